Background: an optimization exercise with open tools, aiming at small area. Do not read the settings as production practice.
At most, simulation tests tie the RTL to the original design; equivalence was not proved.
Order is by start time. A run may have started before the one above it ended, and the first run may already hold edits.
The series may have gaps, and a smaller design here may also do less where the tests do not look.
The RTL of run 1 was laid out without a check of its function.
Power is estimated from default activity; no workload was simulated.

===== flow/run.sh =====
#!/bin/bash
# synth_recipe.tcl (not shown) runs the flow's synth.tcl, then flattens the netlist and writes it again
# the make line also repeats each setting of config.mk as NAME=value (left out here)
make -C /OpenROAD-flow-scripts/flow DESIGN_CONFIG=/design/flow/config.mk WORK_HOME=/design/flow/orfs CLKGATE_MAP_FILE= SYNTH_SCRIPT=/design/flow/synth_recipe.tcl finish

===== flow/config.mk =====
export PLATFORM = sky130hd
export DESIGN_NAME = top1
export DESIGN_NICKNAME = top1
export VERILOG_FILES = /design/flow/design.v
export SDC_FILE = /design/flow/constraint.sdc
export NUM_CORES = 8
export LEC_CHECK = 0
export CAP_MARGIN = 20
export CORE_MARGIN = 2
export CORE_UTILIZATION = 40
export SLEW_MARGIN = 20

===== flow/constraint.sdc =====
create_clock -name core_clock -period 20.0 [get_ports {CLOCK_50}]
set_input_delay 4.0000 -clock core_clock [delete_from_list [all_inputs] [get_ports {CLOCK_50}]]
set_output_delay 4.0000 -clock core_clock [all_outputs]
set_load 0.01 [all_outputs]

===== flow/design.v =====
module LFSR #(parameter NUM_BITS = 10) (
	input i_Clk,
	input i_Rst_n,   
	input i_Enable,  
	output [NUM_BITS-1:0] o_LFSR_Data
);
	reg [NUM_BITS:1] r_LFSR;
	reg              r_XNOR;
	always @(posedge i_Clk) begin
		if (!i_Rst_n) begin
			r_LFSR <= 0;
		end else if (i_Enable == 1'b1) begin
			r_LFSR <= {r_LFSR[NUM_BITS-1:1], r_XNOR};
		end
	end
	always @(*) begin
		r_XNOR = r_LFSR[10] ^~ r_LFSR[7];
    end
	assign o_LFSR_Data = r_LFSR[NUM_BITS:1];
endmodule
module bin2bcd
 #( parameter                W = 10)   
  ( input      [W-1      :0] bin   ,   
    output reg [W+(W-4)/3:0] bcd   );  
  integer i,j;
  always @(bin) begin
    for(i = 0; i <= W+(W-4)/3; i = i+1) bcd[i] = 0;      
    bcd[W-1:0] = bin;                                    
    for(i = 0; i <= W-4; i = i+1)                        
      for(j = 0; j <= i/3; j = j+1)                      
        if (bcd[W-i+4*j -: 4] > 4)                       
          bcd[W-i+4*j -: 4] = bcd[W-i+4*j -: 4] + 4'd3;  
  end
endmodule
module cb7s (
    input [3:0] numero,         
    output reg [6:0] segmentos  
);
always @ (numero) begin
    case(numero)
        4'b0000: segmentos = ~7'b0111111;  
        4'b0001: segmentos = ~7'b0000110;  
        4'b0010: segmentos = ~7'b1011011;  
        4'b0011: segmentos = ~7'b1001111;  
        4'b0100: segmentos = ~7'b1100110;  
        4'b0101: segmentos = ~7'b1101101;  
        4'b0110: segmentos = ~7'b1111101;  
        4'b0111: segmentos = ~7'b0000111;  
        4'b1000: segmentos = ~7'b1111111;  
        4'b1001: segmentos = ~7'b1101111;  
        default: segmentos = ~7'b0000000;  
    endcase
end
endmodule
module switches(
	input clk,        
	input rst_n,      
	input vga_sobe,   
	input [9:0] SW,
	output reg abertura,
	output reg bandeira,
	output reset,
	output debug
);
	assign reset = SW[9];
	assign debug = SW[8];
	reg anterior_0;
	always @(posedge clk) begin
		if (!rst_n) begin
			anterior_0 <= 0;
			abertura <= 0;
		end else if (vga_sobe) begin
			if (reset) begin
				anterior_0 <= SW[0];
				abertura <= 0;
			end else begin
				if (SW[0] != anterior_0) begin
					abertura <= 1;
				end else begin
					abertura <= 0;
				end
				anterior_0 <= SW[0];
			end
		end
	end
	reg anterior_1;
	always @(posedge clk) begin
		if (!rst_n) begin
			anterior_1 <= 0;
			bandeira <= 0;
		end else if (vga_sobe) begin
			if (reset) begin
				anterior_1 <= SW[1];
				bandeira <= 0;
			end else begin
				if (SW[1] != anterior_1) begin
					bandeira <= 1;
				end else begin
					bandeira <= 0;
				end
				anterior_1 <= SW[1];
			end
		end
	end
endmodule
module botoes(
	input [3:0] key,  
	input clk_50,     
	input rst_n,      
	output reg N,
	output reg S,
	output reg L,
	output reg O
);
    localparam [40:0] REPETE = 5000/4;
    reg [40:0] contador0;
    reg [40:0] contador1;
    reg [40:0] contador2;
    reg [40:0] contador3;
    wire [40:0] prox0 = contador0 + 1;
    wire [40:0] prox1 = contador1 + 1;
    wire [40:0] prox2 = contador2 + 1;
    wire [40:0] prox3 = contador3 + 1;
    always @(posedge clk_50) begin
        if (!rst_n) begin
            contador0 <= 0;
            contador1 <= 0;
            contador2 <= 0;
            contador3 <= 0;
            N <= 0;
            S <= 0;
            L <= 0;
            O <= 0;
        end else begin
            if (!key[3]) begin
                if (prox0 >= REPETE) begin
                    contador0 <= 0;
                    N <= 1;
                end else begin
                    contador0 <= prox0;
                    N <= 0;
                end
            end else begin
                N <= 0;
            end
            if (!key[2]) begin
                if (prox1 >= REPETE) begin
                    contador1 <= 0;
                    S <= 1;
                end else begin
                    contador1 <= prox1;
                    S <= 0;
                end
            end else begin
                S <= 0;
            end
            if (!key[0]) begin
                if (prox2 >= REPETE) begin
                    contador2 <= 0;
                    L <= 1;
                end else begin
                    contador2 <= prox2;
                    L <= 0;
                end
            end else begin
                L <= 0;
            end
            if (!key[1]) begin
                if (prox3 >= REPETE) begin
                    contador3 <= 0;
                    O <= 1;
                end else begin
                    contador3 <= prox3;
                    O <= 0;
                end
            end else begin
                O <= 0;
            end
        end
    end
endmodule
module movimentacao(
	input reset,
	input rst_n,      
	input clk_50,
	input N,
	input S,
	input L, 
	input O,
	input [7:0] largura,
	input [7:0] altura,
	output reg [9:0] x_jogador,
	output reg [9:0] y_jogador
);
	always @(posedge clk_50) begin
		if (!rst_n || reset) begin
			x_jogador <= 0;
			y_jogador <= 0;
		end else begin
			case ({N, S, L, O})
				4'b1000: begin
					if (y_jogador != 0) begin
						y_jogador <= y_jogador - 1;
					end else begin
						y_jogador <= altura - 1;
					end
				end
				4'b0100: begin
					if (y_jogador < altura - 1) begin
						y_jogador <= y_jogador + 1;
					end else begin
						y_jogador <= 0;
					end
				end
				4'b0010: begin
					if (x_jogador < largura - 1) begin
						x_jogador <= x_jogador + 1;
					end else begin
						x_jogador <= 0;
					end
				end
				4'b0001: begin
					if (x_jogador != 0) begin
						x_jogador <= x_jogador - 1;
					end else begin
						x_jogador <= largura - 1;
					end
				end
			endcase
		end
	end
endmodule
module temporizador(
	input clk_50,
	input rst_n,      
	input reset,
	input stop,
	output [6:0] s0, 
	output [6:0] s1,
	output [6:0] s2
);
	localparam [26:0] SEGUNDO = 5000;
	reg [9:0] t_seg;
	reg [26:0] cont;
	wire [26:0] prox = cont + 1;
	always @(posedge clk_50) begin
		if (!rst_n || reset) begin
			cont <= 0;
			t_seg <= 0;
		end else if (!stop && t_seg < 1000) begin
			if (prox >= SEGUNDO) begin
				cont <= 0;
				t_seg <= t_seg + 1;
			end else begin
				cont <= prox;
			end
		end
	end
	wire [12:0] bcd;
	bin2bcd b2bcd(
		.bin(t_seg),
		.bcd(bcd)
	);
	cb7s dig0(
		.numero(bcd[3:0]),
		.segmentos(s0)
	);
	cb7s dig1(
		.numero(bcd[7:4]),
		.segmentos(s1)
	);
	cb7s dig2(
		.numero(bcd[11:8]),
		.segmentos(s2)
	);
endmodule
module vga(
	input reset,
	input rst_n,		 
	input clk_50,		 
	output reg VGA_CLK,  
	output reg VGA_HS,
	output reg VGA_VS,
	output VGA_BLANK_N,
	output VGA_SYNC_N,
	output [9:0] vga_x,  
	output [9:0] vga_y,  
	output wire ativo,
	output vga_sobe,     
	output vga_desce     
);
	assign vga_x = contador_h - 144;
	assign vga_y = contador_v - 35;
	reg [9:0] contador_h;
	reg [9:0] contador_v;
	wire [9:0] prox_h = contador_h + 1;
	wire [9:0] prox_v = contador_v + 1;
	assign VGA_BLANK_N = 1;
	assign VGA_SYNC_N = 0;
	assign ativo = (contador_h >= 144 && contador_h < 784) && (contador_v >= 35 && contador_v < 515);
	assign vga_sobe = !VGA_CLK && !reset;
	assign vga_desce = VGA_CLK;
	always @(posedge clk_50) begin
		if (!rst_n || reset) begin
			VGA_CLK <= 0;
		end
		else begin
			VGA_CLK <= ~VGA_CLK;  
		end
	end
	always @(posedge clk_50) begin
		if (!rst_n) begin
			contador_h <= 0;
			contador_v <= 0;
		end else if (vga_sobe) begin
			if (prox_h >= 800) begin
				contador_h <= 0;
				if (prox_v >= 525) begin
					contador_v <= 0;
				end else begin
					contador_v <= prox_v;
				end
			end else begin
				contador_h <= prox_h;
			end
		end
	end
	always @(posedge clk_50) begin
		if (!rst_n) begin
			VGA_HS <= 0;
			VGA_VS <= 0;
		end else if (vga_sobe) begin
			VGA_HS <= (contador_h < 96) ? 0 : 1;
			VGA_VS <= (contador_v < 2) ? 0 : 1;
		end
	end
endmodule
module tela(
	input reset,
	input rst_n,      
	input clk,        
	input vga_sobe,   
	input vga_desce,  
	input [9:0] vga_x,
	input [9:0] vga_y,
	input [9:0] selecao_x,
	input [9:0] selecao_y,
	input [5:0] info_selec,
	input vga_ativo,
	input [7:0] altura,
	input [7:0] largura,
	output reg [8:0] linha,
	output reg [8:0] coluna,
	output reg [7:0] R,
	output reg [7:0] G,
	output reg [7:0] B,
	input debug_minas,
	input explodiu,
	input venceu
);
	always @(posedge clk) begin
		if (!rst_n) begin
			linha  <= 0;
			coluna <= 0;
		end else if (vga_desce) begin
		if (reset) begin
			linha  <= 0;
			coluna <= 0;
		end else begin
			linha  <= vga_y/(480/altura);
			coluna <= vga_x/(640/largura);
		end
		end
	end
	reg [9:0] lin_int;
	reg [9:0] col_int;
	always @(posedge clk) begin
		if (!rst_n) begin
			lin_int <= 0;
			col_int <= 0;
		end else if (vga_desce) begin
		if (reset) begin
			lin_int <= 0;
			col_int <= 0;
		end else begin
			lin_int <= vga_y%(480/altura);
			col_int <= vga_x%(640/largura);
		end
		end
	end
	localparam [0:100] px_num1 = 100'b0000000000000111000000111100000110110000000011000000001100000000110000000011000001111111000000000000;
	localparam [0:100] px_num2 = 100'b0000000000011111100011000111000000011100000011100000011100000011100000011100000011111111000000000000;
	localparam [0:100] px_num3 = 100'b0000000000111111110011111111000000011100001111100000111110000000011100111111110011111111000000000000;
	localparam [0:100] px_num4 = 100'b0000000000000111100000111110000111111000111011100011111111000111111100000011100000001110000000000000;
	localparam [0:100] px_num5 = 100'b0000000000111111110011111111001100000000111111100011111111000000011100111111110011111111000000000000;
	localparam [0:100] px_num6 = 100'b0000000000111111110011111111001100000000111111100011111111001100011100110001110011111111000000000000;
	localparam [0:100] px_num7 = 100'b0000000000111111110011111111000000011100000011100000011100000011100000011100000001110000000000000000;
	localparam [0:100] px_band = 100'b0000000000000001100000001110000001111000001111100000000110000000011000001111100011111111000000000000;
	localparam [0:100] px_mina = 100'b0000000000000110000000111100000110111000111111110011111111000111111000001111000000011000000000000000;
	reg  [0:100] pixels_pos;
	wire bandeira = info_selec[5];
	wire mina = info_selec[4];
	wire aberto = info_selec[3];
	wire [3:0] num_minas = info_selec[2:0];
	wire mostrar_campo = debug_minas || explodiu || venceu;
	always @(posedge clk) begin
		if (!rst_n || reset) begin
			pixels_pos <= 100'b0000000000;
		end else if (!vga_sobe) begin
			pixels_pos <= pixels_pos;
		end else if (bandeira) begin
			pixels_pos <= px_band;
		end else if ((mina && aberto) || (mina && mostrar_campo)) begin
			pixels_pos <= px_mina;
		end else if (aberto || mostrar_campo) begin
			case (num_minas)
				4'd1: pixels_pos <= px_num1;
				4'd2: pixels_pos <= px_num2;
				4'd3: pixels_pos <= px_num3;
				4'd4: pixels_pos <= px_num4;
				4'd5: pixels_pos <= px_num5;
				4'd6: pixels_pos <= px_num6;
				4'd7: pixels_pos <= px_num7;
				default: pixels_pos <= 100'b0000000000;
			endcase
		end else begin
			pixels_pos <= 100'b0000000000;
		end
	end
	always @(posedge clk) begin
		if (!rst_n || reset) begin
			R <= 0;
			G <= 0;
			B <= 0;
		end else if (!vga_sobe) begin
			R <= R;
			G <= G;
			B <= B;
		end else if (vga_ativo) begin
			if (((linha == selecao_y && coluna == selecao_x) && (lin_int < 2 || col_int < 2)) ||
				((linha == selecao_y+1 && coluna == selecao_x) && lin_int < 2) ||
				((linha == selecao_y && coluna == selecao_x+1) && col_int < 2)
			) begin
				R <= 255;
				G <= 0;
				B <= 0;
			end else if (lin_int < 2 || col_int < 2) begin
				R <= 0;
				G <= 0;
				B <= 0;
			end else if ((bandeira || aberto || mostrar_campo) &&
				pixels_pos[(lin_int/((480/altura)/10))*10 + col_int/((640/largura)/10)] == 1
			) begin
				if (bandeira) begin
					if (lin_int/((480/altura)/10) <= 4) begin
						R <= 255;
						G <= 0;
						B <= 0;
					end else if (!mostrar_campo) begin
						R <= 255;
						G <= 255;
						B <= 255;
					end else begin
						R <= 0;
						G <= 0;
						B <= 0;
					end
				end else if ((aberto && mina) || (mina && mostrar_campo)) begin
					R <= 0;
					G <= 0;
					B <= 0;
				end else if (aberto || mostrar_campo) begin
					case (num_minas)
						4'd0: begin
							R <= 255;
							G <= 255;
							B <= 255;
						end
						4'd1: begin
							R <= 0;
							G <= 0;
							B <= 255;
						end
						4'd2: begin
							R <= 0;
							G <= 255;
							B <= 0;
						end
						4'd3: begin
							R <= 255;
							G <= 0;
							B <= 0;
						end
						4'd4: begin
							R <= 0;
							G <= 0;
							B <= 60;
						end
						4'd5: begin
							R <= 127;
							G <= 0;
							B <= 0;
						end
						4'd6: begin
							R <= 0;
							G <= 127;
							B <= 0;
						end
						4'd7: begin
							R <= 0;
							G <= 0;
							B <= 0;
						end
						default: begin
							R <= 255;
							G <= 255;
							B <= 255;
						end
					endcase
				end
			end else if (!aberto && !mostrar_campo) begin
				if ( (linha + coluna + 1) % 2 == 0) begin
					R <= 255/2;
					G <= 255/2;
					B <= 255/2;
				end else begin
					R <= 255/4;
					G <= 255/4;
					B <= 255/4;
				end
			end else begin
				if (explodiu && aberto && mina) begin
					R <= 255;
					G <= 0;
					B <= 0;
				end else begin
					R <= 255;
					G <= 255;
					B <= 255;
				end
			end
		end else begin  
			R <= 0;
			G <= 0;
			B <= 0;
		end
	end
endmodule
module buffer (
	input clk,
	input rst_n,      
	input reset,
	input [9:0] altura,
	input [9:0] largura,
	input done_minas,
	input abertura,          
	input [9:0] write_addr,  
	input [5:0] y_in,	     
	input write_enable,      
	input [9:0] read_addr,   
	output reg venceu,
	output [5:0] y_out       
);
	localparam TAM_MAX = 192;
	reg  [5:0] buffer [0:TAM_MAX-1];
	wire [13:0] tam = altura*largura;
	reg varre;
	reg  [9:0] addr_varre;
	wire [9:0] lin_varre = addr_varre / largura;
	wire [9:0] col_varre = addr_varre % largura;
	reg  [3:0] estado;
	reg possivel_vitoria;
	reg abriu;
	wire       fim_varre  = addr_varre >= tam;
	wire [9:0] addr_prox  = fim_varre ? 10'd0 : addr_varre + 1;
	wire [9:0] a_prox = addr_prox;
	wire [5:0] v_prox = (a_prox < TAM_MAX) ? buffer[a_prox] : 6'd0;
	wire [9:0] a_atual = addr_varre;
	wire [5:0] v_atual = (a_atual < TAM_MAX) ? buffer[a_atual] : 6'd0;
	wire [9:0] a_dir = addr_varre + 1;
	wire [5:0] v_dir = (a_dir < TAM_MAX) ? buffer[a_dir] : 6'd0;
	wire [9:0] a_esq = addr_varre - 1;
	wire [5:0] v_esq = (a_esq < TAM_MAX) ? buffer[a_esq] : 6'd0;
	wire [9:0] a_cima = addr_varre - largura;
	wire [5:0] v_cima = (a_cima < TAM_MAX) ? buffer[a_cima] : 6'd0;
	wire [9:0] a_baixo = addr_varre + largura;
	wire [5:0] v_baixo = (a_baixo < TAM_MAX) ? buffer[a_baixo] : 6'd0;
	wire [9:0] a_cima_dir = addr_varre - largura + 1;
	wire [5:0] v_cima_dir = (a_cima_dir < TAM_MAX) ? buffer[a_cima_dir] : 6'd0;
	wire [9:0] a_cima_esq = addr_varre - largura - 1;
	wire [5:0] v_cima_esq = (a_cima_esq < TAM_MAX) ? buffer[a_cima_esq] : 6'd0;
	wire [9:0] a_baixo_dir = addr_varre + largura + 1;
	wire [5:0] v_baixo_dir = (a_baixo_dir < TAM_MAX) ? buffer[a_baixo_dir] : 6'd0;
	wire [9:0] a_baixo_esq = addr_varre + largura - 1;
	wire [5:0] v_baixo_esq = (a_baixo_esq < TAM_MAX) ? buffer[a_baixo_esq] : 6'd0;
	wire [9:0] a_leitura = read_addr;
	wire [5:0] v_leitura = (a_leitura < TAM_MAX) ? buffer[a_leitura] : 6'd0;
	wire [2:0] tipo_prox  = v_prox >> 3;
	wire       prox_campo = addr_prox < tam;
	wire [5:0] atual_varre = v_atual;
	reg       we;
	reg [9:0] wa;
	reg [5:0] wd;
	always @(*) begin
		we = 0;
		wa = write_addr;
		wd = y_in;
		if (!rst_n || reset) begin
			we = 0;
		end else if (write_enable) begin
			we = 1;
		end else if (abertura && done_minas) begin
			we = 0;
		end else if (varre && estado == 9) begin
			we = 1;
			wa = addr_varre;
			wd = {3'b001, atual_varre[2:0]};  
		end
	end
	always @(posedge clk) begin
		if (we && wa < TAM_MAX)
			buffer[wa] <= wd;
	end
	always @(posedge clk) begin
		if (!rst_n) begin
			possivel_vitoria <= 0;
		end
		if (!rst_n || reset) begin
			addr_varre <= 0;
			estado <= 0;
			abriu <= 0;
			venceu <= 0;
			varre <= 0;
		end else if (write_enable) begin
		end else if (abertura && done_minas) begin
			varre <= 1;
			abriu <= 1;
			addr_varre <= tam;
			possivel_vitoria <= 0;
		end else if (varre) begin
			case (estado)
				0: begin
					if (fim_varre) begin
						if (!abriu) begin
							varre <= 0;  
						end
						abriu <= 0;
						venceu <= possivel_vitoria;
					end
					addr_varre <= addr_prox;
					if (prox_campo && tipo_prox == 3'b000) begin  
						estado <= 1;
						possivel_vitoria <= 0;
					end else if (prox_campo && tipo_prox == 3'b100) begin  
						possivel_vitoria <= 0;
					end else if (fim_varre) begin
						possivel_vitoria <= 1;
					end
				end
				1: begin
					if (col_varre < largura-1 &&
						v_dir == 6'b001000
					) begin
						estado <= 9;
					end else begin
						estado <= 2;
					end
				end
				2: begin
					if (col_varre >= 1 &&
						v_esq == 6'b001000
					) begin
						estado <= 9;
					end else begin
						estado <= 3;
					end
				end
				3: begin
					if (lin_varre >= 1 &&
						v_cima == 6'b001000
					) begin
						estado <= 9;
					end else begin
						estado <= 4;
					end
				end
				4: begin
					if (lin_varre < altura-1 &&
						v_baixo == 6'b001000
					) begin
						estado <= 9;
					end else begin
						estado <= 5;
					end
				end
				5: begin
					if (lin_varre >= 1 && col_varre < largura-1 &&
						v_cima_dir == 6'b001000
					) begin
						estado <= 9;
					end else begin
						estado <= 6;
					end
				end
				6: begin
					if (lin_varre >= 1 && col_varre >= 1 &&
						v_cima_esq == 6'b001000
					) begin
						estado <= 9;
					end else begin
						estado <= 7;
					end
				end
				7: begin
					if (lin_varre < altura-1 && col_varre < largura-1 &&
						v_baixo_dir == 6'b001000
					) begin
						estado <= 9;
					end else begin
						estado <= 8;
					end
				end
				8: begin
					if (lin_varre < altura-1 && col_varre >= 1 &&
						v_baixo_esq == 6'b001000
					) begin
						estado <= 9;
					end else begin
						estado <= 0;
					end
				end
				9: begin
					abriu <= 1;
					estado <= 0;
				end
			endcase
		end
	end
	assign y_out = v_leitura;
endmodule
module matriz_minas (
	input clk,
	input rst_n,      
	input reset,
	input [9:0] read_x,
	input [9:0] read_y,
	input [7:0] largura,
	input [7:0] altura,
	input [7:0] max_minas,
	output [5:0] info,
	output reg [9:0] num_minas,
	input [9:0] x_jogador,
	input [9:0] y_jogador,
	input abertura,
	input bandeira,
	output reg explodiu,
	output venceu
);
	reg [9:0] write_addr;
	wire [5:0] y_in;
	reg write_enable;
	reg [9:0] read_addr;
	reg [5:0] y_out;
	reg  done_minas;
	reg  [2:0] estado_abertura;
	reg  [2:0] estado_bandeira;
	buffer buff_inst(
		.clk(clk),
		.rst_n(rst_n),
		.reset(reset),
		.altura({2'b00, altura}),
		.largura({2'b00, largura}),
		.venceu(venceu),
		.abertura(estado_abertura == 4),  
		.done_minas(done_minas),
		.write_addr(write_addr),  
		.y_in(y_out),  
		.write_enable(write_enable),  
		.read_addr(read_addr),  
		.y_out(y_in)  
	);
	reg h_clk;  
	always @(posedge clk) begin
		if (!rst_n || reset) begin
			h_clk <= 0;
		end else begin
			h_clk <= ~h_clk;
		end
	end
	wire h_sobe = !h_clk && !reset;
	wire [9:0] random;
	LFSR LFSR_inst (
		.i_Clk(clk),
		.i_Rst_n(rst_n),
		.i_Enable(h_sobe),
		.o_LFSR_Data(random)
	);
	reg  [9:0] atual;
	wire [9:0] tam = largura*altura;
	reg  [2:0] cont_lfsr;
	reg  done_clear;
	reg  [9:0] cont_random;
	reg  reset_ant;  
	wire [9:0] random_2 = (random + cont_random) % tam;
	wire leitura_vga = estado_bandeira == 0 && estado_abertura == 0 ? 1 : 0;
	assign info = leitura_vga ? y_in : 0;
	reg [9:0] wr_addr_clear;
	reg [5:0] wr_info_clear;
	reg wr_en_clear;
	reg [3:0] estado_clear;
	always @(posedge clk) begin
		if (!rst_n || reset) begin
			done_clear <= 0;
			wr_addr_clear <= 0;
			wr_en_clear <= 0;
			estado_clear <= 0;
			if (!rst_n)
				wr_info_clear <= 0;
		end else if (h_sobe && !done_clear) begin
			case (estado_clear)
				0: begin
					wr_addr_clear <= 0;
					wr_en_clear <= 1;
					wr_info_clear <= 6'd0;
					estado_clear <= 1;
				end
				1: begin
					if (wr_addr_clear >= tam) begin
						wr_en_clear <= 0;
						estado_clear <= 2;
					end else begin
						wr_en_clear <= 1;
					end
					wr_addr_clear <= wr_addr_clear + 1;
				end
				2: begin
					done_clear <= 1;
				end
			endcase
		end
	end
	always @(posedge clk) begin
		if (!rst_n) begin
			cont_random <= 0;
			reset_ant <= 0;
		end else begin
			if (reset && !reset_ant)
				cont_random <= cont_random + 1;
			reset_ant <= reset;
		end
	end
	reg  [9:0] wr_addr_minas;  
	reg  [5:0] wr_data_minas;  
	reg  [9:0] rd_addr_minas;  
	reg  wr_en_minas;  
	reg  [3:0] estado_minas;
	wire [9:0] lin_minas = atual / largura;
	wire [9:0] col_minas = atual % largura;
	reg  [7:0] minas_geradas;
	always @(posedge clk) begin
		if (!rst_n) begin
			cont_lfsr <= 0;
		end
		if (!rst_n || reset) begin
			done_minas <= 0;
			wr_addr_minas <= 0;
			wr_data_minas <= 0;
			rd_addr_minas <= 0;
			wr_en_minas <= 0;
			atual <= 0;
			estado_minas <= 0;
			minas_geradas <= 0;
		end else if (h_sobe && !done_minas && done_clear) begin
			wr_en_minas <= 0;
			case (estado_minas)
				0: begin
					if (cont_lfsr == 3'b111) begin
						rd_addr_minas <= random_2;
						estado_minas <= 1;
						cont_lfsr <= 0;
					end else begin
						cont_lfsr <= cont_lfsr + 1;
					end
				end
				1: begin
					if (y_in[4] == 1'b0) begin
						wr_data_minas <= {y_in[5], 1'b1, y_in[3:0]};  
						minas_geradas <= minas_geradas + 1;
						atual <= rd_addr_minas;
						wr_addr_minas <= rd_addr_minas;
						wr_en_minas <= 1;
						rd_addr_minas <= rd_addr_minas - largura - 1;  
						estado_minas <= 2;
					end else begin
						estado_minas <= 0;
					end
				end
				2: begin  
					if (lin_minas >= 1 && col_minas >= 1) begin
						wr_data_minas <= y_in + 1;
						wr_addr_minas <= atual - largura - 1;
						wr_en_minas <= 1;
					end
					rd_addr_minas <= atual - largura;
					estado_minas <= 3;
				end
				3: begin  
					if (lin_minas >= 1) begin
						wr_data_minas <= y_in + 1;
						wr_addr_minas <= atual - largura;
						wr_en_minas <= 1;
					end
					rd_addr_minas <= atual - largura + 1;  
					estado_minas <= 4;
				end
				4: begin  
					if (lin_minas >= 1 && col_minas < largura - 1) begin
						wr_data_minas <= y_in + 1;
						wr_addr_minas <= atual - largura + 1;
						wr_en_minas <= 1;
					end
					rd_addr_minas <= atual - 1;  
					estado_minas <= 5;
				end
				5: begin  
					if (col_minas >= 1) begin
						wr_data_minas <= y_in + 1;
						wr_addr_minas <= atual - 1;
						wr_en_minas <= 1;
					end
					rd_addr_minas <= atual + 1;  
					estado_minas <= 6;
				end
				6: begin  
					if (col_minas < largura - 1) begin
						wr_data_minas <= y_in + 1;
						wr_addr_minas <= atual + 1;
						wr_en_minas <= 1;
					end
					rd_addr_minas <= atual + largura - 1;  
					estado_minas <= 7;
				end
				7: begin  
					if (lin_minas < altura - 1 && col_minas >= 1) begin
						wr_data_minas <= y_in + 1;
						wr_addr_minas <= atual + largura - 1;
						wr_en_minas <= 1;
					end
					rd_addr_minas <= atual + largura;  
					estado_minas <= 8;
				end
				8: begin  
					if (lin_minas < altura - 1) begin
						wr_data_minas <= y_in + 1;
						wr_addr_minas <= atual + largura;
						wr_en_minas <= 1;
					end
					rd_addr_minas <= atual + largura + 1;  
					estado_minas <= 9;
				end
				9: begin  
					if (lin_minas < altura - 1 && col_minas < largura - 1) begin
						wr_data_minas <= y_in + 1;
						wr_addr_minas <= atual + largura + 1;
						wr_en_minas <= 1;
					end
					estado_minas <= 10;
				end
				10: begin
					estado_minas <= 11;
				end
				11: begin
					if (minas_geradas >= max_minas) begin
						done_minas <= 1;
					end else begin
						estado_minas <= 0;
					end
				end
			endcase
		end
	end
	reg [9:0] rd_addr_abertura;
	reg [9:0] wr_addr_abertura;
	reg [5:0] wr_data_abertura;
	reg wr_en_abertura;
	wire [2:0] estado_abertura_atual = abertura ? 3'd1 : estado_abertura;
	always @(posedge clk) begin
		if (!rst_n || reset) begin
			rd_addr_abertura <= 0;
			wr_addr_abertura <= 0;
			wr_data_abertura <= 0;
			wr_en_abertura <= 0;
			estado_abertura <= 0;
			explodiu <= 0;
		end else if (h_sobe && done_clear && done_minas) begin
			if (abertura)
				estado_abertura <= 1;
			case (estado_abertura_atual)
				1: begin
					rd_addr_abertura <= y_jogador*largura + x_jogador;
					estado_abertura <= 2;
				end
				2: begin
					if (y_in[5] != 1) begin  
						wr_data_abertura <= {y_in[5:4], 1'b1, y_in[2:0]};
						wr_addr_abertura <= rd_addr_abertura;
						wr_en_abertura <= 1;
						if (y_in[4] == 1) begin  
							explodiu <= 1;
						end
					end
					estado_abertura <= 3;
				end
				3: begin
					wr_en_abertura <= 0;
					estado_abertura <= 4;
				end
				4: begin
					estado_abertura <= 0;
				end
			endcase  
		end
	end
	reg [9:0] rd_addr_bandeira;
	reg [9:0] wr_addr_bandeira;
	reg [5:0] wr_data_bandeira;
	reg wr_en_bandeira;
	wire [2:0] estado_bandeira_atual = bandeira ? 3'd1 : estado_bandeira;
	always @(posedge clk) begin
		if (!rst_n || reset) begin
			rd_addr_bandeira <= 0;
			wr_addr_bandeira <= 0;
			wr_data_bandeira <= 0;
			wr_en_bandeira <= 0;
			estado_bandeira <= 0;
			num_minas <= max_minas;
		end else if (h_sobe && done_clear && done_minas) begin
			if (bandeira)
				estado_bandeira <= 1;
			case (estado_bandeira_atual)
				1: begin
					rd_addr_bandeira <= y_jogador*largura + x_jogador;
					estado_bandeira <= 2;
				end
				2: begin
					if (y_in[3] != 1) begin  
						if (y_in[5] == 0) begin
							num_minas <= num_minas - 1;
						end else begin
							num_minas <= num_minas + 1;
						end
						wr_data_bandeira <= {~y_in[5], y_in[4:0]};
						wr_addr_bandeira <= rd_addr_bandeira;
						wr_en_bandeira <= 1;
					end
					estado_bandeira <= 3;
				end
				3: begin
					wr_en_bandeira <= 0;
					estado_bandeira <= 4;
				end
				4: begin
					estado_bandeira <= 0;
				end
			endcase  
		end
	end
	always @(posedge clk) begin
		if (!rst_n || reset) begin
			write_enable <= 0;
			write_addr <= 0;
			y_out <= 0;
			read_addr <= 0;
		end else begin
			if (!done_clear) begin
				write_enable <= wr_en_clear;
				write_addr <= wr_addr_clear;
				y_out <= wr_info_clear;
			end else if (!done_minas) begin
				write_enable <= wr_en_minas;
				write_addr <= wr_addr_minas;
				y_out <= wr_data_minas;
				read_addr <= rd_addr_minas;
			end else if (leitura_vga) begin
				write_enable <= 0;
				read_addr <= read_y*largura + read_x;
			end else if (!estado_abertura) begin
				write_enable <= wr_en_bandeira;
				write_addr <= wr_addr_bandeira;
				y_out <= wr_data_bandeira;
				read_addr <= rd_addr_bandeira;
			end else begin
				write_enable <= wr_en_abertura;
				write_addr <= wr_addr_abertura;
				y_out <= wr_data_abertura;
				read_addr <= rd_addr_abertura;
			end
		end
	end
endmodule
module top1(
	input CLOCK_50,   
	input RESET_N,    
	input [7:0] KEY,
	input [9:0] SW,
	output [7:0] VGA_R,
	output [7:0] VGA_G,
	output [7:0] VGA_B,
	output VGA_CLK,
	output VGA_HS,
	output VGA_VS,
	output VGA_BLANK_N,
	output VGA_SYNC_N,
	output [6:0] HEX0,  
	output [6:0] HEX1,
	output [6:0] HEX2,
	output [6:0] HEX3,
	output [6:0] HEX4,
	output [6:0] HEX5   
);
	wire [5:0] multiplicador = 4;  
	wire [7:0] altura = 3*multiplicador;
	wire [7:0] largura = 4*multiplicador;
	wire abertura;
	wire bandeira;
	wire debug_minas_vga;
	wire reset;
	wire vga_sobe;
	wire vga_desce;
	switches sw_inst(
		.clk(CLOCK_50),
		.rst_n(RESET_N),
		.vga_sobe(vga_sobe),
		.SW(SW),
		.abertura(abertura),
		.bandeira(bandeira),
		.reset(reset),
		.debug(debug_minas_vga)
	);
	wire vga_ativo;
	wire [9:0] vga_x;
	wire [9:0] vga_y;
	vga vga_inst(
		.reset(reset),
		.rst_n(RESET_N),
		.clk_50(CLOCK_50),
		.VGA_CLK(VGA_CLK),
		.VGA_HS(VGA_HS),
		.VGA_VS(VGA_VS),
		.VGA_BLANK_N(VGA_BLANK_N),
		.VGA_SYNC_N(VGA_SYNC_N),
		.vga_x(vga_x),
		.vga_y(vga_y),
		.ativo(vga_ativo),
		.vga_sobe(vga_sobe),
		.vga_desce(vga_desce)
    );
	wire [9:0] x_jogador;
	wire [9:0] y_jogador;
	wire [5:0] info;
	wire explodiu;
	wire venceu;
	wire [8:0] lin_tela;
	wire [8:0] col_tela;
	tela tela_inst(
		.reset(reset),
		.rst_n(RESET_N),
		.clk(CLOCK_50),
		.vga_sobe(vga_sobe),
		.vga_desce(vga_desce),
		.vga_x(vga_x),
		.vga_y(vga_y),
		.selecao_x(x_jogador),
		.selecao_y(y_jogador),
		.info_selec(info),
		.vga_ativo(vga_ativo),
		.altura(altura),
		.largura(largura),
		.linha(lin_tela),
		.coluna(col_tela),
		.R(VGA_R),
		.G(VGA_G),
		.B(VGA_B),
		.debug_minas(debug_minas_vga),
		.explodiu(explodiu),
		.venceu(venceu)
	);
	wire N, S, L, O;
	botoes botoes_inst(
		.key(KEY[3:0]),
		.clk_50(CLOCK_50),
		.rst_n(RESET_N),
		.N(N),
		.S(S),
		.L(L),
		.O(O)
	);
	movimentacao mov_inst(
		.reset(reset),
		.rst_n(RESET_N),
		.clk_50(CLOCK_50),
		.N(N),
		.S(S),
		.L(L),
		.O(O),
		.largura(largura),
		.altura(altura),
		.x_jogador(x_jogador),
		.y_jogador(y_jogador)
	);
	wire [9:0] num_minas;  
	wire [9:0] max_minas = (altura*largura)/5 > 99 ? 99 : (altura*largura)/5;
	matriz_minas mat(
		.clk(CLOCK_50),
		.rst_n(RESET_N),
		.reset(reset),
		.read_x({1'b0, col_tela}),  
		.read_y({1'b0, lin_tela}),  
		.largura(largura),
		.altura(altura),
		.max_minas(max_minas[7:0]),
		.info(info),  
		.num_minas(num_minas),
		.x_jogador(x_jogador),
		.y_jogador(y_jogador),
		.abertura(abertura),
		.bandeira(bandeira),
		.explodiu(explodiu),
		.venceu(venceu)
	);
	temporizador temp_inst(
		.clk_50(CLOCK_50),
		.rst_n(RESET_N),
		.reset(reset),
		.stop(explodiu || venceu),
		.s0(HEX0),
		.s1(HEX1),
		.s2(HEX2)
	);
	wire [12:0] bcd;
	bin2bcd b2bc(
		.bin(num_minas),
		.bcd(bcd)
	);
	assign HEX3 = 7'b1111111;  
	cb7s conversor4(
		.numero(bcd[3:0]),
		.segmentos(HEX4)
	);
	cb7s conversor5(
		.numero(bcd[7:4]),
		.segmentos(HEX5)
	);
endmodule

==> flow_summary.ini, run 1 <==
[status]
outcome = finished clean

[clocking]
clk_pin_slew_ns = 0.06
clk_latency_ns = 0.91
clock_path_buffers = 4
cts-buffers-inserted = 195
cts_tree = done
cts.htree.levels = 4
post-cts-setup-buffers = 0
ctsHoldBuffers = 0
clock-sinks = 1700
cts_resized = 0
clockRootBuffer = clkbuf_16

[timing]
hold_viol = 0
maxSlewHeadroom = 0.192
period_share = 0.705
finClkSkew_ns = 0.0824
max_slew.worst_pin.slew_ns = 1.21
fin_crit_ns = 14.11
setup_violations = 0
setup_tns_ns = 0
rsz0062_at_grt = no
layout_setup_ws_ns = 5.89
slew_viol_final = 0
max_clock_freq_mhz = 70.9

[placement]
dp_slack_ns = 6.97
hpwl_um = 280000
io_buffers = 71
place_congestion = 0.997
placed_cell_area_sq_mm = 0.115

[flow_run]
maxCapViolations = 0

[setup_path]
r2r_cells = 21
crit_type = flip-flop to output port
worstSetupStartpointType = flip-flop
path_max_fanout = 6
cp.arrival_ns = 10.11
cpMostUsedCell = ha_1
end_kind = output port
worstPathRequired_ns = 16.00
critical_path.slowest_cell = or4_1
slowest_delay_ns = 0.58

[logic_synthesis]
synth_cell_types = 118
postSynth.asyncResetShare = 0
syn_inst = 10300
synth-warning-count = 11
syn_area_sq_mm = 0.111
syn_avg_cell_area_sq_um = 10.8
ys_seq_elements = 1700
synth_seq_area_share = 0.410
synth-edff-count = 1152
synthFlopType = edfxtp_1

[route]
drt-wirelength-per-cell_um = 30.2
drc_errors = 0
final_antenna_net_count = 0
wl_met2_um = 182000
drt-met1-wl_um = 156000
drtPass1Iterations = 9
dr_wl_met3_um = 52400
initialDrtViolationCount = 13700
num_vias = 94700
vias_per_cell = 6.82
top_layer_used = met5
routed_wirelength_um = 419000

[cells_and_area]
final_common_cell = edfxtp_1
seq_area_sq_mm = 0.0456
drive_gt1_frac = 0.160
finalNetCount = 10200
multiInputGateArea_sq_mm = 0.0615
layout_common_cells = edfxtp_1, nor2_1, mux4_2
design_area_sq_mm = 0.121
nFillCells = 25500
syn_to_final_growth_pct = 8.93

[grt]
grtUsageTotal = 0.288
antenna_found_initial = 26
grt_pass1_wl_um = 610000
grt_pass1_vias = 89700
grt_overflow_total = 0
grt_max_degree = 193

[floorplanning]
io_pins = 91
die_x_um = 531
die-area_sq_mm = 0.282
start_util = 0.402
die_h_um = 531
core_area_sq_mm = 0.276
rows = 193

[hold_path]
min_path_cells = 2
hold_path_class = flip-flop to flip-flop
[cells by family after synthesis]
family          after synthesis  synth area share
simple gates               3777             0.165
fa+ha+maj                   189            0.0216
compound gates             2106             0.127
mux                        1222             0.213
flops                      1700             0.410
other cells                   2         0.0000675
xor+xnor                    295            0.0236
buf+inv                    1028            0.0395
[cells in the mapped netlist, types with 54 or more instances]
library cell     n  area (sq um)
edfxtp_1      1152         34600
nor2_1        1126          4230
mux4_2         906         20400
nand2_1        769          2890
a21oi_1        572          2860
dfxtp_1        548         11000
nor3_1         500          2500
clkbuf_1       419          1570
o21ai_0        372          1860
nand3_1        322          1610
mux2i_1        255          2550
inv_1          243           912
and3_1         214          1340
xnor2_1        185          1620
ha_1           180          2250
buf_2          178           891
a211oi_1       176          1320
nor4_1         159           995
buf_1          112           420
xor2_1         105           920
a31oi_1        104           651
or3_1          104           651
nand4_1         87           544
nor2b_1         77           482
nand2b_1        73           457
o311ai_0        69           604
and2_1          62           388
mux2_2          61           687
a311oi_1        59           517
o31ai_1         57           428
a32oi_1         55           482
o211ai_1        54           405
[metal layers]
metal | GRT usage | vias up
li1 | - | 39800
met1 | 0.368 | 46600
met2 | 0.434 | 6763
met3 | 0.0871 | 1510
met4 | 0.163 | 22
met5 | 0 | -
[sequential cells by signal (all words and copies together) (netlist names), 27 cells and up, named ones only]
register               count
botoes_inst.contador0     41
botoes_inst.contador1     41
botoes_inst.contador2     41
botoes_inst.contador3     41
mat.buff_inst.buffer    1152
tela_inst.pixels_pos      39
temp_inst.cont            27
[path summary, 6_finish.rpt]
check	slack [ns]	end	from
min	0.45	tela_inst.pixels_pos[54]	tela_inst.pixels_pos[54]
min reg2reg	0.45	tela_inst.pixels_pos[54]	tela_inst.pixels_pos[54]
max	5.89	HEX0[3]	temp_inst.t_seg[7]
max reg2reg	12.02	mat.num_minas[9]	flip-flop
[worst max-delay path: cells and delay by family (launching register included)]
family          cells  cell delay [ns]
simple gates       12             3.51
fa+ha+maj           9             2.31
compound gates      7             1.41
buf+inv             6             0.96
flops               1             0.45
xor+xnor            2             0.35
mux                 1             0.22
[stage by stage]
step	instances	hold WS, ns	utilization
after floorplan	10300	0.424	-
after global placement	13500	0.440	0.415
after detailed placement	13500	0.450	0.415
after CTS	13900	0.458	0.438
after global routing	13900	0.467	0.438
final	13900	0.455	0.438
[cell type report]
cell class              count  share of cell area
inverters                 256             0.00802
diodes                     18            0.000372
well taps                3705              0.0383
clock inverters           105             0.00820
clock buffers             246              0.0432
repair buffers            245              0.0173
multi-input cells        7598               0.508
flip-flops and latches   1700               0.377
Power of run 1 is not shown: the default activity estimate is doubtful for this run.
==> run 2: changes to the inputs <==
==> flow/design.v (replaced) <==
module bin2bcd
 #( parameter                W = 10)   
  ( input      [W-1      :0] bin   ,   
    output reg [W+(W-4)/3:0] bcd   );  
  integer i,j;
  always @(bin) begin
    for(i = 0; i <= W+(W-4)/3; i = i+1) bcd[i] = 0;      
    bcd[W-1:0] = bin;                                    
    for(i = 0; i <= W-4; i = i+1)                        
      for(j = 0; j <= i/3; j = j+1)                      
        if (bcd[W-i+4*j -: 4] > 4)                       
          bcd[W-i+4*j -: 4] = bcd[W-i+4*j -: 4] + 4'd3;  
  end
endmodule
module cb7s (
    input [3:0] numero,         
    output reg [6:0] segmentos  
);
always @ (numero) begin
    case(numero)
        4'b0000: segmentos = ~7'b0111111;  
        4'b0001: segmentos = ~7'b0000110;  
        4'b0010: segmentos = ~7'b1011011;  
        4'b0011: segmentos = ~7'b1001111;  
        4'b0100: segmentos = ~7'b1100110;  
        4'b0101: segmentos = ~7'b1101101;  
        4'b0110: segmentos = ~7'b1111101;  
        4'b0111: segmentos = ~7'b0000111;  
        4'b1000: segmentos = ~7'b1111111;  
        4'b1001: segmentos = ~7'b1101111;  
        default: segmentos = ~7'b0000000;  
    endcase
end
endmodule
module tela (input [3:0] spr, input [3:0] r, input [3:0] c, output pixbit);
function [8:0] sprite_row(input [3:0] spr, input [3:0] r);
	begin
		sprite_row = 9'd0;
		case ({spr, r})
			{4'd1, 4'd1}: sprite_row = 9'b000111000;
			{4'd1, 4'd2}: sprite_row = 9'b000111100;
			{4'd1, 4'd3}: sprite_row = 9'b000110110;
			{4'd1, 4'd4}: sprite_row = 9'b000110000;
			{4'd1, 4'd5}: sprite_row = 9'b000110000;
			{4'd1, 4'd6}: sprite_row = 9'b000110000;
			{4'd1, 4'd7}: sprite_row = 9'b000110000;
			{4'd1, 4'd8}: sprite_row = 9'b011111110;
			{4'd2, 4'd1}: sprite_row = 9'b001111110;
			{4'd2, 4'd2}: sprite_row = 9'b011100011;
			{4'd2, 4'd3}: sprite_row = 9'b011100000;
			{4'd2, 4'd4}: sprite_row = 9'b001110000;
			{4'd2, 4'd5}: sprite_row = 9'b000111000;
			{4'd2, 4'd6}: sprite_row = 9'b000011100;
			{4'd2, 4'd7}: sprite_row = 9'b000001110;
			{4'd2, 4'd8}: sprite_row = 9'b011111111;
			{4'd3, 4'd1}: sprite_row = 9'b011111111;
			{4'd3, 4'd2}: sprite_row = 9'b011111111;
			{4'd3, 4'd3}: sprite_row = 9'b011100000;
			{4'd3, 4'd4}: sprite_row = 9'b001111100;
			{4'd3, 4'd5}: sprite_row = 9'b001111100;
			{4'd3, 4'd6}: sprite_row = 9'b011100000;
			{4'd3, 4'd7}: sprite_row = 9'b011111111;
			{4'd3, 4'd8}: sprite_row = 9'b011111111;
			{4'd4, 4'd1}: sprite_row = 9'b001111000;
			{4'd4, 4'd2}: sprite_row = 9'b001111100;
			{4'd4, 4'd3}: sprite_row = 9'b001111110;
			{4'd4, 4'd4}: sprite_row = 9'b001110111;
			{4'd4, 4'd5}: sprite_row = 9'b011111111;
			{4'd4, 4'd6}: sprite_row = 9'b011111110;
			{4'd4, 4'd7}: sprite_row = 9'b001110000;
			{4'd4, 4'd8}: sprite_row = 9'b001110000;
			{4'd5, 4'd1}: sprite_row = 9'b011111111;
			{4'd5, 4'd2}: sprite_row = 9'b011111111;
			{4'd5, 4'd3}: sprite_row = 9'b000000011;
			{4'd5, 4'd4}: sprite_row = 9'b001111111;
			{4'd5, 4'd5}: sprite_row = 9'b011111111;
			{4'd5, 4'd6}: sprite_row = 9'b011100000;
			{4'd5, 4'd7}: sprite_row = 9'b011111111;
			{4'd5, 4'd8}: sprite_row = 9'b011111111;
			{4'd6, 4'd1}: sprite_row = 9'b011111111;
			{4'd6, 4'd2}: sprite_row = 9'b011111111;
			{4'd6, 4'd3}: sprite_row = 9'b000000011;
			{4'd6, 4'd4}: sprite_row = 9'b001111111;
			{4'd6, 4'd5}: sprite_row = 9'b011111111;
			{4'd6, 4'd6}: sprite_row = 9'b011100011;
			{4'd6, 4'd7}: sprite_row = 9'b011100011;
			{4'd6, 4'd8}: sprite_row = 9'b011111111;
			{4'd7, 4'd1}: sprite_row = 9'b011111111;
			{4'd7, 4'd2}: sprite_row = 9'b011111111;
			{4'd7, 4'd3}: sprite_row = 9'b011100000;
			{4'd7, 4'd4}: sprite_row = 9'b001110000;
			{4'd7, 4'd5}: sprite_row = 9'b000111000;
			{4'd7, 4'd6}: sprite_row = 9'b000011100;
			{4'd7, 4'd7}: sprite_row = 9'b000001110;
			{4'd7, 4'd8}: sprite_row = 9'b000001110;
			{4'd8, 4'd1}: sprite_row = 9'b001100000;
			{4'd8, 4'd2}: sprite_row = 9'b001110000;
			{4'd8, 4'd3}: sprite_row = 9'b001111000;
			{4'd8, 4'd4}: sprite_row = 9'b001111100;
			{4'd8, 4'd5}: sprite_row = 9'b001100000;
			{4'd8, 4'd6}: sprite_row = 9'b001100000;
			{4'd8, 4'd7}: sprite_row = 9'b001111100;
			{4'd8, 4'd8}: sprite_row = 9'b011111111;
			{4'd9, 4'd1}: sprite_row = 9'b000011000;
			{4'd9, 4'd2}: sprite_row = 9'b000111100;
			{4'd9, 4'd3}: sprite_row = 9'b001110110;
			{4'd9, 4'd4}: sprite_row = 9'b011111111;
			{4'd9, 4'd5}: sprite_row = 9'b011111111;
			{4'd9, 4'd6}: sprite_row = 9'b001111110;
			{4'd9, 4'd7}: sprite_row = 9'b000111100;
			{4'd9, 4'd8}: sprite_row = 9'b000011000;
			default: sprite_row = 9'd0;
		endcase
	end
endfunction
wire [15:0] row = {7'd0, sprite_row(spr, r)};
wire [3:0] cm1 = c - 4'd1;
assign pixbit = row[cm1];   
endmodule
module top1(
	input CLOCK_50,
	input RESET_N,
	input [7:0] KEY,
	input [9:0] SW,
	output [7:0] VGA_R,
	output [7:0] VGA_G,
	output [7:0] VGA_B,
	output VGA_CLK,
	output VGA_HS,
	output VGA_VS,
	output VGA_BLANK_N,
	output VGA_SYNC_N,
	output [6:0] HEX0,
	output [6:0] HEX1,
	output [6:0] HEX2,
	output [6:0] HEX3,
	output [6:0] HEX4,
	output [6:0] HEX5
);
	wire clk = CLOCK_50;
	wire rst = !RESET_N;      
	wire gr  = SW[9];         
	wire rr  = rst || gr;
	reg ph;
	always @(posedge clk) begin
		if (rr) ph <= 1'b0;
		else    ph <= ~ph;
	end
	assign VGA_CLK = ph;
	wire sobe = !ph && !gr;
	reg ant0, ant1, ab_p, bd_p;
	always @(posedge clk) begin
		if (rst) begin
			ant0 <= 0; ant1 <= 0; ab_p <= 0; bd_p <= 0;
		end else if (sobe) begin
			ab_p <= SW[0] != ant0;
			ant0 <= SW[0];
			bd_p <= SW[1] != ant1;
			ant1 <= SW[1];
		end
	end
	wire debug = SW[8];
	reg [4:0] hq; reg [5:0] hr;
	reg [4:0] vq; reg [5:0] vr;
	reg hs_r, vs_r;
	wire h_end = (hq == 5'd16) && (hr == 6'd15);    
	wire v_end = (vq == 5'd12) && (vr == 6'd9);     
	always @(posedge clk) begin
		if (rst) begin
			hq <= 5'd16; hr <= 6'd16; vq <= 5'd24; vr <= 6'd29;
			hs_r <= 0; vs_r <= 0;
		end else if (sobe) begin
			hs_r <= !((hq == 5'd16 && hr >= 6'd16) || (hq == 5'd17) || (hq == 5'd18 && hr < 6'd32));
			vs_r <= !(vq == 5'd24 && (vr == 6'd29 || vr == 6'd30));
			if (hr == 6'd39) begin
				hr <= 6'd0;
				hq <= (hq == 5'd19) ? 5'd0 : hq + 5'd1;
			end else hr <= hr + 6'd1;
			if (h_end) begin
				if (v_end) begin
					vq <= 5'd24; vr <= 6'd29;
				end else if (vq == 5'd25 && vr == 6'd23) begin
					vq <= 5'd0; vr <= 6'd0;
				end else if (vr == 6'd39) begin
					vq <= vq + 5'd1; vr <= 6'd0;
				end else begin
					vr <= vr + 6'd1;
				end
			end
		end
	end
	assign VGA_HS = hs_r;
	assign VGA_VS = vs_r;
	assign VGA_BLANK_N = 1'b1;
	assign VGA_SYNC_N = 1'b0;
	wire ativo = (hq < 5'd16) && (vq < 5'd12);
	reg z;
	always @(posedge clk) begin
		if (rst)     z <= 1'b1;
		else if (ph) z <= gr;
	end
	wire [4:0] linha   = z ? 5'd0 : vq;
	wire [4:0] coluna  = z ? 5'd0 : hq;
	wire [5:0] lin_int = z ? 6'd0 : vr;
	wire [5:0] col_int = z ? 6'd0 : hr;
	reg [10:0] kc0, kc1, kc2, kc3;
	reg kN, kS, kL, kO;
	always @(posedge clk) begin
		if (rst) begin
			kc0 <= 0; kc1 <= 0; kc2 <= 0; kc3 <= 0;
			kN <= 0; kS <= 0; kL <= 0; kO <= 0;
		end else begin
			if (!KEY[3]) begin
				if (kc0 == 11'd68) begin kc0 <= 0; kN <= 1; end
				else begin kc0 <= {kc0[9:0], ~(kc0[10] ^ kc0[8])}; kN <= 0; end
			end else kN <= 0;
			if (!KEY[2]) begin
				if (kc1 == 11'd68) begin kc1 <= 0; kS <= 1; end
				else begin kc1 <= {kc1[9:0], ~(kc1[10] ^ kc1[8])}; kS <= 0; end
			end else kS <= 0;
			if (!KEY[0]) begin
				if (kc2 == 11'd68) begin kc2 <= 0; kL <= 1; end
				else begin kc2 <= {kc2[9:0], ~(kc2[10] ^ kc2[8])}; kL <= 0; end
			end else kL <= 0;
			if (!KEY[1]) begin
				if (kc3 == 11'd68) begin kc3 <= 0; kO <= 1; end
				else begin kc3 <= {kc3[9:0], ~(kc3[10] ^ kc3[8])}; kO <= 0; end
			end else kO <= 0;
		end
	end
	reg [3:0] cx, cy;
	always @(posedge clk) begin
		if (rr) begin
			cx <= 0; cy <= 0;
		end else begin
			case ({kN, kS, kL, kO})
				4'b1000: cy <= (cy != 4'd0) ? cy - 4'd1 : 4'd11;
				4'b0100: cy <= (cy < 4'd11) ? cy + 4'd1 : 4'd0;
				4'b0010: cx <= cx + 4'd1;
				4'b0001: cx <= cx - 4'd1;
				default: ;
			endcase
		end
	end
	reg [2:0] up [0:191];
	reg [2:0] cn [0:191];
	reg [10:1] lfsr;
	always @(posedge clk) begin
		if (rst) lfsr <= 0;
		else if (sobe) lfsr <= {lfsr[9:1], lfsr[10] ~^ lfsr[7]};
	end
	reg [9:0] cont_random;
	reg reset_ant;
	always @(posedge clk) begin
		if (rst) begin
			cont_random <= 0; reset_ant <= 0;
		end else begin
			if (gr && !reset_ant) cont_random <= cont_random + 10'd1;
			reset_ant <= gr;
		end
	end
	wire [9:0] rsum = lfsr + cont_random;
	reg  [1:0] rmod3;
	always @(*) begin
		case (rsum[9:6])
			4'd0, 4'd3, 4'd6, 4'd9, 4'd12, 4'd15: rmod3 = 2'd0;
			4'd1, 4'd4, 4'd7, 4'd10, 4'd13:       rmod3 = 2'd1;
			default:                              rmod3 = 2'd2;
		endcase
	end
	wire [7:0] random_2 = {rmod3, rsum[5:0]};    
	reg done_clear, wr_en_clear;
	reg [1:0] estado_clear;
	reg done_minas;
	reg [7:0] av;
	reg [3:0] est;
	reg [7:0] P;
	reg candmode;           
	reg [4:0] wdg;
	reg weg;
	reg [5:0] minas_geradas;
	reg [2:0] cont_lfsr;
	reg [2:0] estado_ab, estado_bd;
	reg explodiu;
	reg wv;                 
	reg [7:0] rd_bd, wa_bd;
	reg [4:0] wd_bd;        
	reg we_bd;
	reg [9:0] num_minas;
	reg varre, abriu, venceu, pv;
	wire leitura_vga = (estado_bd == 0) && (estado_ab == 0);
	wire [7:0] vga_addr = {vq[3:0], hq[3:0]};
	wire [3:0] lin_m = P[7:4];
	wire [3:0] col_m = P[3:0];
	reg [7:0] roff, woff;
	always @(*) begin
		case (est)
			4'd2: roff = -8'd17;
			4'd3: roff = -8'd16;
			4'd4: roff = -8'd15;
			4'd5: roff = -8'd1;
			4'd6: roff = 8'd1;
			4'd7: roff = 8'd15;
			4'd8: roff = 8'd16;
			default: roff = 8'd17;
		endcase
		case (est)
			4'd3: woff = -8'd17;
			4'd4: woff = -8'd16;
			4'd5: woff = -8'd15;
			4'd6: woff = -8'd1;
			4'd7: woff = 8'd1;
			4'd8: woff = 8'd15;
			4'd9: woff = 8'd16;
			4'd10: woff = 8'd17;
			default: woff = 8'd0;
		endcase
	end
	wire [7:0] rd_gen = candmode ? P : P + roff;
	wire [7:0] wa_gen = P + woff;
	reg [7:0] ra;
	reg       swe;
	reg [7:0] swa;
	reg [5:0] swd;
	reg       sel_ab;
	always @(*) begin
		ra = 8'd0; swe = 0; swa = av; swd = 6'd0; sel_ab = 0;
		if (!done_clear) begin
			swe = wr_en_clear; swa = av; swd = 6'd0; ra = 8'd0;
		end else if (!done_minas) begin
			swe = weg; swa = wa_gen; swd = {1'b0, wdg}; ra = rd_gen;
		end else if (leitura_vga) begin
			swe = 0; ra = vga_addr;
		end else if (estado_ab == 0) begin
			swe = we_bd; swa = wa_bd; swd = {wd_bd[4:3], 1'b0, wd_bd[2:0]}; ra = rd_bd;
		end else begin
			swe = weg; swa = P; swd = {1'b0, wdg}; ra = P; sel_ab = 1;
		end
	end
	wire [5:0] y_in;
	wire [5:0] info = leitura_vga ? y_in : 6'd0;
	reg we_q;
	always @(posedge clk) begin
		if (rr) we_q <= 0;
		else    we_q <= swe;
	end
	wire [3:0] lin_v = av[7:4];
	wire [3:0] col_v = av[3:0];
	wire fim_varre = av >= 8'd192;
	wire [7:0] addr_prox = fim_varre ? 8'd0 : av + 8'd1;
	wire prox_campo = addr_prox < 8'd192;
	wire ab4 = (estado_ab == 3'd4) && done_minas;
	wire run_sw = done_minas && !we_q && !ab4 && varre;    
	wire gen_step = sobe && !done_minas && done_clear;
	wire ab_step  = sobe && done_clear && done_minas;
	wire [2:0] estado_ab_at = ab_p ? 3'd1 : estado_ab;
	wire [2:0] estado_bd_at = bd_p ? 3'd1 : estado_bd;
	reg [7:0] soff;
	always @(*) begin
		case (est)
			4'd1: soff = 8'd1;
			4'd2: soff = -8'd1;
			4'd3: soff = -8'd16;
			4'd4: soff = 8'd16;
			4'd5: soff = -8'd15;
			4'd6: soff = -8'd17;
			4'd7: soff = 8'd17;
			4'd8: soff = 8'd15;
			default: soff = 8'd1;
		endcase
	end
	wire [7:0] sa = (est == 4'd0 && fim_varre) ? 8'd0 : av + soff;
	wire [3:0] sv;
	wire [15:0] rc, sc;
	wire [11:0] rrw, srw;
	genvar g;
	generate for (g = 0; g < 16; g = g + 1) begin : dcol
		assign rc[g] = ra[3:0] == g;
		assign sc[g] = sa[3:0] == g;
	end
	for (g = 0; g < 12; g = g + 1) begin : drow
		assign rrw[g] = ra[7:4] == g;
		assign srw[g] = sa[7:4] == g;
	end endgenerate
	reg [5:0] rrow, rdv;
	reg [3:0] srow, sdv;
	integer i, j;
	always @(*) begin
		rdv = 0; sdv = 0;
		for (j = 0; j < 12; j = j + 1) begin
			rrow = 0; srow = 0;
			for (i = 0; i < 16; i = i + 1) begin
				rrow = rrow | ({6{rc[i]}} & {up[j*16+i], cn[j*16+i]});
				srow = srow | ({4{sc[i]}} & {up[j*16+i], cn[j*16+i] == 3'd0});
			end
			rdv = rdv | ({6{rrw[j]}} & rrow);
			sdv = sdv | ({4{srw[j]}} & srow);
		end
	end
	assign y_in = rdv;
	assign sv = sdv;
	wire nb_vazio = (sv == 4'b0011);
	wire [2:0] tipo_prox = sv[3:1];
	always @(posedge clk) begin
		if (rr) begin
			done_clear <= 0; wr_en_clear <= 0; estado_clear <= 0; av <= 0;
		end else if (!done_clear) begin
			if (sobe) begin
				case (estado_clear)
					2'd0: begin
						av <= 0; wr_en_clear <= 1; estado_clear <= 1;
					end
					2'd1: begin
						if (av >= 8'd192) begin
							wr_en_clear <= 0; estado_clear <= 2;
						end else wr_en_clear <= 1;
						av <= av + 8'd1;
					end
					2'd2: done_clear <= 1;
					default: ;
				endcase
			end
		end else if (!we_q && ab4) begin
			av <= 8'd192;
		end else if (run_sw && est == 4'd0) begin
			av <= addr_prox;
		end
	end
	always @(posedge clk) begin
		if (rst) cont_lfsr <= 0;
		if (rr) begin
			done_minas <= 0; est <= 0; minas_geradas <= 0; candmode <= 1;
		end else if (!done_minas) begin
			if (gen_step) begin
				case (est)
					4'd0: begin
						if (cont_lfsr == 3'b111) begin
							est <= 1; cont_lfsr <= 0; candmode <= 1;
						end else cont_lfsr <= cont_lfsr + 3'd1;
					end
					4'd1: begin
						if (y_in[4] == 1'b0) begin
							minas_geradas <= minas_geradas + 6'd1;
							candmode <= 0;
							est <= 2;
						end else est <= 0;
					end
					4'd11: begin
						if (minas_geradas >= 6'd38) begin
							done_minas <= 1; est <= 0;
						end else est <= 0;
					end
					default: est <= est + 4'd1;
				endcase
			end
		end else if (run_sw) begin
			case (est)
				4'd0: if (prox_campo && tipo_prox == 3'b000) est <= 1;
				4'd1: est <= (col_v < 15 && nb_vazio) ? 4'd9 : 4'd2;
				4'd2: est <= (col_v >= 1 && nb_vazio) ? 4'd9 : 4'd3;
				4'd3: est <= (lin_v >= 1 && nb_vazio) ? 4'd9 : 4'd4;
				4'd4: est <= (lin_v < 11 && nb_vazio) ? 4'd9 : 4'd5;
				4'd5: est <= (lin_v >= 1 && col_v < 15 && nb_vazio) ? 4'd9 : 4'd6;
				4'd6: est <= (lin_v >= 1 && col_v >= 1 && nb_vazio) ? 4'd9 : 4'd7;
				4'd7: est <= (lin_v < 11 && col_v < 15 && nb_vazio) ? 4'd9 : 4'd8;
				4'd8: est <= (lin_v < 11 && col_v >= 1 && nb_vazio) ? 4'd9 : 4'd0;
				4'd9: est <= 0;
				default: ;
			endcase
		end
	end
	reg gwr;    
	always @(*) begin
		case (est)
			4'd2: gwr = lin_m >= 1 && col_m >= 1;
			4'd3: gwr = lin_m >= 1;
			4'd4: gwr = lin_m >= 1 && col_m < 15;
			4'd5: gwr = col_m >= 1;
			4'd6: gwr = col_m < 15;
			4'd7: gwr = lin_m < 11 && col_m >= 1;
			4'd8: gwr = lin_m < 11;
			4'd9: gwr = lin_m < 11 && col_m < 15;
			default: gwr = 0;
		endcase
	end
	wire [5:0] y_inc = y_in + 6'd1;
	always @(posedge clk) begin
		if (rr) begin
			P <= 0; wdg <= 0; weg <= 0;
			estado_ab <= 0; explodiu <= 0; wv <= 0;
		end else if (!done_minas) begin
			if (gen_step) begin
				weg <= 0;
				if (est == 4'd0 && cont_lfsr == 3'b111) P <= random_2;
				if (est == 4'd1 && y_in[4] == 1'b0) begin
					wdg <= {1'b1, y_in[3:0]}; weg <= 1;
				end
				if (gwr) begin
					wdg <= y_inc[4:0]; weg <= 1;
				end
			end
		end else if (ab_step) begin
			wv <= 0;
			if (ab_p) estado_ab <= 1;
			case (estado_ab_at)
				3'd1: begin
					P <= {cy, cx}; estado_ab <= 2;
				end
				3'd2: begin
					if (y_in[5] != 1) begin
						wdg <= {y_in[4], 1'b1, y_in[2:0]};
						weg <= 1; wv <= 1;
						if (y_in[4] == 1) explodiu <= 1;
					end
					estado_ab <= 3;
				end
				3'd3: begin
					weg <= 0; estado_ab <= 4;
				end
				3'd4: estado_ab <= 0;
				default: ;
			endcase
		end
	end
	always @(posedge clk) begin
		if (rr) begin
			rd_bd <= 0; wa_bd <= 0; wd_bd <= 0; we_bd <= 0;
			estado_bd <= 0; num_minas <= 10'd38;
		end else if (ab_step) begin
			if (bd_p) estado_bd <= 1;
			case (estado_bd_at)
				3'd1: begin
					rd_bd <= {cy, cx}; estado_bd <= 2;
				end
				3'd2: begin
					if (y_in[3] != 1) begin
						if (y_in[5] == 0) num_minas <= num_minas - 10'd1;
						else              num_minas <= num_minas + 10'd1;
						wd_bd <= {~y_in[5], y_in[4], y_in[2:0]};
						wa_bd <= rd_bd;
						we_bd <= 1;
					end
					estado_bd <= 3;
				end
				3'd3: begin
					we_bd <= 0; estado_bd <= 4;
				end
				3'd4: estado_bd <= 0;
				default: ;
			endcase
		end
	end
	always @(posedge clk) begin
		if (rst) pv <= 0;
		if (rr) begin
			abriu <= 0; venceu <= 0; varre <= 0;
		end else if (!done_minas || we_q) begin
		end else if (ab4) begin
			varre <= 1; abriu <= 1; pv <= 0;
		end else if (varre) begin
			case (est)
				4'd0: begin
					if (fim_varre) begin
						if (!abriu) varre <= 0;
						abriu <= 0;
						venceu <= pv;
					end
					if (prox_campo && tipo_prox == 3'b000) pv <= 0;
					else if (prox_campo && tipo_prox == 3'b100) pv <= 0;
					else if (fim_varre) pv <= 1;
				end
				4'd9: abriu <= 1;
				default: ;
			endcase
		end
	end
	wire pipe_w = we_q && !ph && !rr && (!sel_ab || wv);
	wire sw_w   = run_sw && (est == 4'd9) && !rr;
	wire       m_we_up = pipe_w || sw_w;
	wire       m_we_cn = pipe_w;
	wire [7:0] m_wa = pipe_w ? swa : av;
	wire [2:0] m_wup = pipe_w ? swd[5:3] : 3'b001;
	integer k;
	always @(posedge clk) begin
		for (k = 0; k < 192; k = k + 1) begin
			if (m_we_up && m_wa == k) up[k] <= m_wup;
			if (m_we_cn && m_wa == k) cn[k] <= swd[2:0];
		end
	end
	wire bandeira = info[5];
	wire mina     = info[4];
	wire aberto   = info[3];
	wire [2:0] num = info[2:0];
	wire mc = debug || explodiu || venceu;
	reg [3:0] spr;
	always @(posedge clk) begin
		if (rr) spr <= 0;
		else if (sobe) begin
			if (bandeira) spr <= 4'd8;
			else if (mina && (aberto || mc)) spr <= 4'd9;
			else if (aberto || mc) spr <= {1'b0, num};
			else spr <= 0;
		end
	end
	wire pixbit;
	tela rom(.spr(spr), .r(lin_int[5:2]), .c(col_int[5:2]), .pixbit(pixbit));
	localparam [3:0] C_BLACK = 0, C_RED = 1, C_WHITE = 2, C_BLUE = 3, C_GREEN = 4,
	                 C_NAVY = 5, C_DRED = 6, C_DGREEN = 7, C_GRAY = 8, C_DGRAY = 9;
	reg [3:0] cor;
	wire borda = (lin_int < 6'd2) || (col_int < 6'd2);
	wire cursor = ((linha == {1'b0, cy} && coluna == {1'b0, cx}) && borda) ||
	              ((linha == {1'b0, cy} + 5'd1 && coluna == {1'b0, cx}) && lin_int < 6'd2) ||
	              ((linha == {1'b0, cy} && coluna == {1'b0, cx} + 5'd1) && col_int < 6'd2);
	always @(posedge clk) begin
		if (rr) cor <= C_BLACK;
		else if (sobe) begin
			if (ativo) begin
				if (cursor) cor <= C_RED;
				else if (borda) cor <= C_BLACK;
				else if ((bandeira || aberto || mc) && pixbit) begin
					if (bandeira) cor <= (lin_int < 6'd20) ? C_RED : (!mc ? C_WHITE : C_BLACK);
					else if (mina && (aberto || mc)) cor <= C_BLACK;
					else begin
						case (num)
							3'd0: cor <= C_WHITE;
							3'd1: cor <= C_BLUE;
							3'd2: cor <= C_GREEN;
							3'd3: cor <= C_RED;
							3'd4: cor <= C_NAVY;
							3'd5: cor <= C_DRED;
							3'd6: cor <= C_DGREEN;
							default: cor <= C_BLACK;
						endcase
					end
				end else if (!aberto && !mc) begin
					cor <= (linha[0] ^ coluna[0]) ? C_GRAY : C_DGRAY;
				end else begin
					cor <= (explodiu && aberto && mina) ? C_RED : C_WHITE;
				end
			end else cor <= C_BLACK;
		end
	end
	reg [7:0] r_o, g_o, b_o;
	always @(*) begin
		case (cor)
			C_RED:    begin r_o = 8'd255; g_o = 8'd0;   b_o = 8'd0;   end
			C_WHITE:  begin r_o = 8'd255; g_o = 8'd255; b_o = 8'd255; end
			C_BLUE:   begin r_o = 8'd0;   g_o = 8'd0;   b_o = 8'd255; end
			C_GREEN:  begin r_o = 8'd0;   g_o = 8'd255; b_o = 8'd0;   end
			C_NAVY:   begin r_o = 8'd0;   g_o = 8'd0;   b_o = 8'd60;  end
			C_DRED:   begin r_o = 8'd127; g_o = 8'd0;   b_o = 8'd0;   end
			C_DGREEN: begin r_o = 8'd0;   g_o = 8'd127; b_o = 8'd0;   end
			C_GRAY:   begin r_o = 8'd127; g_o = 8'd127; b_o = 8'd127; end
			C_DGRAY:  begin r_o = 8'd63;  g_o = 8'd63;  b_o = 8'd63;  end
			default:  begin r_o = 8'd0;   g_o = 8'd0;   b_o = 8'd0;   end
		endcase
	end
	assign VGA_R = r_o;
	assign VGA_G = g_o;
	assign VGA_B = b_o;
	reg [12:0] tcont;
	reg [3:0] d0, d1, d2;
	reg tk;
	wire stop = explodiu || venceu;
	always @(posedge clk) begin
		if (rr) begin
			tcont <= 0; d0 <= 0; d1 <= 0; d2 <= 0; tk <= 0;
		end else if (!stop && !tk) begin
			if (tcont == 13'd1504) begin
				tcont <= 0;
				if (d0 == 4'd9) begin
					d0 <= 0;
					if (d1 == 4'd9) begin
						d1 <= 0;
						if (d2 == 4'd9) begin
							d2 <= 0; tk <= 1;
						end else d2 <= d2 + 4'd1;
					end else d1 <= d1 + 4'd1;
				end else d0 <= d0 + 4'd1;
			end else tcont <= {tcont[11:0], ~(tcont[12] ^ tcont[2])};
		end
	end
	cb7s dig0(.numero(d0), .segmentos(HEX0));
	cb7s dig1(.numero(d1), .segmentos(HEX1));
	cb7s dig2(.numero(d2), .segmentos(HEX2));
	assign HEX3 = 7'b1111111;
	wire [12:0] bcd;
	bin2bcd b2b(.bin(num_minas), .bcd(bcd));
	cb7s dig4(.numero(bcd[3:0]), .segmentos(HEX4));
	cb7s dig5(.numero(bcd[7:4]), .segmentos(HEX5));
endmodule
--- a/flow/config.mk
+++ b/flow/config.mk
@@ -7,5 +7,6 @@
 export LEC_CHECK = 0
 export CAP_MARGIN = 20
 export CORE_MARGIN = 2
-export CORE_UTILIZATION = 40
+export CORE_UTILIZATION = 45
+export CTS_BUF_LIST = sky130_fd_sc_hd__clkbuf_4 sky130_fd_sc_hd__clkbuf_8
 export SLEW_MARGIN = 20
==> run 2 against run 1 <==
Effect of this change:
- non-clock buffer count rose by 11
- critical path depth is 2 lower
- clock skew shrank 0.014 ns
- global-route usage up 8.4 points
- die area shrank 44%
- design area fell by 35%
- worst hold slack gained 0.0033 ns
- register-to-register slack worse by 2.7 ns
- count of clock-buffer cells in the layout increased by 72
- synthesized cell count decreased by 38%
- utilization grew 6.6 points
==> flow_summary.ini, run 2 <==
[timing]
period_share = 0.617
layout_setup_ws_ns = 7.65
finClkSkew_ns = 0.0684
hold_viol = 0
setup_violations = 0
maxSlewHeadroom = 0.118
slew_viol_final = 0
setup_tns_ns = 0
hold_ws_ns = 0.458
fin_crit_ns = 12.35
max_clock_freq_mhz = 81.0
rsz0062_at_grt = no
max_slew.worst_pin.slew_ns = 1.32

[setup_path]
cpMostUsedCell = ha_1
slowest_delay_ns = 0.57
end_kind = output port
crit_type = flip-flop to output port
path_max_fanout = 7
cp_top_family = adder cells
worstSetupStartpointType = flip-flop
worstPathRequired_ns = 16.00
cp.arrival_ns = 8.35
path_buf_inv = 9
critical_path.slowest_cell = clkdlybuf4s50_1

[clocking]
cts.htree.levels = 4
clk_pin_slew_ns = 0.06
cts_resized = 0
clock-sinks = 1418
clk_latency_ns = 1.05
clockRootBuffer = clkbuf_8
clock_path_buffers = 3
cts_tree = done
post-cts-setup-buffers = 0
ctsHoldBuffers = 0
cts-buffers-inserted = 232

[logic_synthesis]
postSynth.asyncResetShare = 0
synthFlopType = edfxtp_1
syn_avg_cell_area_sq_um = 11.0
ys_top_cells_by_count = edfxtp_1, nor2_1, nand2_1, a21oi_1, clkbuf_1
ys_seq_elements = 1418
syn_area_sq_mm = 0.0703
synth_seq_area_share = 0.568
netlist.area_leader.share = 0.492
synth_area_leader_cell = edfxtp_1
synth_most_common_cell = edfxtp_1
synth-warning-count = 6
syn_inst = 6407
synth-edff-count = 1152
synth.area.top_cells = edfxtp_1, dfxtp_1, nor2_1
synth_cell_types = 105

[cells_and_area]
reg_top3 = cn (576), up (576), tcont (13)
final_common_cell = edfxtp_1
syn_to_final_growth_pct = 11.6
nFillCells = 14100
drive_gt1_frac = 0.111
fin_cells = 8720
finalNetCount = 6612
layout_common_cells = edfxtp_1, nor2_1, nand2_1

[power_and_ir_drop]
p_int_mw = 4.66
combPwrFrac = 0.023
p_clk_frac = 0.452
p_leak_nw = 25.8
switchingPower_mw = 1.35
seqPwrFrac = 0.525
peakVddDrop_v = 0.0000773
total_power_mw = 6.01
p_per_area_mw_per_mm2 = 76.6
swShare = 0.224

[route]
final_antenna_net_count = 0
num_vias = 61000
drt-wirelength-per-cell_um = 34.9
drc_errors = 0
vias_per_cell = 6.99
drtPass1Iterations = 12
routed_wirelength_um = 304000
initialDrtViolationCount = 10600

[grt]
grt_pass1_wl_um = 421000
grtUsageTotal = 0.372
grt_pass1_vias = 57000
grt_max_degree = 193
antenna_found_initial = 26
grt_overflow_total = 0

[placement]
dp_slack_ns = 8.57
hpwl_um = 189000
dp.cells = 8278
place_congestion = 1.03
io_buffers = 71

[flow_run]
maxCapViolations = 0

[floorplanning]
io_pins = 91
die-area_sq_mm = 0.159
start_util = 0.452
die_x_um = 399
core_area_sq_mm = 0.156
rows = 145
die_h_um = 399

[hold_path]
hold_path_class = flip-flop to flip-flop

[status]
outcome = finished clean
## run 2: worst register-to-register path, delay by kind of cell, from the launching register on
family | cells | cell delay [ns]
simple gates | 10 | 2.54
fa+ha+maj | 3 | 1.32
buf+inv | 5 | 2.47
xor+xnor | 3 | 0.48
compound gates | 12 | 3.29
flops | 1 | 0.42
## run 2: metal layers
| layer | up-vias | share of wire | GRT usage |
|---|---|---|---|
| met5 | - | 0.0011 | 0 |
| met4 | 33 | 0.082 | 0.253 |
| met3 | 1422 | 0.15 | 0.153 |
| met2 | 5306 | 0.41 | 0.524 |
| met1 | 29300 | 0.36 | 0.466 |
| li1 | 24900 | - | - |
## run 2: area by class of cell
class | instances | area (sq um) | area share
flip-flops and latches | 1418 | 39900 | 0.509
multi-input cells | 4431 | 28400 | 0.362
clock buffers | 318 | 3950 | 0.0503
well taps | 2058 | 2570 | 0.0328
repair buffers | 256 | 2140 | 0.0273
clock inverters | 107 | 946 | 0.0121
inverters | 115 | 432 | 0.00550
diodes | 17 | 42.5 | 0.000542
## run 2: worst paths after layout
| kind | startpoint | to | slack (ns) | depth (start not counted) |
|---|---|---|---|---|
| setup / recovery | num_minas[7] | HEX4[4] | 7.65 | 35 |
| hold / removal | lfsr[8] | lfsr[9] | 0.46 | 2 |
| setup reg to reg | est[0] | num_minas[9] | 9.35 | 33 |
| hold reg to reg | lfsr[8] | lfsr[9] | 0.46 | 2 |
## run 2: stage by stage
stage               cell area (sq um)  utilization
finish                          78400        0.504
detailed placement              73500        0.472
global placement                73500        0.472
CTS                             78400        0.503
global route                    78400        0.504
floorplan                       70300            -
## run 2: kinds of logic (layout without fill, tap and decap cells)
| family | after synthesis | count (layout) | share of synthesized area |
|---|---|---|---|
| other cells | 2 | 26 | 0.000107 |
| xor+xnor | 115 | 115 | 0.0143 |
| simple gates | 2256 | 2256 | 0.153 |
| flops | 1418 | 1418 | 0.568 |
| mux | 232 | 232 | 0.0344 |
| fa+ha+maj | 138 | 138 | 0.0252 |
| compound gates | 1681 | 1681 | 0.170 |
| buf+inv | 565 | 796 | 0.0354 |
## run 2: power groups by stage
stage	sequential, mW	clock, mW	combinational (mW)
2_1_floorplan	3.22	0	0.0729
3_3_place_gp	3.22	0	0.128
3_5_place_dp	3.22	0	0.128
4_1_cts	3.15	2.73	0.129
5_1_grt	3.15	2.86	0.138
6_report	3.15	2.72	0.137
==> run 3: changes to the inputs <==
==> flow/flow/run.sh (new file) <==
#!/bin/bash
# Own flow: the standard layout (standard.sh) with two changes:
#  - synthesis maps the logic with an area-oriented ABC script (flow/abc_speed.script)
#    and leaves adders to ABC (no separate full/half adder mapping);
#    every yosys step before ABC, flip-flop mapping included, is the standard one,
#    so the registers are the same as the standard synthesis's;
#  - clock tree synthesis without dummy loads and with larger sink clusters.
set -euo pipefail
W=$PWD
cp -r "$FLOW_HOME/scripts" "$W/scr"
cp "$W/flow/abc_speed.script" "$W/scr/abc_speed.script"
make -C "$FLOW_HOME" DESIGN_CONFIG="$W/config.mk" WORK_HOME="$W/orfs" CLKGATE_MAP_FILE= \
  SYNTH_SCRIPT="$W/synth_recipe.tcl" SCRIPTS_DIR="$W/scr" ADDER_MAP_FILE= synth > "$W/synth.log" 2>&1
CTS="-sink_clustering_enable -repair_clock_nets -dont_use_dummy_load"
CTS="$CTS -buf_list {sky130_fd_sc_hd__clkbuf_8}"
CTS="$CTS -sink_clustering_size 15 -sink_clustering_max_diameter 50"
bash "$W/standard.sh" "CTS_ARGS=$CTS" finish > "$W/layout.log" 2>&1
==> flow/flow/abc_speed.script (new file) <==
strash
&get -n
&fraig -x
&put
dc2
strash
&get -n
&dch -f
&nf -R 1000
&put
strash
&get -n
&dch -f
&nf -R 1000
&put
topo
==> flow/standard.sh (new file) <==
#!/bin/bash
# synth_recipe.tcl (not shown) runs the flow's synth.tcl, then flattens the netlist and writes it again
# the make line also repeats each setting of config.mk as NAME=value (left out here)
make -C /OpenROAD-flow-scripts/flow DESIGN_CONFIG=/design/flow/config.mk WORK_HOME=/design/flow/orfs CLKGATE_MAP_FILE= SYNTH_SCRIPT=/design/flow/synth_recipe.tcl "${@:-finish}"
==> flow/config.mk (replaced) <==
export PLATFORM = sky130hd
export DESIGN_NAME = top1
export DESIGN_NICKNAME = top1
export VERILOG_FILES = /design/flow/design.v
export SDC_FILE = /design/flow/constraint.sdc
export NUM_CORES = 8
export LEC_CHECK = 0
export CAP_MARGIN = 30
export CORE_MARGIN = 2
export CORE_UTILIZATION = 40
export SLEW_MARGIN = 20
removed: flow/run.sh
==> run 3 against run 2 <==
Effect of this change:
- first-iteration DRC count rose by 8.1%
- via count fell by 18%
- worst setup slack improved by 1.2 ns
- worst hold slack got worse by 0.039 ns
- design area fell by 14%
- highest routed layer unchanged
==> flow_summary.ini, run 3 <==
[cells_and_area]
final_util = 0.447
design_area_sq_mm = 0.0676
reg_top3 = cn (576), up (576), tcont (13)
finalNetCount = 5335
drive_gt1_frac = 0.0668
final_common_cell = edfxtp_1
syn_to_final_growth_pct = 11.3
layout_common_cells = edfxtp_1, nor2_1, nand2_1

[setup_path]
rrSetupSlack_ns = 10.61
r2r_start = est[1]
reg2reg_to = woff[3]
slowest_delay_ns = 0.51
path_max_fanout = 9
path_depth = 27
worstSetupStartpointType = flip-flop
path_buf_inv = 1
critical_path.slowest_cell = clkdlybuf4s50_1
r2r_cells = 30
cp_top_family = simple AND/OR/NAND/NOR gates
cp.arrival_ns = 7.12
end_kind = output port
cpMostUsedCell = o21ai_0
worstPathRequired_ns = 16.00
crit_type = flip-flop to output port

[grt]
grtUsageTotal = 0.282
grt_pass1_vias = 48300
antenna_found_initial = 13
grt_overflow_total = 0
grt_max_degree = 90
grt_pass1_wl_um = 325000

[power_and_ir_drop]
p_clk_frac = 0.332
seqPwrFrac = 0.648
p_per_area_mw_per_mm2 = 72.2
p_int_mw = 3.84
switchingPower_mw = 1.04
p_leak_nw = 20.5
swShare = 0.213
peakVddDrop_v = 0.0000690
combPwrFrac = 0.020

[floorplanning]
start_util = 0.401
die_x_um = 394
die_h_um = 394
rows = 143
io_pins = 91
die-area_sq_mm = 0.155
core_area_sq_mm = 0.151

[hold_path]
min_path_cells = 2
hp-start = kc1[7]
hold_path_class = flip-flop to flip-flop
hold_end = kc1[8]

[timing]
period_share = 0.556
setup_violations = 0
rsz0062_at_grt = no
fin_crit_ns = 11.12
layout_setup_ws_ns = 8.88
slew_viol_final = 0
max_clock_freq_mhz = 89.9
hold_viol = 0
maxSlewHeadroom = 0.270
setup_tns_ns = 0
finClkSkew_ns = 0.122
max_slew.worst_pin.slew_ns = 1.09

[clocking]
cts_resized = 0
clockRootBuffer = clkbuf_8
cts-buffers-inserted = 148
post-cts-setup-buffers = 0
cts_tree = done
clk_pin_slew_ns = 0.09
clk_latency_ns = 0.97
clock-sinks = 1418
clock_path_buffers = 3
ctsHoldBuffers = 0
cts.htree.levels = 4

[route]
drc_errors = 0
vias_per_cell = 6.84
final_antenna_net_count = 0
drtPass1Iterations = 12
drt-wirelength-per-cell_um = 30.8
initialDrtViolationCount = 11500
num_vias = 50200
routed_wirelength_um = 226000

[logic_synthesis]
synth_area_leader_cell = edfxtp_1
synth_cell_types = 62
synth-warning-count = 6
syn_avg_cell_area_sq_um = 12.3
synth_most_common_cell = edfxtp_1
ys_top_cells_by_count = edfxtp_1, nor2_1, nand2_1, a222oi_1, dfxtp_1
synth.area.top_cells = edfxtp_1, dfxtp_1, a222oi_1
netlist.area_leader.share = 0.569
synth_seq_area_share = 0.657
postSynth.asyncResetShare = 0
ys_seq_elements = 1418
synth-edff-count = 1152
syn_area_sq_mm = 0.0607
syn_inst = 4954
synthFlopType = edfxtp_1

[flow_run]
maxCapViolations = 0

[status]
outcome = finished clean

[placement]
io_buffers = 71
place_congestion = 0.979
hpwl_um = 138000
placed_cell_area_sq_mm = 0.0655
dp_slack_ns = 9.89
## run 3: worst max path at each step
stage,from,end,slack (ns)
2_1_floorplan,SW[9],up[0][1],7.57
3_3_place_gp,num_minas[7],HEX4[5],10.17
3_5_place_dp,num_minas[7],HEX4[5],9.89
4_1_cts,num_minas[7],HEX4[5],8.84
5_1_grt,num_minas[7],HEX4[5],7.94
6_report,num_minas[7],HEX4[5],8.88
## run 3: power by group through the flow
| stage | Clock [mW] | Sequential (mW) | Combinational (mW) |
|---|---|---|---|
| after global routing | 1.74 | 3.17 | 0.107 |
| final | 1.62 | 3.17 | 0.0984 |
| after floorplan | 0 | 3.23 | 0.0597 |
| after CTS | 1.63 | 3.17 | 0.0964 |
| after detailed placement | 0 | 3.23 | 0.0960 |
| after global placement | 0 | 3.23 | 0.0956 |
## run 3: area by class of cell
cell class                 count  area (sq um)
inverter                      50           188
tap                         2030          2540
antenna                        4          10.0
timing repair buffer         227          2100
fill                       14000         83700
multi-input combinational   3470         20800
clock buffer                 148          2040
sequential                  1418         39900
## run 3: cell families (layout without fill, tap and decap cells)
group,count (synthesis),count (layout),share of synthesized area
multiplexers,17,17,0.00282
flip-flops,1418,1418,0.657
other,2,13,0.000124
buffers and inverters,73,425,0.00593
AND/OR/NAND/NOR,1956,1956,0.148
adder cells (fa/ha/maj),13,13,0.00214
AO/OA/AOI/OAI,1365,1365,0.168
XOR/XNOR,110,110,0.0159
## run 3: stage by stage
step / hold WS, ns / instances / power, mW
6_report: 0.420 / 7347 / 4.88
2_1_floorplan: 0.436 / 4961 / 3.29
3_5_place_dp: 0.463 / 7190 / 3.33
3_3_place_gp: 0.456 / 7176 / 3.33
4_1_cts: 0.417 / 7338 / 4.90
5_1_grt: 0.457 / 7344 / 5.01
## run 3: tightest hold or removal path, stage by stage (launching register included)
cell and delay, ns:
dfxtp_1 0.30, nor2_1 0.08, nor2_1 0.05
## run 3: per-layer routing
| metal | vias up | GRT usage | part of all wire |
|---|---|---|---|
| met5 | - | 0 | 0.00053 |
| met4 | 18 | 0.152 | 0.060 |
| met3 | 914 | 0.0830 | 0.14 |
| met2 | 4022 | 0.421 | 0.43 |
| met1 | 24200 | 0.369 | 0.37 |
| li1 | 21000 | - | - |
==> run 4: changes to the inputs <==
--- a/flow/design.v
+++ b/flow/design.v
@@ -278,7 +278,6 @@
 	reg candmode;           
 	reg [4:0] wdg;
 	reg weg;
-	reg [5:0] minas_geradas;
 	reg [2:0] cont_lfsr;
 	reg [2:0] estado_ab, estado_bd;
 	reg explodiu;
@@ -420,7 +419,9 @@
 					default: ;
 				endcase
 			end
-		end else if (!we_q && ab4) begin
+		end else if (!done_minas) begin
+			if (gen_step && est == 4'd1 && y_in[4] == 1'b0) av <= av + 8'd1;    
+end else if (!we_q && ab4) begin
 			av <= 8'd192;
 		end else if (run_sw && est == 4'd0) begin
 			av <= addr_prox;
@@ -429,7 +430,7 @@
 	always @(posedge clk) begin
 		if (rst) cont_lfsr <= 0;
 		if (rr) begin
-			done_minas <= 0; est <= 0; minas_geradas <= 0; candmode <= 1;
+			done_minas <= 0; est <= 0; candmode <= 1;
 		end else if (!done_minas) begin
 			if (gen_step) begin
 				case (est)
@@ -440,13 +441,12 @@
 					end
 					4'd1: begin
 						if (y_in[4] == 1'b0) begin
-							minas_geradas <= minas_geradas + 6'd1;
 							candmode <= 0;
 							est <= 2;
 						end else est <= 0;
 					end
 					4'd11: begin
-						if (minas_geradas >= 6'd38) begin
+						if (av >= 8'd231) begin    
 							done_minas <= 1; est <= 0;
 						end else est <= 0;
 					end
==> flow/flow/run.sh (replaced) <==
#!/bin/bash
# Own flow: the standard layout (standard.sh) with these changes:
#  - synthesis maps the logic with an area-oriented ABC script (flow/abc_speed.script)
#    and leaves adders to ABC (no separate full/half adder mapping);
#    every yosys step before ABC, flip-flop mapping included, is the standard one,
#    so the registers are the same as the standard synthesis's;
#  - clock tree synthesis without dummy loads and with larger sink clusters;
#  - the port buffers are the smallest buffer (buf_1).
set -euo pipefail
W=$PWD
cp -r "$FLOW_HOME/scripts" "$W/scr"
cp "$W/flow/abc_speed.script" "$W/scr/abc_speed.script"
make -C "$FLOW_HOME" DESIGN_CONFIG="$W/config.mk" WORK_HOME="$W/orfs" CLKGATE_MAP_FILE= \
  SYNTH_SCRIPT="$W/synth_recipe.tcl" SCRIPTS_DIR="$W/scr" ADDER_MAP_FILE= synth > "$W/synth.log" 2>&1
CTS="-sink_clustering_enable -repair_clock_nets -dont_use_dummy_load"
CTS="$CTS -buf_list {sky130_fd_sc_hd__clkbuf_8}"
CTS="$CTS -sink_clustering_size 15 -sink_clustering_max_diameter 50"
bash "$W/standard.sh" "CTS_ARGS=$CTS" "BUFFER_PORTS_ARGS=-buffer_cell sky130_fd_sc_hd__buf_1" finish > "$W/layout.log" 2>&1
==> run 4 against run 3 <==
Effect of this change:
- final cell count down 0.18%
- design area shrank 0.82%
- synthesized cell count barely moved
- combinational power increased by 39%
- highest routed layer unchanged
==> flow_summary.ini, run 4 <==
[setup_path]
slowest_delay_ns = 0.48
critical_path.slowest_cell = o21ai_0
crit_type = flip-flop to output port
worstPathRequired_ns = 16.00
cp.arrival_ns = 6.92
path_max_fanout = 10
worstSetupStartpointType = flip-flop
rrSetupSlack_ns = 10.05
end_kind = output port
cpMostUsedCell = nor2_1

[timing]
rsz0062_at_grt = no
maxSlewHeadroom = 0.184
max_slew.worst_pin.slew_ns = 1.22
fin_crit_ns = 10.92
max_clock_freq_mhz = 91.5
slew_viol_final = 0
finClkSkew_ns = 0.121
setup_tns_ns = 0
setup_violations = 0
hold_viol = 0
period_share = 0.546

[clocking]
cts.htree.levels = 4
clk_latency_ns = 0.98
post-cts-setup-buffers = 0
clock_path_buffers = 3
ctsHoldBuffers = 0
cts_resized = 0
cts_tree = done
cts-buffers-inserted = 147
clock-sinks = 1412
clockRootBuffer = clkbuf_8
clk_pin_slew_ns = 0.07

[route]
drc_errors = 0
routed_wirelength_um = 229000
vias_per_cell = 6.91
final_antenna_net_count = 0
drt-wirelength-per-cell_um = 31.2
initialDrtViolationCount = 11800
num_vias = 50700
drtPass1Iterations = 12

[floorplanning]
die_x_um = 393
rows = 142
io_pins = 91
start_util = 0.404
core_area_sq_mm = 0.150
die_h_um = 393
die-area_sq_mm = 0.155

[logic_synthesis]
syn_avg_cell_area_sq_um = 12.2
netlist.area_leader.share = 0.570
synth.area.top_cells = edfxtp_1, dfxtp_1, a222oi_1
synth-edff-count = 1152
synth_seq_area_share = 0.656
synth_area_leader_cell = edfxtp_1
syn_area_sq_mm = 0.0606
synth_most_common_cell = edfxtp_1
ys_top_cells_by_count = edfxtp_1, nor2_1, a222oi_1, nand2_1, o21ai_0
synth-warning-count = 6
ys_seq_elements = 1412
postSynth.asyncResetShare = 0
synth_cell_types = 66
syn_inst = 4957
synthFlopType = edfxtp_1

[cells_and_area]
layout_common_cells = edfxtp_1, nor2_1, a222oi_1
syn_to_final_growth_pct = 10.6
drive_gt1_frac = 0.0666
nFillCells = 13800
finalNetCount = 5335
reg_top3 = cn (576), up (576), tcont (13)
final_common_cell = edfxtp_1
final_util = 0.447

[hold_path]
hold_path_class = flip-flop to flip-flop

[power_and_ir_drop]
peakVddDrop_v = 0.0000587
p_leak_nw = 20.7
p_per_area_mw_per_mm2 = 73.1

[flow_run]
maxCapViolations = 0

[grt]
grt_overflow_total = 0
antenna_found_initial = 6
grt_pass1_wl_um = 328000
grt_pass1_vias = 48000
grtUsageTotal = 0.285
grt_max_degree = 93

[placement]
place_congestion = 0.947
io_buffers = 71
hpwl_um = 144000

[status]
outcome = finished clean
==> run 4: cell count changes after synthesis, moves of 13 or more <==
cell,change
a222oi_1,+13
nand3_1,+24
a21oi_1,-29
o22ai_1,-14
nor2b_1,+14
nor4_1,-18
o21ai_0,+50
nor2_1,+13
==> run 4: final timing paths <==
path | startpoint | endpoint | cells past startpoint
min | hr[0] | hr[0] | 1
max reg2reg | est[1] | num_minas[8] | 37
min reg2reg | hr[0] | hr[0] | 1
max | num_minas[7] | HEX4[3] | 29
==> run 4: area by class of cell <==
| cell class | count | area [sq um] | share of cell area |
|---|---|---|---|
| clock buffers | 147 | 2020 | 0.0302 |
| diodes | 5 | 12.5 | 0.000187 |
| flip-flops and latches | 1412 | 39800 | 0.593 |
| repair buffers | 225 | 1680 | 0.0251 |
| multi-input cells | 3491 | 20900 | 0.311 |
| inverters | 38 | 143 | 0.00213 |
| well taps | 2016 | 2520 | 0.0376 |
==> run 4: cells by family (layout without fill, tap and decap cells) <==
family | after synthesis | in the layout | synth area share
compound gates | 1365 | 1365 | 0.168
buf+inv | 61 | 410 | 0.00520
xor+xnor | 108 | 108 | 0.0156
mux | 5 | 5 | 0.000825
simple gates | 1992 | 1992 | 0.152
other cells | 2 | 14 | 0.000124
fa+ha+maj | 12 | 12 | 0.00198
flops | 1412 | 1412 | 0.656
==> run 4: layer usage <==
metal / wire length (um) / GRT usage
met5: 46 / 0
met4: 13400 / 0.146
met3: 33100 / 0.0881
met2: 98800 / 0.427
met1: 83300 / 0.371
==> run 4: through the flow <==
stage	cell area [sq um]	setup WS, ns	cells	hold slack (ns)	total power, mW
final	67100	9.08	7334	0.470	4.90
after detailed placement	65000	10.0	7175	0.467	3.35
after global routing	67100	8.26	7330	0.498	5.04
after global placement	64600	10.13	7160	0.457	3.35
after floorplan	60700	8.49	4964	0.436	3.30
after CTS	67000	8.98	7322	0.475	4.91
==> run 4: critical path, delay by kind of cell (launching register included) <==
kind | cells | cell delay [ns]
buffers and inverters | 2 | 0.38
flip-flops | 1 | 0.39
AO/OA/AOI/OAI | 13 | 2.66
AND/OR/NAND/NOR | 14 | 2.55
==> run 4: power breakdown <==
part           leakage, nW  switching [mW]  internal (mW)
clock network         1.06           0.960          0.652
registers             12.9          0.0123           3.14
logic                 6.77          0.0998         0.0376
==> run 5: changes to the inputs <==
--- a/flow/flow/run.sh
+++ b/flow/flow/run.sh
@@ -14,5 +14,5 @@
   SYNTH_SCRIPT="$W/synth_recipe.tcl" SCRIPTS_DIR="$W/scr" ADDER_MAP_FILE= synth > "$W/synth.log" 2>&1
 CTS="-sink_clustering_enable -repair_clock_nets -dont_use_dummy_load"
 CTS="$CTS -buf_list {sky130_fd_sc_hd__clkbuf_8}"
-CTS="$CTS -sink_clustering_size 15 -sink_clustering_max_diameter 50"
+CTS="$CTS -sink_clustering_size 12 -sink_clustering_max_diameter 60"
 bash "$W/standard.sh" "CTS_ARGS=$CTS" "BUFFER_PORTS_ARGS=-buffer_cell sky130_fd_sc_hd__buf_1" finish > "$W/layout.log" 2>&1
==> flow/flow/abc_speed.script (replaced) <==
strash
&get -n
&fraig -x
&put
dc2
strash
&get -n
&deepsyn -T 300
&put
strash
&get -n
&dch -f
&nf -R 1000
&put
strash
&get -n
&dch -f
&nf -R 1000
&put
topo
==> run 5 against run 4 <==
Effect of this change:
- register-to-register slack better by 1.2 ns
- first-iteration DRC count is 4.9% lower
- global-route usage up 0.68 points
- fmax is 13% higher
- critical endpoint is now HEX4[2]
- clock skew shrank 0.049 ns
- flip-flop and latch count is the same
- die area is 2.0% lower
==> flow_summary.ini, run 5 <==
[status]
outcome = finished clean

[timing]
slew_viol_final = 0
rsz0062_at_grt = no
max_slew.worst_pin.slew_ns = 1.10
max_clock_freq_mhz = 104
maxSlewHeadroom = 0.260
fin_crit_ns = 9.64
period_share = 0.482
hold_viol = 0
setup_violations = 0
finClkSkew_ns = 0.0721
setup_tns_ns = 0

[setup_path]
cpMostUsedCell = nand2_1
end_kind = output port
slowest_delay_ns = 0.57
cp.arrival_ns = 5.64
path_max_fanout = 12
cp_top_family = compound AO/OA/AOI/OAI gates
crit_type = flip-flop to output port
path_buf_inv = 1
setup.worst_path.start = num_minas[6]
worstSetupStartpointType = flip-flop
path_cells = nor2b_1 -> or2_0 -> o32ai_1 -> o21ai_0 -> and3_1 -> nand2b_1 -> a31o_1 -> nand2_1 -> o21ai_0 -> a21oi_1 -> nand2_1 -> xnor2_1 -> nand2_1 -> o22ai_1 -> nand2_1 -> a31oi_1 -> nand2b_1 -> a21boi_0 -> nor2b_1 -> buf_1
critical_path.slowest_cell = dfxtp_1
r2r_start = est[1]
worstPathRequired_ns = 16.00

[route]
initialDrtViolationCount = 11200
drt-wirelength-per-cell_um = 32.8
routed_wirelength_um = 228000
drtPass1Iterations = 15
num_vias = 48600
final_antenna_net_count = 0
drc_errors = 0
vias_per_cell = 7.02

[logic_synthesis]
ys_seq_elements = 1412
synth_most_common_cell = edfxtp_1
ys_top_cells_by_count = edfxtp_1, nor2_1, nand2_1, a222oi_1, dfxtp_1
synth_area_leader_cell = edfxtp_1
netlist.area_leader.share = 0.582
syn_avg_cell_area_sq_um = 12.7
synth_cell_types = 66
synth_seq_area_share = 0.670
syn_inst = 4673
syn_area_sq_mm = 0.0594
postSynth.asyncResetShare = 0
synthFlopType = edfxtp_1
synth.area.top_cells = edfxtp_1, dfxtp_1, a222oi_1
synth-edff-count = 1152
synth-warning-count = 6

[floorplanning]
rows = 141
core_area_sq_mm = 0.148
die_x_um = 389
die-area_sq_mm = 0.152
start_util = 0.402
io_pins = 91
die_h_um = 389

[clocking]
clk_latency_ns = 0.95
clock_path_buffers = 3
ctsHoldBuffers = 0
clk_pin_slew_ns = 0.07
cts_resized = 0
post-cts-setup-buffers = 0
cts_tree = done
cts-buffers-inserted = 142
cts.htree.levels = 4
clockRootBuffer = clkbuf_8
clock-sinks = 1412

[cells_and_area]
reg_top3 = cn (576), up (576), tcont (13)
syn_to_final_growth_pct = 9.91
drive_gt1_frac = 0.0657
layout_common_cells = edfxtp_1, nor2_1, nand2_1, a222oi_1, dfxtp_1
final_common_cell = edfxtp_1
finalNetCount = 5017

[power_and_ir_drop]
p_per_area_mw_per_mm2 = 73.5
peakVddDrop_v = 0.0000521
total_power_mw = 4.80
p_leak_nw = 22.0

[hold_path]
hold_path_class = flip-flop to flip-flop
hp-start = wr_en_clear

[grt]
grt_max_degree = 92
antenna_found_initial = 5
grt_overflow_total = 0
top_usage_layer = met2
grt_pass1_vias = 46400
grt_use_met3 = 0.0926
grt_pass1_wl_um = 324000
met2_usage = 0.431
grtUsageTotal = 0.292
grtUsageMet1 = 0.377

[placement]
hpwl_um = 140000
place_congestion = 0.965
io_buffers = 71

[flow_run]
maxCapViolations = 0
-- run 5: cell count changes after synthesis, sizes merged, moves of 15 or more --
cell / delta
a222oi: -22
a221oi: -61
nor2: -164
o21ai: -131
a22oi: +66
nand3: -18
xnor2: -36
and3: +18
nor2b: -15
a22o: +102
-- run 5: cell type report --
type | count | area, sq um
Clock buffer | 142 | 1950
Fill cell | 13500 | 82400
Antenna cell | 4 | 10.0
Sequential cell | 1412 | 39800
Inverter | 42 | 158
Multi-Input combinational cell | 3203 | 19700
Timing Repair Buffer | 196 | 1250
Tap cell | 1930 | 2410
-- run 5: worst reg2reg max path: stages (launching register included) --
cell	delay [ns]
dfxtp_1	0.64
and2_0	0.37
a22oi_1	0.19
and2_0	0.21
nand2_1	0.11
nor2_1	0.06
mux2_1	0.33
and2_0	0.16
o21ai_0	0.39
or2_0	0.58
nor2_4	0.29
buf_4	0.33
buf_4	0.45
a222oi_1	0.44
nand3_1	0.10
o21ai_0	0.52
o21ai_0	0.33
nor4_1	0.34
nand3_1	0.41
a21oi_1	0.56
a22oi_1	0.27
o21bai_1	0.23
a32oi_1	0.39
clkinv_1	0.19
nor3_1	0.32
or2_0	0.26
a21boi_0	0.18
-- run 5: metrics by stage --
stage / std cells / hold slack (ns) / setup WS, ns / area (sq um) / utilization
floorplan: 4680 / 0.418 / 9.67 / 59500 / -
global route: 6927 / 0.490 / 9.75 / 65300 / 0.442
finish: 6929 / 0.462 / 10.36 / 65300 / 0.442
CTS: 6921 / 0.469 / 10.28 / 65200 / 0.442
detailed placement: 6779 / 0.449 / 9.76 / 63300 / 0.429
global placement: 6773 / 0.445 / 9.77 / 63200 / 0.428
-- run 5: cells by family (layout without fill, tap and decap cells) --
group / after synthesis / in the layout / share of synthesized area
buffers and inverters: 65 / 380 / 0.00556
multiplexers: 7 / 7 / 0.00122
other: 2 / 13 / 0.000126
XOR/XNOR: 65 / 65 / 0.00958
AO/OA/AOI/OAI: 1301 / 1301 / 0.169
adder cells (fa/ha/maj): 1 / 1 / 0.000168
AND/OR/NAND/NOR: 1820 / 1820 / 0.144
flip-flops: 1412 / 1412 / 0.670
-- run 5: path summary, 6_finish.rpt --
kind	to	slack [ns]	cells past startpoint
worst max-delay path	HEX4[2]	10.36	20
worst min-delay path	wr_en_clear	0.46	1
worst max register to register	VGA_B[6]	11.29	26
worst min register to register	wr_en_clear	0.46	1
-- run 5: report_power, final --
| group | total, mW | switching (mW) | internal (mW) |
|---|---|---|---|
| Clock | 1.59 | 0.958 | 0.632 |
| Sequential | 3.14 | 0.00591 | 3.13 |
| Combinational | 0.0729 | 0.0535 | 0.0194 |
-- run 5: layer usage --
| metal | part of all wire | routed length (um) | up-vias |
|---|---|---|---|
| met4 | 0.066 | 14900 | 9 |
| met1 | 0.36 | 82400 | 23500 |
| li1 | - | - | 20000 |
| met5 | 0.0010 | 238 | - |
| met2 | 0.42 | 96600 | 4250 |
| met3 | 0.15 | 33300 | 934 |
==> run 6: changes to the inputs <==
--- a/flow/flow/run.sh
+++ b/flow/flow/run.sh
@@ -14,5 +14,5 @@
   SYNTH_SCRIPT="$W/synth_recipe.tcl" SCRIPTS_DIR="$W/scr" ADDER_MAP_FILE= synth > "$W/synth.log" 2>&1
 CTS="-sink_clustering_enable -repair_clock_nets -dont_use_dummy_load"
 CTS="$CTS -buf_list {sky130_fd_sc_hd__clkbuf_8}"
-CTS="$CTS -sink_clustering_size 12 -sink_clustering_max_diameter 60"
+CTS="$CTS -sink_clustering_size 15 -sink_clustering_max_diameter 50"
 bash "$W/standard.sh" "CTS_ARGS=$CTS" "BUFFER_PORTS_ARGS=-buffer_cell sky130_fd_sc_hd__buf_1" finish > "$W/layout.log" 2>&1
==> flow/flow/abc_speed.script (replaced) <==
strash
&get -n
&fraig -x
&put
dc2
strash
&get -n
&dch -f
&nf -R 1000
&put
strash
&get -n
&dch -f
&nf -R 1000
&put
topo
--- a/flow/config.mk
+++ b/flow/config.mk
@@ -5,7 +5,7 @@
 export SDC_FILE = /design/flow/constraint.sdc
 export NUM_CORES = 8
 export LEC_CHECK = 0
-export CAP_MARGIN = 30
+export CAP_MARGIN = 15
 export CORE_MARGIN = 2
 export CORE_UTILIZATION = 40
-export SLEW_MARGIN = 20
+export SLEW_MARGIN = 5
==> run 6 against run 5 <==
Effect of this change:
- fmax is 12% lower
- wire length is 0.37% higher
- via count is 3.3% higher
- largest cell class unchanged
- register-to-register slack worse by 1.3 ns
- first-iteration DRC count is 6.8% higher
- clock power hardly changed
- final cell count is 5.5% higher
- synthesized area is 2.0% higher
==> flow_summary.ini, run 6 <==
[flow_run]
maxCapViolations = 0

[cells_and_area]
design_area_sq_mm = 0.0667
nFillCells = 13700
finalNetCount = 5313
final_common_cell = edfxtp_1
syn_to_final_growth_pct = 9.94
fin_cells = 7313
reg_top3 = cn (576), up (576), tcont (13)
layout_common_cells = edfxtp_1, nor2_1, a222oi_1
drive_gt1_frac = 0.0620
final_util = 0.444

[timing]
max_slew.worst_pin.slew_ns = 1.34
layout_setup_ws_ns = 9.09
max_clock_freq_mhz = 91.7
setup_tns_ns = 0
finClkSkew_ns = 0.132
period_share = 0.545
rsz0062_at_grt = no
slew_viol_final = 0
hold_viol = 0
fin_crit_ns = 10.91
hold_ws_ns = 0.476
setup_violations = 0
maxSlewHeadroom = 0.105

[setup_path]
worstPathRequired_ns = 16.00
path_max_fanout = 10
crit_type = flip-flop to output port
cp_top_family = compound AO/OA/AOI/OAI gates
path_buf_inv = 4
end_kind = output port
cpMostUsedCell = nor2_1
critical_path.slowest_cell = o21ai_0
slowest_delay_ns = 0.49
cp.arrival_ns = 6.91
worstSetupStartpointType = flip-flop

[logic_synthesis]
synth_seq_area_share = 0.656
synth_cell_types = 66
synth-warning-count = 6
syn_avg_cell_area_sq_um = 12.2
synth_most_common_cell = edfxtp_1
synthFlopType = edfxtp_1
synth-edff-count = 1152
postSynth.asyncResetShare = 0
ys_seq_elements = 1412
synth.area.top_cells = edfxtp_1, dfxtp_1, a222oi_1
syn_inst = 4957
ys_top_cells_by_count = edfxtp_1, nor2_1, a222oi_1, nand2_1, o21ai_0
synth_area_leader_cell = edfxtp_1
syn_area_sq_mm = 0.0606
netlist.area_leader.share = 0.570

[route]
initialDrtViolationCount = 12000
vias_per_cell = 6.87
num_vias = 50300
routed_wirelength_um = 228000
final_antenna_net_count = 0
drt-wirelength-per-cell_um = 31.2
drc_errors = 0
drtPass1Iterations = 15

[grt]
grt_overflow_total = 0
grtUsageTotal = 0.283
grt_max_degree = 102
grt_pass1_wl_um = 326000
antenna_found_initial = 7
grt_pass1_vias = 47500

[power_and_ir_drop]
peakVddDrop_v = 0.0000616
p_leak_nw = 20.5
total_power_mw = 4.90
p_per_area_mw_per_mm2 = 73.4

[clocking]
clockRootBuffer = clkbuf_8
clock_path_buffers = 3
post-cts-setup-buffers = 0
clk_latency_ns = 0.93
ctsHoldBuffers = 0
cts_tree = done
clock-sinks = 1412
clk_pin_slew_ns = 0.08
cts-buffers-inserted = 146
cts.htree.levels = 4
cts_resized = 0

[floorplanning]
rows = 142
die-area_sq_mm = 0.155
io_pins = 91
die_x_um = 393
die_h_um = 393
core_area_sq_mm = 0.150
start_util = 0.404

[status]
outcome = finished clean

[placement]
dp_slack_ns = 10.03
hpwl_um = 142000
place_congestion = 0.947
placed_cell_area_sq_mm = 0.0646
dp.cells = 7161
io_buffers = 71

[hold_path]
hold_path_class = flip-flop to flip-flop
## run 6: cell count changes in the layout (fill, tap and decap cells not counted), moves of 22 or more
cell,change
a221oi_1,+61
a222oi_1,+22
xnor2_1,+37
a22oi_1,-66
o21ai_0,+132
nor2_1,+161
a22o_1,-104
## run 6: worst paths after layout
kind         cells past startpoint           end  slack [ns]    startpoint
max                             30       HEX4[3]        9.09  num_minas[7]
min                              1         hr[0]        0.48         hr[0]
max reg2reg                     36  num_minas[8]        9.94        est[1]
min reg2reg                      1         hr[0]        0.48         hr[0]
## run 6: layer usage
layer | share of wire | vias up | wire, um | global-route usage
met5 | 0.00063 | - | 144 | 0
met4 | 0.061 | 12 | 14000 | 0.148
met3 | 0.15 | 961 | 33500 | 0.0890
met2 | 0.43 | 4315 | 98400 | 0.426
met1 | 0.36 | 24000 | 82300 | 0.365
li1 | - | 21000 | - | -
## run 6: cell type report
type / count / area, sq um / share of cell area
antenna: 6 / 15.0 / 0.000225
multi-input combinational: 3491 / 20900 / 0.313
timing repair buffer: 204 / 1310 / 0.0197
inverter: 38 / 143 / 0.00214
tap: 2016 / 2520 / 0.0378
sequential: 1412 / 39800 / 0.597
clock buffer: 146 / 2010 / 0.0301
## run 6: power breakdown
group          total [mW]  switching, mW  internal (mW)
sequential           3.15         0.0122           3.14
clock                1.60          0.956          0.648
combinational       0.137         0.0999         0.0375
## run 6: cell families after synthesis
| logic type | Yosys count | synth area share |
|---|---|---|
| AOI/OAI and AO/OA | 1365 | 0.168 |
| xor gates and xnor gates | 108 | 0.0156 |
| adders and majority gates | 12 | 0.00198 |
| buffers and inverters | 61 | 0.00520 |
| DFF | 1412 | 0.656 |
| muxes | 5 | 0.000825 |
| other | 2 | 0.000124 |
| and+or+nand+nor | 1992 | 0.152 |
==> run 7: changes to the inputs <==
--- a/flow/flow/run.sh
+++ b/flow/flow/run.sh
@@ -14,5 +14,5 @@
   SYNTH_SCRIPT="$W/synth_recipe.tcl" SCRIPTS_DIR="$W/scr" ADDER_MAP_FILE= synth > "$W/synth.log" 2>&1
 CTS="-sink_clustering_enable -repair_clock_nets -dont_use_dummy_load"
 CTS="$CTS -buf_list {sky130_fd_sc_hd__clkbuf_8}"
-CTS="$CTS -sink_clustering_size 15 -sink_clustering_max_diameter 50"
+CTS="$CTS -sink_clustering_size 12 -sink_clustering_max_diameter 60"
 bash "$W/standard.sh" "CTS_ARGS=$CTS" "BUFFER_PORTS_ARGS=-buffer_cell sky130_fd_sc_hd__buf_1" finish > "$W/layout.log" 2>&1
==> flow/flow/abc_speed.script (replaced) <==
strash
&get -n
&fraig -x
&put
dc2
strash
&get -n
&deepsyn -T 300
&put
strash
&get -n
&dch -f
&nf -R 1000
&put
strash
&get -n
&dch -f
&nf -R 1000
&put
topo
==> run 7 against run 6 <==
Effect of this change:
- design area down 2.2%
- final cell count down 5.3%
- largest cell class unchanged
- sequential power about the same
- clock skew down 0.048 ns
- fmax up 12%
- worst hold slack worse by 0.0044 ns
- wire length down 0.43%
==> flow_summary.ini, run 7 <==
[clocking]
clock-sinks = 1412
cts_resized = 0
clockRootBuffer = clkbuf_8
cts_tree = done
cts-buffers-inserted = 142
clock_path_buffers = 3
ctsHoldBuffers = 0
cts.htree.levels = 4
post-cts-setup-buffers = 0
clk_latency_ns = 0.95
clk_pin_slew_ns = 0.07

[setup_path]
worstSetupStartpointType = primary input
slowest_delay_ns = 1.08
worstPathRequired_ns = 20.52
r2r_cells = 26
crit_type = primary input to flip-flop
r2r_start = est[3]
cp.arrival_ns = 10.25
path_max_fanout = 18
end_kind = flip-flop
path_cells = buf_1 -> nor2_1 -> nand2_1 -> clkinv_1 -> nand2_1 -> a31oi_2 -> buf_4 -> and3_1 -> nor2_1 -> a221oi_1 -> nand2_1 -> nor2_1 -> nand2_1 -> nor2_1
rrSetupSlack_ns = 11.13
reg2reg_to = VGA_B[6]
critical_path.slowest_cell = a221oi_1

[logic_synthesis]
synth-warning-count = 6
synth_most_common_cell = edfxtp_1
syn_inst = 4673
synth_cell_types = 66
netlist.area_leader.share = 0.582
synthFlopType = edfxtp_1
synth-edff-count = 1152
ys_top_cells_by_count = edfxtp_1, nor2_1, nand2_1, a222oi_1, dfxtp_1
synth_area_leader_cell = edfxtp_1
syn_avg_cell_area_sq_um = 12.7
ys_seq_elements = 1412
postSynth.asyncResetShare = 0
synth_seq_area_share = 0.670
synth.area.top_cells = edfxtp_1, dfxtp_1, a222oi_1
syn_area_sq_mm = 0.0594

[timing]
setup_violations = 0
period_share = 0.487
finClkSkew_ns = 0.0847
rsz0062_at_grt = no
slew_viol_final = 0
maxSlewHeadroom = 0.150
hold_viol = 0
max_clock_freq_mhz = 103
setup_tns_ns = 0
fin_crit_ns = 9.73
max_slew.worst_pin.slew_ns = 1.27

[power_and_ir_drop]
p_int_mw = 3.78
combPwrFrac = 0.015
p_per_area_mw_per_mm2 = 73.6
swShare = 0.212
p_clk_frac = 0.331
p_leak_nw = 21.9
total_power_mw = 4.80
seqPwrFrac = 0.654
peakVddDrop_v = 0.0000648
switchingPower_mw = 1.02

[cells_and_area]
finalNetCount = 5008
drive_gt1_frac = 0.0640
reg_top3 = cn (576), up (576), tcont (13)
final_common_cell = edfxtp_1
syn_to_final_growth_pct = 9.75
nFillCells = 13500
layout_common_cells = edfxtp_1, nor2_1, nand2_1, a222oi_1, dfxtp_1

[floorplanning]
die-area_sq_mm = 0.152
core_area_sq_mm = 0.148
rows = 141
io_pins = 91
die_x_um = 389
start_util = 0.402
die_h_um = 389

[route]
vias_per_cell = 7.02
drt-wirelength-per-cell_um = 32.8
final_antenna_net_count = 0
initialDrtViolationCount = 11300
routed_wirelength_um = 227000
num_vias = 48600
drc_errors = 0
drtPass1Iterations = 22

[hold_path]
hp-start = wr_en_clear
hold_end = wr_en_clear
hold_path_class = flip-flop to flip-flop
min_path_cells = 1

[grt]
grt_pass1_vias = 46400
grt_max_degree = 92
grt_overflow_total = 0
grtUsageTotal = 0.291
antenna_found_initial = 4
grt_pass1_wl_um = 324000

[placement]
io_buffers = 71
place_congestion = 0.965
hpwl_um = 140000

[status]
outcome = finished clean

[flow_run]
maxCapViolations = 0
## run 7: cell families after synthesis
kind of cell / count (synthesis) / share of synthesized area
compound gates: 1301 / 0.169
xor+xnor: 65 / 0.00958
fa+ha+maj: 1 / 0.000168
buf+inv: 65 / 0.00556
flops: 1412 / 0.670
mux: 7 / 0.00122
other cells: 2 / 0.000126
simple gates: 1820 / 0.144
## run 7: layout make-up
cell class	instances	area, sq um	share of cell area
multi-input combinational	3203	19700	0.302
timing repair buffer	187	1150	0.0176
antenna	7	17.5	0.000269
clock buffer	142	1950	0.0300
tap	1930	2410	0.0370
inverter	42	158	0.00242
sequential	1412	39800	0.610
## run 7: critical path, delay by kind of cell
kind	cells	cell delay, ns
buffers and inverters	3	1.13
AOI/OAI and AO/OA	2	1.24
and+or+nand+nor	9	3.84
## run 7: worst max-delay path by stage
stage	from	cells after the start	end	slack [ns]
2_1_floorplan	SW[9]	7	up[0][2]	9.67
3_3_place_gp	SW[9]	14	up[79][0]	9.77
5_1_grt	num_minas[8]	21	HEX4[2]	9.76
3_5_place_dp	SW[9]	14	up[74][0]	9.69
4_1_cts	num_minas[6]	21	HEX4[2]	10.28
6_report	SW[9]	14	up[75][1]	10.27
## run 7: routing by layer
layer,routed length (um),GRT usage,up-vias
li1,-,-,20000
met1,82300,0.382,23400
met2,97200,0.435,4299
met3,34000,0.0878,924
met4,13900,0.152,5
met5,85,0.00351,-
## run 7: per-stage QoR
| step | hold WS [ns] | setup slack, ns | std cells | utilization | area (sq um) |
|---|---|---|---|---|---|
| 2_1_floorplan | 0.418 | 9.67 | 4680 | - | 59500 |
| 3_3_place_gp | 0.445 | 9.77 | 6773 | 0.428 | 63200 |
| 3_5_place_dp | 0.449 | 9.69 | 6773 | 0.428 | 63200 |
| 4_1_cts | 0.477 | 10.28 | 6915 | 0.442 | 65200 |
| 5_1_grt | 0.497 | 9.76 | 6919 | 0.442 | 65200 |
| 6_report | 0.472 | 10.27 | 6923 | 0.442 | 65200 |
## run 7: power groups by stage
| stage | clock [mW] | sequential [mW] | combinational (mW) |
|---|---|---|---|
| 2_1_floorplan | 0 | 3.21 | 0.0390 |
| 4_1_cts | 1.61 | 3.14 | 0.0701 |
| 3_5_place_dp | 0 | 3.21 | 0.0699 |
| 5_1_grt | 1.71 | 3.14 | 0.0759 |
| 3_3_place_gp | 0 | 3.21 | 0.0696 |
| 6_report | 1.59 | 3.14 | 0.0726 |
==> run 8: changes to the inputs <==
--- a/flow/flow/run.sh
+++ b/flow/flow/run.sh
@@ -14,5 +14,5 @@
   SYNTH_SCRIPT="$W/synth_recipe.tcl" SCRIPTS_DIR="$W/scr" ADDER_MAP_FILE= synth > "$W/synth.log" 2>&1
 CTS="-sink_clustering_enable -repair_clock_nets -dont_use_dummy_load"
 CTS="$CTS -buf_list {sky130_fd_sc_hd__clkbuf_8}"
-CTS="$CTS -sink_clustering_size 12 -sink_clustering_max_diameter 60"
+CTS="$CTS -sink_clustering_size 14 -sink_clustering_max_diameter 80"
 bash "$W/standard.sh" "CTS_ARGS=$CTS" "BUFFER_PORTS_ARGS=-buffer_cell sky130_fd_sc_hd__buf_1" finish > "$W/layout.log" 2>&1
--- a/flow/config.mk
+++ b/flow/config.mk
@@ -7,5 +7,5 @@
 export LEC_CHECK = 0
 export CAP_MARGIN = 15
 export CORE_MARGIN = 2
-export CORE_UTILIZATION = 40
+export CORE_UTILIZATION = 55
 export SLEW_MARGIN = 5
==> run 8 against run 7 <==
Effect of this change:
- count of clock-buffer cells in the layout down 31
- fmax about the same
- synthesized cell count unchanged
- synthesized area unchanged
- power down 4.0%
- wire length down 3.1%
- die area down 27%
- clock skew up 0.0040 ns
==> flow_summary.ini, run 8 <==
[clocking]
cts_tree = done
clk_pin_slew_ns = 0.09
post-cts-setup-buffers = 0
clk_latency_ns = 0.86
clock-sinks = 1412
cts-buffers-inserted = 111
ctsHoldBuffers = 0
clockRootBuffer = clkbuf_8
clock_path_buffers = 3
cts_resized = 0
cts.htree.levels = 3

[setup_path]
worstSetupStartpointType = primary input
end_kind = flip-flop
crit_type = primary input to flip-flop
path_max_fanout = 18
cp.arrival_ns = 10.27
worstPathRequired_ns = 20.53

[route]
final_antenna_net_count = 0
initialDrtViolationCount = 11500
drtPass1Iterations = 15
routed_wirelength_um = 220000
drt-wirelength-per-cell_um = 34.6
num_vias = 48200
vias_per_cell = 7.58
drc_errors = 0

[placement]
hpwl_um = 133000
dp.cells = 6245
place_congestion = 0.971
dp_slack_ns = 9.49
io_buffers = 71

[floorplanning]
die-area_sq_mm = 0.111
io_pins = 91
die_x_um = 333
die_h_um = 333
core_area_sq_mm = 0.107
start_util = 0.555
rows = 120

[timing]
maxSlewHeadroom = 0.0331
layout_setup_ws_ns = 10.26
slew_viol_final = 0
max_slew.worst_pin.slew_ns = 1.45
hold_viol = 0
hold_ws_ns = 0.467
setup_violations = 0
period_share = 0.487
rsz0062_at_grt = no
setup_tns_ns = 0
finClkSkew_ns = 0.0887
max_clock_freq_mhz = 103
fin_crit_ns = 9.74

[power_and_ir_drop]
p_leak_nw = 21.7
p_per_area_mw_per_mm2 = 71.9
peakVddDrop_v = 0.0000597

[hold_path]
hold_path_class = flip-flop to flip-flop

[logic_synthesis]
syn_area_sq_mm = 0.0594
syn_inst = 4673
synth.area.top_cells = edfxtp_1, dfxtp_1, a222oi_1
postSynth.asyncResetShare = 0
synth_most_common_cell = edfxtp_1
synth_area_leader_cell = edfxtp_1
synth_cell_types = 66
synthFlopType = edfxtp_1
synth_seq_area_share = 0.670
ys_top_cells_by_count = edfxtp_1, nor2_1, nand2_1, a222oi_1, dfxtp_1
netlist.area_leader.share = 0.582
synth-warning-count = 6
synth-edff-count = 1152
syn_avg_cell_area_sq_um = 12.7
ys_seq_elements = 1412

[cells_and_area]
nFillCells = 8754
final_common_cell = edfxtp_1
fin_cells = 6365
layout_common_cells = edfxtp_1, nor2_1, nand2_1, a222oi_1, dfxtp_1
syn_to_final_growth_pct = 7.87
reg_top3 = cn (576), up (576), tcont (13)
finalNetCount = 4977
drive_gt1_frac = 0.0579

[status]
outcome = finished clean

[grt]
grt_max_degree = 101
grt_pass1_wl_um = 314000
grt_overflow_total = 0
grtUsageTotal = 0.389
antenna_found_initial = 10
grt_pass1_vias = 45600

[flow_run]
maxCapViolations = 0
==> run 8: cell count changes in the layout (fill, tap and decap cells not counted), sizes merged <==
cell,previous run,this run
buf,187,186
clkbuf,142,112
==> run 8: final timing paths <==
path / slack, ns / startpoint / cells after the start / endpoint
max reg2reg: 11.26 / est[1] / 26 / VGA_B[6]
min: 0.47 / wr_en_clear / 1 / wr_en_clear
max: 10.26 / SW[9] / 15 / cn[59][2]
min reg2reg: 0.47 / wr_en_clear / 1 / wr_en_clear
==> run 8: cells by family (layout without fill, tap and decap cells) <==
| logic type | count (synthesis) | in the layout | share of synthesized area |
|---|---|---|---|
| xor+xnor | 65 | 65 | 0.00958 |
| simple gates | 1820 | 1820 | 0.144 |
| buf+inv | 65 | 340 | 0.00556 |
| flops | 1412 | 1412 | 0.670 |
| fa+ha+maj | 1 | 1 | 0.000168 |
| compound gates | 1301 | 1301 | 0.169 |
| mux | 7 | 7 | 0.00122 |
| other cells | 2 | 16 | 0.000126 |
==> run 8: per-stage QoR <==
step,area (sq um),total power [mW],util
6_report,64100,4.61,0.599
3_5_place_dp,62500,3.28,0.584
3_3_place_gp,62500,3.28,0.584
5_1_grt,64100,4.72,0.599
4_1_cts,64100,4.62,0.599
2_1_floorplan,59500,3.24,-
==> run 8: metal layers <==
metal / wire, um / share of wire / vias to the layer above / track usage
met5: 167 / 0.00076 / - / 0
met4: 14200 / 0.064 / 14 / 0.206
met3: 33700 / 0.15 / 940 / 0.136
met2: 92200 / 0.42 / 4193 / 0.557
met1: 80200 / 0.36 / 23100 / 0.521
li1: - / - / 20000 / -
==> run 8: report_power, final <==
group / internal (mW) / switching [mW]
combinational: 0.0197 / 0.0535
clock: 0.493 / 0.901
sequential: 3.13 / 0.00585
total: 3.65 / 0.961
==> run 8: critical path: stages <==
cell and delay (ns):
buf_1 0.07, buf_4 0.18, nor2_1 0.56, nand2_1 0.51
clkinv_1 0.49, nand2_1 0.13, a31oi_2 0.15, buf_4 0.31
and3_1 0.44, nor2_1 0.23, a221oi_1 0.95, nand2_1 0.24
nor2_1 0.79, nand2_1 0.72, nor2_1 0.45
==> run 8: final cells by class <==
class	instances	area, sq um	area share
flip-flops and latches	1412	39800	0.621
multi-input cells	3203	19700	0.307
well taps	1403	1760	0.0274
clock buffers	111	1530	0.0238
repair buffers	187	1150	0.0179
inverters	42	158	0.00246
diodes	7	17.5	0.000273
==> run 9: changes to the inputs <==
--- a/flow/design.v
+++ b/flow/design.v
@@ -199,10 +199,10 @@
 		if (rst)     z <= 1'b1;
 		else if (ph) z <= gr;
 	end
-	wire [4:0] linha   = z ? 5'd0 : vq;
-	wire [4:0] coluna  = z ? 5'd0 : hq;
-	wire [5:0] lin_int = z ? 6'd0 : vr;
-	wire [5:0] col_int = z ? 6'd0 : hr;
+	wire [4:0] linha   = vq;
+	wire [4:0] coluna  = hq;
+	wire [5:0] lin_int = vr;
+	wire [5:0] col_int = hr;
 	reg [10:0] kc0, kc1, kc2, kc3;
 	reg kN, kS, kL, kO;
 	always @(posedge clk) begin
@@ -592,6 +592,23 @@
 	wire aberto   = info[3];
 	wire [2:0] num = info[2:0];
 	wire mc = debug || explodiu || venceu;
+	localparam [3:0] C_BLACK = 0, C_RED = 1, C_WHITE = 2, C_BLUE = 3, C_GREEN = 4,
+	                 C_NAVY = 5, C_DRED = 6, C_DGREEN = 7, C_GRAY = 8, C_DGRAY = 9;
+	reg [9:0] cb;    
+	function [9:0] grp(input [3:0] c);
+		case (c)
+			C_RED:    grp = 10'b111_000_0000;
+			C_WHITE:  grp = 10'b111_111_1111;
+			C_BLUE:   grp = 10'b000_000_1111;
+			C_GREEN:  grp = 10'b000_111_0000;
+			C_NAVY:   grp = 10'b000_000_0010;
+			C_DRED:   grp = 10'b011_000_0000;
+			C_DGREEN: grp = 10'b000_011_0000;
+			C_GRAY:   grp = 10'b011_011_0111;
+			C_DGRAY:  grp = 10'b001_001_0011;
+			default:  grp = 10'b000_000_0000;
+		endcase
+	endfunction
 	reg [3:0] spr;
 	always @(posedge clk) begin
 		if (rr) spr <= 0;
@@ -604,57 +621,43 @@
 	end
 	wire pixbit;
 	tela rom(.spr(spr), .r(lin_int[5:2]), .c(col_int[5:2]), .pixbit(pixbit));
-	localparam [3:0] C_BLACK = 0, C_RED = 1, C_WHITE = 2, C_BLUE = 3, C_GREEN = 4,
-	                 C_NAVY = 5, C_DRED = 6, C_DGREEN = 7, C_GRAY = 8, C_DGRAY = 9;
-	reg [3:0] cor;
 	wire borda = (lin_int < 6'd2) || (col_int < 6'd2);
 	wire cursor = ((linha == {1'b0, cy} && coluna == {1'b0, cx}) && borda) ||
 	              ((linha == {1'b0, cy} + 5'd1 && coluna == {1'b0, cx}) && lin_int < 6'd2) ||
 	              ((linha == {1'b0, cy} && coluna == {1'b0, cx} + 5'd1) && col_int < 6'd2);
 	always @(posedge clk) begin
-		if (rr) cor <= C_BLACK;
+		if (rr) cb <= grp(C_BLACK);
 		else if (sobe) begin
 			if (ativo) begin
-				if (cursor) cor <= C_RED;
-				else if (borda) cor <= C_BLACK;
+				if (z) cb <= grp(C_RED);
+				else if (cursor) cb <= grp(C_RED);
+				else if (borda) cb <= grp(C_BLACK);
 				else if ((bandeira || aberto || mc) && pixbit) begin
-					if (bandeira) cor <= (lin_int < 6'd20) ? C_RED : (!mc ? C_WHITE : C_BLACK);
-					else if (mina && (aberto || mc)) cor <= C_BLACK;
+					if (bandeira) cb <= grp((lin_int < 6'd20) ? C_RED : (!mc ? C_WHITE : C_BLACK));
+					else if (mina && (aberto || mc)) cb <= grp(C_BLACK);
 					else begin
 						case (num)
-							3'd0: cor <= C_WHITE;
-							3'd1: cor <= C_BLUE;
-							3'd2: cor <= C_GREEN;
-							3'd3: cor <= C_RED;
-							3'd4: cor <= C_NAVY;
-							3'd5: cor <= C_DRED;
-							3'd6: cor <= C_DGREEN;
-							default: cor <= C_BLACK;
+							3'd0: cb <= grp(C_WHITE);
+							3'd1: cb <= grp(C_BLUE);
+							3'd2: cb <= grp(C_GREEN);
+							3'd3: cb <= grp(C_RED);
+							3'd4: cb <= grp(C_NAVY);
+							3'd5: cb <= grp(C_DRED);
+							3'd6: cb <= grp(C_DGREEN);
+							default: cb <= grp(C_BLACK);
 						endcase
 					end
 				end else if (!aberto && !mc) begin
-					cor <= (linha[0] ^ coluna[0]) ? C_GRAY : C_DGRAY;
+					cb <= grp((linha[0] ^ coluna[0]) ? C_GRAY : C_DGRAY);
 				end else begin
-					cor <= (explodiu && aberto && mina) ? C_RED : C_WHITE;
+					cb <= grp((explodiu && aberto && mina) ? C_RED : C_WHITE);
 				end
-			end else cor <= C_BLACK;
+			end else cb <= grp(C_BLACK);
 		end
 	end
-	reg [7:0] r_o, g_o, b_o;
-	always @(*) begin
-		case (cor)
-			C_RED:    begin r_o = 8'd255; g_o = 8'd0;   b_o = 8'd0;   end
-			C_WHITE:  begin r_o = 8'd255; g_o = 8'd255; b_o = 8'd255; end
-			C_BLUE:   begin r_o = 8'd0;   g_o = 8'd0;   b_o = 8'd255; end
-			C_GREEN:  begin r_o = 8'd0;   g_o = 8'd255; b_o = 8'd0;   end
-			C_NAVY:   begin r_o = 8'd0;   g_o = 8'd0;   b_o = 8'd60;  end
-			C_DRED:   begin r_o = 8'd127; g_o = 8'd0;   b_o = 8'd0;   end
-			C_DGREEN: begin r_o = 8'd0;   g_o = 8'd127; b_o = 8'd0;   end
-			C_GRAY:   begin r_o = 8'd127; g_o = 8'd127; b_o = 8'd127; end
-			C_DGRAY:  begin r_o = 8'd63;  g_o = 8'd63;  b_o = 8'd63;  end
-			default:  begin r_o = 8'd0;   g_o = 8'd0;   b_o = 8'd0;   end
-		endcase
-	end
+	wire [7:0] r_o = {cb[9], cb[8], {6{cb[7]}}};
+	wire [7:0] g_o = {cb[6], cb[5], {6{cb[4]}}};
+	wire [7:0] b_o = {cb[3], cb[2], {4{cb[1]}}, {2{cb[0]}}};
 	assign VGA_R = r_o;
 	assign VGA_G = g_o;
 	assign VGA_B = b_o;
==> run 9 against run 8 <==
Effect of this change:
- power rose by 0.31%
- worst hold slack got worse by 0.011 ns
- clock skew fell by 0.032 ns
- clock power barely moved
- sequential power barely moved
- still clean on timing, DRC and antenna
- sequential share of layout area fell by 0.33 points
- die area rose by 0.22%
- via count rose by 1.3%
- first-iteration DRC count fell by 0.46%
- final cell count rose by 0.75%
==> flow_summary.ini, run 9 <==
[logic_synthesis]
synth_area_leader_cell = edfxtp_1
postSynth.asyncResetShare = 0
synth-warning-count = 6
syn_avg_cell_area_sq_um = 12.6
ys_seq_elements = 1408
synth_cell_types = 64
syn_area_sq_mm = 0.0596
synthFlopType = edfxtp_1
netlist.area_leader.share = 0.581
ys_top_cells_by_count = edfxtp_1, nor2_1, nand2_1, a222oi_1, dfxtp_1
synth_most_common_cell = edfxtp_1
synth.area.top_cells = edfxtp_1, dfxtp_1, a222oi_1
synth-edff-count = 1152
syn_inst = 4716
synth_seq_area_share = 0.667

[cells_and_area]
syn_to_final_growth_pct = 7.99
reg_top3 = cn (576), up (576), tcont (13)
fin_cells = 6413
drive_gt1_frac = 0.0593
layout_common_cells = edfxtp_1, nor2_1, nand2_1
final_common_cell = edfxtp_1
finalNetCount = 5029

[power_and_ir_drop]
switchingPower_mw = 0.981
combPwrFrac = 0.018
p_leak_nw = 21.1
p_int_mw = 3.64
peakVddDrop_v = 0.0000548
p_per_area_mw_per_mm2 = 71.8
swShare = 0.212
seqPwrFrac = 0.677
p_clk_frac = 0.304

[clocking]
ctsHoldBuffers = 0
clockRootBuffer = clkbuf_8
clock_path_buffers = 3
cts-buffers-inserted = 111
post-cts-setup-buffers = 0
cts.htree.levels = 3
clk_latency_ns = 0.84
clock-sinks = 1408
clk_pin_slew_ns = 0.09
cts_resized = 0
cts_tree = done

[hold_path]
hold_path_class = flip-flop to flip-flop
hp-start = abriu

[setup_path]
critical_path.slowest_cell = nand3_1
slowest_delay_ns = 0.92
worstPathRequired_ns = 20.46
r2r_start = est[0]
cpMostUsedCell = nor2_1
cp.arrival_ns = 10.52
crit_type = primary input to flip-flop
path_cells = buf_1 -> nor2_1 -> buf_4 -> nand2_1 -> clkinv_1 -> nand3_1 -> nor2_1 -> nor2_1 -> a2111oi_0 -> a21oi_1 -> clkinv_1 -> nor2_1 -> nand3_1 -> nor2_1
crit_end = cn[151][0]
reg2reg_to = num_minas[9]
rrSetupSlack_ns = 11.10
path_max_fanout = 16
worstSetupStartpointType = primary input
r2r_cells = 28
setup.worst_path.start = SW[9]
end_kind = flip-flop

[route]
initialDrtViolationCount = 11500
drc_errors = 0
drtPass1Iterations = 12
num_vias = 48900
routed_wirelength_um = 224000
final_antenna_net_count = 0
drt-wirelength-per-cell_um = 35.0
vias_per_cell = 7.62

[floorplanning]
core_area_sq_mm = 0.107
io_pins = 91
die-area_sq_mm = 0.111
die_h_um = 333
start_util = 0.556
die_x_um = 333
rows = 120

[placement]
dp.cells = 6298
place_congestion = 0.968
hpwl_um = 136000
io_buffers = 71

[timing]
finClkSkew_ns = 0.0565
rsz0062_at_grt = no
fin_crit_ns = 10.06
setup_tns_ns = 0
slew_viol_final = 0
setup_violations = 0
period_share = 0.503
max_clock_freq_mhz = 99.4
hold_viol = 0
maxSlewHeadroom = 0.152
max_slew.worst_pin.slew_ns = 1.27

[grt]
grt_pass1_vias = 45900
grt_overflow_total = 0
grtUsageTotal = 0.394
antenna_found_initial = 7
grt_max_degree = 101
grt_pass1_wl_um = 318000

[status]
outcome = finished clean

[flow_run]
maxCapViolations = 0
-- run 9: cell count changes in the layout (fill, tap and decap cells not counted), sizes merged, moves of 19 or more --
cell	change
a222oi	-31
nand2	+48
a21oi	-19
a22oi	-37
nand3	-24
nor3	+21
a221oi	+24
-- run 9: how the worst min path moves through the flow --
stage / endpoint / slack, ns / cells past startpoint
finish: varre / 0.46 / 2
global route: cb[5] / 0.48 / 2
CTS: varre / 0.46 / 2
detailed placement: varre / 0.44 / 2
global placement: varre / 0.44 / 2
floorplan: wd_bd[4] / 0.42 / 2
-- run 9: logic make-up after synthesis --
group,count (synthesis),synth area share
AND/OR/NAND/NOR,1856,0.147
flip-flops,1408,0.667
AO/OA/AOI/OAI,1300,0.169
buffers and inverters,73,0.00605
XOR/XNOR,70,0.0103
multiplexers,6,0.00107
other,2,0.000126
adder cells (fa/ha/maj),1,0.000168
-- run 9: power by group through the flow --
stage / Sequential, mW / Clock [mW] / Combinational (mW)
finish: 3.13 / 1.41 / 0.0847
CTS: 3.13 / 1.41 / 0.0814
global placement: 3.20 / 0 / 0.0810
global route: 3.13 / 1.51 / 0.0876
floorplan: 3.20 / 0 / 0.0434
detailed placement: 3.20 / 0 / 0.0810
-- run 9: final cells by class --
class / instances / area [sq um]
flip-flops and latches: 1408 / 39700
diodes: 3 / 7.51
multi-input cells: 3242 / 19900
fillers: 8756 / 42900
clock buffers: 111 / 1530
inverters: 50 / 188
well taps: 1403 / 1760
repair buffers: 196 / 1240
-- run 9: stage by stage --
| stage | power [mW] | cell area, sq um | util | setup slack, ns | hold slack [ns] |
|---|---|---|---|---|---|
| 6_report | 4.62 | 64300 | 0.600 | 9.94 | 0.456 |
| 5_1_grt | 4.73 | 64300 | 0.600 | 9.88 | 0.480 |
| 4_1_cts | 4.63 | 64300 | 0.600 | 10.37 | 0.455 |
| 3_5_place_dp | 3.28 | 62800 | 0.586 | 9.51 | 0.440 |
| 3_3_place_gp | 3.28 | 62800 | 0.586 | 9.60 | 0.436 |
| 2_1_floorplan | 3.24 | 59600 | - | 11.28 | 0.417 |
-- run 9: critical path: cells and delay by family --
kind / cells / cell delay (ns)
and+or+nand+nor: 8 / 4.36
buffers and inverters: 4 / 1.30
AOI/OAI and AO/OA: 2 / 0.84
-- run 9: routing by layer --
layer  GRT usage  part of all wire  up-vias
met5           0           0.00019        -
met4       0.202             0.061        6
met3       0.125              0.16      870
met2       0.561              0.42     4457
met1       0.543              0.36    23400
li1            -                 -    20100
==> run 10: changes to the inputs <==
--- a/flow/config.mk
+++ b/flow/config.mk
@@ -7,5 +7,5 @@
 export LEC_CHECK = 0
 export CAP_MARGIN = 15
 export CORE_MARGIN = 2
-export CORE_UTILIZATION = 55
+export CORE_UTILIZATION = 65
 export SLEW_MARGIN = 5
==> run 10 against run 9 <==
Effect of this change:
- worst hold slack improved by 0.0026 ns
- fmax fell by 4.0%
- global-route usage grew 5.6 points
- still clean
- worst setup slack got worse by 0.42 ns
- clock skew rose by 0.052 ns
- critical path type unchanged
- via count up 1.1%
- first-iteration DRC count up 2.6%
- synthesized area stayed put
- highest routed layer unchanged
- design area down 0.58%
- critical path depth down 2
==> flow_summary.ini, run 10 <==
[status]
outcome = finished clean

[timing]
maxSlewHeadroom = 0.151
rsz0062_at_grt = no
max_slew.worst_pin.slew_ns = 1.27
setup_violations = 0
fin_crit_ns = 10.48
hold_viol = 0
max_clock_freq_mhz = 95.4
finClkSkew_ns = 0.109
layout_setup_ws_ns = 9.52
setup_tns_ns = 0
slew_viol_final = 0
hold_ws_ns = 0.458
period_share = 0.524

[cells_and_area]
drive_gt1_frac = 0.0570
fin_cells = 6187
final_util = 0.701
reg_top3 = cn (576), up (576), tcont (13)
layout_common_cells = edfxtp_1, nor2_1, nand2_1
multiInputGateArea_sq_mm = 0.0199
seq_area_sq_mm = 0.0397
finalNetCount = 5018
syn_to_final_growth_pct = 7.36
nFillCells = 6645
final_common_cell = edfxtp_1

[logic_synthesis]
ys_seq_elements = 1408
synth_cell_types = 64
synth_area_leader_cell = edfxtp_1
synth_seq_area_share = 0.667
synth.area.top_cells = edfxtp_1, dfxtp_1, a222oi_1
syn_avg_cell_area_sq_um = 12.6
ys_top_cells_by_count = edfxtp_1, nor2_1, nand2_1, a222oi_1, dfxtp_1
synth_most_common_cell = edfxtp_1
syn_area_sq_mm = 0.0596
netlist.area_leader.share = 0.581
syn_inst = 4716
postSynth.asyncResetShare = 0
synth-warning-count = 6
synth-edff-count = 1152
synthFlopType = edfxtp_1

[setup_path]
rrSetupSlack_ns = 10.75
cp.arrival_ns = 10.92
r2r_start = est[0]
worstSetupStartpointType = primary input
r2r_cells = 27
reg2reg_to = num_minas[9]
worstPathRequired_ns = 20.44
critical_path.slowest_cell = nor3_1
slowest_delay_ns = 1.02
path_max_fanout = 16
path_cells = buf_1 -> nor2_1 -> nand2_1 -> clkinv_1 -> nand3_1 -> nor3_1 -> nor2_1 -> a2111oi_0 -> a21oi_1 -> nor3b_1 -> nand2_1 -> nor2_1
end_kind = flip-flop
cpMostUsedCell = nor2_1
crit_type = primary input to flip-flop

[floorplanning]
die_x_um = 307
rows = 111
die_h_um = 307
core_area_sq_mm = 0.0912
io_pins = 91
die-area_sq_mm = 0.0941
start_util = 0.653

[clocking]
cts-buffers-inserted = 111
clockRootBuffer = clkbuf_8
cts.htree.levels = 3
cts_resized = 0
clk_pin_slew_ns = 0.09
clock-sinks = 1408
clock_path_buffers = 3
ctsHoldBuffers = 0
clk_latency_ns = 0.87
cts_tree = done
post-cts-setup-buffers = 0

[power_and_ir_drop]
p_int_mw = 3.64
peakVddDrop_v = 0.0000639
swShare = 0.210
combPwrFrac = 0.019
switchingPower_mw = 0.967
seqPwrFrac = 0.679
p_clk_frac = 0.302
p_per_area_mw_per_mm2 = 72.1
p_leak_nw = 21.0

[placement]
dp.cells = 6070
hpwl_um = 131000
io_buffers = 71
dp_slack_ns = 9.28
place_congestion = 1.05

[hold_path]
hold_end = cb[5]
hp-start = cb[5]
min_path_cells = 2
hold_path_class = flip-flop to flip-flop

[route]
routed_wirelength_um = 215000
drtPass1Iterations = 17
num_vias = 49400
final_antenna_net_count = 0
drc_errors = 0
vias_per_cell = 7.98
initialDrtViolationCount = 11800
drt-wirelength-per-cell_um = 34.7

[flow_run]
maxCapViolations = 0

[grt]
grt_max_degree = 104
grt_pass1_wl_um = 309000
grtUsageTotal = 0.449
grt_overflow_total = 0
grt_pass1_vias = 46400
antenna_found_initial = 3
run 10: cell counts after synthesis:
No cell type changed its count.
run 10: power by group through the flow:
stage / Clock (mW) / Combinational, mW / Sequential, mW
2_1_floorplan: 0 / 0.0434 / 3.20
3_3_place_gp: 0 / 0.0797 / 3.20
3_5_place_dp: 0 / 0.0804 / 3.20
4_1_cts: 1.38 / 0.0806 / 3.13
5_1_grt: 1.48 / 0.0880 / 3.13
6_report: 1.39 / 0.0856 / 3.13
run 10: worst max-delay path, delay by kind of cell:
family	cells	cell delay [ns]
AO/OA/AOI/OAI	2	1.12
buffers and inverters	2	0.67
AND/OR/NAND/NOR	8	5.11
run 10: metrics by stage:
stage               total power, mW  area [sq um]
detailed placement             3.28         62400
CTS                            4.59         63900
global route                   4.70         63900
finish                         4.61         63900
global placement               3.28         62400
floorplan                      3.24         59600
run 10: worst max-delay path by stage:
stage,depth (start not counted),end,start
after CTS,12,up[122][0],SW[9]
after global placement,12,up[122][0],SW[9]
final,12,up[122][0],SW[9]
after global routing,12,up[122][0],SW[9]
after floorplan,6,up[0][1],SW[9]
after detailed placement,12,up[122][0],SW[9]
run 10: routing by layer:
layer	vias up	share of wire	GRT usage
met5	-	0.000056	0.00258
met4	2	0.071	0.248
met3	1100	0.18	0.171
met2	5102	0.42	0.642
met1	23200	0.33	0.595
li1	20000	-	-
run 10: cells by family after synthesis:
group,synth area share
buf+inv,0.00605
other cells,0.000126
flops,0.667
xor+xnor,0.0103
simple gates,0.147
mux,0.00107
fa+ha+maj,0.000168
compound gates,0.169
run 10: area by class of cell:
class                   instances  share of cell area
flip-flops and latches       1408               0.621
multi-input cells            3242               0.311
clock buffers                 111              0.0239
well taps                    1186              0.0232
repair buffers                185              0.0179
inverters                      50             0.00294
diodes                          5            0.000196
==> run 11: changes to the inputs <==
==> flow/flow/abc_speed.script (replaced) <==
strash
&get -n
&fraig -x
&put
dc2
strash
&get -n
&deepsyn -T 900
&put
strash
&get -n
&dch -f
&nf -R 1000
&put
strash
&get -n
&dch -f
&nf -R 1000
&put
topo
--- a/flow/config.mk
+++ b/flow/config.mk
@@ -7,5 +7,5 @@
 export LEC_CHECK = 0
 export CAP_MARGIN = 15
 export CORE_MARGIN = 2
-export CORE_UTILIZATION = 65
+export CORE_UTILIZATION = 55
 export SLEW_MARGIN = 5
==> run 11 against run 10 <==
Effect of this change:
- global-route usage fell by 6.2 points
- design area fell by 0.14%
- utilization fell by 10 points
- worst hold slack barely moved
- first-iteration DRC count fell by 6.0%
- via count fell by 2.8%
- die area rose by 17%
- critical endpoint is now num_minas[9]
==> flow_summary.ini, run 11 <==
[logic_synthesis]
syn_avg_cell_area_sq_um = 12.8
synth-compound-area-share = 0.171
synthFlopType = edfxtp_1
netlist.area_leader.share = 0.583
ys_seq_elements = 1408
synth-edff-count = 1152
synth_area_leader_cell = edfxtp_1
synth-adder-area-share = 0
syn_inst = 4633
muxShareOfSynthArea = 0.00165
synth_most_common_cell = edfxtp_1
ys_top_cells_by_count = edfxtp_1, nor2_1, nand2_1, a222oi_1, dfxtp_1
postSynth.asyncResetShare = 0
synth-warning-count = 6
synth_seq_area_share = 0.670
synth-xor-area-share = 0.0102
synth_cell_types = 64
synthSimpleGateAreaFrac = 0.142
synth_top_family_by_area = compound AO/OA/AOI/OAI gates
syn_area_sq_mm = 0.0593
synth.area.top_cells = edfxtp_1, dfxtp_1, a222oi_1

[floorplanning]
io_pins = 91
start_util = 0.554
die_x_um = 332
rows = 120
die-area_sq_mm = 0.110
core_area_sq_mm = 0.107
die_h_um = 332

[setup_path]
cpMostUsedCell = nand2_1
worstSetupStartpointType = flip-flop
path_buf_inv = 0
path_depth = 30
cp.arrival_ns = 10.00
setup.worst_path.start = est[2]
worstPathRequired_ns = 20.68
path_max_fanout = 12
crit_end = num_minas[9]
rrSetupSlack_ns = 10.68
end_kind = flip-flop
critical_path.slowest_cell = a221oi_1
reg2reg_to = num_minas[9]
r2r_cells = 30
slowest_delay_ns = 0.94
crit_type = flip-flop to flip-flop
r2r_start = est[2]
cp_top_family = simple AND/OR/NAND/NOR gates

[timing]
period_share = 0.466
max_slew.worst_pin.slew_ns = 1.23
setup_tns_ns = 0
hold_viol = 0
maxSlewHeadroom = 0.181
rsz0062_at_grt = no
setup_violations = 0
slew_viol_final = 0
max_clock_freq_mhz = 107
fin_crit_ns = 9.32
finClkSkew_ns = 0.0977

[grt]
grt_overflow_total = 0
antenna_found_initial = 7
grt_pass1_wl_um = 312000
grt_max_degree = 96
grt_pass1_vias = 45200
grtUsageTotal = 0.387

[placement]
io_buffers = 71
hpwl_um = 133000
place_congestion = 0.961

[cells_and_area]
layout_common_cells = edfxtp_1, nor2_1, nand2_1
syn_to_final_growth_pct = 7.68
drive_gt1_frac = 0.0568
nFillCells = 8729
reg_top3 = cn (576), up (576), tcont (13)
final_common_cell = edfxtp_1
finalNetCount = 4931

[clocking]
clk_latency_ns = 0.86
cts-buffers-inserted = 110
cts_tree = done
clock-sinks = 1408
cts.htree.levels = 3
clockRootBuffer = clkbuf_8
ctsHoldBuffers = 0
cts_resized = 0
post-cts-setup-buffers = 0
clk_pin_slew_ns = 0.10
clock_path_buffers = 3

[hold_path]
hold_path_class = flip-flop to flip-flop
hp-start = vs_r

[route]
final_antenna_net_count = 0
drt-wirelength-per-cell_um = 34.7
vias_per_cell = 7.60
initialDrtViolationCount = 11100
routed_wirelength_um = 219000
num_vias = 48000
drtPass1Iterations = 14
drc_errors = 0

[flow_run]
maxCapViolations = 0

[status]
outcome = finished clean
## run 11: worst min path at each step
| stage | slack (ns) | endpoint | cells after the start |
|---|---|---|---|
| after floorplan | 0.42 | wdg[3] | 2 |
| after global placement | 0.44 | vs_r | 2 |
| after detailed placement | 0.44 | vs_r | 2 |
| after CTS | 0.47 | vs_r | 2 |
| after global routing | 0.49 | wr_en_clear | 1 |
| final | 0.46 | vs_r | 2 |
## run 11: cell type report
type                    instances  area (sq um)  area share
diodes                          4          10.0    0.000157
clock buffers                 110          1510      0.0237
inverters                      45           169     0.00265
multi-input cells            3164         19600       0.307
flip-flops and latches       1408         39700       0.622
well taps                    1403          1760      0.0275
repair buffers                182          1110      0.0173
## run 11: through the flow
stage           util  cell area (sq um)  std cells  worst slack [ns]  hold slack (ns)
2_1_floorplan      -              59300       4640             10.41            0.425
4_1_cts        0.596              63800       6310             10.81            0.466
6_report       0.596              63800       6316             10.68            0.459
3_5_place_dp   0.582              62300       6200             10.48            0.444
5_1_grt        0.596              63800       6313             10.18            0.492
3_3_place_gp   0.582              62300       6200             10.46            0.437
## run 11: worst register-to-register path, delay by kind of cell (launching register included)
| kind | cells | cell delay (ns) |
|---|---|---|
| flops | 1 | 0.58 |
| simple gates | 20 | 5.60 |
| compound gates | 8 | 2.71 |
| xor+xnor | 2 | 0.28 |
## run 11: logic make-up after synthesis
| group | Yosys count |
|---|---|
| compound gates | 1297 |
| xor+xnor | 69 |
| buf+inv | 68 |
| flops | 1408 |
| mux | 9 |
| other cells | 2 |
| simple gates | 1780 |
## run 11: layer usage
| metal | routed length (um) | part of all wire | GRT usage | vias up |
|---|---|---|---|---|
| li1 | - | - | - | 19800 |
| met1 | 79900 | 0.36 | 0.529 | 23200 |
| met2 | 94000 | 0.43 | 0.574 | 4154 |
| met3 | 33000 | 0.15 | 0.111 | 796 |
| met4 | 12300 | 0.056 | 0.181 | 4 |
| met5 | 25 | 0.00011 | 0.000434 | - |
Power of run 11 is not shown: the default activity estimate is doubtful for this run.
==> run 12: changes to the inputs <==
==> flow/flow/abc_speed.script (replaced) <==
strash
&get -n
&fraig -x
&put
dc2
strash
&get -n
&deepsyn -T 900
&put
strash
&get -n
&dch -f
&nf -R 1000 -C 32 -F 16
&put
strash
&get -n
&dch -f
&nf -R 1000 -C 32 -F 16
&put
strash
&get -n
&dch -f
&nf -R 1000 -C 32 -F 16
&put
topo
==> run 12 against run 11 <==
Effect of this change:
- still clean on timing, DRC and antenna
- synthesized cell count down 1.7%
- fmax down 0.10%
- utilization is 0.099 points higher
- synthesized area shrank 0.39%
- final cell count down 1.1%
- count of clock-buffer cells in the layout rose by 1
- wire length increased by 1.8%
- global-route usage up 0.72 points
- register-to-register slack about the same
- critical path depth stayed put
- critical path type unchanged
- critical endpoint is now soff[4]
- highest routed layer unchanged
==> flow_summary.ini, run 12 <==
[route]
num_vias = 47700
vias_per_cell = 7.63
drc_errors = 0
routed_wirelength_um = 223000
drtPass1Iterations = 17
initialDrtViolationCount = 11500
final_antenna_net_count = 0
drt-wirelength-per-cell_um = 35.7

[setup_path]
crit_type = flip-flop to flip-flop
reg2reg_to = soff[4]
critical_path.slowest_cell = dfxtp_1
end_kind = flip-flop
path_max_fanout = 20
slowest_delay_ns = 0.68
worstSetupStartpointType = flip-flop
worstPathRequired_ns = 20.70
r2r_cells = 30
rrSetupSlack_ns = 10.67
r2r_start = av[7]
cp.arrival_ns = 10.02

[flow_run]
maxCapViolations = 0

[floorplanning]
die_x_um = 332
io_pins = 91
core_area_sq_mm = 0.107
start_util = 0.553
rows = 120
die-area_sq_mm = 0.110
die_h_um = 332

[cells_and_area]
nFillCells = 8684
final_util = 0.597
seq_area_sq_mm = 0.0397
finalNetCount = 4862
syn_to_final_growth_pct = 7.98
multiInputGateArea_sq_mm = 0.0194
reg_top3 = cn (576), up (576), tcont (13)
final_common_cell = edfxtp_1
drive_gt1_frac = 0.0595
layout_common_cells = edfxtp_1, nor2_1, a222oi_1
design_area_sq_mm = 0.0638

[timing]
hold_viol = 0
finClkSkew_ns = 0.125
rsz0062_at_grt = no
max_slew.worst_pin.slew_ns = 1.32
maxSlewHeadroom = 0.118
fin_crit_ns = 9.33
setup_violations = 0
hold_ws_ns = 0.463
max_clock_freq_mhz = 107
setup_tns_ns = 0
slew_viol_final = 0
period_share = 0.466

[logic_synthesis]
synth-edff-count = 1152
synth.area.top_cells = edfxtp_1, dfxtp_1, a222oi_1
ys_seq_elements = 1408
netlist.area_leader.share = 0.586
syn_inst = 4556
synthFlopType = edfxtp_1
postSynth.asyncResetShare = 0
synth_seq_area_share = 0.672
syn_area_sq_mm = 0.0591
synth_most_common_cell = edfxtp_1
syn_avg_cell_area_sq_um = 13.0
synth-warning-count = 6
synth_cell_types = 63
synth_area_leader_cell = edfxtp_1
ys_top_cells_by_count = edfxtp_1, nor2_1, a222oi_1, nand2_1, dfxtp_1

[power_and_ir_drop]
p_int_mw = 3.64
combPwrFrac = 0.015
p_per_area_mw_per_mm2 = 72.1
swShare = 0.209
p_leak_nw = 19.2
seqPwrFrac = 0.681
switchingPower_mw = 0.960
total_power_mw = 4.60
p_clk_frac = 0.304
peakVddDrop_v = 0.0000715

[placement]
io_buffers = 71
place_congestion = 0.966
hpwl_um = 136000
placed_cell_area_sq_mm = 0.0622

[grt]
grt_pass1_vias = 45100
grt_overflow_total = 0
grt_max_degree = 103
grt_pass1_wl_um = 315000
grtUsageTotal = 0.394
antenna_found_initial = 11

[hold_path]
hold_end = we_bd
hold_path_class = flip-flop to flip-flop
min_path_cells = 2
hp-start = we_bd

[clocking]
cts_resized = 0
cts-buffers-inserted = 111
clock_path_buffers = 3
clock-sinks = 1408
cts.htree.levels = 3
post-cts-setup-buffers = 0
cts_tree = done
clk_pin_slew_ns = 0.11
ctsHoldBuffers = 0
clockRootBuffer = clkbuf_8
clk_latency_ns = 0.88

[status]
outcome = finished clean
-- run 12: layout make-up --
type | instances | area share
Sequential cell | 1408 | 0.623
Multi-Input combinational cell | 3091 | 0.304
Tap cell | 1403 | 0.0275
Clock buffer | 111 | 0.0240
Timing Repair Buffer | 189 | 0.0192
Inverter | 41 | 0.00241
Antenna cell | 5 | 0.000196
-- run 12: how the worst max path moves through the flow --
| stage | end | start | slack (ns) |
|---|---|---|---|
| after floorplan | up[0][2] | SW[9] | 9.64 |
| after global placement | soff[4] | av[7] | 11.32 |
| after detailed placement | cn[72][1] | SW[9] | 11.27 |
| after CTS | HEX4[2] | num_minas[6] | 11.06 |
| after global routing | soff[4] | av[7] | 10.36 |
| final | soff[4] | av[7] | 10.67 |
-- run 12: power by group through the flow --
stage	Sequential (mW)	Clock, mW	Combinational, mW
4_1_cts	3.13	1.40	0.0671
3_3_place_gp	3.20	0	0.0670
5_1_grt	3.13	1.50	0.0724
2_1_floorplan	3.20	0	0.0356
3_5_place_dp	3.20	0	0.0670
6_report	3.13	1.39	0.0700
-- run 12: stage by stage --
stage,std cells,setup WS [ns]
2_1_floorplan,4563,9.64
3_3_place_gp,6130,11.32
3_5_place_dp,6130,11.27
4_1_cts,6241,11.06
5_1_grt,6244,10.36
6_report,6248,10.67
-- run 12: routing by layer --
layer / vias to the layer above / track usage / wire, um
met1: 23000 / 0.536 / 81300
li1: 19600 / - / -
met4: 14 / 0.194 / 13700
met2: 4163 / 0.578 / 94200
met5: - / 0.00608 / 280
met3: 864 / 0.121 / 33600
-- run 12: logic make-up after synthesis --
kind of cell / Yosys count / share of synthesized area
buf+inv: 64 / 0.00553
compound gates: 1325 / 0.177
flops: 1408 / 0.672
xor+xnor: 76 / 0.0113
fa+ha+maj: 1 / 0.000169
mux: 8 / 0.00142
other cells: 2 / 0.000127
simple gates: 1672 / 0.132
-- run 12: worst max-delay path, delay by kind of cell, from the launching register on --
family / cells / cell delay, ns
mux: 2 / 0.26
simple gates: 16 / 4.76
flops: 1 / 0.68
compound gates: 10 / 2.83
buf+inv: 2 / 0.64
==> run 13: changes to the inputs <==
--- a/flow/design.v
+++ b/flow/design.v
@@ -291,7 +291,7 @@
 	wire [7:0] vga_addr = {vq[3:0], hq[3:0]};
 	wire [3:0] lin_m = P[7:4];
 	wire [3:0] col_m = P[3:0];
-	reg [7:0] roff, woff;
+	reg [7:0] roff;
 	always @(*) begin
 		case (est)
 			4'd2: roff = -8'd17;
@@ -303,20 +303,9 @@
 			4'd8: roff = 8'd16;
 			default: roff = 8'd17;
 		endcase
-		case (est)
-			4'd3: woff = -8'd17;
-			4'd4: woff = -8'd16;
-			4'd5: woff = -8'd15;
-			4'd6: woff = -8'd1;
-			4'd7: woff = 8'd1;
-			4'd8: woff = 8'd15;
-			4'd9: woff = 8'd16;
-			4'd10: woff = 8'd17;
-			default: woff = 8'd0;
-		endcase
 	end
 	wire [7:0] rd_gen = candmode ? P : P + roff;
-	wire [7:0] wa_gen = P + woff;
+	reg [7:0] wa_gen;
 	reg [7:0] ra;
 	reg       swe;
 	reg [7:0] swa;
@@ -351,6 +340,7 @@
 	wire ab4 = (estado_ab == 3'd4) && done_minas;
 	wire run_sw = done_minas && !we_q && !ab4 && varre;    
 	wire gen_step = sobe && !done_minas && done_clear;
+	always @(posedge clk) if (gen_step) wa_gen <= rd_gen;
 	wire ab_step  = sobe && done_clear && done_minas;
 	wire [2:0] estado_ab_at = ab_p ? 3'd1 : estado_ab;
 	wire [2:0] estado_bd_at = bd_p ? 3'd1 : estado_bd;
==> run 13 against run 12 <==
Effect of this change:
- still clean on timing, DRC and antenna
- final cell count is 1.3% lower
- global-route usage is 0.44 points lower
- clock skew is 0.063 ns lower
- worst hold slack worse by 0.012 ns
- flip-flop and latch count is 4 higher
- worst setup slack worse by 0.11 ns
- synthesized area hardly changed
- register-to-register slack worse by 0.11 ns
- first-iteration DRC count is 2.5% higher
- critical path depth is 4 lower
- fmax is 1.1% lower
- count of clock-buffer cells in the layout stayed put
- critical path type unchanged
- largest cell class unchanged
- highest routed layer unchanged
==> flow_summary.ini, run 13 <==
[logic_synthesis]
syn_inst = 4484
synth_most_common_cell = edfxtp_1
ys_top_cells_by_count = edfxtp_1, nor2_1, a222oi_1, nand2_1, dfxtp_1
syn_avg_cell_area_sq_um = 13.2
synth_seq_area_share = 0.675
synth-edff-count = 1160
synth-warning-count = 6
synth.area.top_cells = edfxtp_1, dfxtp_1, a222oi_1
synthFlopType = edfxtp_1
synth_cell_types = 64
postSynth.asyncResetShare = 0
syn_area_sq_mm = 0.0591
synth_area_leader_cell = edfxtp_1
netlist.area_leader.share = 0.590
ys_seq_elements = 1412

[setup_path]
rrSetupSlack_ns = 10.57
worstPathRequired_ns = 20.66
reg2reg_to = soff[0]
worstSetupStartpointType = flip-flop
crit_type = flip-flop to flip-flop
setup.worst_path.start = av[2]
r2r_start = av[2]
cp.arrival_ns = 10.10
path_max_fanout = 28
end_kind = flip-flop
r2r_cells = 26

[timing]
rsz0062_at_grt = no
max_slew.worst_pin.slew_ns = 1.18
finClkSkew_ns = 0.0623
period_share = 0.472
hold_viol = 0
fin_crit_ns = 9.43
setup_violations = 0
slew_viol_final = 0
hold_ws_ns = 0.451
setup_tns_ns = 0
maxSlewHeadroom = 0.193
max_clock_freq_mhz = 106

[clocking]
post-cts-setup-buffers = 0
cts_resized = 0
cts_tree = done
clockRootBuffer = clkbuf_8
clk_pin_slew_ns = 0.10
cts.htree.levels = 3
ctsHoldBuffers = 0
cts-buffers-inserted = 111
clk_latency_ns = 0.86
clock_path_buffers = 3
clock-sinks = 1412

[hold_path]
min_path_cells = 2
hold_path_class = flip-flop to flip-flop
hp-start = hs_r
hold_end = hs_r

[floorplanning]
io_pins = 91
rows = 120
die_h_um = 332
core_area_sq_mm = 0.107
die_x_um = 332
start_util = 0.553
die-area_sq_mm = 0.110

[cells_and_area]
design_area_sq_mm = 0.0637
reg_top3 = cn (576), up (576), tcont (13)
final_common_cell = edfxtp_1
final_util = 0.597
finalNetCount = 4782
layout_common_cells = edfxtp_1, nor2_1, a222oi_1
drive_gt1_frac = 0.0588
syn_to_final_growth_pct = 7.86

[power_and_ir_drop]
total_power_mw = 4.62
p_leak_nw = 20.7
p_per_area_mw_per_mm2 = 72.5
peakVddDrop_v = 0.0000676

[placement]
place_congestion = 0.942
io_buffers = 71
placed_cell_area_sq_mm = 0.0622
hpwl_um = 132000

[route]
num_vias = 47400
vias_per_cell = 7.69
drtPass1Iterations = 13
initialDrtViolationCount = 11800
drc_errors = 0
drt-wirelength-per-cell_um = 35.7
final_antenna_net_count = 0
routed_wirelength_um = 221000

[flow_run]
maxCapViolations = 0

[grt]
grt_pass1_vias = 44800
grt_pass1_wl_um = 314000
grtUsageTotal = 0.390
grt_max_degree = 193
grt_overflow_total = 0
antenna_found_initial = 8

[status]
outcome = finished clean
## run 13: cell types whose count changed in the layout (fill, tap and decap cells not counted), sizes merged, moves of 15 or more
| cell | delta |
|---|---|
| a41oi | +35 |
| nor2b | +20 |
| a21oi | -24 |
| a22oi | +36 |
| nor3 | +34 |
| nand4 | -50 |
| nand2 | -52 |
| a221oi | +20 |
| nor4 | -43 |
| nand3 | -15 |
| o21ai | -23 |
## run 13: cell type report
type	count	area, sq um
antenna	5	12.5
clock buffer	111	1530
fill	8611	43100
inverter	47	176
multi-input combinational	3009	19200
sequential	1412	39900
tap	1403	1760
timing repair buffer	181	1140
## run 13: cell families (layout without fill, tap and decap cells)
group                      after synthesis  after routing  synth area share
other                                    2             14          0.000127
AOI/OAI and AO/OA                     1340           1340             0.182
buffers and inverters                   70            339           0.00591
and+or+nand+nor                       1570           1570             0.123
adders and majority gates                3              3          0.000509
xor gates and xnor gates                82             82            0.0122
muxes                                    5              5          0.000869
DFF                                   1412           1412             0.675
## run 13: through the flow
step	setup WS, ns	cells
floorplan	4.45	4491
global placement	11.16	6052
detailed placement	11.16	6052
CTS	11.09	6163
global route	10.21	6164
finish	10.57	6168
## run 13: power by group
part | internal [mW] | switching [mW] | total [mW]
clock | 0.493 | 0.914 | 1.41
sequential | 3.14 | 0.00672 | 3.14
combinational | 0.0180 | 0.0482 | 0.0663
## run 13: how the worst max path moves through the flow
stage | endpoint | slack, ns
after floorplan | up[0][1] | 4.45
after global placement | soff[0] | 11.16
after detailed placement | soff[0] | 11.16
after CTS | soff[0] | 11.09
after global routing | soff[0] | 10.21
final | soff[0] | 10.57
## run 13: routing by layer
| metal | wire length [um] | up-vias | GRT usage |
|---|---|---|---|
| met5 | 97 | - | 0.00434 |
| met4 | 13200 | 6 | 0.199 |
| met3 | 34300 | 876 | 0.116 |
| met2 | 92900 | 4317 | 0.566 |
| met1 | 80000 | 22800 | 0.534 |
| li1 | - | 19400 | - |
## run 13: critical path, cell delays in order, from the launching register on
cell      delay [ns]
dfxtp_1         0.66
nand2_1         0.20
o21ai_0         0.42
or2_0           0.41
nor2_1          0.09
a31oi_1         0.33
nor3_2          0.24
buf_4           0.40
buf_4           0.34
a222oi_1        0.39
nand3_1         0.11
a221oi_1        0.25
nand4_1         0.19
a31oi_1         0.59
nand4_1         0.16
nor4_1          0.86
nand4_1         0.54
o41ai_1         0.71
a21boi_0        0.40
nand2_1         0.15
a22oi_1         0.22
o21ai_0         0.16
o221ai_1        0.34
clkinv_1        0.13
o21bai_1        0.22
clkinv_1        0.11
or4_1           0.61

[separate check: timing with driven ports]
No port has a modelled driver above. Below, the same layouts with a new extraction and two added sets of constraints. Step 1 (the two cells are an assumption about what drives the block):
set clk [get_ports {CLOCK_50}]
set_driving_cell -lib_cell sky130_fd_sc_hd__clkbuf_16 $clk
set_driving_cell -lib_cell sky130_fd_sc_hd__buf_2 [delete_from_list [all_inputs] $clk]
Step 2 adds t to the input delays and takes it off the output delays; t is the mean of the earliest and latest rising clock arrival at the registers after step 1. Input paths then give back, and output paths get back, about the clock's delay inside the block. Three values: ideal, step 1, step 2; two values: the first two.
run	shift t [ns]	slack for setup (ns)	worst data-port slew with drivers (ns)
run 1	0.969	5.892 / 5.795 / 6.764	0.04
run 2	1.099	7.652 / 7.570 / 8.669	0.04
run 3	0.974	8.875 / 8.800 / 9.774	0.04
run 4	1.005	9.075 / 8.989 / 9.994	0.06
run 5	0.986	10.356 / 10.269 / 9.671	0.04
run 6	0.942	9.093 / 9.019 / 9.942	0.06
run 7	0.978	10.266 / 10.310 / 9.344	0.05
run 8	0.891	10.256 / 10.308 / 9.417	0.07
run 9	0.869	9.944 / 9.983 / 9.114	0.04
run 10	0.879	9.521 / 9.559 / 8.680	0.04
run 11	0.875	10.683 / 10.683 / 10.378	0.04
run 12	0.890	10.674 / 10.674 / 10.674	0.06
run 13	0.889	10.568 / 10.568 / 10.568	0.04
After both steps setup and hold are still met in every run listed. The setup slack of run 7, which loses most, moves by +0.044 ns with the drivers and by -0.922 ns with both steps.
